What follows belongs to an exercise in optimizing a design on an open flow for small area and a short achievable clock period; a production flow would make more cautious choices. Only simulation tests tie the RTL to the original design; equivalence was not proved. Order is by start time. A run may have started before the one above it ended, and the first run may already hold edits. Not every run is shown, and edits may drop behaviour that the tests do not exercise. Power figures rest on the tool's default switching activity, not on a simulated workload.

$ cat flow/design.v
`timescale 1ns / 1ps
module decode(
    input wire          clk,
                        rst,
                        wb_reg_write,
    input wire [4:0]    wb_write_reg_location,
    input wire [31:0]   mem_wb_write_data,
                        if_id_instr,
                        if_id_npc,
    output wire [1:0]   id_ex_wb,
    output wire [2:0]   id_ex_mem,
    output wire [3:0]   id_ex_execute,
    output wire [31:0]  id_ex_npc,
                        id_ex_readdat1,
                        id_ex_readdat2,
                        id_ex_sign_ext,
    output wire [4:0]   id_ex_instr_bits_20_16,
                        id_ex_instr_bits_15_11
);
    wire [31:0] sign_ext_internal;
    wire [31:0] readdat1_internal;
    wire [31:0] readdat2_internal;
    wire [1:0] wb_internal;
    wire [2:0] mem_internal;
    wire [3:0] ex_internal;
    signExt sE0 (
        .immediate(if_id_instr[15:0]),
        .extended(sign_ext_internal)
    );
    regfile rf0 (
        .clk(clk),
        .rst(rst),
        .regwrite(wb_reg_write),
        .rs(if_id_instr[25:21]),
        .rt(if_id_instr[20:16]),
        .rd(wb_write_reg_location),
        .writedata(mem_wb_write_data),
        .A_readdat1(readdat1_internal),
        .B_readdat2(readdat2_internal)
    );
    control c0 (
        .clk(clk),
        .rst(rst),
        .opcode(if_id_instr[31:26]),
        .wb(wb_internal),
        .mem(mem_internal),
        .ex(ex_internal)
    ); 
    idExLatch iEL0 (
        .clk(clk),
        .rst(rst),
        .ctl_wb(wb_internal),
        .ctl_mem(mem_internal),
        .ctl_ex(ex_internal),
        .npc(if_id_npc),
        .readdat1(readdat1_internal),
        .readdat2(readdat2_internal),
        .sign_ext(sign_ext_internal),
        .instr_bits_20_16(if_id_instr[20:16]),
        .instr_bits_15_11(if_id_instr[15:11]),
        .wb_out(id_ex_wb),
        .mem_out(id_ex_mem),
        .ctl_out(id_ex_execute),
        .npc_out(id_ex_npc),
        .readdat1_out(id_ex_readdat1),
        .readdat2_out(id_ex_readdat2),
        .sign_ext_out(id_ex_sign_ext),
        .instr_bits_20_16_out(id_ex_instr_bits_20_16),
        .instr_bits_15_11_out(id_ex_instr_bits_15_11)
    );
endmodule
module signExt(
    input wire [15:0] immediate,
    output wire [31:0] extended
);
    assign extended = {{16{immediate[15]}}, immediate};
endmodule
`timescale 1ns / 1ps
module regfile(
    input wire clk, rst, regwrite, 
    input wire [4:0] rs, rt, rd,
    input wire [31:0] writedata,
    output reg [31:0] A_readdat1, B_readdat2   
);
    reg [31:0] REG [0:31];
    integer i;
    always @(posedge clk) begin
        if (rst) begin
            for (i = 0; i < 32; i = i + 1)
                REG[i] <= 32'b0;
        end
        else if (regwrite) begin
            REG[rd] <= writedata;
        end
    end
    always @(*) begin
        if (rst) begin
            A_readdat1 = 32'b0;
            B_readdat2 = 32'b0;
        end
        else begin
            A_readdat1 = REG[rs];
            B_readdat2 = REG[rt];
        end
    end
endmodule
module control(
    input wire clk, rst,
    input wire [5:0] opcode,
    output reg [1:0] wb,
    output reg [2:0] mem,
    output reg [3:0] ex
);
    parameter RTYPE = 6'b000000;
    parameter LW = 6'b100011;  
    parameter SW = 6'b101011;  
    parameter BEQ = 6'b000100;  
    parameter NOP = 6'b100000;  
    always @(*) begin
        case (opcode)
            RTYPE: begin
                wb = 2'b10;
                mem = 3'b000;
                ex = 4'b1100;
            end
            LW: begin
                wb = 2'b11;
                mem = 3'b010;
                ex = 4'b0001;
            end
            SW: begin
                wb = 2'b00;
                mem = 3'b001;
                ex = 4'b0001;
            end
            BEQ: begin
                wb = 2'b00;
                mem = 3'b100;
                ex = 4'b0010;
            end
            default: begin 
                wb = 2'b0;
                mem = 3'b0;
                ex = 4'b0;
            end
        endcase
    end
endmodule
module idExLatch(
    input wire clk, rst,
    input wire [1:0] ctl_wb,
    input wire [2:0] ctl_mem,
    input wire [3:0] ctl_ex,
    input wire [31:0] npc, readdat1, readdat2, sign_ext, 
    input wire [4:0] instr_bits_20_16, instr_bits_15_11, 
    output reg [1:0] wb_out, 
    output reg [2:0] mem_out,
    output reg [3:0] ctl_out,
    output reg [31:0] npc_out, readdat1_out, readdat2_out, sign_ext_out, 
    output reg [4:0] instr_bits_20_16_out, instr_bits_15_11_out
);
    always @(posedge clk) begin
        if (rst) begin
            wb_out <= 2'b00;
            mem_out <= 3'b000;
            ctl_out <= 4'b0000;
            npc_out <= 32'b0;
            readdat1_out <= 32'b0;
            readdat2_out <= 32'b0;
            sign_ext_out <= 32'b0;
            instr_bits_20_16_out <= 5'b00000;
            instr_bits_15_11_out <= 5'b00000;
        end
        else begin
            wb_out <= ctl_wb;
            mem_out <= ctl_mem;
            ctl_out <= ctl_ex;
            npc_out <= npc;
            readdat1_out <= readdat1;
            readdat2_out <= readdat2;
            sign_ext_out <= sign_ext;
            instr_bits_20_16_out <= instr_bits_20_16;
            instr_bits_15_11_out <= instr_bits_15_11;
        end
    end    
endmodule
`timescale 1ns / 1ps
module execute(
    input  wire        clk,
    input  wire        reset,
    input  wire [1:0]  wb_ctl,
    input  wire [2:0]  m_ctl,
    input  wire        regdst,
    input  wire        alusrc,
    input  wire [1:0]  aluop,
    input  wire [31:0] npcout,
    input  wire [31:0] rdata1,
    input  wire [31:0] rdata2,
    input  wire [31:0] s_extendout,
    input  wire [4:0]  instrout_2016,
    input  wire [4:0]  instrout_1511,
    input  wire [5:0]  funct,
    output wire [1:0]  wb_ctlout,
    output wire        branch,
    output wire        memread,
    output wire        memwrite,
    output wire [31:0] EX_MEM_NPC,
    output wire        zero,
    output wire [31:0] alu_result,
    output wire [31:0] rdata2out,
    output wire [4:0]  five_bit_muxout
);
wire [31:0] shifted_imm;
wire [31:0] adder_out;
wire [31:0] b_input;
wire [31:0] aluout;
wire [4:0]  reg_mux_out;
wire [2:0]  alu_ctrl;
wire        aluzero;
assign shifted_imm = s_extendout << 2;
adder adder3 (
    .add_in1(npcout),
    .add_in2(shifted_imm),
    .add_out(adder_out)
);
bottom_mux bottom_mux3 (
    .a(instrout_1511),
    .b(instrout_2016),
    .sel(regdst),
    .y(reg_mux_out)
);
alu_control alu_control3 (
    .funct(funct),
    .aluop(aluop),
    .select(alu_ctrl)
);
top_mux top_mux3 (
    .a(s_extendout),
    .b(rdata2),
    .sel(alusrc),
    .y(b_input)
);
alu alu3 (
    .a(rdata1),
    .b(b_input),
    .control(alu_ctrl),
    .result(aluout),
    .zero(aluzero)
);
ex_mem ex_mem3 (
    .clk(clk),
    .reset(reset),
    .ctlwb_in(wb_ctl),
    .ctlm_in(m_ctl),
    .adder_in(adder_out),
    .zero_in(aluzero),
    .alu_in(aluout),
    .rdata2_in(rdata2),
    .mux_in(reg_mux_out),
    .ctlwb_out(wb_ctlout),
    .branch(branch),
    .memread(memread),
    .memwrite(memwrite),
    .add_result(EX_MEM_NPC),
    .zero(zero),
    .alu_result(alu_result),
    .rdata2_out(rdata2out),
    .five_bit_muxout(five_bit_muxout)
);
endmodule
module adder(
    input wire [31:0] add_in1,
    input wire [31:0] add_in2,
    output wire [31:0] add_out
    );
    assign add_out = add_in1 + add_in2;
endmodule
module bottom_mux(
    input  wire [4:0] a,   
    input  wire [4:0] b,   
    input  wire sel,
    output wire [4:0] y    
);
    assign y = sel ? a : b;
endmodule
module alu_control(
    input  wire [5:0] funct,
    input  wire [1:0] aluop,
    output reg  [2:0] select
);
    localparam Rtype  = 2'b10;     
    localparam LW_SW  = 2'b00;     
    localparam BEQ    = 2'b01;     
    localparam UNKNOWN= 2'b11;     
    localparam ALU_AND = 3'b000;
    localparam ALU_OR  = 3'b001;
    localparam ALU_ADD = 3'b010;
    localparam ALU_SUB = 3'b110;
    localparam ALU_SLT = 3'b111;
    localparam ALU_X   = 3'b011;    
    localparam FUNCT_ADD = 6'b100000;
    localparam FUNCT_SUB = 6'b100010;
    localparam FUNCT_AND = 6'b100100;
    localparam FUNCT_OR  = 6'b100101;
    localparam FUNCT_SLT = 6'b101010;
    always @(*) begin
        case (aluop)
            Rtype: begin
                case (funct)
                    FUNCT_ADD: select = ALU_ADD;
                    FUNCT_SUB: select = ALU_SUB;
                    FUNCT_AND: select = ALU_AND;
                    FUNCT_OR:  select = ALU_OR;
                    FUNCT_SLT: select = ALU_SLT;
                    default:    select = ALU_X;
                endcase
            end
            LW_SW: select = ALU_ADD;
            BEQ:   select = ALU_SUB;
            UNKNOWN: select = ALU_X;
            default: select = ALU_X;
        endcase
    end
endmodule
module top_mux(
    input  wire [31:0] a,   
    input  wire [31:0] b,   
    input  wire sel,
    output wire [31:0] y      
);
    assign y = sel ? a : b;
endmodule
module alu(
    input  wire [31:0] a,
    input  wire [31:0] b,
    input  wire [2:0]  control,
    output reg  [31:0] result,
    output wire        zero
);
    localparam ALU_AND = 3'b000;
    localparam ALU_OR  = 3'b001;
    localparam ALU_ADD = 3'b010;
    localparam ALU_X   = 3'b011;      
    localparam ALU_SUB = 3'b110;
    localparam ALU_SLT = 3'b111;
    always @(*) begin
        case (control)
            ALU_AND: result = a & b;
            ALU_OR:  result = a | b;
            ALU_ADD: result = a + b;
            ALU_SUB: result = a - b;
            ALU_SLT: result = ($signed(a) < $signed(b)) ? 32'd1 : 32'd0;
            default: result = 32'd0;
        endcase
    end
    assign zero = (result == 32'd0);
endmodule
module ex_mem(
    input  wire        clk,
    input  wire        reset,
    input  wire [1:0]  ctlwb_in,
    input  wire [2:0]  ctlm_in,
    input  wire [31:0] adder_in,
    input  wire        zero_in,
    input  wire [31:0] alu_in,
    input  wire [31:0] rdata2_in,
    input  wire [4:0]  mux_in,
    output reg [1:0]   ctlwb_out,
    output reg         branch,
    output reg         memread,
    output reg         memwrite,
    output reg [31:0]  add_result,
    output reg         zero,
    output reg [31:0]  alu_result,
    output reg [31:0]  rdata2_out,
    output reg [4:0]   five_bit_muxout
);
    always @(posedge clk) begin
        if (reset) begin
            ctlwb_out      <= 0;
            branch         <= 0;
            memread        <= 0;
            memwrite       <= 0;
            add_result     <= 0;
            zero           <= 0;
            alu_result     <= 0;
            rdata2_out     <= 0;
            five_bit_muxout<= 0;
        end 
        else begin
            ctlwb_out      <= ctlwb_in;
            branch         <= ctlm_in[2];
            memread        <= ctlm_in[1];
            memwrite       <= ctlm_in[0];
            add_result     <= adder_in;
            zero           <= zero_in;
            alu_result     <= alu_in;
            rdata2_out     <= rdata2_in;
            five_bit_muxout<= mux_in;
        end
    end
endmodule
`timescale 1ns / 1ps
module mips_id_ex(
    input  wire        clk,
    input  wire        rst,
    input  wire        wb_reg_write,
    input  wire [4:0]  wb_write_reg_location,
    input  wire [31:0] mem_wb_write_data,
    input  wire [31:0] if_id_instr,
    input  wire [31:0] if_id_npc,
    output wire [1:0]  ex_mem_wb,
    output wire        ex_mem_branch,
    output wire        ex_mem_memread,
    output wire        ex_mem_memwrite,
    output wire [31:0] ex_mem_npc,
    output wire        ex_mem_zero,
    output wire [31:0] ex_mem_alu_result,
    output wire [31:0] ex_mem_rdata2,
    output wire [4:0]  ex_mem_write_reg
);
    wire [1:0]  id_ex_wb;
    wire [2:0]  id_ex_mem;
    wire [3:0]  id_ex_execute;
    wire [31:0] id_ex_npc, id_ex_readdat1, id_ex_readdat2, id_ex_sign_ext;
    wire [4:0]  id_ex_instr_bits_20_16, id_ex_instr_bits_15_11;
    decode id0 (
        .clk(clk),
        .rst(rst),
        .wb_reg_write(wb_reg_write),
        .wb_write_reg_location(wb_write_reg_location),
        .mem_wb_write_data(mem_wb_write_data),
        .if_id_instr(if_id_instr),
        .if_id_npc(if_id_npc),
        .id_ex_wb(id_ex_wb),
        .id_ex_mem(id_ex_mem),
        .id_ex_execute(id_ex_execute),
        .id_ex_npc(id_ex_npc),
        .id_ex_readdat1(id_ex_readdat1),
        .id_ex_readdat2(id_ex_readdat2),
        .id_ex_sign_ext(id_ex_sign_ext),
        .id_ex_instr_bits_20_16(id_ex_instr_bits_20_16),
        .id_ex_instr_bits_15_11(id_ex_instr_bits_15_11)
    );
    execute ex0 (
        .clk(clk),
        .reset(rst),
        .wb_ctl(id_ex_wb),
        .m_ctl(id_ex_mem),
        .regdst(id_ex_execute[3]),
        .alusrc(id_ex_execute[0]),
        .aluop(id_ex_execute[2:1]),
        .npcout(id_ex_npc),
        .rdata1(id_ex_readdat1),
        .rdata2(id_ex_readdat2),
        .s_extendout(id_ex_sign_ext),
        .instrout_2016(id_ex_instr_bits_20_16),
        .instrout_1511(id_ex_instr_bits_15_11),
        .funct(id_ex_sign_ext[5:0]),
        .wb_ctlout(ex_mem_wb),
        .branch(ex_mem_branch),
        .memread(ex_mem_memread),
        .memwrite(ex_mem_memwrite),
        .EX_MEM_NPC(ex_mem_npc),
        .zero(ex_mem_zero),
        .alu_result(ex_mem_alu_result),
        .rdata2out(ex_mem_rdata2),
        .five_bit_muxout(ex_mem_write_reg)
    );
endmodule
$ cat flow/run.sh
#!/bin/bash
# synth_recipe.tcl (not shown) runs the flow's synth.tcl, then flattens the netlist and writes it again
# the make line also repeats each setting of config.mk as NAME=value (left out here)
make -C /OpenROAD-flow-scripts/flow DESIGN_CONFIG=/design/flow/config.mk WORK_HOME=/design/flow/orfs CLKGATE_MAP_FILE= SYNTH_SCRIPT=/design/flow/synth_recipe.tcl finish
$ cat flow/config.mk
export PLATFORM = sky130hd
export DESIGN_NAME = mips_id_ex
export DESIGN_NICKNAME = mips_id_ex
export VERILOG_FILES = /design/flow/design.v
export SDC_FILE = /design/flow/constraint.sdc
export NUM_CORES = 4
export LEC_CHECK = 0
export ABC_AREA = 0
export CAP_MARGIN = 20
export CORE_MARGIN = 2
export CORE_UTILIZATION = 40
export SLEW_MARGIN = 20
$ cat flow/constraint.sdc
create_clock -name core_clock -period 5.0 [get_ports {clk}]
set_input_delay 1.0000 -clock core_clock [delete_from_list [all_inputs] [get_ports {clk}]]
set_output_delay 1.0000 -clock core_clock [all_outputs]
set_load 0.01 [all_outputs]
==> impl_metrics.toml, run 1 <==
[outcome]
status = "finished clean"

[cells_and_area]
nets = 5083
final_common_cell = "and2_1"
largest_register_ffs = 1024
final_cell_mix = "1041 x and2_1, 1024 x edfxtp_1, 640 x mux4_2, 229 x dfxtp_1, 209 x nor2_1"
areaGrowthSynthToFinish_pct = 15.5
drive_above_1_share = 0.227
regMostFlops = "id0.rf0.REG"

[worst_setup_path]
critPathLaunch = "id0.iEL0.ctl_out[0]$_SDFF_PP0_"
worstSetupPathType = "reg -> reg"
cp.depth = 14
critPathSlowestCell = "a2111oi_0"
crit_family = "compound AO/OA/AOI/OAI gates"
r2r_start = "id0.iEL0.ctl_out[0]$_SDFF_PP0_"
critPathMaxStageDelay_ps = 600
cp-end-kind = "register"
r2r_cells = 14
cp_num_buf_inv = 1
crit_chain = "buf_12 > mux2i_1 > ha_1 > nand2b_1 > a221oi_1 > o311ai_1 > a2111oi_2 > a21oi_1 > a21bo_2 > o22ai_1 > nand3_1 > a2111oi_0 > nand4_1 > nor2_1"
cp-start-kind = "register"
crit_fanout = 17
critPathArrivalTime_ps = 5320
cp.required_ps = 5720

[clock_tree]
cts_tree = "built"
cts-buffers-inserted = 140
clock-sinks = 1253
htree_levels = 4
clockRootBuffer = "clkbuf_16"
clockBufferDepth = 3
clock_latency_ps = 800
cts.clk_slew.worst_paths_ps = 60

[grt]
gr-total-overflow = 0
antenna_found_initial = 34
track_usage = 0.265
grt_max_degree = 79
grt_pass1_wl_um = 320000
grt_pass1_vias = 43000

[timing]
hold_viol = 0
rsz0062_at_grt = "false"
worstMarginPinSlew_ps = 1120
fin_skew_ps = 24.6
fmax_mhz = 217
period_minus_slack_ps = 4600
drv_slew = 0
finalCritPeriodShare = 0.920
finalSetupViolCount = 0
final.setup.tns_ps = 0
setup_slack_ps = 398
slew_headroom = 0.252

[placed_design]
gp_congestion = 0.896
port_buffers = 210
dp_slack_ps = 301
hpwl_um = 142000

[logic_synthesis]
ys.flop_type = "edfxtp_1"
synth_edf_count = 1024
synth_cells = 4753
async_flop_share = 0
seq_area_frac_synth = 0.528
yosysWarnings = 6
synth.distinct_cells = 90
synthesis.nets = 4988
ys_ff_latch = 1253
syn_area_per_cell_um2 = 14.1
syn_area_um2 = 66900

[routing]
finalWirelength_um = 227000
vias = 43300
first_pass_iters = 6
drt-vias-per-instance = 6.04
ant_nets = 0
routedWlPerCell_um = 31.6
drcViolationCount = 0
drtIter0Drc = 6056

[hold_path]
min_path_cells = 1
min_from = "id0.iEL0.npc_out[1]$_SDFF_PP0_"
hp-class = "reg -> reg"

[power]
power_frac_seq = 0.450
clkPwrFrac = 0.388
power_density_nw_per_um2 = 351
switching_share = 0.271
power_switching_mw = 7.36
total_power_mw = 27.2
peakVddDrop_v = 0.000377
comb_power_share = 0.162
power_leakage_nw = 27.3
power.internal_mw = 19.8

[floorplanning]
ios = 211
die_w_um = 413
rows = 150
start_util = 0.402
die_h_um = 413
dieArea_um2 = 171000
core_area_um2 = 167000

[flow_run]
timing.max_cap.violations = 0
final timing paths:
path | to | slack, ps
setup / recovery | ex0.ex_mem3.zero$_SDFF_PP0_ | 400
hold / removal | ex0.ex_mem3.add_result[1]$_SDFF_PP0_ | 440
setup reg to reg | ex0.ex_mem3.zero$_SDFF_PP0_ | 400
hold reg to reg | ex0.ex_mem3.add_result[1]$_SDFF_PP0_ | 440
timing repair:
item	in CTS	in global routing
setup buffers	0	0
setup endpoints to repair	0	1
resized for setup	0	2
hold buffers	0	0
routing by layer:
layer / wire (µm) / share of wire / up-vias / global-route usage
li1: - / - / 18100 / -
met1: 92100 / 0.41 / 22300 / 0.375
met2: 104000 / 0.46 / 2441 / 0.409
met3: 24500 / 0.11 / 405 / 0.0588
met4: 6660 / 0.029 / 18 / 0.0774
met5: 125 / 0.00055 / - / 0
cells by family (layout without fill, tap and decap cells):
logic type,after synthesis,after routing,share of synthesized area
AOI/OAI and AO/OA,441,441,0.0446
xor gates and xnor gates,25,25,0.00327
adders and majority gates,131,131,0.0248
buffers and inverters,572,776,0.0322
DFF,1253,1253,0.528
and+or+nand+nor,1597,1597,0.138
muxes,734,734,0.229
other,0,9,0
Yosys cell counts, drive strengths merged, types with 8 or more instances:
cell    count  area (µm²)
and2     1041        6510
edfxtp   1024       30700
mux4      640       14400
clkbuf    366        1370
nor2      241         905
dfxtp     229        4580
inv       138         518
ha        128        1600
a21oi     115         576
mux2i      94         941
o21ai      91         455
nor2b      87         544
nand2      71         267
buf        67         260
a21o       36         270
nor3       30         155
nand3      29         145
a31oi      22         138
xnor2      19         166
a211oi     15         135
nand2b     15        93.8
nor4       15         100
o211ai     15         113
nand4      14        87.6
a221oi     12         111
o31ai      12        90.1
or3        11        68.8
a221o      10         100
and3       10        62.6
o21a       10        75.1
a211o       9        78.8
nand3b      9        67.6
o22ai       8        50.1
through the flow:
step | hold slack [ps] | std cells | util | cell area [µm²]
final | 438 | 7170 | 0.464 | 77300
after floorplan | 408 | 4753 | - | 66900
after CTS | 440 | 7160 | 0.464 | 77300
after global placement | 418 | 6909 | 0.436 | 72700
after detailed placement | 425 | 6909 | 0.436 | 72700
after global routing | 455 | 7161 | 0.464 | 77300
power groups by stage:
stage / Combinational [mW] / Clock, mW / Sequential, mW
3_5_place_dp: 4.35 / 0 / 12.5
4_1_cts: 4.37 / 10.7 / 12.2
6_report: 4.41 / 10.5 / 12.2
5_1_grt: 4.66 / 11.1 / 12.3
3_3_place_gp: 4.36 / 0 / 12.4
2_1_floorplan: 2.64 / 0 / 12.4
cell type report:
class / count / area (µm²)
flip-flops and latches: 1253 / 35300
repair buffers: 386 / 4010
multi-input cells: 2928 / 30100
clock inverters: 83 / 973
diodes: 9 / 22.5
fillers: 14500 / 89300
clock buffers: 168 / 3640
inverters: 139 / 523
well taps: 2204 / 2760
==> run 2, diff against run 1 <==
==> flow/design.v (replaced) <==
`timescale 1ns / 1ps
module decode(
    input  wire        clk,
    input  wire        rst,
    input  wire        wb_reg_write,
    input  wire [4:0]  wb_write_reg_location,
    input  wire [31:0] mem_wb_write_data,
    input  wire [31:0] if_id_instr,
    input  wire [31:0] if_id_npc,
    output reg  [1:0]  id_ex_wb,
    output reg  [2:0]  id_ex_mem,
    output reg  [5:0]  id_ex_alu,
    output reg  [31:0] id_ex_npc,
    output reg  [31:0] id_ex_rs_val,
    output reg  [31:0] id_ex_rt_val,
    output reg  [15:0] id_ex_imm,
    output reg  [4:0]  id_ex_write_reg,
    output reg         id_ex_cleared
);
    wire [5:0] opcode = if_id_instr[31:26];
    wire [4:0] rs     = if_id_instr[25:21];
    wire [4:0] rt     = if_id_instr[20:16];
    wire [4:0] rd     = if_id_instr[15:11];
    wire [5:0] funct  = if_id_instr[5:0];
    wire [31:0] rs_val, rt_val;
    regfile rf0 (
        .clk(clk),
        .rst(rst),
        .we(wb_reg_write),
        .waddr(wb_write_reg_location),
        .wdata(mem_wb_write_data),
        .ra(rs),
        .rb(rt),
        .rdata_a(rs_val),
        .rdata_b(rt_val)
    );
    wire is_r   = (opcode == 6'b000000);
    wire is_lw  = (opcode == 6'b100011);
    wire is_sw  = (opcode == 6'b101011);
    wire is_beq = (opcode == 6'b000100);
    wire f_add = (funct == 6'b100000);
    wire f_sub = (funct == 6'b100010);
    wire f_and = (funct == 6'b100100);
    wire f_or  = (funct == 6'b100101);
    wire f_slt = (funct == 6'b101010);
    wire alusrc  = is_lw | is_sw;
    wire sel_slt = is_r & f_slt;
    wire sel_and = is_r & f_and;
    wire sel_or  = is_r & f_or;
    wire sel_sum = is_r ? (f_add | f_sub) : 1'b1;
    wire inv_b   = is_beq | (is_r & (f_sub | f_slt));
    always @(posedge clk) begin
        id_ex_cleared   <= rst;
        id_ex_wb        <= {is_r | is_lw, is_lw};
        id_ex_mem       <= {is_beq, is_lw, is_sw};
        id_ex_alu       <= {alusrc, inv_b, sel_sum, sel_slt, sel_and, sel_or};
        id_ex_npc       <= if_id_npc;
        id_ex_rs_val    <= rs_val;
        id_ex_rt_val    <= rt_val;
        id_ex_imm       <= if_id_instr[15:0];
        id_ex_write_reg <= is_r ? rd : rt;
    end
endmodule
module regfile(
    input  wire        clk,
    input  wire        rst,
    input  wire        we,
    input  wire [4:0]  waddr,
    input  wire [31:0] wdata,
    input  wire [4:0]  ra,
    input  wire [4:0]  rb,
    output reg  [31:0] rdata_a,
    output reg  [31:0] rdata_b
);
    reg [31:0] regs [0:31];
    reg [31:0] valid;
    integer i;
    genvar w;
    generate
        for (w = 0; w < 32; w = w + 1) begin : word
            wire wen = we & (waddr == w);
            always @(posedge clk)
                if (wen) regs[w] <= wdata;
            always @(posedge clk)
                valid[w] <= ~rst & (valid[w] | wen);
        end
    endgenerate
    always @(*) begin
        rdata_a = 32'b0;
        rdata_b = 32'b0;
        for (i = 0; i < 32; i = i + 1) begin
            rdata_a = rdata_a | (regs[i] & {32{valid[i] & (ra == i)}});
            rdata_b = rdata_b | (regs[i] & {32{valid[i] & (rb == i)}});
        end
    end
endmodule
`timescale 1ns / 1ps
module execute(
    input  wire        clk,
    input  wire        rst,
    input  wire        cleared,
    input  wire [1:0]  wb_ctl,
    input  wire [2:0]  m_ctl,
    input  wire [5:0]  alu_ctl,
    input  wire [31:0] npc,
    input  wire [31:0] rs_val,
    input  wire [31:0] rt_val,
    input  wire [15:0] imm,
    input  wire [4:0]  write_reg,
    output reg  [1:0]  ex_mem_wb,
    output reg         ex_mem_branch,
    output reg         ex_mem_memread,
    output reg         ex_mem_memwrite,
    output reg  [31:0] ex_mem_npc,
    output reg         ex_mem_zero,
    output reg  [31:0] ex_mem_alu_result,
    output reg  [31:0] ex_mem_rdata2,
    output reg  [4:0]  ex_mem_write_reg
);
    wire alusrc  = alu_ctl[5];
    wire inv_b   = alu_ctl[4];
    wire sel_sum = alu_ctl[3];
    wire sel_slt = alu_ctl[2];
    wire sel_and = alu_ctl[1];
    wire sel_or  = alu_ctl[0];
    wire [31:0] sext = {{16{imm[15]}}, imm};
    wire [31:0] a    = rs_val;
    wire [31:0] b    = alusrc ? sext : rt_val;
    wire [31:0] bx   = b ^ {32{inv_b}};
    wire [31:0] sum = a + bx + {31'b0, inv_b};
    wire [31:0] cin_z = {a[30:0] | bx[30:0], inv_b};
    wire sum_zero = &(~(a ^ bx ^ cin_z));
    wire lt = (a[31] ^ bx[31]) ? sum[31] : a[31];
    wire [31:0] and_ab = a & b;
    wire [31:0] or_ab  = a | b;
    wire [31:0] result = ({32{sel_sum}} & sum)
                       | {31'b0, sel_slt & lt}
                       | ({32{sel_and}} & and_ab)
                       | ({32{sel_or}}  & or_ab);
    wire zero = sel_sum ? sum_zero :
                sel_slt ? ~lt :
                sel_and ? ~|and_ab :
                sel_or  ? ~|or_ab : 1'b1;
    wire [31:0] target = npc + {sext[29:0], 2'b00};
    wire kill = rst | cleared;
    always @(posedge clk) begin
        if (kill) begin
            ex_mem_wb         <= 2'b00;
            ex_mem_branch     <= 1'b0;
            ex_mem_memread    <= 1'b0;
            ex_mem_memwrite   <= 1'b0;
            ex_mem_npc        <= 32'b0;
            ex_mem_alu_result <= 32'b0;
            ex_mem_rdata2     <= 32'b0;
            ex_mem_write_reg  <= 5'b0;
        end
        else begin
            ex_mem_wb         <= wb_ctl;
            ex_mem_branch     <= m_ctl[2];
            ex_mem_memread    <= m_ctl[1];
            ex_mem_memwrite   <= m_ctl[0];
            ex_mem_npc        <= target;
            ex_mem_alu_result <= result;
            ex_mem_rdata2     <= rt_val;
            ex_mem_write_reg  <= write_reg;
        end
        ex_mem_zero <= ~rst & (cleared | zero);
    end
endmodule
`timescale 1ns / 1ps
module mips_id_ex(
    input  wire        clk,
    input  wire        rst,
    input  wire        wb_reg_write,
    input  wire [4:0]  wb_write_reg_location,
    input  wire [31:0] mem_wb_write_data,
    input  wire [31:0] if_id_instr,
    input  wire [31:0] if_id_npc,
    output wire [1:0]  ex_mem_wb,
    output wire        ex_mem_branch,
    output wire        ex_mem_memread,
    output wire        ex_mem_memwrite,
    output wire [31:0] ex_mem_npc,
    output wire        ex_mem_zero,
    output wire [31:0] ex_mem_alu_result,
    output wire [31:0] ex_mem_rdata2,
    output wire [4:0]  ex_mem_write_reg
);
    wire [1:0]  id_ex_wb;
    wire [2:0]  id_ex_mem;
    wire [5:0]  id_ex_alu;
    wire [31:0] id_ex_npc, id_ex_rs_val, id_ex_rt_val;
    wire [15:0] id_ex_imm;
    wire [4:0]  id_ex_write_reg;
    wire        id_ex_cleared;
    decode id0 (
        .clk(clk),
        .rst(rst),
        .wb_reg_write(wb_reg_write),
        .wb_write_reg_location(wb_write_reg_location),
        .mem_wb_write_data(mem_wb_write_data),
        .if_id_instr(if_id_instr),
        .if_id_npc(if_id_npc),
        .id_ex_wb(id_ex_wb),
        .id_ex_mem(id_ex_mem),
        .id_ex_alu(id_ex_alu),
        .id_ex_npc(id_ex_npc),
        .id_ex_rs_val(id_ex_rs_val),
        .id_ex_rt_val(id_ex_rt_val),
        .id_ex_imm(id_ex_imm),
        .id_ex_write_reg(id_ex_write_reg),
        .id_ex_cleared(id_ex_cleared)
    );
    execute ex0 (
        .clk(clk),
        .rst(rst),
        .cleared(id_ex_cleared),
        .wb_ctl(id_ex_wb),
        .m_ctl(id_ex_mem),
        .alu_ctl(id_ex_alu),
        .npc(id_ex_npc),
        .rs_val(id_ex_rs_val),
        .rt_val(id_ex_rt_val),
        .imm(id_ex_imm),
        .write_reg(id_ex_write_reg),
        .ex_mem_wb(ex_mem_wb),
        .ex_mem_branch(ex_mem_branch),
        .ex_mem_memread(ex_mem_memread),
        .ex_mem_memwrite(ex_mem_memwrite),
        .ex_mem_npc(ex_mem_npc),
        .ex_mem_zero(ex_mem_zero),
        .ex_mem_alu_result(ex_mem_alu_result),
        .ex_mem_rdata2(ex_mem_rdata2),
        .ex_mem_write_reg(ex_mem_write_reg)
    );
endmodule
==> run 2 against run 1 <==
Compared with the run above:
- clock skew up 12 ps
- count of clock-buffer cells in the layout up 9
- sequential power about the same
- critical path depth unchanged
- register-to-register slack better by 430 ps
- area after synthesis down 19%
- setup slack better by 430 ps
- first-iteration DRC count up 72%
- via count up 3.8%
- cell count down 14%
- die area down 19%
- combinational power down 82%
- critical path type unchanged
==> impl_metrics.toml, run 2 <==
[grt]
grt_pass1_vias = 41400
track_usage = 0.365
gr-total-overflow = 0
grt_pass1_wl_um = 345000
grt_max_degree = 51
antenna_found_initial = 23

[timing]
drv_slew = 0
fin_skew_ps = 36.9
fmax_mhz = 240
finalCritPeriodShare = 0.834
final.setup.tns_ps = 0
rsz0062_at_grt = "false"
worstMarginPinSlew_ps = 1350
slew_headroom = 0.103
period_minus_slack_ps = 4170
hold_viol = 0
fin_hold_ws_ps = 422
finalSetupViolCount = 0

[hold_path]
min_path_cells = 1
hp-class = "reg -> reg"
hold_end = "ex0.ex_mem_branch$_SDFF_PP0_"
min_from = "id0.id_ex_mem[2]$_DFF_P_"

[routing]
ant_nets = 0
drcViolationCount = 0
routedWlPerCell_um = 42.2
first_pass_iters = 10
drtIter0Drc = 10400
vias = 44900
drt-vias-per-instance = 7.32
finalWirelength_um = 259000

[logic_synthesis]
synth.largest_area_cell = "edfxtp_1"
ys.flop_type = "edfxtp_1"
synthTopCellsByArea = "edfxtp_1 57%, dfxtp_1 9.8%, a22oi_1 9.2%"
yosysWarnings = 4
seq_area_frac_synth = 0.665
syn_area_per_cell_um2 = 13.5
async_flop_share = 0
synth.distinct_cells = 87
synthesis.nets = 4219
synth_edf_count = 1024
yosysMostFrequentCell = "edfxtp_1"
ys_ff_latch = 1290
synth_cells = 4023
syn_area_um2 = 54300
synth.top_cell.area_share = 0.567
ys_top_cells_by_count = "1024 x edfxtp_1, 667 x a22oi_1, 282 x clkbuf_1"

[power]
clkPwrFrac = 0.450
power.internal_mw = 18.0
switching_share = 0.219
comb_power_share = 0.035
power_frac_seq = 0.515
total_power_mw = 23.0
power_leakage_nw = 21.6
peakVddDrop_v = 0.000371
power_density_nw_per_um2 = 360
power_switching_mw = 5.04

[worst_setup_path]
rr_endpoint = "ex0.ex_mem_alu_result[30]$_SDFF_PP0_"
critPathArrivalTime_ps = 4850
r2r_cells = 14
cp-end-kind = "register"
cp-start-kind = "register"
worstSetupPathType = "reg -> reg"
r2r_setup_slack_ps = 830
cp.required_ps = 5680
crit_fanout = 19
r2r_start = "id0.id_ex_alu[5]$_DFF_P_"

[placed_design]
hpwl_um = 154000
port_buffers = 210
gp_congestion = 0.977
place_inst = 5878

[clock_tree]
cts-buffers-inserted = 135
cts_tree = "built"
clock_latency_ps = 800
clock-sinks = 1290
cts_setup_buffers = 0
clockBufferDepth = 3
cts_hold_buf = 0
cts.clk_slew.worst_paths_ps = 60
htree_levels = 4
ctsResizeCount = 0
clockRootBuffer = "clkbuf_16"

[outcome]
status = "finished clean"

[cells_and_area]
stdcell_count = 6140
final_common_cell = "edfxtp_1"
drive_above_1_share = 0.121
fill_cells = 11800
regMostFlops = "id0.rf0.regs"
areaGrowthSynthToFinish_pct = 17.8
largest_register_ffs = 1024
final_cell_mix = "1024 x edfxtp_1, 667 x a22oi_1, 263 x dfxtp_1, 201 x clkdlybuf4s50_1, 196 x a221oi_1"
nets = 4430

[floorplanning]
dieArea_um2 = 139000
core_area_um2 = 135000
start_util = 0.402
die_h_um = 372
rows = 135
die_w_um = 372
ios = 211

[flow_run]
timing.max_cap.violations = 0
## run 2: cell types whose count changed in the layout (fill, tap and decap cells not counted), sizes merged, moves of 81 or more
cell    previous run  this run
nand4             14       175
a22oi              4       667
and2            1041        34
a22o               7       183
a221oi            12       196
mux2i             94        13
mux4             640         0
## run 2: logic make-up after synthesis
family	Yosys count	synth area share
AND/OR/NAND/NOR	818	0.0806
flip-flops	1290	0.665
multiplexers	23	0.00454
buffers and inverters	408	0.0287
AO/OA/AOI/OAI	1281	0.182
XOR/XNOR	111	0.0179
adder cells (fa/ha/maj)	92	0.0215
## run 2: cell type report
class                           instances  area, µm²  area share
Clock inverter                         73        778      0.0122
Tap cell                             1781       2230      0.0349
Inverter                               94        353     0.00552
Timing Repair Buffer                  388       3780      0.0591
Antenna cell                           12       30.0    0.000470
Clock buffer                          177       3710      0.0581
Multi-Input combinational cell       2325      17000       0.265
Sequential cell                      1290      36100       0.564
## run 2: worst max-delay path by stage
stage                     depth (start not counted)                 startpoint  slack [ps]                              endpoint
final                                            14   id0.id_ex_alu[5]$_DFF_P_         830  ex0.ex_mem_alu_result[30]$_SDFF_PP0_
after global routing                             14   id0.id_ex_alu[5]$_DFF_P_         520  ex0.ex_mem_alu_result[28]$_SDFF_PP0_
after CTS                                        14   id0.id_ex_alu[5]$_DFF_P_         840  ex0.ex_mem_alu_result[30]$_SDFF_PP0_
after detailed placement                          8            if_id_instr[18]         860          id0.id_ex_rt_val[29]$_DFF_P_
after global placement                           14   id0.id_ex_alu[5]$_DFF_P_         860  ex0.ex_mem_alu_result[28]$_SDFF_PP0_
after floorplan                                  15  id0.id_ex_imm[15]$_DFF_P_        1510  ex0.ex_mem_alu_result[30]$_SDFF_PP0_
## run 2: critical path, cell delays in order (launching register included)
cell and delay, ps:
dfxtp_2 650, nand2_1 440, o21ai_0 380, xor2_1 240, inv_1 70, ha_1 400, nand2_1 160, nor4_1 280
o2111ai_1 190, a21oi_1 300, o2111ai_1 190, nand2_1 180, nand2_1 90, mux2i_1 130, a311o_1 350
## run 2: metal layers
metal	vias up	part of all wire	global-route usage
met1	21500	0.34	0.456
li1	16800	-	-
met3	1446	0.18	0.176
met2	5168	0.40	0.513
met5	-	0.0013	0
met4	25	0.078	0.207
## run 2: power groups by stage
| stage | Clock, mW | Sequential (mW) | Combinational, mW |
|---|---|---|---|
| 3_3_place_gp | 0 | 12.1 | 0.781 |
| 2_1_floorplan | 0 | 12.0 | 0.345 |
| 6_report | 10.4 | 11.9 | 0.803 |
| 3_5_place_dp | 0 | 12.1 | 0.786 |
| 5_1_grt | 10.8 | 11.9 | 0.855 |
| 4_1_cts | 10.4 | 11.8 | 0.789 |
## run 2: per-stage QoR
step | util | area, µm² | setup slack, ps
6_report | 0.473 | 63900 | 832
4_1_cts | 0.473 | 63900 | 839
3_5_place_dp | 0.440 | 59500 | 858
5_1_grt | 0.473 | 63900 | 516
2_1_floorplan | - | 54300 | 1510
3_3_place_gp | 0.440 | 59500 | 857
==> run 3, diff against run 2 <==
--- a/flow/config.mk
+++ b/flow/config.mk
@@ -6,7 +6,9 @@
 export NUM_CORES = 4
 export LEC_CHECK = 0
 export ABC_AREA = 0
+export ABC_CLOCK_PERIOD_IN_PS = 2500
 export CAP_MARGIN = 20
 export CORE_MARGIN = 2
 export CORE_UTILIZATION = 40
+export SETUP_SLACK_MARGIN = 2.0
 export SLEW_MARGIN = 20
==> run 3 against run 2 <==
Compared with the run above:
- register-to-register slack gained 730 ps
- sequential share of layout area is 2.2 points lower
- critical path type unchanged
- flip-flop and latch count is the same
- setup slack better by 730 ps
- area after synthesis is the same
- power rose by 1.7%
- cell count rose by 1.9%
- maximum frequency up 21%
- synthesized cell count did not move
- critical endpoint is now ex0.ex_mem_alu_result[28]$_SDFF_PP0_
- critical path depth up 2
- utilization rose by 1.9 points
==> impl_metrics.toml, run 3 <==
[outcome]
status = "finished clean"

[cells_and_area]
final_common_cell = "edfxtp_1"
multi_input_area_um2 = 18300
fin_area_um2 = 66600
regMostFlops = "id0.rf0.regs"
nets = 4541
largest_register_ffs = 1024
areaGrowthSynthToFinish_pct = 22.6
regArea_um2 = 36100
fill_cells = 11700
drive_above_1_share = 0.174
final_cell_mix = "1024 x edfxtp_1, 666 x a22oi_1, 254 x dfxtp_1, 213 x buf_4, 197 x clkdlybuf4s50_1"

[routing]
first_pass_iters = 10
routedWlPerCell_um = 43.8
drcViolationCount = 0
drt-vias-per-instance = 7.29
ant_nets = 0
vias = 45600
finalWirelength_um = 274000
drtIter0Drc = 9610

[timing]
worstMarginPinSlew_ps = 1200
final.setup.tns_ps = 0
slew_headroom = 0.198
finalSetupViolCount = 0
drv_slew = 0
rsz0062_at_grt = "true"
fmax_mhz = 291
period_minus_slack_ps = 3440
finalCritPeriodShare = 0.688
fin_skew_ps = 48.9
hold_viol = 0

[worst_setup_path]
r2r_start = "id0.id_ex_alu[5]$_DFF_P_"
cp-start-kind = "register"
worstSetupPathType = "reg -> reg"
critPathMaxStageDelay_ps = 410
crit_chain = "buf_8 > buf_4 > mux2_4 > xor2_2 > inv_2 > ha_4 > a21o_1 > a221o_1 > a21oi_2 > o2bb2ai_2 > o2111ai_2 > nand2_2 > buf_6 > o31ai_4 > xor2_1 > o22ai_1"
cp.required_ps = 5640
crit_fanout = 6
cp-end-kind = "register"
critPathSlowestCell = "dfxtp_4"
rr_endpoint = "ex0.ex_mem_alu_result[28]$_SDFF_PP0_"
r2r_cells = 16
r2r_setup_slack_ps = 1560
critPathArrivalTime_ps = 4080

[logic_synthesis]
synth_edf_count = 1024
ys_ff_latch = 1290
synth.distinct_cells = 87
synth.top_cell.area_share = 0.567
synthesis.nets = 4219
synthTopCellsByArea = "edfxtp_1 57%, dfxtp_1 9.8%, a22oi_1 9.2%"
syn_area_um2 = 54300
synth_mux_area_frac = 0.00454
synth_cells = 4023
syn_area_per_cell_um2 = 13.5
synth-xor-area-share = 0.0179
synth.largest_area_cell = "edfxtp_1"
synth-compound-area-share = 0.182
synthAdderAreaFrac = 0.0215
synthSimpleGateAreaFrac = 0.0806
async_flop_share = 0
seq_area_frac_synth = 0.665
yosysMostFrequentCell = "edfxtp_1"
synth_top_family_by_area = "compound AO/OA/AOI/OAI gates"
ys_top_cells_by_count = "1024 x edfxtp_1, 667 x a22oi_1, 282 x clkbuf_1"
yosysWarnings = 4
ys.flop_type = "edfxtp_1"

[hold_path]
hp-class = "reg -> reg"
min_from = "id0.id_ex_write_reg[0]$_DFF_P_"
min_path_cells = 1
hold_end = "ex0.ex_mem_write_reg[0]$_SDFF_PP0_"

[clock_tree]
cts.clk_slew.worst_paths_ps = 60
clock_latency_ps = 810
htree_levels = 4
cts_hold_buf = 0
clockRootBuffer = "clkbuf_16"
cts-buffers-inserted = 143
clockBufferDepth = 3
clock-sinks = 1290
cts_tree = "built"

[floorplanning]
die_w_um = 372
dieArea_um2 = 139000
die_h_um = 372
ios = 211
core_area_um2 = 135000
rows = 135
start_util = 0.402

[flow_run]
timing.max_cap.violations = 0

[power]
power_leakage_nw = 22.4
power_density_nw_per_um2 = 352
peakVddDrop_v = 0.000264

[placed_design]
post_dp_cell_area_um2 = 59800
hpwl_um = 163000
gp_congestion = 0.977
port_buffers = 210

[grt]
track_usage = 0.384
grt_pass1_vias = 42400
grt_pass1_wl_um = 361000
gr-total-overflow = 0
grt_max_degree = 61
antenna_found_initial = 23
==> run 3: changes by cell type in the layout (fill, tap and decap cells not counted), moves of 13 or more <==
cell     previous run  this run
buf_4             147       213
and3_4              1        60
and3_2             64        10
ha_1               90        60
buf_12             31        50
ha_4                0        17
o21ai_0            39        24
ha_2                0        13
==> run 3: kinds of logic (layout without fill, tap and decap cells) <==
logic type	after synthesis	after routing
DFF	1290	1290
AOI/OAI and AO/OA	1281	1281
and+or+nand+nor	818	822
buffers and inverters	408	843
xor gates and xnor gates	111	111
adders and majority gates	92	92
muxes	23	23
other	0	14
==> run 3: final cells by class <==
| class | count | area share |
|---|---|---|
| repair buffers | 487 | 0.0728 |
| inverters | 94 | 0.00530 |
| clock inverters | 70 | 0.0111 |
| multi-input cells | 2329 | 0.275 |
| well taps | 1781 | 0.0335 |
| clock buffers | 192 | 0.0594 |
| flip-flops and latches | 1290 | 0.542 |
| diodes | 14 | 0.000526 |
==> run 3: stage by stage <==
step | worst slack [ps] | instances | utilization | power, mW | hold slack, ps
floorplan | 1710 | 4023 | - | 12.4 | 406
global placement | 692 | 5883 | 0.443 | 12.9 | 409
detailed placement | 761 | 5883 | 0.443 | 12.9 | 412
finish | 1560 | 6257 | 0.493 | 23.4 | 414
CTS | 1580 | 6198 | 0.486 | 23.3 | 409
global route | 1470 | 6245 | 0.492 | 23.9 | 424
==> run 3: worst max path at each step <==
stage | from | endpoint | slack, ps | cells past startpoint
after floorplan | wb_write_reg_location[0] | id0.rf0.regs[28][0]$_DFFE_PP_ | 1710 | 3
after global placement | id0.id_ex_alu[5]$_DFF_P_ | ex0.ex_mem_alu_result[30]$_SDFF_PP0_ | 690 | 12
after detailed placement | id0.id_ex_alu[5]$_DFF_P_ | ex0.ex_mem_alu_result[30]$_SDFF_PP0_ | 760 | 12
after CTS | id0.id_ex_alu[5]$_DFF_P_ | ex0.ex_mem_alu_result[30]$_SDFF_PP0_ | 1580 | 14
after global routing | id0.id_ex_alu[5]$_DFF_P_ | ex0.ex_mem_alu_result[30]$_SDFF_PP0_ | 1470 | 15
final | id0.id_ex_alu[5]$_DFF_P_ | ex0.ex_mem_alu_result[28]$_SDFF_PP0_ | 1560 | 16
==> run 3: critical path: cells and delay by family (launching register included) <==
kind,cells,cell delay (ps)
adders and majority gates,1,270
DFF,1,410
buffers and inverters,4,460
muxes,1,330
and+or+nand+nor,1,120
xor gates and xnor gates,2,360
AOI/OAI and AO/OA,7,1340
==> run 3: power breakdown <==
part	switching, mW	internal [mW]
logic	0.560	0.331
clock network	4.53	6.12
registers	0.117	11.7
total	5.21	18.2
==> run 3: what timing repair did <==
action / in CTS / in global routing
setup buffers: 51 / 43
pin swaps: 48 / 59
resized for setup: 173 / 93
setup endpoints to repair: 89 / 77
gates cloned: 2 / 2
endpoints found under the hold margin: 0 / 0
==> run 3: routing by layer <==
layer	wire length, µm	share of wire	global-route usage
met1	93300	0.34	0.477
met2	112000	0.41	0.556
met3	45600	0.17	0.160
met4	22600	0.082	0.227
met5	331	0.0012	0.00629
==> run 4, diff against run 3 <==
--- a/flow/design.v
+++ b/flow/design.v
@@ -9,19 +9,20 @@
     input  wire [31:0] if_id_npc,
     output reg  [1:0]  id_ex_wb,
     output reg  [2:0]  id_ex_mem,
-    output reg  [5:0]  id_ex_alu,
-    output reg  [31:0] id_ex_npc,
+    output reg  [4:0]  id_ex_alu,
+    output reg  [31:0] id_ex_target,
     output reg  [31:0] id_ex_rs_val,
     output reg  [31:0] id_ex_rt_val,
-    output reg  [15:0] id_ex_imm,
+    output reg  [31:0] id_ex_b,
     output reg  [4:0]  id_ex_write_reg,
     output reg         id_ex_cleared
 );
-    wire [5:0] opcode = if_id_instr[31:26];
-    wire [4:0] rs     = if_id_instr[25:21];
-    wire [4:0] rt     = if_id_instr[20:16];
-    wire [4:0] rd     = if_id_instr[15:11];
-    wire [5:0] funct  = if_id_instr[5:0];
+    wire [5:0]  opcode = if_id_instr[31:26];
+    wire [4:0]  rs     = if_id_instr[25:21];
+    wire [4:0]  rt     = if_id_instr[20:16];
+    wire [4:0]  rd     = if_id_instr[15:11];
+    wire [5:0]  funct  = if_id_instr[5:0];
+    wire [31:0] sext   = {{16{if_id_instr[15]}}, if_id_instr[15:0]};
     wire [31:0] rs_val, rt_val;
     regfile rf0 (
         .clk(clk),
@@ -49,15 +50,16 @@
     wire sel_or  = is_r & f_or;
     wire sel_sum = is_r ? (f_add | f_sub) : 1'b1;
     wire inv_b   = is_beq | (is_r & (f_sub | f_slt));
+    wire [31:0] b = alusrc ? sext : rt_val;
     always @(posedge clk) begin
         id_ex_cleared   <= rst;
         id_ex_wb        <= {is_r | is_lw, is_lw};
         id_ex_mem       <= {is_beq, is_lw, is_sw};
-        id_ex_alu       <= {alusrc, inv_b, sel_sum, sel_slt, sel_and, sel_or};
-        id_ex_npc       <= if_id_npc;
+        id_ex_alu       <= {inv_b, sel_sum, sel_slt, sel_and, sel_or};
+        id_ex_target    <= if_id_npc + {sext[29:0], 2'b00};
         id_ex_rs_val    <= rs_val;
         id_ex_rt_val    <= rt_val;
-        id_ex_imm       <= if_id_instr[15:0];
+        id_ex_b         <= b ^ {32{inv_b}};
         id_ex_write_reg <= is_r ? rd : rt;
     end
 endmodule
@@ -101,11 +103,11 @@
     input  wire        cleared,
     input  wire [1:0]  wb_ctl,
     input  wire [2:0]  m_ctl,
-    input  wire [5:0]  alu_ctl,
-    input  wire [31:0] npc,
+    input  wire [4:0]  alu_ctl,
+    input  wire [31:0] target,
     input  wire [31:0] rs_val,
     input  wire [31:0] rt_val,
-    input  wire [15:0] imm,
+    input  wire [31:0] b,
     input  wire [4:0]  write_reg,
     output reg  [1:0]  ex_mem_wb,
     output reg         ex_mem_branch,
@@ -117,20 +119,17 @@
     output reg  [31:0] ex_mem_rdata2,
     output reg  [4:0]  ex_mem_write_reg
 );
-    wire alusrc  = alu_ctl[5];
     wire inv_b   = alu_ctl[4];
     wire sel_sum = alu_ctl[3];
     wire sel_slt = alu_ctl[2];
     wire sel_and = alu_ctl[1];
     wire sel_or  = alu_ctl[0];
-    wire [31:0] sext = {{16{imm[15]}}, imm};
-    wire [31:0] a    = rs_val;
-    wire [31:0] b    = alusrc ? sext : rt_val;
-    wire [31:0] bx   = b ^ {32{inv_b}};
-    wire [31:0] sum = a + bx + {31'b0, inv_b};
-    wire [31:0] cin_z = {a[30:0] | bx[30:0], inv_b};
-    wire sum_zero = &(~(a ^ bx ^ cin_z));
-    wire lt = (a[31] ^ bx[31]) ? sum[31] : a[31];
+    wire [31:0] a = rs_val;
+    wire [32:0] sum33 = {a, 1'b1} + {b, inv_b};
+    wire [31:0] sum   = sum33[32:1];
+    wire [31:0] cin_z = {a[30:0] | b[30:0], inv_b};
+    wire sum_zero = &(~(a ^ b ^ cin_z));
+    wire lt = (a[31] ^ b[31]) ? sum[31] : a[31];
     wire [31:0] and_ab = a & b;
     wire [31:0] or_ab  = a | b;
     wire [31:0] result = ({32{sel_sum}} & sum)
@@ -141,7 +140,6 @@
                 sel_slt ? ~lt :
                 sel_and ? ~|and_ab :
                 sel_or  ? ~|or_ab : 1'b1;
-    wire [31:0] target = npc + {sext[29:0], 2'b00};
     wire kill = rst | cleared;
     always @(posedge clk) begin
         if (kill) begin
@@ -188,9 +186,8 @@
 );
     wire [1:0]  id_ex_wb;
     wire [2:0]  id_ex_mem;
-    wire [5:0]  id_ex_alu;
-    wire [31:0] id_ex_npc, id_ex_rs_val, id_ex_rt_val;
-    wire [15:0] id_ex_imm;
+    wire [4:0]  id_ex_alu;
+    wire [31:0] id_ex_target, id_ex_rs_val, id_ex_rt_val, id_ex_b;
     wire [4:0]  id_ex_write_reg;
     wire        id_ex_cleared;
     decode id0 (
@@ -204,10 +201,10 @@
         .id_ex_wb(id_ex_wb),
         .id_ex_mem(id_ex_mem),
         .id_ex_alu(id_ex_alu),
-        .id_ex_npc(id_ex_npc),
+        .id_ex_target(id_ex_target),
         .id_ex_rs_val(id_ex_rs_val),
         .id_ex_rt_val(id_ex_rt_val),
-        .id_ex_imm(id_ex_imm),
+        .id_ex_b(id_ex_b),
         .id_ex_write_reg(id_ex_write_reg),
         .id_ex_cleared(id_ex_cleared)
     );
@@ -218,10 +215,10 @@
         .wb_ctl(id_ex_wb),
         .m_ctl(id_ex_mem),
         .alu_ctl(id_ex_alu),
-        .npc(id_ex_npc),
+        .target(id_ex_target),
         .rs_val(id_ex_rs_val),
         .rt_val(id_ex_rt_val),
-        .imm(id_ex_imm),
+        .b(id_ex_b),
         .write_reg(id_ex_write_reg),
         .ex_mem_wb(ex_mem_wb),
         .ex_mem_branch(ex_mem_branch),
--- a/flow/config.mk
+++ b/flow/config.mk
@@ -6,9 +6,8 @@
 export NUM_CORES = 4
 export LEC_CHECK = 0
 export ABC_AREA = 0
-export ABC_CLOCK_PERIOD_IN_PS = 2500
 export CAP_MARGIN = 20
 export CORE_MARGIN = 2
 export CORE_UTILIZATION = 40
-export SETUP_SLACK_MARGIN = 2.0
+export SETUP_SLACK_MARGIN = 2.5
 export SLEW_MARGIN = 20
==> run 4 against run 3 <==
Compared with the run above:
- clock power is essentially flat
- wire length grew 3.6%
- non-clock buffer count grew 239
- area after synthesis grew 1.1%
- synthesized cell count shrank 0.20%
- flip-flop and latch count grew 15
- critical path type unchanged
- power grew 0.31%
- still clean on timing, DRC and antenna
- clock skew shrank 11 ps
- register-to-register slack gained 810 ps
==> impl_metrics.toml, run 4 <==
[worst_setup_path]
crit_fanout = 3
worstSetupPathType = "reg -> reg"
critPathMaxStageDelay_ps = 450
r2r_setup_slack_ps = 2380
crit_chain = "fa_2 > a21oi_4 > o2bb2ai_4 > a31oi_4 > o31ai_4 > a2111o_1 > a211oi_4 > a31o_2 > a21oi_2"
critPathArrivalTime_ps = 3290
cp-end-kind = "register"
r2r_start = "id0.id_ex_alu[4]$_DFF_P_"
cp.required_ps = 5670
crit_path_end = "ex0.ex_mem_zero$_DFF_P_"
critPathLaunch = "id0.id_ex_alu[4]$_DFF_P_"
r2r_cells = 9
cp-start-kind = "register"
rr_endpoint = "ex0.ex_mem_zero$_DFF_P_"
critPathSlowestCell = "a2111o_1"

[routing]
drt-vias-per-instance = 7.23
vias = 46800
ant_nets = 0
routedWlPerCell_um = 43.8
drtIter0Drc = 9944
finalWirelength_um = 284000
first_pass_iters = 8
drcViolationCount = 0

[grt]
gr-total-overflow = 0
track_usage = 0.387
grt_pass1_vias = 43400
grt_pass1_wl_um = 371000
grt_max_degree = 37
antenna_found_initial = 24

[clock_tree]
clock_latency_ps = 820
clock-sinks = 1305
cts-buffers-inserted = 139
clockRootBuffer = "clkbuf_16"
cts_hold_buf = 0
cts_tree = "built"
cts.clk_slew.worst_paths_ps = 70
htree_levels = 4
clockBufferDepth = 3

[timing]
fmax_mhz = 381
worstMarginPinSlew_ps = 1250
drv_slew = 0
slew_headroom = 0.163
fin_skew_ps = 38.2
finalSetupViolCount = 0
period_minus_slack_ps = 2620
hold_viol = 0
final.setup.tns_ps = 0
finalCritPeriodShare = 0.525
rsz0062_at_grt = "true"

[hold_path]
hp-class = "in -> reg"
min_from = "if_id_instr[0]"

[logic_synthesis]
syn_area_per_cell_um2 = 13.7
synthTopCellsByArea = "edfxtp_1 56%, dfxtp_1 10%, a22oi_1 8.6%"
syn_area_um2 = 54800
synth.top_cell.area_share = 0.561
synthesis.nets = 4214
async_flop_share = 0
ys_top_cells_by_count = "1024 x edfxtp_1, 626 x a22oi_1, 281 x dfxtp_1"
yosysMostFrequentCell = "edfxtp_1"
ys_ff_latch = 1305
synth_edf_count = 1024
ys.flop_type = "edfxtp_1"
yosysWarnings = 4
synth.distinct_cells = 74
seq_area_frac_synth = 0.663
synth.largest_area_cell = "edfxtp_1"
synth_cells = 4015

[cells_and_area]
final_cell_mix = "1024 x edfxtp_1, 518 x a22oi_1, 359 x buf_4, 262 x dfxtp_1, 200 x a22o_1"
largest_register_ffs = 1024
fill_cells = 11300
regMostFlops = "id0.rf0.regs"
final_common_cell = "edfxtp_1"
nets = 4774
drive_above_1_share = 0.296
stdcell_count = 6483
areaGrowthSynthToFinish_pct = 29.7

[floorplanning]
rows = 135
die_w_um = 374
dieArea_um2 = 140000
start_util = 0.404
die_h_um = 374
core_area_um2 = 136000
ios = 211

[placed_design]
hpwl_um = 167000
place_inst = 5918
gp_congestion = 0.991
port_buffers = 210

[power]
power_density_nw_per_um2 = 330
switching_share = 0.227
clkPwrFrac = 0.443
power_leakage_nw = 24.7
power_frac_seq = 0.512
power.internal_mw = 18.1
comb_power_share = 0.045
power_switching_mw = 5.33
peakVddDrop_v = 0.000233

[outcome]
status = "finished clean"

[flow_run]
timing.max_cap.violations = 0
## run 4: cell count changes after synthesis, sizes merged, moves of 15 or more
cell | before | now
xor2 | 67 | 41
and2 | 34 | 78
nor2 | 221 | 168
nand4 | 175 | 190
xnor2 | 44 | 70
a22o | 183 | 200
a22oi | 667 | 626
o21ai | 50 | 79
dfxtp | 266 | 281
buf | 31 | 86
clkbuf | 283 | 231
## run 4: power groups by stage
stage	registers, mW	clock network, mW	logic (mW)
4_1_cts	12.0	10.4	0.948
5_1_grt	12.0	10.9	1.10
3_5_place_dp	12.2	0	0.884
6_report	12.0	10.4	1.05
2_1_floorplan	12.2	0	0.405
3_3_place_gp	12.2	0	0.877
## run 4: worst min-delay path by stage
| stage | to | cells after the start |
|---|---|---|
| floorplan | ex0.ex_mem_branch$_SDFF_PP0_ | 1 |
| global placement | ex0.ex_mem_write_reg[3]$_SDFF_PP0_ | 1 |
| detailed placement | ex0.ex_mem_npc[16]$_SDFF_PP0_ | 1 |
| CTS | id0.id_ex_alu[1]$_DFF_P_ | 2 |
| global route | id0.id_ex_target[2]$_DFF_P_ | 2 |
| finish | id0.id_ex_target[2]$_DFF_P_ | 2 |
## run 4: final cells by class
type                       instances  area [µm²]  area share
timing repair buffer             726        7410       0.104
antenna                           13        32.5    0.000457
sequential                      1305       36400       0.512
clock buffer                     173        3730      0.0525
multi-input combinational       2305       20200       0.284
clock inverter                    82         773      0.0109
tap                             1781        2230      0.0313
inverter                          98         368     0.00517
## run 4: critical path, delay by kind of cell (launching register included)
kind                       cells  cell delay, ps
AOI/OAI and AO/OA              8            1720
DFF                            1             330
adders and majority gates      1             420
## run 4: cells by family after synthesis
| kind of cell | share of synthesized area |
|---|---|
| flip-flops | 0.663 |
| AO/OA/AOI/OAI | 0.180 |
| AND/OR/NAND/NOR | 0.0805 |
| buffers and inverters | 0.0326 |
| XOR/XNOR | 0.0177 |
| adder cells (fa/ha/maj) | 0.0219 |
| multiplexers | 0.00420 |
## run 4: layer usage
metal / global-route usage / up-vias / part of all wire
li1: - / 17400 / -
met1: 0.476 / 22800 / 0.34
met2: 0.555 / 5104 / 0.41
met3: 0.174 / 1494 / 0.17
met4: 0.236 / 28 / 0.080
met5: 0 / - / 0.00088
## run 4: repair_timing
| action | in CTS | in global routing |
|---|---|---|
| endpoints found under the setup margin | 790 | 318 |
| resized for setup | 478 | 221 |
| setup buffers | 187 | 95 |
| pin swaps | 104 | 118 |
| gates cloned | 7 | 8 |
| endpoints found under the hold margin | 0 | 0 |
## run 4: through the flow
stage                     hold slack [ps]  setup WS [ps]  instance area (µm²)  power, mW   util
final                                 407           2380                71100       23.5  0.524
after CTS                             375           2390                69300       23.4  0.510
after detailed placement              410            618                62000       13.1  0.456
after global placement                411            642                62000       13.1  0.456
after global routing                  400           2290                71100       24.0  0.524
after floorplan                       406           1850                57900       12.6      -
==> run 5, diff against run 4 <==
--- a/flow/config.mk
+++ b/flow/config.mk
@@ -9,5 +9,5 @@
 export CAP_MARGIN = 20
 export CORE_MARGIN = 2
 export CORE_UTILIZATION = 40
-export SETUP_SLACK_MARGIN = 2.5
+export SETUP_SLACK_MARGIN = 3.0
 export SLEW_MARGIN = 20
==> run 5 against run 4 <==
Compared with the run above:
- cell area rose by 8.2%
- count of clock-buffer cells in the layout is 7 lower
- critical path depth increased by 1
- die area is the same
- hold slack worse by 13 ps
- area after synthesis stayed put
- clock skew is 2.4 ps lower
- global-route usage grew 2.3 points
- power increased by 1.8%
- critical path type unchanged
- largest power group unchanged
- highest routed layer unchanged
==> impl_metrics.toml, run 5 <==
[grt]
grt_pass1_wl_um = 393000
grt_max_degree = 38
antenna_found_initial = 33
track_usage = 0.411
gr-total-overflow = 0
grt_pass1_vias = 46400

[timing]
finalCritPeriodShare = 0.532
fmax_mhz = 376
period_minus_slack_ps = 2660
hold_viol = 0
slew_headroom = 0.202
drv_slew = 0
worstMarginPinSlew_ps = 1190
fin_skew_ps = 35.7
finalSetupViolCount = 0
final.setup.tns_ps = 0
rsz0062_at_grt = "true"

[routing]
drt-vias-per-instance = 7.38
drcViolationCount = 0
routedWlPerCell_um = 44.3
vias = 50200
first_pass_iters = 10
finalWirelength_um = 302000
drtIter0Drc = 10000
ant_nets = 0

[logic_synthesis]
syn_area_per_cell_um2 = 13.7
ys.flop_type = "edfxtp_1"
synth.distinct_cells = 74
synth_mux_area_frac = 0.00420
seq_area_frac_synth = 0.663
synthAdderAreaFrac = 0.0219
ys_top_cells_by_count = "1024 x edfxtp_1, 626 x a22oi_1, 281 x dfxtp_1"
synth-xor-area-share = 0.0177
synth-compound-area-share = 0.180
synthTopCellsByArea = "edfxtp_1 56%, dfxtp_1 10%, a22oi_1 8.6%"
yosysWarnings = 4
syn_area_um2 = 54800
synth_cells = 4015
yosysMostFrequentCell = "edfxtp_1"
ys_ff_latch = 1305
synthSimpleGateAreaFrac = 0.0805
async_flop_share = 0
synth_top_family_by_area = "compound AO/OA/AOI/OAI gates"
synth_edf_count = 1024
synthesis.nets = 4214
synth.largest_area_cell = "edfxtp_1"
synth.top_cell.area_share = 0.561

[worst_setup_path]
worstSetupPathType = "reg -> reg"
crit_fanout = 4
cp-end-kind = "register"
cp-start-kind = "register"
critPathArrivalTime_ps = 3320
cp.required_ps = 5660

[cells_and_area]
stdcell_count = 6802
drive_above_1_share = 0.418
largest_register_ffs = 1024
areaGrowthSynthToFinish_pct = 40.3
regMostFlops = "id0.rf0.regs"
final_cell_mix = "1024 x edfxtp_1, 462 x buf_4, 418 x a22oi_1, 208 x a22oi_2, 197 x a22o_1"
nets = 5089
final_common_cell = "edfxtp_1"

[power]
power_density_nw_per_um2 = 310
peakVddDrop_v = 0.000368
power_leakage_nw = 26.9
total_power_mw = 23.9

[hold_path]
hp-class = "in -> reg"

[clock_tree]
clock_latency_ps = 830
cts-buffers-inserted = 140
clockBufferDepth = 3
cts_tree = "built"
cts.clk_slew.worst_paths_ps = 60
htree_levels = 4
cts_hold_buf = 0
clock-sinks = 1305
clockRootBuffer = "clkbuf_16"

[placed_design]
port_buffers = 210
gp_congestion = 1.00
place_inst = 5893
hpwl_um = 161000

[floorplanning]
start_util = 0.404
dieArea_um2 = 140000
core_area_um2 = 136000
ios = 211
die_w_um = 374
rows = 135
die_h_um = 374

[flow_run]
timing.max_cap.violations = 0

[outcome]
status = "finished clean"
run 5: changes by cell type in the layout (fill, tap and decap cells not counted), moves of 24 or more:
cell | before | now
a22oi_1 | 518 | 418
a22oi_2 | 108 | 208
buf_12 | 99 | 164
buf_16 | 2 | 26
buf_2 | 12 | 65
buf_4 | 359 | 462
buf_6 | 48 | 194
dfxtp_1 | 262 | 187
dfxtp_2 | 16 | 81
dlygate4sd2_1 | 111 | 14
run 5: routing by layer:
metal,share of wire,track usage
met1,0.32,0.472
met2,0.39,0.573
met3,0.18,0.222
met4,0.11,0.306
met5,0.0018,0.00309
run 5: area by class of cell:
type,count,area [µm²]
Clock inverter,88,925
Antenna cell,19,47.5
Sequential cell,1305,36500
Fill cell,10600,58900
Timing Repair Buffer,1024,11500
Clock buffer,166,3680
Multi-Input combinational cell,2321,21700
Inverter,98,378
Tap cell,1781,2230
run 5: final timing paths:
check                                     to  slack [ps]                          from  cells after the start
min              id0.id_ex_target[2]$_DFF_P_         390                if_id_instr[0]                      2
min reg2reg  ex0.ex_mem_rdata2[9]$_SDFF_PP0_         420   id0.id_ex_rt_val[9]$_DFF_P_                      1
max reg2reg          ex0.ex_mem_zero$_DFF_P_        2340  id0.id_ex_rs_val[19]$_DFF_P_                     10
max                  ex0.ex_mem_zero$_DFF_P_        2340  id0.id_ex_rs_val[19]$_DFF_P_                     10
run 5: through the flow:
| step | hold WS (ps) | setup WS (ps) | utilization | instance area [µm²] |
|---|---|---|---|---|
| 2_1_floorplan | 406 | 1850 | - | 58600 |
| 3_3_place_gp | 409 | 412 | 0.458 | 62200 |
| 3_5_place_dp | 410 | 389 | 0.458 | 62200 |
| 4_1_cts | 371 | 2380 | 0.550 | 74600 |
| 5_1_grt | 382 | 2320 | 0.566 | 76900 |
| 6_report | 394 | 2340 | 0.566 | 76900 |
run 5: cell families (layout without fill, tap and decap cells):
group | Yosys count | count (layout)
AND/OR/NAND/NOR | 805 | 831
buffers and inverters | 415 | 1376
multiplexers | 21 | 21
other | 0 | 19
flip-flops | 1305 | 1305
adder cells (fa/ha/maj) | 95 | 95
AO/OA/AOI/OAI | 1263 | 1263
XOR/XNOR | 111 | 111
run 5: where the power goes:
part	total [mW]	switching, mW	internal [mW]
clock	10.6	4.62	6.03
sequential	12.0	0.122	11.9
combinational	1.21	0.714	0.501
total	23.9	5.45	18.4
run 5: critical path, stage by stage (launching register included):
cell and delay (ps):
dfxtp_4 450, inv_2 60, ha_4 230, and3_4 160, a221o_1 390, o21ai_2 170
nand2_1 60, a2111o_1 380, a211oi_4 350, a31o_2 210, a21oi_2 50
run 5: what timing repair did:
action / 4_1_cts / 5_1_grt
pin swaps: 338 / 237
buffers inserted: 455 / 125
setup endpoints to repair: 1364 / 486
gates cloned: 47 / 7
gates resized for setup: 1392 / 268
==> run 6, diff against run 5 <==
--- a/flow/config.mk
+++ b/flow/config.mk
@@ -5,9 +5,9 @@
 export SDC_FILE = /design/flow/constraint.sdc
 export NUM_CORES = 4
 export LEC_CHECK = 0
-export ABC_AREA = 0
+export ABC_AREA = 1
 export CAP_MARGIN = 20
 export CORE_MARGIN = 2
 export CORE_UTILIZATION = 40
-export SETUP_SLACK_MARGIN = 3.0
+export SETUP_SLACK_MARGIN = 2.7
 export SLEW_MARGIN = 20
==> run 6 against run 5 <==
Compared with the run above:
- still clean on timing, DRC and antenna
- utilization fell by 6.4 points
- clock power rose by 8%
- combinational power rose by 12%
- cell area rose by 0.55%
- sequential share of layout area fell by 0.34 points
- non-clock buffer count fell by 357
- flip-flop and latch count did not move
- register-to-register slack improved by 310 ps
- highest routed layer unchanged
==> impl_metrics.toml, run 6 <==
[cells_and_area]
nets = 7739
drive_above_1_share = 0.162
largest_register_ffs = 1024
areaGrowthSynthToFinish_pct = 25.0
fin_area_um2 = 77400
regMostFlops = "id0.rf0.regs"
final_common_cell = "nand2_1"
final_cell_mix = "2092 x nand2_1, 1024 x edfxtp_1, 733 x nand3_1, 689 x nor2_1, 674 x inv_1"
fill_cells = 14400

[timing]
slew_headroom = 0.231
rsz0062_at_grt = "true"
fin_hold_ws_ps = 399
fmax_mhz = 423
period_minus_slack_ps = 2370
finalCritPeriodShare = 0.473
finalSetupViolCount = 0
final.setup.tns_ps = 0
fin_skew_ps = 40.7
hold_viol = 0
worstMarginPinSlew_ps = 1150
drv_slew = 0

[worst_setup_path]
crit_family = "simple AND/OR/NAND/NOR gates"
cp_num_buf_inv = 4
cp_common_cell = "nand2_1"
crit_fanout = 15
critPathSlowestCell = "buf_8"
critPathArrivalTime_ps = 3120
cp-start-kind = "input pin"
critPathMaxStageDelay_ps = 250
crit_chain = "buf_12 > buf_4 > nand2_1 > inv_1 > nand2_1 > buf_8 > o21ai_0 > nor2_1 > nand2_1 > nor2_4 > nand2_1 > nand2_1 > nand3_1 > nand2_1"
worstSetupPathType = "in -> reg"
cp-end-kind = "register"
cp.required_ps = 5750

[logic_synthesis]
synth-xor-area-share = 0.00467
yosysWarnings = 4
synth.top_cell.area_share = 0.497
syn_area_per_cell_um2 = 8.86
synth.largest_area_cell = "edfxtp_1"
synthesis.nets = 7182
ys_top_cells_by_count = "2171 x nand2_1, 1024 x edfxtp_1, 800 x nor2_1"
synth.distinct_cells = 43
synthTopCellsByArea = "edfxtp_1 50%, nand2_1 13%, dfxtp_1 9.1%"
synthSimpleGateAreaFrac = 0.260
synth_cells = 6983
synth-compound-area-share = 0.0661
ys.flop_type = "edfxtp_1"
synth_mux_area_frac = 0
seq_area_frac_synth = 0.588
async_flop_share = 0
yosysMostFrequentCell = "nand2_1"
ys_ff_latch = 1305
syn_area_um2 = 61900
synthAdderAreaFrac = 0.0194
synth_top_family_by_area = "simple AND/OR/NAND/NOR gates"
synth_edf_count = 1024

[placed_design]
port_buffers = 210
gp_congestion = 1.07
post_dp_cell_area_um2 = 69100
hpwl_um = 230000

[outcome]
status = "finished clean"

[routing]
drcViolationCount = 0
drt-vias-per-instance = 6.35
vias = 62000
first_pass_iters = 12
finalWirelength_um = 366000
routedWlPerCell_um = 37.5
ant_nets = 0
drtIter0Drc = 12500

[clock_tree]
cts-buffers-inserted = 146
clockRootBuffer = "clkbuf_16"
clock-sinks = 1305
clock_latency_ps = 840
htree_levels = 4
clockBufferDepth = 3
cts.clk_slew.worst_paths_ps = 60
cts_tree = "built"

[grt]
grt_pass1_wl_um = 475000
gr-total-overflow = 0
grt_max_degree = 44
antenna_found_initial = 37
grt_pass1_vias = 55700
track_usage = 0.448

[floorplanning]
rows = 144
core_area_um2 = 154000
die_h_um = 397
die_w_um = 397
dieArea_um2 = 158000
start_util = 0.402
ios = 211

[power]
total_power_mw = 24.7
power_density_nw_per_um2 = 320
peakVddDrop_v = 0.000391
power_leakage_nw = 32.2

[flow_run]
timing.max_cap.violations = 0

[hold_path]
hp-class = "reg -> reg"
## run 6: changes by cell type after synthesis, moves of 105 or more
cell	before	now
nand2_1	71	2171
nand3_1	82	737
nor2_1	168	800
a22oi_1	626	19
inv_1	98	698
o21ai_0	61	281
a22o_1	200	17
a221oi_1	175	20
clkbuf_1	231	124
nand4_1	190	85
## run 6: final cells by class
| cell class | instances | area (µm²) | area share |
|---|---|---|---|
| sequential | 1305 | 36500 | 0.471 |
| multi-input combinational | 4702 | 23400 | 0.303 |
| timing repair buffer | 667 | 7020 | 0.0907 |
| clock buffer | 186 | 4000 | 0.0517 |
| inverter | 717 | 2810 | 0.0363 |
| tap | 2044 | 2560 | 0.0331 |
| clock inverter | 87 | 977 | 0.0126 |
| antenna | 45 | 113 | 0.00146 |
| timing repair inverter | 1 | 5.00 | 0.0000647 |
## run 6: through the flow
step           instances   util  setup WS, ps
3_3_place_gp        9285  0.449           816
3_5_place_dp        9285  0.449           805
4_1_cts             9670  0.493          2600
6_report            9754  0.503          2630
5_1_grt             9718  0.502          2620
2_1_floorplan       6983      -          2430
## run 6: worst reg2reg max path: stages (launching register included)
cell	delay, ps
dfxtp_1	330
inv_1	110
nor2_4	260
buf_4	240
buf_4	430
nand3_1	150
nand2_1	120
nor2_1	60
nand2_1	70
nor2_1	50
nand2_2	190
nand2_1	120
nand3_1	80
nand2_1	50
## run 6: logic make-up after synthesis
logic type	count (synthesis)
adder cells (fa/ha/maj)	95
AND/OR/NAND/NOR	3918
XOR/XNOR	33
AO/OA/AOI/OAI	656
buffers and inverters	976
flip-flops	1305
## run 6: final timing paths
check	endpoint	slack, ps	cells past startpoint	start
worst max-delay path	id0.id_ex_b[2]$_DFF_P_	2630	14	if_id_instr[20]
worst min-delay path	ex0.ex_mem_rdata2[5]$_SDFF_PP0_	400	2	id0.id_ex_rt_val[5]$_DFF_P_
worst max register to register	id0.id_ex_b[23]$_DFF_P_	2650	13	id0.rf0.valid[1]$_DFF_P_
worst min register to register	ex0.ex_mem_rdata2[5]$_SDFF_PP0_	400	2	id0.id_ex_rt_val[5]$_DFF_P_
## run 6: power breakdown
| part | total (mW) | switching (mW) | internal, mW |
|---|---|---|---|
| Combinational | 1.36 | 0.962 | 0.396 |
| Clock | 11.4 | 4.77 | 6.62 |
| Sequential | 12.0 | 0.103 | 11.9 |
## run 6: timing repair
item / CTS / global route
cloned: 6 / 4
pin swaps: 38 / 23
resized for setup: 807 / 270
setup buffers: 106 / 34
endpoints found under the setup margin: 1036 / 211
hold buffers: 0 / 0
## run 6: per-layer routing
layer | wire length (µm) | GRT usage | vias to the layer above
li1 | - | - | 24500
met1 | 125000 | 0.547 | 29000
met2 | 144000 | 0.622 | 6529
met3 | 63100 | 0.213 | 1891
met4 | 33300 | 0.302 | 34
met5 | 690 | 0.00999 | -
==> run 7, diff against run 6 <==
--- a/flow/design.v
+++ b/flow/design.v
@@ -7,8 +7,8 @@
     input  wire [31:0] mem_wb_write_data,
     input  wire [31:0] if_id_instr,
     input  wire [31:0] if_id_npc,
-    output reg  [1:0]  id_ex_wb,
-    output reg  [2:0]  id_ex_mem,
+    output wire [1:0]  id_ex_wb,
+    output wire [2:0]  id_ex_mem,
     output reg  [4:0]  id_ex_alu,
     output reg  [31:0] id_ex_target,
     output reg  [31:0] id_ex_rs_val,
@@ -51,10 +51,15 @@
     wire sel_sum = is_r ? (f_add | f_sub) : 1'b1;
     wire inv_b   = is_beq | (is_r & (f_sub | f_slt));
     wire [31:0] b = alusrc ? sext : rt_val;
+    reg id_ex_regwrite, id_ex_lw, id_ex_beq, id_ex_sw;
+    assign id_ex_wb  = {id_ex_regwrite, id_ex_lw};
+    assign id_ex_mem = {id_ex_beq, id_ex_lw, id_ex_sw};
     always @(posedge clk) begin
         id_ex_cleared   <= rst;
-        id_ex_wb        <= {is_r | is_lw, is_lw};
-        id_ex_mem       <= {is_beq, is_lw, is_sw};
+        id_ex_regwrite  <= is_r | is_lw;
+        id_ex_lw        <= is_lw;
+        id_ex_beq       <= is_beq;
+        id_ex_sw        <= is_sw;
         id_ex_alu       <= {inv_b, sel_sum, sel_slt, sel_and, sel_or};
         id_ex_target    <= if_id_npc + {sext[29:0], 2'b00};
         id_ex_rs_val    <= rs_val;
@@ -71,12 +76,13 @@
     input  wire [31:0] wdata,
     input  wire [4:0]  ra,
     input  wire [4:0]  rb,
-    output reg  [31:0] rdata_a,
-    output reg  [31:0] rdata_b
+    output wire [31:0] rdata_a,
+    output wire [31:0] rdata_b
 );
     reg [31:0] regs [0:31];
     reg [31:0] valid;
-    integer i;
+    wire [31:0] sel_a, sel_b;
+    wire [1023:0] flat;
     genvar w;
     generate
         for (w = 0; w < 32; w = w + 1) begin : word
@@ -85,16 +91,63 @@
                 if (wen) regs[w] <= wdata;
             always @(posedge clk)
                 valid[w] <= ~rst & (valid[w] | wen);
+            assign sel_a[w] = valid[w] & (ra == w);
+            assign sel_b[w] = valid[w] & (rb == w);
+            assign flat[32*w +: 32] = regs[w];
         end
     endgenerate
-    always @(*) begin
-        rdata_a = 32'b0;
-        rdata_b = 32'b0;
-        for (i = 0; i < 32; i = i + 1) begin
-            rdata_a = rdata_a | (regs[i] & {32{valid[i] & (ra == i)}});
-            rdata_b = rdata_b | (regs[i] & {32{valid[i] & (rb == i)}});
-        end
-    end
+    rf_read_port pa (.sel(sel_a), .regs(flat), .data(rdata_a));
+    rf_read_port pb (.sel(sel_b), .regs(flat), .data(rdata_b));
+endmodule
+module rf_read_port(
+    input  wire [31:0]   sel,
+    input  wire [1023:0] regs,
+    output wire [31:0]   data
+);
+    genvar i, j;
+    generate
+        for (i = 0; i < 32; i = i + 1) begin : bitn
+            wire [10:0] n1;
+            wire [2:0]  n2;
+            wire        n3a, n3b;
+            for (j = 0; j < 10; j = j + 1) begin : trio
+                rf_aoi222 g1 (.a1(sel[3*j]),   .a2(regs[32*(3*j) + i]),
+                              .b1(sel[3*j+1]), .b2(regs[32*(3*j+1) + i]),
+                              .c1(sel[3*j+2]), .c2(regs[32*(3*j+2) + i]),
+                              .y(n1[j]));
+            end
+            rf_aoi22 g1l (.a1(sel[30]), .a2(regs[32*30 + i]),
+                          .b1(sel[31]), .b2(regs[32*31 + i]),
+                          .y(n1[10]));
+            rf_nand4 g2a (.a(n1[0]), .b(n1[1]), .c(n1[2]), .d(n1[3]), .y(n2[0]));
+            rf_nand4 g2b (.a(n1[4]), .b(n1[5]), .c(n1[6]), .d(n1[7]), .y(n2[1]));
+            rf_nand3 g2c (.a(n1[8]), .b(n1[9]), .c(n1[10]), .y(n2[2]));
+            rf_nor2  g3a (.a(n2[0]), .b(n2[1]), .y(n3a));
+            rf_inv   g3b (.a(n2[2]), .y(n3b));
+            rf_nand2 g4  (.a(n3a), .b(n3b), .y(data[i]));
+        end
+    endgenerate
+endmodule
+module rf_aoi222(input wire a1, a2, b1, b2, c1, c2, output wire y);
+    assign y = ~((a1 & a2) | (b1 & b2) | (c1 & c2));
+endmodule
+module rf_aoi22(input wire a1, a2, b1, b2, output wire y);
+    assign y = ~((a1 & a2) | (b1 & b2));
+endmodule
+module rf_nand4(input wire a, b, c, d, output wire y);
+    assign y = ~(a & b & c & d);
+endmodule
+module rf_nand3(input wire a, b, c, output wire y);
+    assign y = ~(a & b & c);
+endmodule
+module rf_nor2(input wire a, b, output wire y);
+    assign y = ~(a | b);
+endmodule
+module rf_inv(input wire a, output wire y);
+    assign y = ~a;
+endmodule
+module rf_nand2(input wire a, b, output wire y);
+    assign y = ~(a & b);
 endmodule
 `timescale 1ns / 1ps
 module execute(
@@ -109,10 +162,10 @@
     input  wire [31:0] rt_val,
     input  wire [31:0] b,
     input  wire [4:0]  write_reg,
-    output reg  [1:0]  ex_mem_wb,
-    output reg         ex_mem_branch,
-    output reg         ex_mem_memread,
-    output reg         ex_mem_memwrite,
+    output wire [1:0]  ex_mem_wb,
+    output wire        ex_mem_branch,
+    output wire        ex_mem_memread,
+    output wire        ex_mem_memwrite,
     output reg  [31:0] ex_mem_npc,
     output reg         ex_mem_zero,
     output reg  [31:0] ex_mem_alu_result,
@@ -125,8 +178,8 @@
     wire sel_and = alu_ctl[1];
     wire sel_or  = alu_ctl[0];
     wire [31:0] a = rs_val;
-    wire [32:0] sum33 = {a, 1'b1} + {b, inv_b};
-    wire [31:0] sum   = sum33[32:1];
+    wire [31:0] sum;
+    ex_adder add0 (.a(a), .b(b), .cin(inv_b), .sum(sum));
     wire [31:0] cin_z = {a[30:0] | b[30:0], inv_b};
     wire sum_zero = &(~(a ^ b ^ cin_z));
     wire lt = (a[31] ^ b[31]) ? sum[31] : a[31];
@@ -141,22 +194,27 @@
                 sel_and ? ~|and_ab :
                 sel_or  ? ~|or_ab : 1'b1;
     wire kill = rst | cleared;
+    reg ex_mem_regwrite, ex_mem_lw, ex_mem_br, ex_mem_sw;
+    assign ex_mem_wb       = {ex_mem_regwrite, ex_mem_lw};
+    assign ex_mem_branch   = ex_mem_br;
+    assign ex_mem_memread  = ex_mem_lw;
+    assign ex_mem_memwrite = ex_mem_sw;
     always @(posedge clk) begin
         if (kill) begin
-            ex_mem_wb         <= 2'b00;
-            ex_mem_branch     <= 1'b0;
-            ex_mem_memread    <= 1'b0;
-            ex_mem_memwrite   <= 1'b0;
+            ex_mem_regwrite   <= 1'b0;
+            ex_mem_lw         <= 1'b0;
+            ex_mem_br         <= 1'b0;
+            ex_mem_sw         <= 1'b0;
             ex_mem_npc        <= 32'b0;
             ex_mem_alu_result <= 32'b0;
             ex_mem_rdata2     <= 32'b0;
             ex_mem_write_reg  <= 5'b0;
         end
         else begin
-            ex_mem_wb         <= wb_ctl;
-            ex_mem_branch     <= m_ctl[2];
-            ex_mem_memread    <= m_ctl[1];
-            ex_mem_memwrite   <= m_ctl[0];
+            ex_mem_regwrite   <= wb_ctl[1];
+            ex_mem_lw         <= wb_ctl[0];
+            ex_mem_br         <= m_ctl[2];
+            ex_mem_sw         <= m_ctl[0];
             ex_mem_npc        <= target;
             ex_mem_alu_result <= result;
             ex_mem_rdata2     <= rt_val;
@@ -164,6 +222,76 @@
         end
         ex_mem_zero <= ~rst & (cleared | zero);
     end
+endmodule
+module ex_adder(
+    input  wire [31:0] a,
+    input  wire [31:0] b,
+    input  wire        cin,
+    output wire [31:0] sum
+);
+    wire [31:0] gl [0:5];
+    wire [31:0] tl [0:5];
+    genvar l, k;
+    generate
+        ex_inv n0 (.a(cin), .y(gl[0][0]));
+        assign tl[0][0] = 1'b1;
+        for (k = 1; k < 32; k = k + 1) begin : l0
+            ex_nand2 gn (.a(a[k-1]), .b(b[k-1]), .y(gl[0][k]));
+            ex_nor2  tn (.a(a[k-1]), .b(b[k-1]), .y(tl[0][k]));
+        end
+        for (l = 1; l <= 5; l = l + 1) begin : lvl
+            localparam integer D = 1 << (l - 1);
+            for (k = 0; k < 32; k = k + 1) begin : node
+                if (k < D) begin : done
+                    ex_inv pass (.a(gl[l-1][k]), .y(gl[l][k]));
+                    assign tl[l][k] = 1'b0;
+                end
+                else if (l % 2 == 1) begin : odd
+                    ex_o21ai g (.a1(tl[l-1][k]), .a2(gl[l-1][k-D]), .b1(gl[l-1][k]),
+                                .y(gl[l][k]));
+                    if (k >= 2 * D) begin : t
+                        ex_nor2 tt (.a(tl[l-1][k]), .b(tl[l-1][k-D]), .y(tl[l][k]));
+                    end
+                    else begin : tnone
+                        assign tl[l][k] = 1'b0;
+                    end
+                end
+                else begin : even
+                    ex_a21oi g (.a1(tl[l-1][k]), .a2(gl[l-1][k-D]), .b1(gl[l-1][k]),
+                                .y(gl[l][k]));
+                    if (k >= 2 * D) begin : t
+                        ex_nand2 tt (.a(tl[l-1][k]), .b(tl[l-1][k-D]), .y(tl[l][k]));
+                    end
+                    else begin : tnone
+                        assign tl[l][k] = 1'b1;
+                    end
+                end
+            end
+        end
+        for (k = 0; k < 32; k = k + 1) begin : s
+            wire x;
+            ex_xor2 hx (.a(a[k]), .b(b[k]), .y(x));
+            ex_xor2 sx (.a(x), .b(gl[5][k]), .y(sum[k]));
+        end
+    endgenerate
+endmodule
+module ex_inv(input wire a, output wire y);
+    assign y = ~a;
+endmodule
+module ex_nand2(input wire a, b, output wire y);
+    assign y = ~(a & b);
+endmodule
+module ex_nor2(input wire a, b, output wire y);
+    assign y = ~(a | b);
+endmodule
+module ex_o21ai(input wire a1, a2, b1, output wire y);
+    assign y = ~((a1 | a2) & b1);
+endmodule
+module ex_a21oi(input wire a1, a2, b1, output wire y);
+    assign y = ~((a1 & a2) | b1);
+endmodule
+module ex_xor2(input wire a, b, output wire y);
+    assign y = a ^ b;
 endmodule
 `timescale 1ns / 1ps
 module mips_id_ex(
--- a/flow/config.mk
+++ b/flow/config.mk
@@ -5,9 +5,11 @@
 export SDC_FILE = /design/flow/constraint.sdc
 export NUM_CORES = 4
 export LEC_CHECK = 0
-export ABC_AREA = 1
+export ABC_AREA = 0
 export CAP_MARGIN = 20
 export CORE_MARGIN = 2
 export CORE_UTILIZATION = 40
-export SETUP_SLACK_MARGIN = 2.7
+export SETUP_SLACK_MARGIN = 2.6
 export SLEW_MARGIN = 20
+export SYNTH_HIERARCHICAL = 1
+export SYNTH_MINIMUM_KEEP_SIZE = 0
==> run 7 against run 6 <==
Compared with the run above:
- hold slack better by 24 ps
- via count down 31%
- critical path type unchanged
- die area shrank 12%
- flip-flop and latch count unchanged
- sequential power about the same
- still clean on timing, DRC and antenna
- cell area fell by 13%
- first-iteration DRC count down 19%
- sequential share of layout area rose by 6.7 points
- area after synthesis shrank 12%
- power down 5.2%
- critical path depth is 3 lower
- register-to-register slack worse by 290 ps
==> impl_metrics.toml, run 7 <==
[hold_path]
hp-class = "reg -> reg"

[power]
peakVddDrop_v = 0.000214
total_power_mw = 23.5
power_leakage_nw = 23.5
power_density_nw_per_um2 = 347

[cells_and_area]
drive_above_1_share = 0.235
areaGrowthSynthToFinish_pct = 24.9
final_cell_mix = "1024 x edfxtp_1, 672 x a222oi_1, 236 x inv_1, 228 x dfxtp_1, 152 x clkbuf_16"
fill_cells = 11400
fin_area_um2 = 67600
regMostFlops = "id0.rf0.regs"
final_common_cell = "edfxtp_1"
nets = 4542
final_util = 0.501
largest_register_ffs = 1024

[placed_design]
port_buffers = 210
post_dp_cell_area_um2 = 59600
hpwl_um = 121000
gp_congestion = 0.935

[floorplanning]
die_w_um = 372
dieArea_um2 = 138000
ios = 211
die_h_um = 372
core_area_um2 = 135000
start_util = 0.401
rows = 135

[timing]
fmax_mhz = 363
drv_slew = 0
final.setup.tns_ps = 0
fin_skew_ps = 28.9
rsz0062_at_grt = "true"
finalCritPeriodShare = 0.551
hold_viol = 0
finalSetupViolCount = 0
slew_headroom = 0.389
worstMarginPinSlew_ps = 913
period_minus_slack_ps = 2750

[worst_setup_path]
cp-end-kind = "register"
cp.required_ps = 5670
critPathArrivalTime_ps = 3420
crit_fanout = 8
cp-start-kind = "input pin"
worstSetupPathType = "in -> reg"

[clock_tree]
htree_levels = 4
cts-buffers-inserted = 140
cts.clk_slew.worst_paths_ps = 60
clock_latency_ps = 790
clock-sinks = 1305
clockRootBuffer = "clkbuf_16"
cts_hold_buf = 0
clockBufferDepth = 3
cts_tree = "built"

[grt]
track_usage = 0.305
gr-total-overflow = 0
use_met1 = 0.371
grt_busiest_layer = "met2"
antenna_found_initial = 27
globalRouteMet2Util = 0.483
grt_pass1_vias = 40200
grt_max_degree = 58
use_met3 = 0.0861
grt_pass1_wl_um = 298000

[outcome]
status = "finished clean"

[routing]
drt-vias-per-instance = 6.87
drtIter0Drc = 10200
first_pass_iters = 13
vias = 42900
routedWlPerCell_um = 35.4
drcViolationCount = 0
finalWirelength_um = 221000
ant_nets = 0

[logic_synthesis]
syn_area_um2 = 54200
synth_cells = 3762
yosysWarnings = 11
synthesis.nets = 3960
syn_area_per_cell_um2 = 14.4

[flow_run]
timing.max_cap.violations = 0
==> run 7: repair_timing <==
action                     in CTS  in global routing
setup endpoints to repair    1185                719
hold endpoints to repair        0                  0
cloned                         51                 11
buffers inserted               89                 40
pin swaps                     191                183
resized for setup             540                235
==> run 7: layout make-up <==
| cell class | count | area [µm²] | share of cell area |
|---|---|---|---|
| well taps | 1781 | 2230 | 0.0329 |
| clock inverters | 59 | 566 | 0.00836 |
| inverters | 237 | 890 | 0.0132 |
| diodes | 8 | 20.0 | 0.000296 |
| flip-flops and latches | 1305 | 36400 | 0.539 |
| multi-input cells | 2210 | 18800 | 0.278 |
| clock buffers | 191 | 3960 | 0.0586 |
| repair buffers | 450 | 4700 | 0.0695 |
==> run 7: critical path, cell delays in order <==
cell and delay [ps]:
buf_16 130, nor3b_4 160, buf_12 150, buf_8 140, and3_4 220, a222oi_1 480, nand4_1 420, nor2_4 330
nand2_2 110, a21oi_2 160, xnor2_1 80
==> run 7: worst paths after layout <==
check | from | endpoint | slack (ps) | cells past startpoint
worst min-delay path | id0.id_ex_write_reg[3]$_DFF_P_ | ex0.ex_mem_write_reg[3]$_SDFF_PP0_ | 420 | 1
worst min register to register | id0.id_ex_write_reg[3]$_DFF_P_ | ex0.ex_mem_write_reg[3]$_SDFF_PP0_ | 420 | 1
worst max-delay path | if_id_instr[18] | id0.id_ex_b[27]$_DFF_P_ | 2250 | 11
worst max register to register | id0.rf0.valid[0]$_DFF_P_ | id0.id_ex_b[8]$_DFF_P_ | 2360 | 8
==> run 7: report_power, final <==
group          total (mW)  internal [mW]  switching [mW]
logic                1.12          0.423           0.695
clock network        10.3           6.02            4.31
registers            12.0           11.9           0.109
==> run 7: routing by layer <==
metal,vias up,share of wire
met5,-,0.00043
met4,14,0.076
met3,905,0.14
met2,3729,0.45
met1,20900,0.34
li1,17300,-
==> run 7: metrics by stage <==
stage	hold WS (ps)	worst slack (ps)	instances
3_5_place_dp	413	683	5792
3_3_place_gp	408	739	5792
5_1_grt	434	2340	6239
4_1_cts	424	2370	6182
2_1_floorplan	406	2010	3762
6_report	423	2250	6241
==> run 8, diff against run 7 <==
--- a/flow/design.v
+++ b/flow/design.v
@@ -50,7 +50,18 @@
     wire sel_or  = is_r & f_or;
     wire sel_sum = is_r ? (f_add | f_sub) : 1'b1;
     wire inv_b   = is_beq | (is_r & (f_sub | f_slt));
-    wire [31:0] b = alusrc ? sext : rt_val;
+    wire keep_rt = ~alusrc & ~inv_b;
+    wire flip_rt = ~alusrc & inv_b;
+    wire [31:0] imm_b = {32{alusrc}} & sext;
+    wire [31:0] b_hi_n = ~({32{keep_rt}} | imm_b);
+    wire [31:0] b_lo_n = ~({32{flip_rt}} | imm_b);
+    wire [31:0] b;
+    genvar i;
+    generate
+        for (i = 0; i < 32; i = i + 1) begin : bsel
+            id_mux2i m (.s(rt_val[i]), .a0(b_lo_n[i]), .a1(b_hi_n[i]), .y(b[i]));
+        end
+    endgenerate
     reg id_ex_regwrite, id_ex_lw, id_ex_beq, id_ex_sw;
     assign id_ex_wb  = {id_ex_regwrite, id_ex_lw};
     assign id_ex_mem = {id_ex_beq, id_ex_lw, id_ex_sw};
@@ -64,7 +75,7 @@
         id_ex_target    <= if_id_npc + {sext[29:0], 2'b00};
         id_ex_rs_val    <= rs_val;
         id_ex_rt_val    <= rt_val;
-        id_ex_b         <= b ^ {32{inv_b}};
+        id_ex_b         <= b;
         id_ex_write_reg <= is_r ? rd : rt;
     end
 endmodule
@@ -99,6 +110,9 @@
     rf_read_port pa (.sel(sel_a), .regs(flat), .data(rdata_a));
     rf_read_port pb (.sel(sel_b), .regs(flat), .data(rdata_b));
 endmodule
+module id_mux2i(input wire s, a0, a1, output wire y);
+    assign y = ~(s ? a1 : a0);
+endmodule
 module rf_read_port(
     input  wire [31:0]   sel,
     input  wire [1023:0] regs,
==> run 8 against run 7 <==
Compared with the run above:
- via count up 1.3%
- cell area down 0.44%
- synthesized cell count down 1.2%
- sequential share of layout area up 0.33 points
- area after synthesis down 0.51%
- sequential power about the same
- first-iteration DRC count up 1.8%
- hold slack better by 1.5 ps
- largest cell class unchanged
==> impl_metrics.toml, run 8 <==
[timing]
slew_headroom = 0.315
worstMarginPinSlew_ps = 1030
setup_slack_ps = 2470
fin_skew_ps = 32.8
final.setup.tns_ps = 0
finalSetupViolCount = 0
period_minus_slack_ps = 2530
hold_viol = 0
finalCritPeriodShare = 0.506
rsz0062_at_grt = "true"
fmax_mhz = 395
drv_slew = 0

[worst_setup_path]
critPathArrivalTime_ps = 3180
crit_fanout = 16
cp-start-kind = "input pin"
worstSetupPathType = "in -> reg"
cp_common_cell = "buf_4"
cp-end-kind = "register"
critPathSlowestCell = "a222oi_1"
crit_chain = "buf_4 > and2_4 > buf_4 > and3_4 > a222oi_1 > nand4_1 > nor2_4 > nand2_1 > mux2i_1"
critPathMaxStageDelay_ps = 370
cp.required_ps = 5650

[routing]
routedWlPerCell_um = 36.7
drtIter0Drc = 10400
finalWirelength_um = 228000
first_pass_iters = 14
vias = 43500
drcViolationCount = 0
ant_nets = 0
drt-vias-per-instance = 7.01

[power]
peakVddDrop_v = 0.000365
power_density_nw_per_um2 = 348
power_leakage_nw = 23.4

[grt]
grt_busiest_layer = "met2"
antenna_found_initial = 22
gr-total-overflow = 0
globalRouteMet2Util = 0.470
grt_max_degree = 59
grt_pass1_vias = 40500
use_met1 = 0.390
track_usage = 0.316
grt_pass1_wl_um = 305000
use_met3 = 0.118

[flow_run]
timing.max_cap.violations = 0

[clock_tree]
clockBufferDepth = 3
htree_levels = 4
cts.clk_slew.worst_paths_ps = 60
clock_latency_ps = 800
clockRootBuffer = "clkbuf_16"
cts_tree = "built"
cts-buffers-inserted = 135
clock-sinks = 1305

[hold_path]
hp-class = "reg -> reg"

[cells_and_area]
nets = 4508
fill_cells = 11200
multi_input_area_um2 = 18300
drive_above_1_share = 0.237
largest_register_ffs = 1024
final_cell_mix = "1024 x edfxtp_1, 672 x a222oi_1, 232 x inv_1, 220 x dfxtp_1, 176 x buf_4"
regArea_um2 = 36500
areaGrowthSynthToFinish_pct = 25.0
final_common_cell = "edfxtp_1"
regMostFlops = "id0.rf0.regs"

[floorplanning]
ios = 211
die_w_um = 371
dieArea_um2 = 138000
rows = 134
start_util = 0.403
die_h_um = 371
core_area_um2 = 134000

[outcome]
status = "finished clean"

[placed_design]
port_buffers = 210
gp_congestion = 0.926
dp_slack_ps = 580
hpwl_um = 129000

[logic_synthesis]
syn_area_um2 = 53900
synthesis.nets = 3913
synth_cells = 3715
yosysWarnings = 11
syn_area_per_cell_um2 = 14.5
run 8: path summary, 6_finish.rpt:
path | startpoint | to | slack, ps | cells after the start
setup reg to reg | id0.rf0.valid[6]$_DFF_P_ | id0.id_ex_b[20]$_DFF_P_ | 2610 | 6
hold / removal | id0.id_ex_target[5]$_DFF_P_ | ex0.ex_mem_npc[5]$_SDFF_PP0_ | 420 | 1
hold reg to reg | id0.id_ex_target[5]$_DFF_P_ | ex0.ex_mem_npc[5]$_SDFF_PP0_ | 420 | 1
setup / recovery | if_id_instr[16] | id0.id_ex_b[17]$_DFF_P_ | 2470 | 9
run 8: layout make-up:
class,instances,area share
multi-input cells,2157,0.271
diodes,10,0.000372
clock inverters,64,0.0123
repair buffers,476,0.0725
inverters,235,0.0131
clock buffers,185,0.0554
well taps,1768,0.0328
flip-flops and latches,1305,0.542
run 8: critical path, delay by kind of cell:
kind / cells / cell delay, ps
multiplexers: 1 / 130
AO/OA/AOI/OAI: 1 / 370
AND/OR/NAND/NOR: 5 / 1290
buffers and inverters: 2 / 360
run 8: layer usage:
layer,up-vias,share of wire
met5,-,0.0012
met4,16,0.077
li1,17200,-
met3,987,0.16
met2,4049,0.43
met1,21200,0.34
run 8: metrics by stage:
step / util / cells / total power [mW] / hold WS, ps / area, µm²
floorplan: - / 3715 / 12.6 / 406 / 54500
global placement: 0.447 / 5767 / 13.1 / 410 / 59700
detailed placement: 0.447 / 5768 / 13.1 / 412 / 59700
CTS: 0.494 / 6106 / 23.4 / 425 / 66000
global route: 0.504 / 6193 / 24.0 / 440 / 67300
finish: 0.504 / 6200 / 23.5 / 424 / 67300
run 8: power breakdown:
group | internal [mW] | total, mW | switching, mW
logic | 0.381 | 1.04 | 0.663
clock network | 6.02 | 10.4 | 4.41
registers | 11.9 | 12.0 | 0.111
run 8: what timing repair did:
item | in CTS | in global routing
hold buffers | 0 | 0
gates cloned | 34 | 9
endpoints found under the setup margin | 412 | 424
setup buffers | 55 | 75
resized for setup | 570 | 204
pin swaps | 73 | 132
==> run 9, diff against run 8 <==
--- a/flow/config.mk
+++ b/flow/config.mk
@@ -9,6 +9,8 @@
 export CAP_MARGIN = 20
 export CORE_MARGIN = 2
 export CORE_UTILIZATION = 40
+export CTS_CLUSTER_DIAMETER = 150
+export CTS_CLUSTER_SIZE = 24
 export SETUP_SLACK_MARGIN = 2.6
 export SLEW_MARGIN = 20
 export SYNTH_HIERARCHICAL = 1
==> run 9 against run 8 <==
Compared with the run above:
- the flow now stops in global routing
- area after synthesis unchanged
- synthesized cell count did not move
==> impl_metrics.toml, run 9 <==
[outcome]
status = "aborted with a tool error"
stop_stage = "global routing"
firstError = "[ERROR GRT-0232] Routing congestion too high. Check the congestion heatmap in the GUI."

[placed_design]
port_buffers = 210
post_dp_cell_area_um2 = 59700
hpwl_um = 129000
gp_congestion = 0.926

[logic_synthesis]
syn_area_um2 = 53900
synthesis.nets = 3913
synth_cells = 3715
yosysWarnings = 11
syn_area_per_cell_um2 = 14.5

[floorplanning]
start_util = 0.403
die_w_um = 371
die_h_um = 371
rows = 134
ios = 211

[clock_tree]
clockRootBuffer = "clkbuf_16"
clock-sinks = 1305
htree_levels = 2
cts_hold_buf = 0
cts-buffers-inserted = 60
clockBufferDepth = 3

[grt]
grt_max_degree = 59
track_usage = 0.318
gr-total-overflow = 3
==> run 9: how the worst min path moves through the flow <==
stage / start / endpoint / slack [ps]
2_1_floorplan: id0.id_ex_target[0]$_DFF_P_ / ex0.ex_mem_npc[0]$_SDFF_PP0_ / 410
3_3_place_gp: id0.id_ex_target[2]$_DFF_P_ / ex0.ex_mem_npc[2]$_SDFF_PP0_ / 410
3_5_place_dp: id0.id_ex_rt_val[3]$_DFF_P_ / ex0.ex_mem_rdata2[3]$_SDFF_PP0_ / 410
4_1_cts: id0.id_ex_target[17]$_DFF_P_ / ex0.ex_mem_npc[17]$_SDFF_PP0_ / 430
==> run 9: power groups by stage <==
stage,Sequential [mW],Clock (mW),Combinational [mW]
CTS,12.0,5.77,0.978
detailed placement,12.2,0,0.905
global placement,12.2,0,0.901
floorplan,12.2,0,0.422
==> run 9: per-layer routing <==
metal,overflow,GRT usage
met1,0,0.389
met2,0,0.481
met3,3,0.122
met4,0,0.178
met5,0,0.00944
==> run 9: metrics by stage <==
step,utilization,std cells,hold WS [ps],worst slack (ps)
after global placement,0.447,5767,410,613
after detailed placement,0.447,5768,412,580
after CTS,0.475,5988,429,2560
after floorplan,-,3715,406,2010
==> run 9: what timing repair did <==
action,4_1_cts
pin swaps,107
buffers inserted,68
setup endpoints to repair,599
resized for setup,554
gates cloned,43
==> run 10, diff against run 9 <==
--- a/flow/design.v
+++ b/flow/design.v
@@ -122,7 +122,7 @@
     generate
         for (i = 0; i < 32; i = i + 1) begin : bitn
             wire [10:0] n1;
-            wire [2:0]  n2;
+            wire [3:0]  n2;
             wire        n3a, n3b;
             for (j = 0; j < 10; j = j + 1) begin : trio
                 rf_aoi222 g1 (.a1(sel[3*j]),   .a2(regs[32*(3*j) + i]),
@@ -133,11 +133,12 @@
             rf_aoi22 g1l (.a1(sel[30]), .a2(regs[32*30 + i]),
                           .b1(sel[31]), .b2(regs[32*31 + i]),
                           .y(n1[10]));
-            rf_nand4 g2a (.a(n1[0]), .b(n1[1]), .c(n1[2]), .d(n1[3]), .y(n2[0]));
-            rf_nand4 g2b (.a(n1[4]), .b(n1[5]), .c(n1[6]), .d(n1[7]), .y(n2[1]));
-            rf_nand3 g2c (.a(n1[8]), .b(n1[9]), .c(n1[10]), .y(n2[2]));
+            rf_nand3 g2a (.a(n1[0]), .b(n1[1]), .c(n1[2]),  .y(n2[0]));
+            rf_nand3 g2b (.a(n1[3]), .b(n1[4]), .c(n1[5]),  .y(n2[1]));
+            rf_nand3 g2c (.a(n1[6]), .b(n1[7]), .c(n1[8]),  .y(n2[2]));
+            rf_nand2 g2d (.a(n1[9]), .b(n1[10]),            .y(n2[3]));
             rf_nor2  g3a (.a(n2[0]), .b(n2[1]), .y(n3a));
-            rf_inv   g3b (.a(n2[2]), .y(n3b));
+            rf_nor2  g3b (.a(n2[2]), .b(n2[3]), .y(n3b));
             rf_nand2 g4  (.a(n3a), .b(n3b), .y(data[i]));
         end
     endgenerate
@@ -148,18 +149,12 @@
 module rf_aoi22(input wire a1, a2, b1, b2, output wire y);
     assign y = ~((a1 & a2) | (b1 & b2));
 endmodule
-module rf_nand4(input wire a, b, c, d, output wire y);
-    assign y = ~(a & b & c & d);
-endmodule
 module rf_nand3(input wire a, b, c, output wire y);
     assign y = ~(a & b & c);
 endmodule
 module rf_nor2(input wire a, b, output wire y);
     assign y = ~(a | b);
 endmodule
-module rf_inv(input wire a, output wire y);
-    assign y = ~a;
-endmodule
 module rf_nand2(input wire a, b, output wire y);
     assign y = ~(a & b);
 endmodule
--- a/flow/config.mk
+++ b/flow/config.mk
@@ -9,9 +9,7 @@
 export CAP_MARGIN = 20
 export CORE_MARGIN = 2
 export CORE_UTILIZATION = 40
-export CTS_CLUSTER_DIAMETER = 150
-export CTS_CLUSTER_SIZE = 24
-export SETUP_SLACK_MARGIN = 2.6
+export SETUP_SLACK_MARGIN = 2.85
 export SLEW_MARGIN = 20
 export SYNTH_HIERARCHICAL = 1
 export SYNTH_MINIMUM_KEEP_SIZE = 0
==> run 10 against run 9 <==
Compared with the run above:
- the run now finishes clean
- synthesized cell count grew 1.7%
- area after synthesis grew 0.13%
==> impl_metrics.toml, run 10 <==
[outcome]
status = "finished clean"

[timing]
finalSetupViolCount = 0
worstMarginPinSlew_ps = 991
fmax_mhz = 409
drv_slew = 0
period_minus_slack_ps = 2440
slew_headroom = 0.337
fin_skew_ps = 33.7
hold_viol = 0
finalCritPeriodShare = 0.488
rsz0062_at_grt = "true"
final.setup.tns_ps = 0

[worst_setup_path]
worstSetupPathType = "in -> reg"
cp-start-kind = "input pin"
critPathSlowestCell = "a222oi_1"
cp.required_ps = 5660
r2r_cells = 6
crit_chain = "buf_12 > nor2b_4 > buf_12 > buf_4 > and3_4 > a222oi_1 > nand3_1 > nor2_2 > nand2_2 > mux2i_1"
cp_common_cell = "buf_12"
r2r_setup_slack_ps = 2710
crit_fanout = 8
r2r_start = "id0.rf0.valid[6]$_DFF_P_"
cp-end-kind = "register"
critPathArrivalTime_ps = 3100
critPathMaxStageDelay_ps = 490
rr_endpoint = "id0.id_ex_b[31]$_DFF_P_"

[logic_synthesis]
yosysWarnings = 11
synthesis.nets = 3977
syn_area_um2 = 54000
synth_cells = 3779
syn_area_per_cell_um2 = 14.3

[power]
clkPwrFrac = 0.442
switching_share = 0.225
comb_power_share = 0.053
power_switching_mw = 5.36
peakVddDrop_v = 0.000225
power_density_nw_per_um2 = 338
power.internal_mw = 18.4
power_leakage_nw = 25.1
total_power_mw = 23.8
power_frac_seq = 0.505

[hold_path]
hold_end = "ex0.ex_mem_write_reg[1]$_SDFF_PP0_"
hp-class = "reg -> reg"
min_from = "id0.id_ex_write_reg[1]$_DFF_P_"
min_path_cells = 1

[placed_design]
port_buffers = 210
gp_congestion = 0.957
post_dp_cell_area_um2 = 59400
hpwl_um = 112000

[grt]
antenna_found_initial = 19
gr-total-overflow = 0
track_usage = 0.326
grt_max_degree = 45
grt_pass1_wl_um = 315000
grt_pass1_vias = 42300

[cells_and_area]
regArea_um2 = 36600
fill_cells = 10800
largest_register_ffs = 1024
nets = 4678
final_common_cell = "edfxtp_1"
final_cell_mix = "1024 x edfxtp_1, 672 x a222oi_1, 167 x nand3_1, 165 x dfxtp_1"
regMostFlops = "id0.rf0.regs"
fin_area_um2 = 70400
drive_above_1_share = 0.337
areaGrowthSynthToFinish_pct = 30.5
multi_input_area_um2 = 21000

[floorplanning]
start_util = 0.404
die_w_um = 371
dieArea_um2 = 138000
rows = 134
die_h_um = 371
ios = 211
core_area_um2 = 134000

[clock_tree]
clock_latency_ps = 810
clock-sinks = 1305
clockRootBuffer = "clkbuf_16"
cts.clk_slew.worst_paths_ps = 70
cts-buffers-inserted = 140
clockBufferDepth = 3
htree_levels = 4
cts_tree = "built"

[routing]
vias = 44700
drtIter0Drc = 10300
drcViolationCount = 0
routedWlPerCell_um = 36.9
drt-vias-per-instance = 7.02
finalWirelength_um = 235000
ant_nets = 0
first_pass_iters = 13

[flow_run]
timing.max_cap.violations = 0
==> run 10: power groups by stage <==
stage / sequential, mW / combinational [mW] / clock (mW)
finish: 12.0 / 1.27 / 10.5
global route: 12.0 / 1.31 / 11.0
CTS: 12.0 / 1.13 / 10.5
detailed placement: 12.2 / 0.905 / 0
global placement: 12.2 / 0.899 / 0
floorplan: 12.2 / 0.435 / 0
==> run 10: what timing repair did <==
action,4_1_cts,5_1_grt
pin swaps,303,288
cloned,112,14
endpoints found under the setup margin,1245,965
buffers inserted,156,51
gates resized for setup,1281,353
hold buffers,0,0
==> run 10: how the worst max path moves through the flow <==
stage / start / to / slack [ps]
2_1_floorplan: wb_write_reg_location[4] / id0.rf0.regs[0][0]$_DFFE_PP_ / 2010
3_3_place_gp: if_id_instr[20] / id0.id_ex_b[30]$_DFF_P_ / 1120
3_5_place_dp: if_id_instr[18] / id0.id_ex_b[17]$_DFF_P_ / 1050
4_1_cts: ex0.ex_mem_lw$_SDFF_PP0_ / ex_mem_memread / 2700
5_1_grt: if_id_instr[17] / id0.id_ex_b[7]$_DFF_P_ / 2600
6_report: if_id_instr[17] / id0.id_ex_b[27]$_DFF_P_ / 2560
==> run 10: cell type report <==
class	count	share of cell area
flip-flops and latches	1305	0.520
diodes	9	0.000320
clock inverters	71	0.0113
clock buffers	185	0.0542
multi-input cells	2361	0.299
well taps	1768	0.0314
repair buffers	501	0.0751
inverters	171	0.00930
==> run 10: layer usage <==
layer	part of all wire	wire [µm]	global-route usage	up-vias
met5	0.00033	77	0.00210	-
met4	0.10	23700	0.250	14
met3	0.15	34300	0.111	1292
met2	0.44	103000	0.500	4089
met1	0.32	74300	0.375	21600
li1	-	-	-	17700
==> run 10: worst max-delay path, delay by kind of cell <==
| family | cells | cell delay, ps |
|---|---|---|
| AND/OR/NAND/NOR | 5 | 1040 |
| AO/OA/AOI/OAI | 1 | 490 |
| buffers and inverters | 3 | 400 |
| multiplexers | 1 | 150 |
==> run 10: stage by stage <==
| stage | hold WS [ps] | setup WS, ps | instances | util |
|---|---|---|---|---|
| 6_report | 418 | 2560 | 6371 | 0.527 |
| 5_1_grt | 415 | 2600 | 6367 | 0.527 |
| 4_1_cts | 415 | 2700 | 6297 | 0.512 |
| 3_5_place_dp | 411 | 1050 | 5773 | 0.444 |
| 3_3_place_gp | 409 | 1120 | 5773 | 0.445 |
| 2_1_floorplan | 406 | 2010 | 3779 | - |
==> run 11, diff against run 10 <==
--- a/flow/config.mk
+++ b/flow/config.mk
@@ -9,7 +9,7 @@
 export CAP_MARGIN = 20
 export CORE_MARGIN = 2
 export CORE_UTILIZATION = 40
-export SETUP_SLACK_MARGIN = 2.85
+export SETUP_SLACK_MARGIN = 2.6
 export SLEW_MARGIN = 20
 export SYNTH_HIERARCHICAL = 1
 export SYNTH_MINIMUM_KEEP_SIZE = 0
==> run 11 against run 10 <==
Compared with the run above:
- power down 0.70%
- global-route usage is 0.50 points lower
- maximum frequency shrank 2.7%
- via count decreased by 3.5%
- combinational power decreased by 14%
- sequential power about the same
- sequential share of layout area rose by 2.3 points
- critical path depth decreased by 1
- synthesized cell count is the same
- wire length down 3.4%
- non-clock buffer count is 45 lower
- area after synthesis is the same
- largest cell class unchanged
==> impl_metrics.toml, run 11 <==
[outcome]
status = "finished clean"

[cells_and_area]
fill_cells = 11300
multi_input_area_um2 = 18700
fin_area_um2 = 67300
final_cell_mix = "1024 x edfxtp_1, 672 x a222oi_1, 218 x dfxtp_1, 215 x nand2_1, 190 x nand3_1"
areaGrowthSynthToFinish_pct = 24.7
nets = 4551
regMostFlops = "id0.rf0.regs"
final_common_cell = "edfxtp_1"
drive_above_1_share = 0.238
largest_register_ffs = 1024
regArea_um2 = 36500

[worst_setup_path]
worstSetupPathType = "in -> reg"
r2r_cells = 6
cp-end-kind = "register"
crit_fanout = 16
rr_endpoint = "id0.id_ex_b[28]$_DFF_P_"
r2r_start = "id0.rf0.valid[15]$_DFF_P_"
critPathArrivalTime_ps = 3210
r2r_setup_slack_ps = 2600
cp.required_ps = 5700
cp-start-kind = "input pin"

[hold_path]
min_from = "id0.id_ex_target[2]$_DFF_P_"
min_path_cells = 1
hp-class = "reg -> reg"
hold_end = "ex0.ex_mem_npc[2]$_SDFF_PP0_"

[logic_synthesis]
yosysWarnings = 11
syn_area_um2 = 54000
synthesis.nets = 3977
synth_cells = 3779
syn_area_per_cell_um2 = 14.3

[placed_design]
gp_congestion = 0.957
post_dp_cell_area_um2 = 59500
port_buffers = 210
hpwl_um = 126000

[floorplanning]
rows = 134
dieArea_um2 = 138000
start_util = 0.404
die_w_um = 371
core_area_um2 = 134000
die_h_um = 371
ios = 211

[clock_tree]
htree_levels = 4
cts_hold_buf = 0
clock_latency_ps = 800
clockBufferDepth = 3
clock-sinks = 1305
clockRootBuffer = "clkbuf_16"
cts-buffers-inserted = 141
cts_tree = "built"
cts.clk_slew.worst_paths_ps = 70

[routing]
drtIter0Drc = 10100
finalWirelength_um = 227000
ant_nets = 0
vias = 43100
routedWlPerCell_um = 36.2
drcViolationCount = 0
drt-vias-per-instance = 6.88
first_pass_iters = 15

[grt]
track_usage = 0.321
grt_max_degree = 60
antenna_found_initial = 25
grt_pass1_wl_um = 310000
gr-total-overflow = 0
grt_pass1_vias = 40800

[power]
power_leakage_nw = 24.0
total_power_mw = 23.6
peakVddDrop_v = 0.000341
power_density_nw_per_um2 = 351

[timing]
final.setup.tns_ps = 0
finalSetupViolCount = 0
worstMarginPinSlew_ps = 1100
hold_viol = 0
period_minus_slack_ps = 2510
fmax_mhz = 398
rsz0062_at_grt = "true"
drv_slew = 0
finalCritPeriodShare = 0.502
slew_headroom = 0.266
fin_skew_ps = 42.3

[flow_run]
timing.max_cap.violations = 0
-- run 11: per-stage QoR --
step / utilization / setup slack, ps / hold WS (ps) / instances
after floorplan: - / 2010 / 406 / 3779
after global placement: 0.446 / 739 / 408 / 5828
after detailed placement: 0.445 / 741 / 411 / 5828
after CTS: 0.496 / 2520 / 425 / 6201
after global routing: 0.503 / 2530 / 437 / 6265
final: 0.504 / 2490 / 423 / 6273
-- run 11: worst max-delay path, stage by stage --
cell and delay (ps):
buf_6 130, nor3b_4 170, buf_12 150, and3_2 460
a222oi_1 480, nand3_1 170, nor2_1 230, nand2_1 160
mux2i_1 230
-- run 11: report_power, final --
group | switching (mW) | internal [mW] | leakage, nW
clock | 4.45 | 6.08 | 2.28
combinational | 0.691 | 0.397 | 10.2
sequential | 0.113 | 11.9 | 11.6
-- run 11: final cells by class --
class,instances,share of cell area
tap,1768,0.0329
clock inverter,71,0.0108
timing repair buffer,456,0.0661
inverter,171,0.00978
clock buffer,191,0.0589
antenna,33,0.00123
multi-input combinational,2278,0.277
sequential,1305,0.543
-- run 11: how the worst max path moves through the flow --
| stage | startpoint | endpoint | slack [ps] | cells past startpoint |
|---|---|---|---|---|
| 2_1_floorplan | wb_write_reg_location[4] | id0.rf0.regs[0][0]$_DFFE_PP_ | 2010 | 4 |
| 4_1_cts | if_id_instr[17] | id0.id_ex_b[4]$_DFF_P_ | 2520 | 10 |
| 5_1_grt | id0.id_ex_rs_val[7]$_DFF_P_ | ex0.ex_mem_alu_result[14]$_SDFF_PP0_ | 2530 | 9 |
| 3_3_place_gp | if_id_instr[17] | id0.id_ex_b[4]$_DFF_P_ | 740 | 8 |
| 6_report | if_id_instr[18] | id0.id_ex_b[31]$_DFF_P_ | 2490 | 9 |
| 3_5_place_dp | if_id_instr[17] | id0.id_ex_b[4]$_DFF_P_ | 740 | 8 |
-- run 11: timing repair --
| item | in CTS | in global routing |
|---|---|---|
| buffers inserted | 79 | 35 |
| setup endpoints to repair | 1264 | 179 |
| gates cloned | 32 | 2 |
| gates resized for setup | 604 | 220 |
| pin swaps | 82 | 94 |
-- run 11: per-layer routing --
layer / routed length, µm / track usage / vias to the layer above
met5: 285 / 0.000699 / -
met4: 17000 / 0.201 / 16
met3: 34100 / 0.116 / 893
met2: 99300 / 0.486 / 3889
met1: 76300 / 0.389 / 21000
li1: - / - / 17300
==> run 12, diff against run 11 <==
--- a/flow/design.v
+++ b/flow/design.v
@@ -187,22 +187,49 @@
     wire sel_and = alu_ctl[1];
     wire sel_or  = alu_ctl[0];
     wire [31:0] a = rs_val;
-    wire [31:0] sum;
-    ex_adder add0 (.a(a), .b(b), .cin(inv_b), .sum(sum));
+    wire [31:0] sum, carry;
+    ex_adder add0 (.a(a), .b(b), .cin(inv_b), .sum(sum), .carry(carry));
+    wire kill = rst | cleared;
     wire [31:0] cin_z = {a[30:0] | b[30:0], inv_b};
     wire sum_zero = &(~(a ^ b ^ cin_z));
-    wire lt = (a[31] ^ b[31]) ? sum[31] : a[31];
+    wire x31 = a[31] ^ b[31];
     wire [31:0] and_ab = a & b;
     wire [31:0] or_ab  = a | b;
-    wire [31:0] result = ({32{sel_sum}} & sum)
-                       | {31'b0, sel_slt & lt}
-                       | ({32{sel_and}} & and_ab)
-                       | ({32{sel_or}}  & or_ab);
-    wire zero = sel_sum ? sum_zero :
-                sel_slt ? ~lt :
-                sel_and ? ~|and_ab :
-                sel_or  ? ~|or_ab : 1'b1;
-    wire kill = rst | cleared;
+    wire ss = sel_sum & ~kill;
+    wire sx = sel_slt & x31 & ~kill;             
+    wire [31:0] other = ({32{sel_and & ~kill}} & and_ab)
+                      | ({32{sel_or  & ~kill}} & or_ab)
+                      | {31'b0, sel_slt & ~x31 & a[31] & ~kill};
+    wire [31:0] other_n = ~other;
+    wire [31:0] t_sum;
+    wire        t_slt;
+    wire [31:0] result_d;
+    genvar i;
+    generate
+        for (i = 0; i < 32; i = i + 1) begin : res
+            ex_nand2 ts (.a(ss), .b(sum[i]), .y(t_sum[i]));
+            if (i == 0) begin : b0
+                ex_nand3 r (.a(t_sum[0]), .b(t_slt), .c(other_n[0]), .y(result_d[0]));
+            end
+            else begin : bn
+                ex_nand2 r (.a(t_sum[i]), .b(other_n[i]), .y(result_d[i]));
+            end
+        end
+    endgenerate
+    ex_nand2 tl (.a(sx), .b(sum[31]), .y(t_slt));
+    wire sum31_n;
+    ex_xnor2 s31n (.a(x31), .b(carry[31]), .y(sum31_n));
+    wire zx = sel_slt & x31 & ~rst;
+    wire zero_rest = ~rst & (cleared |
+                             (sel_sum & sum_zero) |
+                             (sel_slt & ~x31 & ~a[31]) |
+                             (sel_and & ~|and_ab) |
+                             (sel_or  & ~|or_ab) |
+                             ~(sel_sum | sel_slt | sel_and | sel_or));
+    wire zero_rest_n = ~zero_rest;
+    wire t_z, zero_d;
+    ex_nand2 tz (.a(zx), .b(sum31_n), .y(t_z));
+    ex_nand2 zd (.a(t_z), .b(zero_rest_n), .y(zero_d));
     reg ex_mem_regwrite, ex_mem_lw, ex_mem_br, ex_mem_sw;
     assign ex_mem_wb       = {ex_mem_regwrite, ex_mem_lw};
     assign ex_mem_branch   = ex_mem_br;
@@ -215,7 +242,6 @@
             ex_mem_br         <= 1'b0;
             ex_mem_sw         <= 1'b0;
             ex_mem_npc        <= 32'b0;
-            ex_mem_alu_result <= 32'b0;
             ex_mem_rdata2     <= 32'b0;
             ex_mem_write_reg  <= 5'b0;
         end
@@ -225,18 +251,19 @@
             ex_mem_br         <= m_ctl[2];
             ex_mem_sw         <= m_ctl[0];
             ex_mem_npc        <= target;
-            ex_mem_alu_result <= result;
             ex_mem_rdata2     <= rt_val;
             ex_mem_write_reg  <= write_reg;
         end
-        ex_mem_zero <= ~rst & (cleared | zero);
+        ex_mem_alu_result <= result_d;
+        ex_mem_zero       <= zero_d;
     end
 endmodule
 module ex_adder(
     input  wire [31:0] a,
     input  wire [31:0] b,
     input  wire        cin,
-    output wire [31:0] sum
+    output wire [31:0] sum,
+    output wire [31:0] carry
 );
     wire [31:0] gl [0:5];
     wire [31:0] tl [0:5];
@@ -277,6 +304,7 @@
                 end
             end
         end
+        assign carry = gl[5];
         for (k = 0; k < 32; k = k + 1) begin : s
             wire x;
             ex_xor2 hx (.a(a[k]), .b(b[k]), .y(x));
@@ -302,6 +330,12 @@
 module ex_xor2(input wire a, b, output wire y);
     assign y = a ^ b;
 endmodule
+module ex_xnor2(input wire a, b, output wire y);
+    assign y = ~(a ^ b);
+endmodule
+module ex_nand3(input wire a, b, c, output wire y);
+    assign y = ~(a & b & c);
+endmodule
 `timescale 1ns / 1ps
 module mips_id_ex(
     input  wire        clk,
==> run 12 against run 11 <==
Compared with the run above:
- power grew 0.19%
- wire length down 3.9%
- critical endpoint is now id0.id_ex_target[29]$_DFF_P_
- register-to-register slack about the same
- largest power group unchanged
- still clean
- hold slack about the same
- setup slack better by 24 ps
- highest routed layer unchanged
==> impl_metrics.toml, run 12 <==
[logic_synthesis]
synthesis.nets = 4010
synth_cells = 3812
syn_area_um2 = 53900
syn_area_per_cell_um2 = 14.1
yosysWarnings = 11

[floorplanning]
start_util = 0.403
ios = 211
die_w_um = 371
rows = 134
core_area_um2 = 134000
die_h_um = 371
dieArea_um2 = 138000

[power]
power_density_nw_per_um2 = 356
peakVddDrop_v = 0.000357
total_power_mw = 23.7
power_leakage_nw = 23.4

[timing]
finalSetupViolCount = 0
fmax_mhz = 402
hold_viol = 0
final.setup.tns_ps = 0
period_minus_slack_ps = 2490
fin_hold_ws_ps = 423
fin_skew_ps = 35.9
rsz0062_at_grt = "true"
worstMarginPinSlew_ps = 1080
slew_headroom = 0.281
finalCritPeriodShare = 0.497
drv_slew = 0

[clock_tree]
cts.clk_slew.worst_paths_ps = 60
htree_levels = 4
clock-sinks = 1305
cts_tree = "built"
clockBufferDepth = 3
cts-buffers-inserted = 139
clock_latency_ps = 800
clockRootBuffer = "clkbuf_16"

[grt]
track_usage = 0.303
gr-total-overflow = 0
grt_pass1_vias = 39900
grt_max_degree = 77
grt_pass1_wl_um = 295000
antenna_found_initial = 17

[routing]
ant_nets = 0
routedWlPerCell_um = 34.9
drtIter0Drc = 9170
drt-vias-per-instance = 6.79
vias = 42500
drcViolationCount = 0
first_pass_iters = 13
finalWirelength_um = 218000

[outcome]
status = "finished clean"

[cells_and_area]
largest_register_ffs = 1024
drive_above_1_share = 0.200
final_util = 0.497
regMostFlops = "id0.rf0.regs"
nets = 4541
final_cell_mix = "1024 x edfxtp_1, 640 x a222oi_1, 284 x nand2_1, 259 x dfxtp_1, 210 x nor2_1"
final_common_cell = "edfxtp_1"
areaGrowthSynthToFinish_pct = 23.3
fin_area_um2 = 66400

[placed_design]
hpwl_um = 122000
gp_congestion = 0.946
post_dp_cell_area_um2 = 59500
port_buffers = 210

[worst_setup_path]
crit_fanout = 6
cp-end-kind = "register"
critPathArrivalTime_ps = 3140
cp.required_ps = 5660
cp-start-kind = "input pin"
worstSetupPathType = "in -> reg"

[hold_path]
hp-class = "reg -> reg"

[flow_run]
timing.max_cap.violations = 0
-- run 12: layout make-up --
type	count	area (µm²)
timing repair buffer	402	3870
fill	11300	67200
clock buffer	174	3790
multi-input combinational	2355	18600
clock inverter	83	912
antenna	28	70.1
sequential	1305	36400
inverter	140	531
tap	1768	2210
-- run 12: layer usage --
layer	track usage	vias up	wire (µm)
met5	0.00629	-	151
met4	0.193	6	15800
met3	0.0924	905	29300
met2	0.470	3490	97500
met1	0.368	20800	75400
li1	-	17300	-
-- run 12: final timing paths --
path	start	endpoint	slack [ps]	cells past startpoint
min	id0.id_ex_target[3]$_DFF_P_	ex0.ex_mem_npc[3]$_SDFF_PN0_	420	1
min reg2reg	id0.id_ex_target[3]$_DFF_P_	ex0.ex_mem_npc[3]$_SDFF_PN0_	420	1
max	if_id_instr[13]	id0.id_ex_target[29]$_DFF_P_	2510	8
max reg2reg	id0.id_ex_rs_val[27]$_DFF_P_	ex0.ex_mem_zero$_DFF_P_	2610	8
-- run 12: where the power goes --
part	switching (mW)	internal, mW
combinational	0.668	0.376
clock	4.46	6.16
sequential	0.103	11.9
total	5.23	18.4
-- run 12: worst max-delay path, cell delays in order --
cell and delay (ps):
clkdlybuf4s15_2 410, ha_4 430, and3_4 240, and2_1 210, nand3_1 150, o32ai_4 350, a41oi_2 180, xnor2_1 170
-- run 12: per-stage QoR --
stage	setup WS, ps	std cells
finish	2510	6255
global placement	932	5870
floorplan	2010	3812
detailed placement	842	5870
global route	2540	6242
CTS	2580	6183
-- run 12: repair_timing --
item | in CTS | in global routing
setup buffers | 27 | 36
hold endpoints to repair | 0 | 0
resized for setup | 507 | 152
hold buffers | 0 | 0
pin swaps | 57 | 90
cloned | 29 | 8
endpoints found under the setup margin | 1161 | 348
==> run 13, diff against run 12 <==
--- a/flow/config.mk
+++ b/flow/config.mk
@@ -9,7 +9,7 @@
 export CAP_MARGIN = 20
 export CORE_MARGIN = 2
 export CORE_UTILIZATION = 40
-export SETUP_SLACK_MARGIN = 2.6
+export SETUP_SLACK_MARGIN = 2.85
 export SLEW_MARGIN = 20
 export SYNTH_HIERARCHICAL = 1
 export SYNTH_MINIMUM_KEEP_SIZE = 0
==> run 13 against run 12 <==
Compared with the run above:
- hold slack better by 0.53 ps
- critical path depth increased by 1
- synthesized cell count unchanged
- sequential power barely moved
- combinational power grew 21%
- utilization increased by 2.2 points
- area after synthesis unchanged
- power down 0.49%
- clock skew grew 1.2 ps
- maximum frequency grew 3.9%
- critical endpoint is now id0.id_ex_b[28]$_DFF_P_
- highest routed layer unchanged
==> impl_metrics.toml, run 13 <==
[timing]
finalSetupViolCount = 0
rsz0062_at_grt = "true"
finalCritPeriodShare = 0.479
fin_skew_ps = 37.2
drv_slew = 0
final.setup.tns_ps = 0
worstMarginPinSlew_ps = 1200
hold_viol = 0
period_minus_slack_ps = 2390
slew_headroom = 0.198
fmax_mhz = 418

[routing]
drcViolationCount = 0
drtIter0Drc = 10400
routedWlPerCell_um = 37.6
ant_nets = 0
vias = 44900
drt-vias-per-instance = 7.03
first_pass_iters = 15
finalWirelength_um = 240000

[logic_synthesis]
yosysWarnings = 11
synth_cells = 3812
synthesis.nets = 4010
syn_area_um2 = 53900
syn_area_per_cell_um2 = 14.1

[floorplanning]
ios = 211
core_area_um2 = 134000
start_util = 0.403
dieArea_um2 = 138000
rows = 134
die_h_um = 371
die_w_um = 371

[clock_tree]
cts_tree = "built"
clockRootBuffer = "clkbuf_16"
cts-buffers-inserted = 138
htree_levels = 4
cts.clk_slew.worst_paths_ps = 60
clock_latency_ps = 780
clockBufferDepth = 3
clock-sinks = 1305

[worst_setup_path]
crit_fanout = 8
worstSetupPathType = "in -> reg"
critPathArrivalTime_ps = 3030
cp.required_ps = 5640
cp-start-kind = "input pin"
cp-end-kind = "register"

[placed_design]
hpwl_um = 113000
post_dp_cell_area_um2 = 59300
gp_congestion = 0.944
port_buffers = 210

[grt]
grt_pass1_wl_um = 314000
gr-total-overflow = 0
track_usage = 0.324
grt_max_degree = 45
grt_pass1_vias = 41800
antenna_found_initial = 15

[outcome]
status = "finished clean"

[cells_and_area]
final_util = 0.519
fill_cells = 11100
final_cell_mix = "1024 x edfxtp_1, 640 x a222oi_1, 246 x nand2_1, 184 x nor2_1, 180 x dfxtp_1"
areaGrowthSynthToFinish_pct = 28.7
fin_area_um2 = 69300
nets = 4691
drive_above_1_share = 0.297
largest_register_ffs = 1024
final_common_cell = "edfxtp_1"
regMostFlops = "id0.rf0.regs"

[power]
power.internal_mw = 18.4
peakVddDrop_v = 0.000242
power_switching_mw = 5.19
comb_power_share = 0.053
total_power_mw = 23.5
power_leakage_nw = 24.6
power_frac_seq = 0.510
clkPwrFrac = 0.437
power_density_nw_per_um2 = 340
switching_share = 0.221

[flow_run]
timing.max_cap.violations = 0

[hold_path]
hp-class = "reg -> reg"
==> run 13: power by group through the flow <==
stage	sequential (mW)	clock [mW]	combinational [mW]
finish	12.0	10.3	1.26
detailed placement	12.2	0	0.888
floorplan	12.2	0	0.419
CTS	12.0	10.3	1.12
global route	12.0	10.8	1.30
global placement	12.2	0	0.883
==> run 13: timing repair <==
item	CTS	global route
setup endpoints to repair	1265	791
buffers inserted	129	43
hold buffers	0	0
cloned	111	33
resized for setup	1262	204
pin swaps	310	219
==> run 13: final timing paths <==
check,from,end,slack [ps],cells past startpoint
min reg2reg,id0.id_ex_target[19]$_DFF_P_,ex0.ex_mem_npc[19]$_SDFF_PN0_,420,1
min,id0.id_ex_target[19]$_DFF_P_,ex0.ex_mem_npc[19]$_SDFF_PN0_,420,1
max,if_id_instr[17],id0.id_ex_b[28]$_DFF_P_,2610,9
max reg2reg,id0.rf0.valid[27]$_DFF_P_,id0.id_ex_b[29]$_DFF_P_,2700,6
==> run 13: per-layer routing <==
metal | part of all wire | up-vias | global-route usage
met5 | 0.00042 | - | 0
li1 | - | 17800 | -
met4 | 0.10 | 12 | 0.240
met3 | 0.14 | 1309 | 0.0922
met1 | 0.32 | 21500 | 0.379
met2 | 0.44 | 4246 | 0.507
==> run 13: layout make-up <==
class | instances | area (µm²) | area share
clock inverters | 68 | 644 | 0.00929
well taps | 1768 | 2210 | 0.0319
diodes | 9 | 22.5 | 0.000325
clock buffers | 181 | 3840 | 0.0554
flip-flops and latches | 1305 | 36600 | 0.527
multi-input cells | 2441 | 20600 | 0.297
repair buffers | 467 | 4960 | 0.0716
inverters | 140 | 531 | 0.00765
==> run 13: metrics by stage <==
step / setup slack (ps) / cells / hold WS [ps]
final: 2610 / 6379 / 423
after global routing: 2660 / 6370 / 443
after CTS: 2750 / 6294 / 426
after detailed placement: 1000 / 5805 / 413
after global placement: 1050 / 5804 / 413
after floorplan: 2010 / 3812 / 406
==> run 13: critical path: stages <==
cell and delay (ps):
buf_12 120, nor2b_4 180, clkbuf_16 200, and3_4 250, a222oi_1 430, nand3_1 330, nor2_4 240, nand2_2 120
mux2i_1 130
==> run 14, diff against run 13 <==
--- a/flow/config.mk
+++ b/flow/config.mk
@@ -9,7 +9,9 @@
 export CAP_MARGIN = 20
 export CORE_MARGIN = 2
 export CORE_UTILIZATION = 40
-export SETUP_SLACK_MARGIN = 2.85
+export CTS_CLUSTER_DIAMETER = 118
+export CTS_CLUSTER_SIZE = 20
+export SETUP_SLACK_MARGIN = 2.6
 export SLEW_MARGIN = 20
 export SYNTH_HIERARCHICAL = 1
 export SYNTH_MINIMUM_KEEP_SIZE = 0
==> run 14 against run 13 <==
Compared with the run above:
- sequential power hardly changed
- non-clock buffer count shrank 24
- synthesized cell count unchanged
- power shrank 17%
- largest power group unchanged
==> impl_metrics.toml, run 14 <==
[worst_setup_path]
crit_fanout = 11
cp.depth = 10
worstSetupPathType = "in -> reg"
r2r_cells = 8
cp_num_buf_inv = 3
critPathMaxStageDelay_ps = 340
cp-end-kind = "register"
rr_endpoint = "ex0.ex_mem_zero$_DFF_P_"
r2r_setup_slack_ps = 2610
crit_family = "simple AND/OR/NAND/NOR gates"
critPathSlowestCell = "a222oi_1"
critPathLaunch = "if_id_instr[17]"
critPathArrivalTime_ps = 3060
crit_chain = "buf_6 > nor2b_4 > buf_12 > and3_4 > buf_8 > a222oi_1 > nand3_1 > nor2_4 > nand2_2 > mux2i_1"
cp-start-kind = "input pin"
crit_path_end = "id0.id_ex_b[15]$_DFF_P_"
cp.required_ps = 5570
r2r_start = "id0.id_ex_b[13]$_DFF_P_"

[cells_and_area]
nets = 4519
regArea_um2 = 36400
areaGrowthSynthToFinish_pct = 19.5
regMostFlops = "id0.rf0.regs"
multi_input_area_um2 = 18700
final_cell_mix = "1024 x edfxtp_1, 640 x a222oi_1, 272 x nand2_1, 261 x dfxtp_1, 208 x nor2_1"
largest_register_ffs = 1024
drive_above_1_share = 0.182
fill_cells = 11500
fin_area_um2 = 64400
final_common_cell = "edfxtp_1"

[floorplanning]
start_util = 0.403
core_area_um2 = 134000
rows = 134
die_w_um = 371
die_h_um = 371
ios = 211
dieArea_um2 = 138000

[clock_tree]
cts_tree = "built"
clock_latency_ps = 700
htree_levels = 3
clockRootBuffer = "clkbuf_16"
clockBufferDepth = 3
cts_hold_buf = 0
cts.clk_slew.worst_paths_ps = 80
clock-sinks = 1305
cts-buffers-inserted = 76

[grt]
antenna_found_initial = 15
gr-total-overflow = 0
grt_max_degree = 77
grt_pass1_vias = 39500
grt_pass1_wl_um = 295000
track_usage = 0.303

[timing]
drv_slew = 0
finalCritPeriodShare = 0.496
fin_skew_ps = 41.8
finalSetupViolCount = 0
hold_viol = 0
slew_headroom = 0.257
worstMarginPinSlew_ps = 1110
rsz0062_at_grt = "true"
final.setup.tns_ps = 0
fmax_mhz = 403
period_minus_slack_ps = 2480

[logic_synthesis]
syn_area_per_cell_um2 = 14.1
yosysWarnings = 11
syn_area_um2 = 53900
synth_cells = 3812
synthesis.nets = 4010

[hold_path]
hp-class = "reg -> reg"

[routing]
ant_nets = 0
drcViolationCount = 0
vias = 42400
finalWirelength_um = 219000
drt-vias-per-instance = 6.87
routedWlPerCell_um = 35.5
drtIter0Drc = 9535
first_pass_iters = 14

[power]
power_leakage_nw = 22.7
power_density_nw_per_um2 = 305
peakVddDrop_v = 0.000246

[flow_run]
timing.max_cap.violations = 0

[outcome]
status = "finished clean"

[placed_design]
port_buffers = 210
hpwl_um = 122000
post_dp_cell_area_um2 = 59500
gp_congestion = 0.946
## run 14: cell type report
type | instances | share of cell area
Antenna cell | 23 | 0.000894
Multi-Input combinational cell | 2355 | 0.290
Sequential cell | 1305 | 0.566
Clock inverter | 8 | 0.00150
Inverter | 140 | 0.00838
Clock buffer | 124 | 0.0332
Tap cell | 1768 | 0.0344
Timing Repair Buffer | 443 | 0.0663
## run 14: report_power, final
group          total [mW]  switching (mW)  internal (mW)
logic                1.05           0.669          0.383
clock network        6.58            3.61           2.97
registers            12.0           0.103           11.9
## run 14: routing by layer
| metal | GRT usage | part of all wire | vias up |
|---|---|---|---|
| met4 | 0.187 | 0.075 | 10 |
| met5 | 0 | 0.00028 | - |
| met2 | 0.478 | 0.45 | 3500 |
| li1 | - | - | 17200 |
| met3 | 0.0786 | 0.13 | 814 |
| met1 | 0.372 | 0.35 | 20900 |
## run 14: through the flow
step	hold WS [ps]	utilization	setup slack [ps]	power [mW]	std cells
6_report	416	0.482	2520	19.6	6166
5_1_grt	426	0.482	2510	20.1	6158
4_1_cts	413	0.476	2560	19.6	6089
3_5_place_dp	411	0.445	842	13.1	5870
3_3_place_gp	408	0.446	932	13.1	5870
2_1_floorplan	406	-	2010	12.6	3812
## run 14: worst min-delay path by stage
| stage | startpoint | end | slack (ps) | cells after the start |
|---|---|---|---|---|
| 6_report | id0.id_ex_target[3]$_DFF_P_ | ex0.ex_mem_npc[3]$_SDFF_PN0_ | 420 | 1 |
| 5_1_grt | id0.id_ex_target[3]$_DFF_P_ | ex0.ex_mem_npc[3]$_SDFF_PN0_ | 430 | 1 |
| 4_1_cts | id0.id_ex_target[3]$_DFF_P_ | ex0.ex_mem_npc[3]$_SDFF_PN0_ | 410 | 1 |
| 3_5_place_dp | id0.id_ex_target[3]$_DFF_P_ | ex0.ex_mem_npc[3]$_SDFF_PN0_ | 410 | 1 |
| 3_3_place_gp | id0.id_ex_target[6]$_DFF_P_ | ex0.ex_mem_npc[6]$_SDFF_PN0_ | 410 | 1 |
| 2_1_floorplan | id0.id_ex_target[0]$_DFF_P_ | ex0.ex_mem_npc[0]$_SDFF_PN0_ | 410 | 1 |
## run 14: what timing repair did
action | in CTS | in global routing
cloned | 31 | 9
pin swaps | 87 | 121
endpoints found under the hold margin | 0 | 0
endpoints found under the setup margin | 1235 | 313
resized for setup | 528 | 125
setup buffers | 56 | 45
==> run 15, diff against run 14 <==
--- a/flow/config.mk
+++ b/flow/config.mk
@@ -10,7 +10,7 @@
 export CORE_MARGIN = 2
 export CORE_UTILIZATION = 40
 export CTS_CLUSTER_DIAMETER = 118
-export CTS_CLUSTER_SIZE = 20
+export CTS_CLUSTER_SIZE = 24
 export SETUP_SLACK_MARGIN = 2.6
 export SLEW_MARGIN = 20
 export SYNTH_HIERARCHICAL = 1
==> run 15 against run 14 <==
Compared with the run above:
- global-route usage increased by 0.056 points
- utilization decreased by 0.50 points
- power decreased by 4.1%
- clock power decreased by 12%
- cell area decreased by 1.0%
- flip-flop and latch count unchanged
- cell count decreased by 0.47%
- first-iteration DRC count increased by 0.24%
- die area unchanged
- area after synthesis unchanged
- count of clock-buffer cells in the layout decreased by 17
- combinational power about the same
==> impl_metrics.toml, run 15 <==
[cells_and_area]
nets = 4490
final_common_cell = "edfxtp_1"
fin_area_um2 = 63700
final_cell_mix = "1024 x edfxtp_1, 640 x a222oi_1, 285 x nand2_1, 259 x dfxtp_1, 208 x nor2_1"
regMostFlops = "id0.rf0.regs"
largest_register_ffs = 1024
areaGrowthSynthToFinish_pct = 18.3
drive_above_1_share = 0.173

[routing]
first_pass_iters = 14
drtIter0Drc = 9558
routedWlPerCell_um = 35.7
vias = 42100
drt-vias-per-instance = 6.87
ant_nets = 0
drcViolationCount = 0
finalWirelength_um = 219000

[worst_setup_path]
r2r_start = "id0.id_ex_b[13]$_DFF_P_"
critPathArrivalTime_ps = 3090
critPathLaunch = "if_id_instr[13]"
cp-start-kind = "input pin"
crit_path_end = "id0.id_ex_target[29]$_DFF_P_"
worstSetupPathType = "in -> reg"
cp-end-kind = "register"
r2r_cells = 8
cp.required_ps = 5620
crit_fanout = 5
rr_endpoint = "ex0.ex_mem_zero$_DFF_P_"
r2r_setup_slack_ps = 2640

[timing]
hold_viol = 0
fin_hold_ws_ps = 430
final.setup.tns_ps = 0
period_minus_slack_ps = 2470
rsz0062_at_grt = "true"
worstMarginPinSlew_ps = 1070
drv_slew = 0
slew_headroom = 0.282
finalCritPeriodShare = 0.494
finalSetupViolCount = 0
fin_skew_ps = 27.8
fmax_mhz = 405

[grt]
grt_max_degree = 77
gr-total-overflow = 0
grt_pass1_vias = 39300
grt_pass1_wl_um = 295000
antenna_found_initial = 23
track_usage = 0.304

[logic_synthesis]
syn_area_per_cell_um2 = 14.1
syn_area_um2 = 53900
synth_cells = 3812
yosysWarnings = 11
synthesis.nets = 4010

[floorplanning]
die_h_um = 371
rows = 134
core_area_um2 = 134000
start_util = 0.403
dieArea_um2 = 138000
die_w_um = 371
ios = 211

[power]
peakVddDrop_v = 0.000303
power_switching_mw = 4.20
clkPwrFrac = 0.308
power_leakage_nw = 22.3
power.internal_mw = 14.6
switching_share = 0.223
power_density_nw_per_um2 = 295
comb_power_share = 0.055
power_frac_seq = 0.637

[clock_tree]
clock_latency_ps = 740
clockRootBuffer = "clkbuf_16"
htree_levels = 2
cts_tree = "built"
cts.clk_slew.worst_paths_ps = 100
clock-sinks = 1305
cts-buffers-inserted = 61
clockBufferDepth = 3
cts_hold_buf = 0

[placed_design]
port_buffers = 210
gp_congestion = 0.946
hpwl_um = 122000
post_dp_cell_area_um2 = 59500

[hold_path]
hp-class = "reg -> reg"

[outcome]
status = "finished clean"

[flow_run]
timing.max_cap.violations = 0
[run 15: stage by stage]
step / total power [mW] / utilization / setup WS, ps / instances
6_report: 18.8 / 0.477 / 2530 / 6137
5_1_grt: 19.3 / 0.477 / 2550 / 6128
4_1_cts: 18.8 / 0.470 / 2590 / 6048
3_5_place_dp: 13.1 / 0.445 / 842 / 5870
3_3_place_gp: 13.1 / 0.446 / 932 / 5870
2_1_floorplan: 12.6 / - / 2010 / 3812
[run 15: layout make-up]
cell class                      instances  area, µm²
Inverter                              140        539
Clock buffer                          107       1720
Sequential cell                      1305      36400
Clock inverter                          3       45.0
Multi-Input combinational cell       2358      18600
Fill cell                           11600      69900
Antenna cell                           30       75.1
Timing Repair Buffer                  426       4080
Tap cell                             1768       2210
[run 15: power by group through the flow]
stage / logic [mW] / clock network, mW / registers, mW
final: 1.04 / 5.79 / 12.0
after global routing: 1.09 / 6.20 / 12.0
after CTS: 0.976 / 5.82 / 12.0
after detailed placement: 0.893 / 0 / 12.2
after global placement: 0.886 / 0 / 12.2
after floorplan: 0.405 / 0 / 12.2
[run 15: worst min-delay path by stage]
stage                                       startpoint                            end  slack, ps  depth (start not counted)
after global placement     id0.id_ex_target[6]$_DFF_P_   ex0.ex_mem_npc[6]$_SDFF_PN0_        410                          1
after floorplan            id0.id_ex_target[0]$_DFF_P_   ex0.ex_mem_npc[0]$_SDFF_PN0_        410                          1
final                     id0.id_ex_target[13]$_DFF_P_  ex0.ex_mem_npc[13]$_SDFF_PN0_        430                          1
after global routing      id0.id_ex_target[18]$_DFF_P_  ex0.ex_mem_npc[18]$_SDFF_PN0_        450                          1
after detailed placement   id0.id_ex_target[3]$_DFF_P_   ex0.ex_mem_npc[3]$_SDFF_PN0_        410                          1
after CTS                 id0.id_ex_target[13]$_DFF_P_  ex0.ex_mem_npc[13]$_SDFF_PN0_        430                          1
[run 15: routing by layer]
metal / vias to the layer above / GRT usage / wire length [µm]
li1: 17100 / - / -
met1: 20600 / 0.368 / 73900
met2: 3559 / 0.479 / 97800
met3: 860 / 0.0926 / 30600
met4: 12 / 0.176 / 16400
met5: - / 0 / 80
[run 15: worst max-delay path: stages]
cell	delay, ps
clkdlybuf4s15_2	390
ha_4	410
and3_4	240
and2_1	210
nand3_1	150
o32ai_4	350
a41oi_2	180
xnor2_1	160
[run 15: repair_timing]
item,4_1_cts,5_1_grt
pin swaps,63,99
setup endpoints to repair,1225,469
resized for setup,502,141
gates cloned,32,9
buffers inserted,36,50

[what the ideal ports hide]
The flow's constraints put no driver on any port. The routed layouts listed below were extracted and timed again, unchanged, in two steps.
Step 1, drivers: a clkbuf_16 drives clk and a buf_2 each remaining input, both assumed.
Step 2 times the ports against the registers' clock, not the clock port: input delays grow and output delays shrink by t, the midpoint of the rising clock arrivals with the driver on.
a / b / c = no drivers / after step 1 / after step 2; a / b = the first two.
run	t (ns)	setup slack, ns	hold slack, ns	worst data-port slew with drivers (ns)	cell pins on the clock port's net
run 1	0.861	0.398 / 0.398 / 0.398	0.438 / 0.438 / 0.438	0.14	1
run 2	0.863	0.832 / 0.832 / 0.542	0.422 / 0.422 / 0.422	0.19	1
run 3	0.867	1.562 / 1.562 / 1.008	0.414 / 0.414 / 0.414	0.15	1
run 4	0.889	2.375 / 2.305 / 1.416	0.407 / 0.382 / 0.421	0.21	1
run 5	0.887	2.341 / 2.213 / 1.326	0.394 / 0.360 / 0.421	0.33	1
run 6	0.905	2.635 / 2.558 / 1.754	0.399 / 0.399 / 0.399	0.17	1
run 7	0.851	2.246 / 2.174 / 1.322	0.423 / 0.423 / 0.423	0.25	1
run 8	0.865	2.471 / 2.512 / 1.647	0.424 / 0.424 / 0.424	0.24	1
run 10	0.873	2.558 / 2.586 / 1.712	0.418 / 0.407 / 0.418	0.13	1
run 11	0.861	2.490 / 2.536 / 1.675	0.423 / 0.423 / 0.423	0.12	1
run 12	0.856	2.514 / 2.568 / 1.715	0.423 / 0.423 / 0.423	0.10	1
run 13	0.831	2.607 / 2.569 / 1.738	0.423 / 0.423 / 0.423	0.16	1
run 14	0.760	2.518 / 2.541 / 1.781	0.416 / 0.416 / 0.416	0.11	1
run 15	0.803	2.532 / 2.565 / 1.786	0.430 / 0.430 / 0.430	0.13	1
After both steps setup and hold are still met in every run listed. The setup slack of run 5, which loses most, moves by -0.128 ns with the drivers and by -1.015 ns with both steps.
